This is an optimization exercise on Yosys and OpenROAD, whose aim is small area, a short achievable clock period and few clock cycles per item, not a production implementation. RTL that was checked went through simulation tests only; none was proved equivalent to the original. Order is by start time. A run may have started before the one above it ended, and the first run may already hold edits. Some runs may be left out. An edit can pass the tests and still lose a function that they never use. Function not checked in runs 2, 8, 14 and 27: the RTL went through the layout flow alone. Power and IR drop assume default switching activity.

$ cat config.mk
export PLATFORM = sky130hd
export DESIGN_NAME = keccak
export DESIGN_NICKNAME = keccak
export VERILOG_FILES = /design/flow/design.v
export SDC_FILE = /design/flow/constraint.sdc
export NUM_CORES = 8
export LEC_CHECK = 0
export CAP_MARGIN = 50
export CORE_MARGIN = 2
export CORE_UTILIZATION = 30
export PLACE_DENSITY = 0.4
export SLEW_MARGIN = 50
$ cat constraint.sdc
create_clock -name core_clock -period 10.0 [get_ports {clk}]
set_input_delay 2.0000 -clock core_clock [delete_from_list [all_inputs] [get_ports {clk}]]
set_output_delay 2.0000 -clock core_clock [all_outputs]
set_load 0.01 [all_outputs]
$ cat design.v
module padder1 (in, byte_num, out);
  input      [63:0]  in;
  input      [2:0]   byte_num;
  output reg [63:0]  out;
  always @ (*)
    case (byte_num)
      0: out =             64'h0600000000000000;
      1: out = {in[63:56], 56'h06000000000000};
      2: out = {in[63:48], 48'h060000000000};
      3: out = {in[63:40], 40'h0600000000};
      4: out = {in[63:32], 32'h06000000};
      5: out = {in[63:24], 24'h060000};
      6: out = {in[63:16], 16'h0600};
      7: out = {in[63:8],   8'h06};
    endcase
endmodule
module padder #(
  parameter r       = 576,   
  parameter c       = 1024,  
  parameter d       = 512,   
  parameter BUF_SZ  = 9      
) (clk, reset, in, in_ready, is_last, byte_num, buffer_full, out, out_ready, f_ack);
    input                         clk, reset;
    input      [63:0]             in;
    input                         in_ready, is_last;
    input      [2:0]              byte_num;
    output                        buffer_full;  
    output reg [r-1:0]            out;          
    output                        out_ready;    
    input                         f_ack;        
    reg                           state;       
    reg                           done;         
    reg        [BUF_SZ-1:0]       i;            
    wire       [63:0]             v0;           
    reg        [63:0]             v1;           
    wire                          accept,       
                                  update;
    assign buffer_full = i[BUF_SZ-1];
    assign out_ready = buffer_full;
    assign accept = (~ state) & in_ready & (~ buffer_full);  
    assign update = (accept | (state & (~ buffer_full))) & (~ done);  
    always @ (posedge clk)
      if (reset)
        out <= 0;
      else if (update)
        out <= {out[0 +: (r - 64)], v1};
    always @ (posedge clk)
      if (reset)
        i <= 0;
      else if (f_ack | update)
        i <= {i[BUF_SZ-2:0], 1'b1} & {BUF_SZ{~ f_ack}};
    always @ (posedge clk)
      if (reset)
        state <= 0;
      else if (is_last)
        state <= 1;
    always @ (posedge clk)
      if (reset)
        done <= 0;
      else if (state & out_ready)
        done <= 1;
    padder1 p0 (in, byte_num, v0);
    always @ (*)
      begin
        if (state)
          begin
            v1 = 0;
            v1[7] = v1[7] | i[BUF_SZ-2];  
          end
        else if (is_last == 0)
          v1 = in;
        else
          begin
            v1 = v0;
            v1[7] = v1[7] | i[BUF_SZ-2];
          end
      end
endmodule
module rconst2in1(i, rc1, rc2);
    input  [11:0] i;
    output [63:0] rc1, rc2;
    reg    [63:0] rc1, rc2;
    always @ (i)
      begin
        rc1 = 0;
        rc1[0] = i[0] | i[2] | i[3] | i[5] | i[6] | i[7] | i[10] | i[11];
        rc1[1] = i[1] | i[2] | i[4] | i[6] | i[8] | i[9];
        rc1[3] = i[1] | i[2] | i[4] | i[5] | i[6] | i[7] | i[9];
        rc1[7] = i[1] | i[2] | i[3] | i[4] | i[6] | i[7] | i[10];
        rc1[15] = i[1] | i[2] | i[3] | i[5] | i[6] | i[7] | i[8] | i[9] | i[10];
        rc1[31] = i[3] | i[5] | i[6] | i[10] | i[11];
        rc1[63] = i[1] | i[3] | i[7] | i[8] | i[10];
      end
    always @ (i)
      begin
        rc2 = 0;
        rc2[0] = i[2] | i[3] | i[6] | i[7];
        rc2[1] = i[0] | i[5] | i[6] | i[7] | i[9];
        rc2[3] = i[3] | i[4] | i[5] | i[6] | i[9] | i[11];
        rc2[7] = i[0] | i[4] | i[6] | i[8] | i[10];
        rc2[15] = i[0] | i[1] | i[3] | i[7] | i[10] | i[11];
        rc2[31] = i[1] | i[2] | i[5] | i[9] | i[11];
        rc2[63] = i[1] | i[3] | i[6] | i[7] | i[8] | i[9] | i[10] | i[11];
      end
endmodule
module round2in1(in, round_const_1, round_const_2, out);
    input  [1599:0] in;
    input  [63:0]   round_const_1, round_const_2;
    output [1599:0] out;
    wire   [63:0]   a[4:0][4:0];
    wire   [63:0]   b[4:0];
    wire   [63:0]   c[4:0][4:0], d[4:0][4:0], e[4:0][4:0], f[4:0][4:0], g[4:0][4:0];
    wire   [63:0]   bb[4:0];
    wire   [63:0]   cc[4:0][4:0], dd[4:0][4:0], ee[4:0][4:0], ff[4:0][4:0], gg[4:0][4:0];
    genvar x, y;
    generate
      for(y=0; y<5; y=y+1)
        begin : L0
          for(x=0; x<5; x=x+1)
            begin : L1
              assign a[x][y] = in[1599 - 64*(5*y+x) : 1599 - 64*(5*y+x) - 63];
            end
        end
    endgenerate
    generate
      for(x=0; x<5; x=x+1)
        begin : L2
          assign b[x] = a[x][0] ^ a[x][1] ^ a[x][2] ^ a[x][3] ^ a[x][4];
        end
    endgenerate
    generate
      for(y=0; y<5; y=y+1)
        begin : L3
          for(x=0; x<5; x=x+1)
            begin : L4
              assign c[x][y] = a[x][y] ^ b[(x == 0 ? 4 : x - 1)] ^ {b[(x == 4 ? 0 : x + 1)][62:0], b[(x == 4 ? 0 : x + 1)][63]};
            end
        end
    endgenerate
    assign d[0][0] = c[0][0];
    assign d[1][0] = {c[1][0][62:0], c[1][0][63]};
    assign d[2][0] = {c[2][0][63-62:0], c[2][0][63:63-62+1]};
    assign d[3][0] = {c[3][0][63-28:0], c[3][0][63:63-28+1]};
    assign d[4][0] = {c[4][0][63-27:0], c[4][0][63:63-27+1]};
    assign d[0][1] = {c[0][1][63-36:0], c[0][1][63:63-36+1]};
    assign d[1][1] = {c[1][1][63-44:0], c[1][1][63:63-44+1]};
    assign d[2][1] = {c[2][1][63-6:0], c[2][1][63:63-6+1]};
    assign d[3][1] = {c[3][1][63-55:0], c[3][1][63:63-55+1]};
    assign d[4][1] = {c[4][1][63-20:0], c[4][1][63:63-20+1]};
    assign d[0][2] = {c[0][2][63-3:0], c[0][2][63:63-3+1]};
    assign d[1][2] = {c[1][2][63-10:0], c[1][2][63:63-10+1]};
    assign d[2][2] = {c[2][2][63-43:0], c[2][2][63:63-43+1]};
    assign d[3][2] = {c[3][2][63-25:0], c[3][2][63:63-25+1]};
    assign d[4][2] = {c[4][2][63-39:0], c[4][2][63:63-39+1]};
    assign d[0][3] = {c[0][3][63-41:0], c[0][3][63:63-41+1]};
    assign d[1][3] = {c[1][3][63-45:0], c[1][3][63:63-45+1]};
    assign d[2][3] = {c[2][3][63-15:0], c[2][3][63:63-15+1]};
    assign d[3][3] = {c[3][3][63-21:0], c[3][3][63:63-21+1]};
    assign d[4][3] = {c[4][3][63-8:0], c[4][3][63:63-8+1]};
    assign d[0][4] = {c[0][4][63-18:0], c[0][4][63:63-18+1]};
    assign d[1][4] = {c[1][4][63-2:0], c[1][4][63:63-2+1]};
    assign d[2][4] = {c[2][4][63-61:0], c[2][4][63:63-61+1]};
    assign d[3][4] = {c[3][4][63-56:0], c[3][4][63:63-56+1]};
    assign d[4][4] = {c[4][4][63-14:0], c[4][4][63:63-14+1]};
    assign e[0][0] = d[0][0];
    assign e[0][2] = d[1][0];
    assign e[0][4] = d[2][0];
    assign e[0][1] = d[3][0];
    assign e[0][3] = d[4][0];
    assign e[1][3] = d[0][1];
    assign e[1][0] = d[1][1];
    assign e[1][2] = d[2][1];
    assign e[1][4] = d[3][1];
    assign e[1][1] = d[4][1];
    assign e[2][1] = d[0][2];
    assign e[2][3] = d[1][2];
    assign e[2][0] = d[2][2];
    assign e[2][2] = d[3][2];
    assign e[2][4] = d[4][2];
    assign e[3][4] = d[0][3];
    assign e[3][1] = d[1][3];
    assign e[3][3] = d[2][3];
    assign e[3][0] = d[3][3];
    assign e[3][2] = d[4][3];
    assign e[4][2] = d[0][4];
    assign e[4][4] = d[1][4];
    assign e[4][1] = d[2][4];
    assign e[4][3] = d[3][4];
    assign e[4][0] = d[4][4];
    generate
      for(y=0; y<5; y=y+1)
        begin : L5
          for(x=0; x<5; x=x+1)
            begin : L6
              assign f[x][y] = e[x][y] ^ ((~ e[(x == 4 ? 0 : x + 1)][y]) & e[(x == 3 ? 0 : x == 4 ? 1 : x + 2)][y]);
            end
        end
    endgenerate
    generate
      for(x=0; x<64; x=x+1)
        begin : L60
          if(x==0 || x==1 || x==3 || x==7 || x==15 || x==31 || x==63)
            assign g[0][0][x] = f[0][0][x] ^ round_const_1[x];
          else
            assign g[0][0][x] = f[0][0][x];
        end
    endgenerate
    generate
      for(y=0; y<5; y=y+1)
        begin : L7
          for(x=0; x<5; x=x+1)
            begin : L8
              if(x!=0 || y!=0)
                assign g[x][y] = f[x][y];
            end
        end
    endgenerate
    generate
      for(x=0; x<5; x=x+1)
        begin : L12
          assign bb[x] = g[x][0] ^ g[x][1] ^ g[x][2] ^ g[x][3] ^ g[x][4];
        end
    endgenerate
    generate
      for(y=0; y<5; y=y+1)
        begin : L13
          for(x=0; x<5; x=x+1)
            begin : L14
              assign cc[x][y] = g[x][y] ^ bb[(x == 0 ? 4 : x - 1)] ^ {bb[(x == 4 ? 0 : x + 1)][62:0], bb[(x == 4 ? 0 : x + 1)][63]};
            end
        end
    endgenerate
    assign dd[0][0] = cc[0][0];
    assign dd[1][0] = {cc[1][0][62:0], cc[1][0][63]};
    assign dd[2][0] = {cc[2][0][63-62:0], cc[2][0][63:63-62+1]};
    assign dd[3][0] = {cc[3][0][63-28:0], cc[3][0][63:63-28+1]};
    assign dd[4][0] = {cc[4][0][63-27:0], cc[4][0][63:63-27+1]};
    assign dd[0][1] = {cc[0][1][63-36:0], cc[0][1][63:63-36+1]};
    assign dd[1][1] = {cc[1][1][63-44:0], cc[1][1][63:63-44+1]};
    assign dd[2][1] = {cc[2][1][63-6:0], cc[2][1][63:63-6+1]};
    assign dd[3][1] = {cc[3][1][63-55:0], cc[3][1][63:63-55+1]};
    assign dd[4][1] = {cc[4][1][63-20:0], cc[4][1][63:63-20+1]};
    assign dd[0][2] = {cc[0][2][63-3:0], cc[0][2][63:63-3+1]};
    assign dd[1][2] = {cc[1][2][63-10:0], cc[1][2][63:63-10+1]};
    assign dd[2][2] = {cc[2][2][63-43:0], cc[2][2][63:63-43+1]};
    assign dd[3][2] = {cc[3][2][63-25:0], cc[3][2][63:63-25+1]};
    assign dd[4][2] = {cc[4][2][63-39:0], cc[4][2][63:63-39+1]};
    assign dd[0][3] = {cc[0][3][63-41:0], cc[0][3][63:63-41+1]};
    assign dd[1][3] = {cc[1][3][63-45:0], cc[1][3][63:63-45+1]};
    assign dd[2][3] = {cc[2][3][63-15:0], cc[2][3][63:63-15+1]};
    assign dd[3][3] = {cc[3][3][63-21:0], cc[3][3][63:63-21+1]};
    assign dd[4][3] = {cc[4][3][63-8:0], cc[4][3][63:63-8+1]};
    assign dd[0][4] = {cc[0][4][63-18:0], cc[0][4][63:63-18+1]};
    assign dd[1][4] = {cc[1][4][63-2:0], cc[1][4][63:63-2+1]};
    assign dd[2][4] = {cc[2][4][63-61:0], cc[2][4][63:63-61+1]};
    assign dd[3][4] = {cc[3][4][63-56:0], cc[3][4][63:63-56+1]};
    assign dd[4][4] = {cc[4][4][63-14:0], cc[4][4][63:63-14+1]};
    assign ee[0][0] = dd[0][0];
    assign ee[0][2] = dd[1][0];
    assign ee[0][4] = dd[2][0];
    assign ee[0][1] = dd[3][0];
    assign ee[0][3] = dd[4][0];
    assign ee[1][3] = dd[0][1];
    assign ee[1][0] = dd[1][1];
    assign ee[1][2] = dd[2][1];
    assign ee[1][4] = dd[3][1];
    assign ee[1][1] = dd[4][1];
    assign ee[2][1] = dd[0][2];
    assign ee[2][3] = dd[1][2];
    assign ee[2][0] = dd[2][2];
    assign ee[2][2] = dd[3][2];
    assign ee[2][4] = dd[4][2];
    assign ee[3][4] = dd[0][3];
    assign ee[3][1] = dd[1][3];
    assign ee[3][3] = dd[2][3];
    assign ee[3][0] = dd[3][3];
    assign ee[3][2] = dd[4][3];
    assign ee[4][2] = dd[0][4];
    assign ee[4][4] = dd[1][4];
    assign ee[4][1] = dd[2][4];
    assign ee[4][3] = dd[3][4];
    assign ee[4][0] = dd[4][4];
    generate
      for(y=0; y<5; y=y+1)
        begin : L15
          for(x=0; x<5; x=x+1)
            begin : L16
              assign ff[x][y] = ee[x][y] ^ ((~ ee[(x == 4 ? 0 : x + 1)][y]) & ee[(x == 3 ? 0 : x == 4 ? 1 : x + 2)][y]);
            end
        end
    endgenerate
    generate
      for(x=0; x<64; x=x+1)
        begin : L160
          if(x==0 || x==1 || x==3 || x==7 || x==15 || x==31 || x==63)
            assign gg[0][0][x] = ff[0][0][x] ^ round_const_2[x];
          else
            assign gg[0][0][x] = ff[0][0][x];
        end
    endgenerate
    generate
      for(y=0; y<5; y=y+1)
        begin : L17
          for(x=0; x<5; x=x+1)
            begin : L18
              if(x!=0 || y!=0)
                assign gg[x][y] = ff[x][y];
            end
        end
    endgenerate
    generate
      for(y=0; y<5; y=y+1)
        begin : L99
          for(x=0; x<5; x=x+1)
            begin : L100
              assign out[1599 - 64*(5*y+x) : 1599 - 64*(5*y+x) - 63] = gg[x][y];
            end
        end
    endgenerate
endmodule
module f_permutation #(
  parameter r = 576,   
  parameter c = 1024,  
  parameter d = 512    
) (clk, resetn, in, in_ready, ack, out, out_ready);
    input                     clk, resetn;
    input      [r-1:0]        in;
    input                     in_ready;
    output                    ack;
    output reg [1599:0]       out;
    output reg                out_ready;
    reg        [10:0]         i;  
    wire       [1599:0]       round_in, round_out;
    wire       [63:0]         rc1, rc2;
    wire                      update;
    wire                      accept;
    reg                       calc;  
    reg                       ready_tick;
    assign accept = in_ready & (~ calc);  
    always @ (posedge clk)
      if (resetn) i <= 0;
      else       i <= {i[9:0], accept};
    always @ (posedge clk)
      if (resetn) calc <= 0;
      else       calc <= (calc & (~ i[10])) | accept;
    assign update = calc | accept;
    assign ack = accept;
    always @ (posedge clk)
      if (resetn) begin
        out_ready <= 0;
        ready_tick <= 0;
      end else if (accept)
        out_ready <= 0;
      else if (i[10] & ~ready_tick) begin  
        out_ready <= 1;
        ready_tick <= 1;
      end else begin
        out_ready <= 0;
        ready_tick <= 0;
      end
    assign round_in = accept ? {in ^ out[1599 -: r], out[0 +: c]} : out;
    rconst2in1
      rconst_ (
        .i({i, accept}), .rc1(rc1), .rc2(rc2)
      );
    round2in1
      round_ (
        .in(round_in), 
        .round_const_1(rc1), 
        .round_const_2(rc2), 
        .out(round_out)
      );
    always @ (posedge clk)
      if (resetn)
        out <= 0;
      else if (update)
        out <= round_out;
endmodule
module keccak #(
  parameter r       = 576,   
  parameter c       = 1024,  
  parameter d       = 512    
) (clk, reset, in, in_ready, is_last, byte_num, buffer_full, out, out_ready);
  input                 clk, reset;
  input       [63:0]    in;
  input                 in_ready, is_last;
  input       [2:0]     byte_num;
  output                buffer_full;         
  output      [d-1:0]   out;
  output reg            out_ready;
  reg                   state;              
  wire        [r-1:0]   padder_out,
                        padder_out_1;        
  wire                  padder_out_ready;
  wire                  f_ack;
  wire        [1599:0]  f_out;
  wire                  f_out_ready;
  wire        [d-1:0]   out1;                
  reg         [10:0]    i;                   
  genvar w, b;
  localparam OUTPUT_W = (d == 'd256) ? 4  : 8;   
  localparam PADDER_W = (d == 'd256) ? 17 : 9;   
  assign out1 = f_out[1599 -: d];
  always @ (posedge clk)
    if (reset)
      i <= 0;
    else
      i <= {i[9:0], state & f_ack};
  always @ (posedge clk)
    if (reset)
      state <= 0;
    else if (is_last)
      state <= 1;
  generate
    for(w=0; w<OUTPUT_W; w=w+1)
      begin : L0
        for(b=0; b<8; b=b+1)
          begin : L1
            assign out[(((w)*64 + (b)*8) + 7):((w)*64 + (b)*8)] = out1[(((w)*64 + (7-b)*8) + 7):((w)*64 + (7-b)*8)];
          end
      end
  endgenerate
  generate
    for(w=0; w<PADDER_W; w=w+1)
      begin : L2
        for(b=0; b<8; b=b+1)
          begin : L3
            assign padder_out[(((w)*64 + (b)*8) + 7):((w)*64 + (b)*8)] = padder_out_1[(((w)*64 + (7-b)*8) + 7):((w)*64 + (7-b)*8)];
          end
      end
  endgenerate
  always @ (posedge clk)
    if (reset)
      out_ready <= 0;
    else if (i[10])
      out_ready <= 1;
  padder #(.r(r), .c(c), .BUF_SZ(r/64))  
    padder_ (clk, reset, in, in_ready, is_last, byte_num, buffer_full, padder_out_1, padder_out_ready, f_ack);
  f_permutation #(.r(r), .c(c))
    f_permutation_ (clk, reset, padder_out, padder_out_ready, f_ack, f_out, f_out_ready);
endmodule
$ cat run.sh
#!/bin/bash
# synth_recipe.tcl (not shown) runs the flow's synth.tcl, then flattens the netlist and writes it again
# the make line also repeats each setting of config.mk as NAME=value (left out here)
make -C /OpenROAD-flow-scripts/flow DESIGN_CONFIG=/design/flow/config.mk WORK_HOME=/design/flow/orfs CLKGATE_MAP_FILE= SYNTH_SCRIPT=/design/flow/synth_recipe.tcl finish
==> results of run 1 <==
==> per-layer routing <==
layer,part of all wire,wire (um),GRT usage,vias up
met1,0.32,851000,0.615,120000
li1,-,-,-,78200
met2,0.36,952000,0.795,26300
met5,0.0061,16000,0.164,-
met3,0.17,458000,0.473,8194
met4,0.14,370000,0.664,190
==> sequential cells by signal, summed over array words and instances, names as in the netlist <==
register / flops
out_ready: 1
padder_.out: 576
padder_.i: 9
f_permutation_.i: 11
f_permutation_.calc: 1
padder_.done: 1
padder_.state: 1
i: 11
f_permutation_.out: 1600
==> cells by family (layout without fill, tap and decap cells) <==
| kind of cell | count (synthesis) | after routing |
|---|---|---|
| AOI/OAI and AO/OA | 2414 | 2414 |
| muxes | 9 | 9 |
| other | 0 | 608 |
| xor gates and xnor gates | 9775 | 9775 |
| DFF | 2211 | 2211 |
| buffers and inverters | 1589 | 2750 |
| and+or+nand+nor | 6922 | 6922 |
==> layout make-up <==
cell class                 count  area [um^2]
clock buffer                 444         9160
tap                        10600        13300
antenna                      608         1520
inverter                      22         90.1
fill                       79500       515000
timing repair buffer        2151        20000
sequential                  2211        44300
clock inverter               133         1970
multi-input combinational  19100       197000
==> worst paths after layout <==
path           startpoint                      end  slack, ns
max          padder_.i[8]  f_permutation_.out[608]       1.76
min                  i[3]                     i[4]       0.44
max reg2reg  padder_.i[8]  f_permutation_.out[608]       1.76
min reg2reg          i[3]                     i[4]       0.44
==> power breakdown <==
group | leakage (nW) | switching [W] | internal [W]
sequential | 17.8 | 0.0000707 | 0.00884
clock | 5.41 | 0.00591 | 0.00730
combinational | 107 | 0.00691 | 0.00225
==> worst max-delay path: stages, from the launching register on <==
cell and delay [ns]:
dfxtp_4 0.61, nand2b_4 0.54, buf_12 0.39, buf_16 0.24
nor2_1 0.33, xnor3_4 0.73, xnor3_2 0.79, nor2b_1 0.30
xnor2_1 0.42, xor2_1 0.25, xor3_1 0.69, xnor3_2 0.70
nor2_1 0.41, xor2_2 0.64, buf_4 0.33, a211oi_1 0.10
==> stage by stage <==
stage	cell area [um^2]	setup TNS, ns
2_1_floorplan	241000	0
3_3_place_gp	266000	-19.77
3_5_place_dp	274000	0
4_1_cts	285000	0
5_1_grt	287000	0
6_report	288000	0
==> Yosys cell counts, drive strengths merged, types with 19 or more instances <==
| cell type | number |
|---|---|
| nand3 | 151 |
| a211o | 19 |
| a22oi | 37 |
| a311oi | 56 |
| nor2 | 1781 |
| xor2 | 2111 |
| xnor3 | 3430 |
| nor2b | 522 |
| nand3b | 157 |
| nand2b | 451 |
| nand4 | 36 |
| xor3 | 516 |
| clkbuf | 652 |
| inv | 21 |
| nor3b | 21 |
| dfxtp | 2211 |
| a21oi | 613 |
| nand2 | 3549 |
| or3 | 85 |
| o211ai | 22 |
| xnor2 | 3718 |
| a211oi | 368 |
| nor3 | 65 |
| o21ai | 1162 |
| buf | 915 |
| nor4 | 22 |
| a31oi | 53 |
==> impl_metrics.toml, run 1 <==
[place]
gp_congestion = 1.28
dp.cells = 34100
dp_hpwl_um = 2330000
io_buffers = 584
place_ws_ns = 2.33

[layout]
nNetsFinal = 23900
fin_util = 0.359
instances_no_fill = 35300
mostFrequentLayoutCells = "nand2_1, xnor2_1, xnor3_1, dfxtp_1, xor2_1"
synthToLayoutAreaGrowth_pct = 19.1
drive_above_1_share = 0.186
layout_commonest_cell = "nand2_1"

[die]
start_util = 0.301
io_pins = 585
coreArea_um2 = 802000
dieArea_um2 = 812000
rows = 329
die_w_um = 901
fp.dieH_um = 901

[sta]
hold_viol = 0
fin_crit_ns = 8.24
setup_viol_count_final = 0
setup_ws_ns = 1.76
period_share = 0.824
tightest_slew_ns = 1.13
clock_skew_ns = 0.109
drv_slew = 0
rsz0062_at_grt = "false"
slew_headroom = 0.249
max_freq_ghz = 0.121
fin_hold_ws_ns = 0.441

[job]
maxCapViolations = 0

[clocking]
cts_resized = 0
cts_tree = "yes"
clk_pin_slew_ns = 0.06
postCtsSetupRepairBufs = 0
cts_htree_levels = 5
root_buffer = "clkbuf_16"
cts_hold_buf = 0
cts.sinks = 2211
clock_path_buffers = 4
worstSkewPairLatency_ns = 1.25
cts_made_buffers = 322

[logic_synthesis]
syn_area_um2 = 241000
muxShareOfSynthArea = 0.000373
synth_edf_count = 0
synth_xor_area_frac = 0.597
synth_fa_ha_area_frac = 0
seq_area_frac_synth = 0.183
yosysWarnings = 6
synthSimpleGateAreaFrac = 0.125
yosys.area.top_type = "xnor3_1"
synth_top_area_frac = 0.319
ys.flop_type = "dfxtp_1"
async_flop_share = 0
synth_cells = 22900
synth.ff_latch_count = 2211
synth.area.top_cells = "xnor3_1, dfxtp_1, xnor2_1"
ys_types = 77
syn_area_per_cell_um2 = 10.5
synth_top_family_by_area = "XOR/XNOR gates"
synth-compound-area-share = 0.0573

[pwr]
power.leakage_nw = 130
p_per_area_nw_per_um2 = 109
total_power_w = 0.0313
ir_drop_mv = 0.152

[routing]
drtIter0Drc = 47200
viasPerCell = 6.61
finalWirelength_um = 2650000
vias = 233000
antenna_left = 0
drtPass1Iterations = 10
drcViolationCount = 0
wl_per_cell_um = 75.0

[setup_path]
path_class = "register to register"
cp.arrival_ns = 9.23
crit_required_ns = 10.99
r2r_cells = 15
end_kind = "register"
critPathMaxFanout = 48
critPathLaunchType = "register"

[status]
status = "no timing/DRC/antenna violations"

[global_route]
grt_pass1_vias = 191000
grt.overflow.total = 0
grt_pass1_wl_um = 3090000
grt_max_degree = 115
antenna_found_initial = 407
grt.total_usage = 0.629

[hold_path]
holdPathStages = 1
hold_class = "register to register"
Testbench counts, summed over its fixed seeds: cycles 3,036, bytes 9,368.
==> inputs of run 2 (changes only) <==
==> design.v (replaced) <==
module keccak (clk, reset, in, in_ready, is_last, byte_num, buffer_full, out, out_ready);
  input              clk, reset;
  input      [63:0]  in;
  input              in_ready, is_last;
  input      [2:0]   byte_num;
  output reg         buffer_full;
  output     [511:0] out;
  output reg         out_ready;
  reg  [63:0] st [0:24];       
  reg  [3:0]  cnt;             
  reg  [4:0]  rnd;             
  reg         perm;            
  reg         last;            
  wire        take = in_ready & ~buffer_full;
  wire [63:0] w_sw;
  reg  [63:0] w_pad;
  genvar gi;
  generate
    for (gi = 0; gi < 8; gi = gi + 1) begin : SW
      assign w_sw[8*gi +: 8] = in[63-8*gi -: 8];
    end
  endgenerate
  integer k;
  always @(*) begin
    for (k = 0; k < 8; k = k + 1)
      if (~is_last || k < byte_num)
        w_pad[8*k +: 8] = w_sw[8*k +: 8];
      else if (k == byte_num)
        w_pad[8*k +: 8] = 8'h06;
      else
        w_pad[8*k +: 8] = 8'h00;
  end
  function integer rotc(input integer i);
    case (i)
       0: rotc =  0;  1: rotc =  1;  2: rotc = 62;  3: rotc = 28;  4: rotc = 27;
       5: rotc = 36;  6: rotc = 44;  7: rotc =  6;  8: rotc = 55;  9: rotc = 20;
      10: rotc =  3; 11: rotc = 10; 12: rotc = 43; 13: rotc = 25; 14: rotc = 39;
      15: rotc = 41; 16: rotc = 45; 17: rotc = 15; 18: rotc = 21; 19: rotc =  8;
      20: rotc = 18; 21: rotc =  2; 22: rotc = 61; 23: rotc = 56; default: rotc = 14;
    endcase
  endfunction
  wire [63:0] c [0:4];
  wire [63:0] d [0:4];
  wire [63:0] th [0:24];
  wire [63:0] b [0:24];
  wire [63:0] ro [0:24];
  reg  [63:0] rc;
  genvar x, y;
  generate
    for (x = 0; x < 5; x = x + 1) begin : TC
      assign c[x] = st[x] ^ st[x+5] ^ st[x+10] ^ st[x+15] ^ st[x+20];
    end
    for (x = 0; x < 5; x = x + 1) begin : TD
      assign d[x] = c[(x+4)%5] ^ {c[(x+1)%5][62:0], c[(x+1)%5][63]};
    end
    for (y = 0; y < 5; y = y + 1) begin : RY
      for (x = 0; x < 5; x = x + 1) begin : RX
        assign th[x+5*y] = st[x+5*y] ^ d[x];
        if (rotc(x+5*y) == 0) begin : R0
          assign b[y+5*((2*x+3*y)%5)] = th[x+5*y];
        end else begin : RN
          assign b[y+5*((2*x+3*y)%5)] =
            {th[x+5*y][63-rotc(x+5*y):0], th[x+5*y][63:64-rotc(x+5*y)]};
        end
      end
    end
    for (y = 0; y < 5; y = y + 1) begin : CY
      for (x = 0; x < 5; x = x + 1) begin : CX
        if (x == 0 && y == 0) begin : I0
          assign ro[0] = b[0] ^ (~b[1] & b[2]) ^ rc;
        end else begin : IN
          assign ro[x+5*y] = b[x+5*y] ^ (~b[(x+1)%5+5*y] & b[(x+2)%5+5*y]);
        end
      end
    end
  endgenerate
  always @(*) begin
    rc = 64'd0;
    case (rnd)
       0: rc = 64'h0000000000000001;  1: rc = 64'h0000000000008082;
       2: rc = 64'h800000000000808A;  3: rc = 64'h8000000080008000;
       4: rc = 64'h000000000000808B;  5: rc = 64'h0000000080000001;
       6: rc = 64'h8000000080008081;  7: rc = 64'h8000000000008009;
       8: rc = 64'h000000000000008A;  9: rc = 64'h0000000000000088;
      10: rc = 64'h0000000080008009; 11: rc = 64'h000000008000000A;
      12: rc = 64'h000000008000808B; 13: rc = 64'h800000000000008B;
      14: rc = 64'h8000000000008089; 15: rc = 64'h8000000000008003;
      16: rc = 64'h8000000000008002; 17: rc = 64'h8000000000000080;
      18: rc = 64'h000000000000800A; 19: rc = 64'h800000008000000A;
      20: rc = 64'h8000000080008081; 21: rc = 64'h8000000000008080;
      22: rc = 64'h0000000080000001; 23: rc = 64'h8000000080008008;
      default: rc = 64'd0;
    endcase
  end
  generate
    for (gi = 0; gi < 25; gi = gi + 1) begin : ST
      always @(posedge clk)
        if (reset)
          st[gi] <= 64'd0;
        else if (perm)
          st[gi] <= ro[gi];
        else if (gi < 9) begin
          if (take && cnt == gi)
            st[gi] <= st[gi] ^ w_pad ^ ((gi == 8 && is_last) ? 64'h8000000000000000 : 64'd0);
          else if (gi == 8 && take && is_last)
            st[gi] <= st[gi] ^ 64'h8000000000000000;
        end
    end
  endgenerate
  always @(posedge clk)
    if (reset) begin
      cnt <= 0;
      rnd <= 0;
      perm <= 0;
      last <= 0;
      buffer_full <= 0;
      out_ready <= 0;
    end else if (perm) begin
      rnd <= rnd + 1'b1;
      if (rnd == 5'd23) begin
        rnd <= 0;
        perm <= 0;
        if (last)
          out_ready <= 1;
        else
          buffer_full <= 0;
      end
    end else if (take) begin
      if (is_last || cnt == 4'd8) begin
        cnt <= 0;
        perm <= 1;
        buffer_full <= 1;
        last <= is_last;
      end else
        cnt <= cnt + 1'b1;
    end
  generate
    for (gi = 0; gi < 64; gi = gi + 1) begin : OUT
      assign out[511-8*gi -: 8] = st[gi/8][8*(gi%8) +: 8];
    end
  endgenerate
endmodule
==> impl_metrics.toml, run 2 <==
[sta]
setup_viol_count_final = 0
drv_slew = 0
rsz0062_at_grt = "false"
slew_headroom = 0.378
period_share = 0.466
clock_skew_ns = 0.0657
tightest_slew_ns = 0.934
fin_crit_ns = 4.66
max_freq_ghz = 0.215
tns_ns = 0
hold_viol = 0

[layout]
layout_commonest_cell = "xnor2_1"
largest_reg_flops = 1600
nFillCells = 45500
fin_util = 0.356
regMostFlops = "st"
mostFrequentLayoutCells = "xnor2_1, dfxtp_1, nor2_1, xnor3_1, a211oi_1"
nNetsFinal = 13400
synthToLayoutAreaGrowth_pct = 18.4
drive_above_1_share = 0.132

[routing]
wl_per_cell_um = 55.6
finalWirelength_um = 1100000
drtIter0Drc = 20000
vias = 119000
antenna_left = 0
drtPass1Iterations = 7
viasPerCell = 5.99
drcViolationCount = 0

[clocking]
cts_resized = 0
clk_pin_slew_ns = 0.06
root_buffer = "clkbuf_16"
clock_path_buffers = 4
cts_made_buffers = 233
postCtsSetupRepairBufs = 0
cts.sinks = 1620
cts_htree_levels = 4
worstSkewPairLatency_ns = 1.04
cts_tree = "yes"
cts_hold_buf = 0

[global_route]
grt.overflow.total = 0
antenna_found_initial = 192
grt_pass1_vias = 103000
grt_pass1_wl_um = 1330000
grt_max_degree = 136
grt.total_usage = 0.459

[die]
fp.dieH_um = 683
die_w_um = 683
start_util = 0.301
coreArea_um2 = 459000
rows = 249
io_pins = 585
dieArea_um2 = 466000

[logic_synthesis]
yosysMostFrequentCell = "xnor2_1"
synth_top_area_frac = 0.270
synth.area.top_cells = "xnor3_1, dfxtp_1, xnor2_1"
yosys.area.top_type = "xnor3_1"
seq_area_frac_synth = 0.235
ys_types = 69
synth_edf_count = 0
synth.ff_latch_count = 1620
yosysWarnings = 2
synth_commonest_cells = "xnor2_1, xnor3_1, dfxtp_1, nor2_1, a211oi_1"
synth_cells = 12800
ys.flop_type = "dfxtp_1"
async_flop_share = 0
syn_area_per_cell_um2 = 10.8
syn_area_um2 = 138000

[setup_path]
crit_required_ns = 8.00
rr_startpoint = "perm"
cp.arrival_ns = 2.66
end_kind = "output pin"
slowest_delay_ns = 0.90
r2r_cells = 8
critPathMaxFanout = 4
critPathBufInv = 1
cp_cell_sequence = "clkdlybuf4s50_1"
regToRegSetupSlack_ns = 5.91
path_class = "register to output pin"
r2r-end = "st[11][39]"
crit_slowest_cell = "dfxtp_1"
cpLargestDelayFamily = "flip-flops"
critPathLaunchType = "register"

[place]
dp_hpwl_um = 926000
gp_congestion = 1.11
io_buffers = 584

[status]
status = "no timing/DRC/antenna violations"

[hold_path]
whs_endpoint = "out_ready"
hp-start = "out_ready"
holdPathStages = 2
hold_class = "register to register"

[job]
maxCapViolations = 0
## run 2: final cells by class
class | instances | area, um^2 | share of cell area
antenna | 147 | 368 | 0.00225
clock buffer | 357 | 7050 | 0.0431
clock inverter | 76 | 785 | 0.00480
inverter | 11 | 41.3 | 0.000253
multi-input combinational | 10400 | 105000 | 0.640
sequential | 1620 | 32400 | 0.198
tap | 6149 | 7690 | 0.0470
timing repair buffer | 1033 | 10400 | 0.0636
## run 2: cell families (layout without fill, tap and decap cells)
kind of cell / Yosys count / after routing / synth area share
compound gates: 3054 / 3054 / 0.137
flops: 1620 / 1620 / 0.235
xor+xnor: 4287 / 4287 / 0.500
buf+inv: 738 / 1477 / 0.0202
fa+ha+maj: 12 / 12 / 0.00109
mux: 12 / 12 / 0.000924
other cells: 0 / 147 / 0
simple gates: 3069 / 3069 / 0.105
## run 2: worst max-delay path by stage
| stage | start | cells past startpoint | endpoint |
|---|---|---|---|
| 3_5_place_dp | in_ready | 10 | st[2][53] |
| 5_1_grt | st[6][34] | 1 | out[90] |
| 6_report | st[6][34] | 1 | out[90] |
| 3_3_place_gp | is_last | 7 | st[5][18] |
| 2_1_floorplan | byte_num[1] | 8 | st[8][2] |
| 4_1_cts | st[5][32] | 1 | out[152] |
## run 2: per-layer routing
metal | global-route usage | vias to the layer above | share of wire
met3 | 0.180 | 1889 | 0.13
met2 | 0.618 | 9211 | 0.39
met1 | 0.562 | 61200 | 0.38
met4 | 0.405 | 66 | 0.11
li1 | - | 46300 | -
met5 | 0.00876 | - | 0.0016
## run 2: through the flow
| step | std cells | hold WS [ns] | area (um^2) | worst slack (ns) |
|---|---|---|---|---|
| after floorplan | 12800 | 0.461 | 138000 | 6.05 |
| after global placement | 19200 | 0.494 | 152000 | 3.89 |
| after detailed placement | 19200 | 0.496 | 155000 | 4.64 |
| after CTS | 19700 | 0.508 | 163000 | 5.44 |
| after global routing | 19700 | 0.524 | 163000 | 5.45 |
| final | 19800 | 0.497 | 164000 | 5.34 |
## run 2: worst min-delay path: stages (launching register included)
cell and delay [ns]:
dfxtp_1 0.34, a31oi_1 0.05, nor2_1 0.07
Power of run 2 is left out: the tool's default activity adds up to more than one toggle a clock period on the data nets, which glitch-free logic cannot reach.
==> inputs of run 3 (changes only) <==
--- a/design.v
+++ b/design.v
@@ -1,3 +1,25 @@
+module kc_andn (b, c, y);
+  input  [63:0] b, c;
+  output [63:0] y;
+  assign y = ~b & c;
+endmodule
+module kc_and (s, w, y);
+  input         s;
+  input  [63:0] w;
+  output [63:0] y;
+  assign y = {64{s}} & w;
+endmodule
+module kc_xor (a, b, y);
+  input  [63:0] a, b;
+  output [63:0] y;
+  assign y = a ^ b;
+endmodule
+module kc_upd (perm, keep, r, q, d);
+  input         perm, keep;
+  input  [63:0] r, q;
+  output [63:0] d;
+  assign d = ({64{perm}} & r) | ({64{keep}} & q);
+endmodule
 module keccak (clk, reset, in, in_ready, is_last, byte_num, buffer_full, out, out_ready);
   input              clk, reset;
   input      [63:0]  in;
@@ -7,11 +29,48 @@
   output     [511:0] out;
   output reg         out_ready;
   reg  [63:0] st [0:24];       
-  reg  [3:0]  cnt;             
+  reg  [8:0]  ptr;             
   reg  [4:0]  rnd;             
   reg         perm;            
   reg         last;            
-  wire        take = in_ready & ~buffer_full;
+  reg  [24:0] perm_l;          
+  reg  [24:0] keep_l;          
+  wire end_blk = in_ready & (is_last | ptr[8]) & ~buffer_full;
+  wire end_prm = perm & (rnd == 5'd23);
+  wire perm_nx = ~reset & (perm ? ~end_prm : end_blk);
+  always @(posedge clk) begin
+    perm_l <= {25{perm_nx}};
+    keep_l <= {25{~reset & ~perm_nx}};
+  end
+  always @(posedge clk)
+    if (reset) begin
+      ptr <= 9'd1;
+      rnd <= 0;
+      perm <= 0;
+      last <= 0;
+      buffer_full <= 0;
+      out_ready <= 0;
+    end else begin
+      perm <= perm_nx;
+      if (perm) begin
+        rnd <= end_prm ? 5'd0 : rnd + 1'b1;
+        if (end_prm) begin
+          if (last)
+            out_ready <= 1;
+          else begin
+            buffer_full <= 0;
+            ptr <= 9'd1;
+          end
+        end
+      end else if (in_ready & ~buffer_full) begin
+        if (is_last | ptr[8]) begin
+          ptr <= 0;
+          buffer_full <= 1;
+          last <= is_last;
+        end else
+          ptr <= {ptr[7:0], 1'b0};
+      end
+    end
   wire [63:0] w_sw;
   reg  [63:0] w_pad;
   genvar gi;
@@ -30,6 +89,8 @@
       else
         w_pad[8*k +: 8] = 8'h00;
   end
+  wire [63:0] w8 = ({64{ptr[8]}} & w_pad) ^ {is_last, 63'd0};
+  wire [8:0]  sel = {in_ready & (ptr[8] | (is_last & ~buffer_full)), ptr[7:0] & {8{in_ready}}};
   function integer rotc(input integer i);
     case (i)
        0: rotc =  0;  1: rotc =  1;  2: rotc = 62;  3: rotc = 28;  4: rotc = 27;
@@ -43,19 +104,25 @@
   wire [63:0] d [0:4];
   wire [63:0] th [0:24];
   wire [63:0] b [0:24];
+  wire [63:0] ch [0:24];
   wire [63:0] ro [0:24];
+  wire [63:0] nx [0:24];
   reg  [63:0] rc;
   genvar x, y;
   generate
     for (x = 0; x < 5; x = x + 1) begin : TC
-      assign c[x] = st[x] ^ st[x+5] ^ st[x+10] ^ st[x+15] ^ st[x+20];
+      wire [63:0] p01, p23, p234;
+      kc_xor x01 (st[x], st[x+5], p01);
+      kc_xor x23 (st[x+10], st[x+15], p23);
+      kc_xor x234 (p23, st[x+20], p234);
+      kc_xor xc (p01, p234, c[x]);
     end
     for (x = 0; x < 5; x = x + 1) begin : TD
-      assign d[x] = c[(x+4)%5] ^ {c[(x+1)%5][62:0], c[(x+1)%5][63]};
+      kc_xor dx (c[(x+4)%5], {c[(x+1)%5][62:0], c[(x+1)%5][63]}, d[x]);
     end
     for (y = 0; y < 5; y = y + 1) begin : RY
       for (x = 0; x < 5; x = x + 1) begin : RX
-        assign th[x+5*y] = st[x+5*y] ^ d[x];
+        kc_xor tx (st[x+5*y], d[x], th[x+5*y]);
         if (rotc(x+5*y) == 0) begin : R0
           assign b[y+5*((2*x+3*y)%5)] = th[x+5*y];
         end else begin : RN
@@ -66,16 +133,18 @@
     end
     for (y = 0; y < 5; y = y + 1) begin : CY
       for (x = 0; x < 5; x = x + 1) begin : CX
+        wire [63:0] an;
+        kc_andn ax (b[(x+1)%5+5*y], b[(x+2)%5+5*y], an);
+        kc_xor cx (b[x+5*y], an, ch[x+5*y]);
         if (x == 0 && y == 0) begin : I0
-          assign ro[0] = b[0] ^ (~b[1] & b[2]) ^ rc;
+          assign ro[0] = ch[0] ^ rc;
         end else begin : IN
-          assign ro[x+5*y] = b[x+5*y] ^ (~b[(x+1)%5+5*y] & b[(x+2)%5+5*y]);
+          assign ro[x+5*y] = ch[x+5*y];
         end
       end
     end
   endgenerate
   always @(*) begin
-    rc = 64'd0;
     case (rnd)
        0: rc = 64'h0000000000000001;  1: rc = 64'h0000000000008082;
        2: rc = 64'h800000000000808A;  3: rc = 64'h8000000080008000;
@@ -94,46 +163,18 @@
   end
   generate
     for (gi = 0; gi < 25; gi = gi + 1) begin : ST
+      if (gi < 9) begin : RT
+        wire [63:0] h, m;
+        kc_upd u (perm_l[gi], keep_l[gi], ro[gi], st[gi], h);
+        kc_and a (sel[gi], gi == 8 ? w8 : w_pad, m);
+        kc_xor xi (h, m, nx[gi]);
+      end else begin : CP
+        kc_upd u (perm_l[gi], keep_l[gi], ro[gi], st[gi], nx[gi]);
+      end
       always @(posedge clk)
-        if (reset)
-          st[gi] <= 64'd0;
-        else if (perm)
-          st[gi] <= ro[gi];
-        else if (gi < 9) begin
-          if (take && cnt == gi)
-            st[gi] <= st[gi] ^ w_pad ^ ((gi == 8 && is_last) ? 64'h8000000000000000 : 64'd0);
-          else if (gi == 8 && take && is_last)
-            st[gi] <= st[gi] ^ 64'h8000000000000000;
-        end
+        st[gi] <= nx[gi];
     end
   endgenerate
-  always @(posedge clk)
-    if (reset) begin
-      cnt <= 0;
-      rnd <= 0;
-      perm <= 0;
-      last <= 0;
-      buffer_full <= 0;
-      out_ready <= 0;
-    end else if (perm) begin
-      rnd <= rnd + 1'b1;
-      if (rnd == 5'd23) begin
-        rnd <= 0;
-        perm <= 0;
-        if (last)
-          out_ready <= 1;
-        else
-          buffer_full <= 0;
-      end
-    end else if (take) begin
-      if (is_last || cnt == 4'd8) begin
-        cnt <= 0;
-        perm <= 1;
-        buffer_full <= 1;
-        last <= is_last;
-      end else
-        cnt <= cnt + 1'b1;
-    end
   generate
     for (gi = 0; gi < 64; gi = gi + 1) begin : OUT
       assign out[511-8*gi -: 8] = st[gi/8][8*(gi%8) +: 8];
--- a/config.mk
+++ b/config.mk
@@ -10,3 +10,4 @@
 export CORE_UTILIZATION = 30
 export PLACE_DENSITY = 0.4
 export SLEW_MARGIN = 50
+export SYNTH_HIERARCHICAL = 1
==> impl_metrics.toml, run 3 <==
[status]
status = "no timing/DRC/antenna violations"

[setup_path]
crit_required_ns = 8.00
critPathMaxFanout = 4
path_class = "register to output pin"
critPathBufInv = 1
crit_slowest_cell = "dfxtp_1"
cpLargestDelayFamily = "flip-flops"
cp_cell_sequence = "clkdlybuf4s50_1"
cp.arrival_ns = 2.48
end_kind = "output pin"
slowest_delay_ns = 0.77
critPathLaunchType = "register"

[layout]
instances_no_fill = 18600
layout_commonest_cell = "xor2_1"
mostFrequentLayoutCells = "xor2_1, dfxtp_1, a22o_1, nor2b_4, xor2_2"
regMostFlops = "st"
largest_reg_flops = 1600
fin_util = 0.400
multi_input_area_um2 = 105000
nFillCells = 40300
synthToLayoutAreaGrowth_pct = 32.8
nNetsFinal = 12900
regArea_um2 = 32600
drive_above_1_share = 0.372

[logic_synthesis]
synth_top_family_by_area = "XOR/XNOR gates"
synth.ff_latch_count = 1627
yosysMostFrequentCell = "xor2_1"
synth_fa_ha_area_frac = 0.000792
synth_top_area_frac = 0.373
async_flop_share = 0
synth-compound-area-share = 0.114
muxShareOfSynthArea = 0.000495
synth_xor_area_frac = 0.373
syn_area_per_cell_um2 = 11.0
synth_edf_count = 0
ys.flop_type = "dfxtp_1"
yosys.area.top_type = "xor2_1"
synth_commonest_cells = "xor2_1, dfxtp_1, a22o_1, nor2b_4, and2_2"
yosysWarnings = 9
synthSimpleGateAreaFrac = 0.218
syn_area_um2 = 126000
synth_cells = 11500
synth.area.top_cells = "xor2_1, dfxtp_1, nor2b_4"
ys_types = 62
seq_area_frac_synth = 0.258

[global_route]
grt_max_degree = 119
antenna_found_initial = 64
grt_pass1_vias = 95600
grt.total_usage = 0.450
grt.overflow.total = 0
grt_pass1_wl_um = 1200000

[place]
place_ws_ns = 5.04
io_buffers = 584
gp_congestion = 1.10
dp_hpwl_um = 861000
dp.cells = 18100

[clocking]
cts.sinks = 1627
cts_tree = "yes"
clk_pin_slew_ns = 0.06
cts_htree_levels = 4
worstSkewPairLatency_ns = 1.03
postCtsSetupRepairBufs = 0
clock_path_buffers = 4
root_buffer = "clkbuf_16"
cts_hold_buf = 0
cts_resized = 0
cts_made_buffers = 230

[die]
fp.dieH_um = 653
rows = 238
coreArea_um2 = 420000
die_w_um = 653
dieArea_um2 = 426000
start_util = 0.301
io_pins = 585

[hold_path]
hold_class = "register to register"

[routing]
antenna_left = 0
drcViolationCount = 0
finalWirelength_um = 987000
drtIter0Drc = 12100
viasPerCell = 5.34
wl_per_cell_um = 53.2
vias = 99100
drtPass1Iterations = 5

[sta]
hold_viol = 0
drv_slew = 0
clock_skew_ns = 0.0609
fin_crit_ns = 4.48
period_share = 0.448
tightest_slew_ns = 0.895
max_freq_ghz = 0.223
rsz0062_at_grt = "false"
tns_ns = 0
slew_headroom = 0.403
setup_viol_count_final = 0
setup_ws_ns = 5.52

[job]
maxCapViolations = 0
[run 3: cell types whose count changed in the layout (fill, tap and decap cells not counted), sizes merged, moves of 443 or more]
cell and change:
xor2 +5027, xnor2 -2010, xnor3 -1663, a22o +1603, nor2 -1449, nor2b +1375, a211oi -1132, a21oi -898
nand2b -839, and2 +614, buf +483, o21ai -461, a31oi -443
[run 3: worst paths after layout]
path	depth (start not counted)	to	slack (ns)	from
min	2	ptr[7]	0.47	ptr[7]
min reg2reg	2	ptr[7]	0.47	ptr[7]
max reg2reg	12	st[0][7]	5.80	st[12][26]
max	1	out[271]	5.52	st[3][55]
[run 3: modules after synthesis, one instance, submodules excluded]
module   cells  copies in the design  cell area [um^2]
kc_and      70                     9               510
kc_andn     64                    25               881
kc_upd      78                    25               718
kc_xor      64                    84               561
keccak    1966                     1             34700
[run 3: logic make-up (layout without fill, tap and decap cells)]
family          after synthesis  in the layout
compound gates             1660           1660
xor+xnor                   5386           5386
fa+ha+maj                     8              8
buf+inv                     442           1942
flops                      1627           1627
mux                           4              4
other cells                   0             19
simple gates               2395           2395
[run 3: final cells by class]
class	count	area share
Sequential cell	1627	0.194
Antenna cell	19	0.000283
Timing Repair Buffer	1515	0.0912
Multi-Input combinational cell	9453	0.626
Clock buffer	355	0.0416
Inverter	10	0.000239
Tap cell	5520	0.0412
Clock inverter	62	0.00483
[run 3: routing by layer]
layer	share of wire	global-route usage	vias up
met5	0.000034	0	-
met4	0.093	0.337	6
met2	0.42	0.661	5099
met1	0.39	0.547	53000
met3	0.098	0.147	1434
li1	-	-	39600
[run 3: metrics by stage]
step           cell area, um^2  hold slack (ns)
2_1_floorplan           126000            0.441
4_1_cts                 167000            0.466
3_3_place_gp            148000            0.462
6_report                168000            0.469
5_1_grt                 168000            0.520
3_5_place_dp            159000            0.460
Testbench counts for the RTL of run 3, summed over its fixed seeds: cycles 5,495, bytes 9,368.
Power of run 3 is left out for the same reason.
==> inputs of run 4 (changes only) <==
==> config.mk (replaced) <==
export PLATFORM = sky130hd
export DESIGN_NAME = keccak
export DESIGN_NICKNAME = keccak
export VERILOG_FILES = /design/flow/design.v
export SDC_FILE = /design/flow/constraint.sdc
export NUM_CORES = 8
export LEC_CHECK = 0
export CAP_MARGIN = 20
export CORE_MARGIN = 2
export CORE_UTILIZATION = 55
export PLACE_DENSITY = 0.65
export SLEW_MARGIN = 20
export SYNTH_HIERARCHICAL = 1
==> impl_metrics.toml, run 4 <==
[logic_synthesis]
synth_xor_area_frac = 0.373
syn_area_um2 = 126000
synth.area.top_cells = "xor2_1, dfxtp_1, nor2b_4"
synth-compound-area-share = 0.114
synth.ff_latch_count = 1627
synth_edf_count = 0
ys.flop_type = "dfxtp_1"
synth_fa_ha_area_frac = 0.000792
yosysWarnings = 9
yosys.area.top_type = "xor2_1"
synth_top_family_by_area = "XOR/XNOR gates"
synth_commonest_cells = "xor2_1, dfxtp_1, a22o_1, nor2b_4, and2_2"
muxShareOfSynthArea = 0.000495
yosysMostFrequentCell = "xor2_1"
syn_area_per_cell_um2 = 11.0
seq_area_frac_synth = 0.258
synthSimpleGateAreaFrac = 0.218
async_flop_share = 0
ys_types = 62
synth_top_area_frac = 0.373
synth_cells = 11500

[routing]
wl_per_cell_um = 49.3
antenna_left = 0
drcViolationCount = 0
drtPass1Iterations = 10
viasPerCell = 6.68
drtIter0Drc = 18500
finalWirelength_um = 767000
vias = 104000

[clocking]
cts_made_buffers = 194
cts_resized = 0
cts.sinks = 1627
root_buffer = "clkbuf_16"
clock_path_buffers = 3
clk_pin_slew_ns = 0.06
cts_tree = "yes"
worstSkewPairLatency_ns = 0.92
cts_hold_buf = 0
cts_htree_levels = 4
postCtsSetupRepairBufs = 0

[setup_path]
cp.arrival_ns = 5.56
critPathLaunchType = "register"
regToRegSetupSlack_ns = 5.24
path_class = "register to register"
critPathBufInv = 0
critPathMaxFanout = 5
end_kind = "register"
crit_required_ns = 10.80
cp_cell_sequence = "xor2_1 -> xor2_1 -> xor2_1 -> xor2_1 -> xor2_1 -> nor2b_4 -> xor2_1 -> a22o_1"
path_common_cell = "xor2_1"
cpLargestDelayFamily = "XOR/XNOR gates"
slowest_delay_ns = 1.15
crit_slowest_cell = "xor2_1"

[global_route]
antenna_found_initial = 39
grt_pass1_wl_um = 971000
grt.overflow.total = 0
grt_max_degree = 203
grt_pass1_vias = 95000
grt.total_usage = 0.630

[layout]
mostFrequentLayoutCells = "xor2_1, dfxtp_1, a22o_1, nor2b_4, and2_2"
drive_above_1_share = 0.284
layout_commonest_cell = "xor2_1"
largest_reg_flops = 1600
synthToLayoutAreaGrowth_pct = 16.4
regMostFlops = "st"
nNetsFinal = 12400

[die]
die_w_um = 483
coreArea_um2 = 228000
fp.dieH_um = 483
rows = 175
io_pins = 585
start_util = 0.554
dieArea_um2 = 234000

[sta]
period_share = 0.476
slew_headroom = -0.00589
max_freq_ghz = 0.210
rsz0062_at_grt = "false"
drv_slew = 4
hold_viol = 0
tns_ns = 0
fin_crit_ns = 4.76
setup_viol_count_final = 0
clock_skew_ns = 0.0419
tightest_slew_ns = 1.51

[place]
dp_hpwl_um = 638000
gp_congestion = 1.33
io_buffers = 584

[hold_path]
hold_class = "register to register"

[job]
maxCapViolations = 3

[status]
status = "complete, but fails checks"
violations = "max-capacitance violations, max-slew violations"
-- run 4: final cells by class --
type	instances	area, um^2
Multi-Input combinational cell	9453	94000
Fill cell	18200	80800
Sequential cell	1627	32600
Timing Repair Buffer	1080	9790
Clock buffer	287	5860
Tap cell	3009	3760
Clock inverter	77	1020
Inverter	10	40.0
Antenna cell	10	25.0
-- run 4: stage by stage --
stage / util / instance area, um^2 / setup slack (ns) / std cells / hold WS [ns]
after detailed placement: 0.612 / 139000 / 4.86 / 15200 / 0.479
final: 0.645 / 147000 / 5.24 / 15600 / 0.489
after floorplan: - / 126000 / 6.29 / 11500 / 0.441
after CTS: 0.642 / 146000 / 5.71 / 15500 / 0.489
after global placement: 0.609 / 139000 / 4.86 / 15200 / 0.469
after global routing: 0.645 / 147000 / 5.53 / 15500 / 0.520
-- run 4: logic make-up (layout without fill, tap and decap cells) --
logic type	Yosys count	after routing
buf+inv	442	1454
simple gates	2395	2395
fa+ha+maj	8	8
other cells	0	10
flops	1627	1627
mux	4	4
compound gates	1660	1660
xor+xnor	5386	5386
-- run 4: final timing paths --
check              from    endpoint  depth (start not counted)
max reg2reg  st[16][45]  st[16][60]                          8
max          st[16][45]  st[16][60]                          8
min reg2reg      ptr[5]      ptr[6]                          2
min              ptr[5]      ptr[6]                          2
-- run 4: worst min-delay path: stages (launching register included) --
cell and delay (ns):
dfxtp_1 0.32, nand3_1 0.07, a21oi_1 0.06
-- run 4: per-layer routing --
layer	wire length [um]	GRT usage	part of all wire	up-vias
li1	-	-	-	39200
met1	245000	0.648	0.32	52100
met2	277000	0.810	0.36	9430
met3	135000	0.420	0.18	3162
met4	104000	0.648	0.14	60
met5	5150	0.145	0.0067	-
-- run 4: per-module statistics from Yosys (local to each module, per instance) --
module	area (um^2)	cells	flops+latches	copies in the design
kc_and	510	70	0	9
kc_andn	881	64	0	25
kc_upd	718	78	0	25
kc_xor	561	64	0	84
keccak	34700	1966	1627	1
Power of run 4 is left out for the same reason.
==> inputs of run 5 (changes only) <==
--- a/design.v
+++ b/design.v
@@ -35,12 +35,14 @@
   reg         last;            
   reg  [24:0] perm_l;          
   reg  [24:0] keep_l;          
+  reg         rst_r;           
   wire end_blk = in_ready & (is_last | ptr[8]) & ~buffer_full;
   wire end_prm = perm & (rnd == 5'd23);
   wire perm_nx = ~reset & (perm ? ~end_prm : end_blk);
   always @(posedge clk) begin
     perm_l <= {25{perm_nx}};
-    keep_l <= {25{~reset & ~perm_nx}};
+    keep_l <= {{16{~reset & ~perm_nx}}, ~perm_nx, {7{~reset & ~perm_nx}}, ~perm_nx};
+    rst_r <= reset;
   end
   always @(posedge clk)
     if (reset) begin
@@ -135,12 +137,14 @@
       for (x = 0; x < 5; x = x + 1) begin : CX
         wire [63:0] an;
         kc_andn ax (b[(x+1)%5+5*y], b[(x+2)%5+5*y], an);
-        kc_xor cx (b[x+5*y], an, ch[x+5*y]);
         if (x == 0 && y == 0) begin : I0
-          assign ro[0] = ch[0] ^ rc;
+          wire [63:0] bi;
+          kc_xor ix (b[0], rc, bi);     
+          kc_xor cx (bi, an, ch[0]);
         end else begin : IN
-          assign ro[x+5*y] = ch[x+5*y];
+          kc_xor cx (b[x+5*y], an, ch[x+5*y]);
         end
+        assign ro[x+5*y] = ch[x+5*y];
       end
     end
   endgenerate
@@ -163,11 +167,17 @@
   end
   generate
     for (gi = 0; gi < 25; gi = gi + 1) begin : ST
-      if (gi < 9) begin : RT
-        wire [63:0] h, m;
-        kc_upd u (perm_l[gi], keep_l[gi], ro[gi], st[gi], h);
+      if (gi == 0 || gi == 8) begin : R0
+        wire [63:0] qm, m, xw;
+        kc_and a0 (~rst_r, st[gi], qm);
         kc_and a (sel[gi], gi == 8 ? w8 : w_pad, m);
-        kc_xor xi (h, m, nx[gi]);
+        kc_xor xi (qm, m, xw);
+        kc_upd u (perm_l[gi], keep_l[gi], ro[gi], xw, nx[gi]);
+      end else if (gi < 9) begin : RT
+        wire [63:0] m, xw;
+        kc_and a (sel[gi], gi == 8 ? w8 : w_pad, m);
+        kc_xor xi (st[gi], m, xw);
+        kc_upd u (perm_l[gi], keep_l[gi], ro[gi], xw, nx[gi]);
       end else begin : CP
         kc_upd u (perm_l[gi], keep_l[gi], ro[gi], st[gi], nx[gi]);
       end
==> flow/run.sh (new file) <==
#!/bin/bash
# Own layout flow: the standard flow (standard.sh) with these changes:
#  1. after the standard synthesis, every combinational cell is set to its
#     smallest drive strength (downsize.tcl); the repair steps size up what
#     timing, slew and capacitance need;
#  2. the repair steps aim at a setup slack margin (SETUP_MARGIN below);
#  3. the port buffers are plain buffers (buf_2) instead of delay cells.
# Each tool's output goes to a log file of its own in this folder.
set -euo pipefail
HERE=$(pwd)
SETUP_MARGIN=${SETUP_MARGIN:-6.3}
PORT_BUF=${PORT_BUF:-sky130_fd_sc_hd__buf_2}
R=$HERE/orfs/results/$FLOW_PLATFORM/keccak/base

bash standard.sh synth > log_1_synth.txt 2>&1

ODB_IN=$R/1_synth.odb ODB_OUT=$R/1_synth.odb \
  openroad -no_init -exit flow/downsize.tcl > log_1b_downsize.txt 2>&1

bash standard.sh SETUP_SLACK_MARGIN=$SETUP_MARGIN \
  "BUFFER_PORTS_ARGS=-buffer_cell $PORT_BUF" finish > log_2_layout.txt 2>&1
==> flow/downsize.tcl (new file) <==
# Set every combinational cell of the synthesized netlist to the smallest
# drive strength of its function; the later repair steps size up what the
# timing and slew limits need. Registers, ties and taps are left alone.
read_db $::env(ODB_IN)
set db [ord::get_db]
set block [ord::get_db_block]
set dont_use [list]
if {[info exists ::env(DONT_USE_CELLS)]} { set dont_use $::env(DONT_USE_CELLS) }
set n 0
set saved 0.0
foreach inst [$block getInsts] {
  set m [$inst getMaster]
  set name [$m getName]
  if {![regexp {^(sky130_fd_sc_hd__)([a-z0-9]+)_([0-9]+)$} $name -> pfx base sz]} { continue }
  if {[regexp {^(df|edf|sdf|sedf|dl|conb|tap|decap|fill|diode|clk)} $base]} { continue }
  foreach s {0 1 2} {
    if {$s >= $sz} { break }
    set cand "${pfx}${base}_${s}"
    if {[lsearch -exact $dont_use $cand] >= 0} { continue }
    set cm [$db findMaster $cand]
    if {$cm == "NULL" || $cm == ""} { continue }
    set saved [expr {$saved + ([$m getWidth] - [$cm getWidth]) * [$m getHeight] / 1e6}]
    $inst swapMaster $cm
    incr n
    break
  }
}
puts "downsize: swapped $n instances, area saved [format %.1f $saved] um^2"
write_db $::env(ODB_OUT)
==> standard.sh (new file) <==
#!/bin/bash
# synth_recipe.tcl (not shown) runs the flow's synth.tcl, then flattens the netlist and writes it again
# the make line also repeats each setting of config.mk as NAME=value (left out here)
make -C /OpenROAD-flow-scripts/flow DESIGN_CONFIG=/design/flow/config.mk WORK_HOME=/design/flow/orfs CLKGATE_MAP_FILE= SYNTH_SCRIPT=/design/flow/synth_recipe.tcl "${@:-finish}"
==> config.mk (replaced) <==
export PLATFORM = sky130hd
export DESIGN_NAME = keccak
export DESIGN_NICKNAME = keccak
export VERILOG_FILES = /design/flow/design.v
export SDC_FILE = /design/flow/constraint.sdc
export NUM_CORES = 8
export LEC_CHECK = 0
export CAP_MARGIN = 35
export CORE_MARGIN = 2
export CORE_UTILIZATION = 40
export PLACE_DENSITY = 0.55
export SLEW_MARGIN = 35
export SYNTH_HIERARCHICAL = 1
removed: run.sh
==> impl_metrics.toml, run 5 <==
[clocking]
root_buffer = "clkbuf_16"
worstSkewPairLatency_ns = 0.96
cts.sinks = 1629
cts_htree_levels = 4
cts_hold_buf = 0
cts_made_buffers = 207
clock_path_buffers = 4
cts_tree = "yes"
clk_pin_slew_ns = 0.06

[routing]
dr_wl_met2_um = 314000
wl_per_cell_um = 50.5
dr.max_layer_used = "met5"
drtPass1Iterations = 8
drcViolationCount = 0
antenna_left = 0
viasPerCell = 6.37
met3_length_um = 140000
vias = 107000
drtIter0Drc = 17600
finalWirelength_um = 846000
wl_met1_um = 279000

[sta]
max_freq_ghz = 0.249
setup_viol_count_final = 0
period_share = 0.401
drv_slew = 0
fin_crit_ns = 4.01
hold_viol = 0
tightest_slew_ns = 1.22
clock_skew_ns = 0.0414
slew_headroom = 0.189
tns_ns = 0
rsz0062_at_grt = "true"

[setup_path]
critPathMaxFanout = 5
critPathLaunchType = "register"
cp.arrival_ns = 4.90
crit_required_ns = 10.89
path_class = "register to register"
end_kind = "register"

[die]
io_pins = 585
start_util = 0.402
die_w_um = 534
rows = 194
fp.dieH_um = 534
dieArea_um2 = 285000
coreArea_um2 = 279000

[global_route]
grt.total_usage = 0.570
grt_max_degree = 187
grt_pass1_vias = 96700
grt.overflow.total = 0
grt_pass1_wl_um = 1050000
antenna_found_initial = 148

[layout]
drive_above_1_share = 0.198
nNetsFinal = 12800
synthToLayoutAreaGrowth_pct = 25.2
largest_reg_flops = 1600
mostFrequentLayoutCells = "xor2_1, nor2b_1, a22o_1, dfxtp_1, and2_0"
finalInstanceArea_um2 = 141000
layout_commonest_cell = "xor2_1"
nFillCells = 25400
regMostFlops = "st"

[place]
dp_hpwl_um = 705000
gp_congestion = 1.25
postPlaceCellArea_um2 = 130000
io_buffers = 584

[logic_synthesis]
syn_area_per_cell_um2 = 9.58
syn_area_um2 = 112000
synth_cells = 11700
yosysWarnings = 9

[job]
maxCapViolations = 0

[hold_path]
hold_class = "register to register"

[status]
status = "no timing/DRC/antenna violations"
==> run 5: path summary, 6_finish.rpt <==
check / start / endpoint / slack, ns / cells after the start
worst max-delay path: st[13][47] / st[11][55] / 5.99 / 8
worst min register to register: ptr[3] / ptr[3] / 0.48 / 2
worst min-delay path: ptr[3] / ptr[3] / 0.48 / 2
worst max register to register: st[13][47] / st[11][55] / 5.99 / 8
==> run 5: repair_timing <==
action                                  CTS  global route
gates resized for setup                 289           101
hold endpoints to repair                  0             0
endpoints found under the setup margin  371           246
setup buffers                             6            11
pin swaps                                 3            16
==> run 5: per-layer routing <==
layer	track usage	vias to the layer above
met1	0.604	53600
met5	0.0273	-
li1	-	40000
met2	0.745	10000
met4	0.587	60
met3	0.348	2998
==> run 5: cell type report <==
cell class                      instances  area (um^2)  area share
Multi-Input combinational cell       9695        88000       0.626
Sequential cell                      1629        32900       0.234
Timing Repair Buffer                 1132         7600      0.0541
Clock buffer                          326         6340      0.0451
Tap cell                             3724         4660      0.0332
Clock inverter                         51          577     0.00410
Antenna cell                          181          453     0.00322
Inverter                               12         47.5    0.000338
==> run 5: worst max-delay path: stages, from the launching register on <==
cell and delay (ns):
dfxtp_1 0.46, xor2_1 0.30, xor2_1 0.43, xor2_1 0.37, xor2_2 0.54, xor2_1 0.83, nor2b_1 0.28, xor2_1 0.49
a22o_1 0.23
==> run 5: through the flow <==
stage	utilization	std cells	hold slack [ns]	setup WS [ns]
after floorplan	-	11800	0.441	6.32
after global placement	0.449	16200	0.450	4.80
after detailed placement	0.467	16200	0.470	4.90
after CTS	0.495	16600	0.477	6.16
after global routing	0.502	16600	0.503	6.18
final	0.503	16800	0.484	5.99
Testbench counts for the RTL of run 5, summed over its fixed seeds: cycles 5,495, bytes 9,368.
Power of run 5 is left out for the same reason.
==> inputs of run 6 (changes only) <==
--- a/design.v
+++ b/design.v
@@ -138,8 +138,7 @@
         wire [63:0] an;
         kc_andn ax (b[(x+1)%5+5*y], b[(x+2)%5+5*y], an);
         if (x == 0 && y == 0) begin : I0
-          wire [63:0] bi;
-          kc_xor ix (b[0], rc, bi);     
+          wire [63:0] bi = b[0] ^ rc;   
           kc_xor cx (bi, an, ch[0]);
         end else begin : IN
           kc_xor cx (b[x+5*y], an, ch[x+5*y]);
--- a/config.mk
+++ b/config.mk
@@ -8,6 +8,8 @@
 export CAP_MARGIN = 35
 export CORE_MARGIN = 2
 export CORE_UTILIZATION = 40
+export CTS_CLUSTER_DIAMETER = 100
+export CTS_CLUSTER_SIZE = 20
 export PLACE_DENSITY = 0.55
 export SLEW_MARGIN = 35
 export SYNTH_HIERARCHICAL = 1
==> impl_metrics.toml, run 6 <==
[logic_synthesis]
yosysWarnings = 9
synth_cells = 11700
syn_area_per_cell_um2 = 9.58
syn_area_um2 = 112000

[layout]
mostFrequentLayoutCells = "xor2_1, nor2b_1, a22o_1, dfxtp_1, and2_0"
layout_commonest_cell = "xor2_1"
nNetsFinal = 12500
drive_above_1_share = 0.175
nFillCells = 26100
synthToLayoutAreaGrowth_pct = 21.1
regMostFlops = "st"
multi_input_area_um2 = 86800
regArea_um2 = 32700
largest_reg_flops = 1600

[setup_path]
critPathMaxFanout = 4
critPathLaunchType = "register"
crit_required_ns = 10.82
path_class = "register to register"
cp.arrival_ns = 4.83
end_kind = "register"

[clocking]
worstSkewPairLatency_ns = 0.88
root_buffer = "clkbuf_16"
cts_htree_levels = 3
cts_tree = "yes"
cts.sinks = 1629
clk_pin_slew_ns = 0.10
cts_made_buffers = 111
clock_path_buffers = 3

[global_route]
grt_max_degree = 202
grt_pass1_wl_um = 1010000
antenna_found_initial = 133
grt_pass1_vias = 93000
grt.total_usage = 0.549
grt.overflow.total = 0

[routing]
viasPerCell = 6.32
finalWirelength_um = 812000
wl_per_cell_um = 49.6
drtPass1Iterations = 8
drtIter0Drc = 16500
wl_met1_um = 275000
dr.max_layer_used = "met5"
dr_wl_met2_um = 301000
antenna_left = 0
vias = 103000
met3_length_um = 131000
drcViolationCount = 0

[die]
dieArea_um2 = 284000
coreArea_um2 = 279000
io_pins = 585
die_w_um = 533
rows = 194
start_util = 0.401
fp.dieH_um = 533

[sta]
tightest_slew_ns = 1.18
period_share = 0.402
drv_slew = 0
max_freq_ghz = 0.249
tns_ns = 0
setup_viol_count_final = 0
slew_headroom = 0.212
rsz0062_at_grt = "true"
fin_crit_ns = 4.02
hold_viol = 0
clock_skew_ns = 0.0587

[job]
maxCapViolations = 0

[place]
dp_hpwl_um = 681000
gp_congestion = 1.31
io_buffers = 584

[hold_path]
hold_class = "register to register"

[status]
status = "no timing/DRC/antenna violations"
==> run 6: what timing repair did <==
item                                    4_1_cts  5_1_grt
buffers inserted                              0        2
pin swaps                                     0       11
hold buffers                                  0        0
resized for setup                           139       94
endpoints found under the setup margin      335      247
==> run 6: final cells by class <==
type | count | share of cell area
Multi-Input combinational cell | 9581 | 0.641
Sequential cell | 1629 | 0.242
Timing Repair Buffer | 1084 | 0.0520
Tap cell | 3724 | 0.0344
Clock buffer | 129 | 0.0222
Clock inverter | 63 | 0.00492
Antenna cell | 152 | 0.00281
Inverter | 12 | 0.000370
==> run 6: final timing paths <==
kind	from	end	slack, ns	cells after the start
max	st[16][54]	st[15][27]	5.98	9
min	ptr[7]	ptr[8]	0.48	2
max reg2reg	st[16][54]	st[15][27]	5.98	9
min reg2reg	ptr[7]	ptr[8]	0.48	2
==> run 6: worst max-delay path, stage by stage (launching register included) <==
cell and delay [ns]:
dfxtp_1 0.40, xor2_1 0.48, xor2_1 0.30, xor2_2 0.45, xor2_2 0.47, buf_4 0.28
xor2_4 0.61, nor2b_1 0.13, xor2_1 0.57, a22o_1 0.23
==> run 6: metrics by stage <==
| step | std cells | instance area, um^2 | utilization | worst slack (ns) | hold WS, ns |
|---|---|---|---|---|---|
| 3_3_place_gp | 16000 | 124000 | 0.445 | 4.84 | 0.448 |
| 5_1_grt | 16200 | 135000 | 0.484 | 6.13 | 0.499 |
| 6_report | 16400 | 135000 | 0.486 | 5.98 | 0.478 |
| 3_5_place_dp | 16000 | 129000 | 0.463 | 4.87 | 0.470 |
| 2_1_floorplan | 11700 | 112000 | - | 6.32 | 0.441 |
| 4_1_cts | 16200 | 133000 | 0.478 | 6.20 | 0.482 |
==> run 6: metal layers <==
layer / global-route usage / up-vias
li1: - / 39300
met5: 0.0504 / -
met1: 0.597 / 52500
met2: 0.712 / 9141
met3: 0.326 / 2446
met4: 0.548 / 54
Testbench counts for the RTL of run 6, summed over its fixed seeds: cycles 5,495, bytes 9,368.
Power of run 6 is left out for the same reason.
==> inputs of run 7 (changes only) <==
--- a/config.mk
+++ b/config.mk
@@ -7,9 +7,10 @@
 export LEC_CHECK = 0
 export CAP_MARGIN = 35
 export CORE_MARGIN = 2
-export CORE_UTILIZATION = 40
+export CORE_UTILIZATION = 35
 export CTS_CLUSTER_DIAMETER = 100
 export CTS_CLUSTER_SIZE = 20
-export PLACE_DENSITY = 0.55
+export GPL_ROUTABILITY_DRIVEN = 0
+export PLACE_DENSITY = 0.5
 export SLEW_MARGIN = 35
 export SYNTH_HIERARCHICAL = 1
==> impl_metrics.toml, run 7 <==
[die]
die_w_um = 569
io_pins = 585
start_util = 0.352
dieArea_um2 = 324000
fp.dieH_um = 569
rows = 207
coreArea_um2 = 318000

[place]
io_buffers = 584
dp_hpwl_um = 645000
place_ws_ns = 5.19
dp.cells = 16500
postPlaceCellArea_um2 = 128000

[global_route]
grt_max_degree = 192
antenna_found_initial = 111
grt.total_usage = 0.460
grt_pass1_vias = 90400
grt_pass1_wl_um = 966000
grt.overflow.total = 0

[clocking]
worstSkewPairLatency_ns = 1.01
root_buffer = "clkbuf_16"
clk_pin_slew_ns = 0.09
cts_htree_levels = 3
cts.sinks = 1629
cts_tree = "yes"
cts_made_buffers = 114
clock_path_buffers = 4

[logic_synthesis]
synth_cells = 11700
syn_area_um2 = 112000
yosysWarnings = 9
syn_area_per_cell_um2 = 9.58

[layout]
largest_reg_flops = 1600
nFillCells = 31000
mostFrequentLayoutCells = "xor2_1, nor2b_1, a22o_1, dfxtp_1, and2_0"
nNetsFinal = 12500
layout_commonest_cell = "xor2_1"
drive_above_1_share = 0.181
synthToLayoutAreaGrowth_pct = 20.5
instances_no_fill = 16800
regMostFlops = "st"
finalInstanceArea_um2 = 135000

[routing]
wl_per_cell_um = 46.3
vias = 100000
drcViolationCount = 0
finalWirelength_um = 776000
viasPerCell = 5.97
drtPass1Iterations = 8
drtIter0Drc = 15800
antenna_left = 0

[setup_path]
crit_required_ns = 10.90
path_common_cell = "xor2_1"
slowest_delay_ns = 0.86
crit_slowest_cell = "xor2_1"
cp.arrival_ns = 4.89
end_kind = "register"
path_class = "register to register"
cp_cell_sequence = "xor2_1 -> xor2_1 -> xor2_1 -> xor2_1 -> buf_4 -> xor2_1 -> nor2b_1 -> xor2_1 -> a22o_1"
critPathMaxFanout = 5
critPathLaunchType = "register"

[sta]
clock_skew_ns = 0.0839
setup_viol_count_final = 0
setup_ws_ns = 6.00
fin_crit_ns = 4.00
tns_ns = 0
max_freq_ghz = 0.250
slew_headroom = 0.154
drv_slew = 0
hold_viol = 0
rsz0062_at_grt = "true"
tightest_slew_ns = 1.27
period_share = 0.400

[job]
maxCapViolations = 0

[status]
status = "no timing/DRC/antenna violations"

[hold_path]
hold_class = "register to register"
-- run 7: path summary, 6_finish.rpt --
kind / slack, ns / endpoint / depth (start not counted) / startpoint
setup / recovery: 6.00 / st[10][3] / 9 / st[12][42]
hold / removal: 0.48 / ptr[7] / 2 / ptr[7]
hold reg to reg: 0.48 / ptr[7] / 2 / ptr[7]
setup reg to reg: 6.00 / st[10][3] / 9 / st[12][42]
-- run 7: worst max-delay path: cells and delay by family (launching register included) --
family          cells  cell delay [ns]
flops               1             0.42
xor+xnor            6             2.77
simple gates        1             0.25
compound gates      1             0.18
buf+inv             1             0.25
-- run 7: per-layer routing --
| metal | up-vias | track usage | part of all wire |
|---|---|---|---|
| li1 | 39400 | - | - |
| met1 | 50800 | 0.496 | 0.34 |
| met2 | 7590 | 0.608 | 0.37 |
| met3 | 2240 | 0.274 | 0.16 |
| met4 | 60 | 0.447 | 0.12 |
| met5 | - | 0.0251 | 0.0023 |
-- run 7: what timing repair did --
action / CTS / global route
hold buffers: 0 / 0
resized for setup: 296 / 80
gates cloned: 0 / 2
setup buffers: 1 / 2
pin swaps: 1 / 4
endpoints found under the setup margin: 340 / 148
-- run 7: cell type report --
type / count / area [um^2] / share of cell area
repair buffers: 1092 / 7170 / 0.0532
multi-input cells: 9583 / 85100 / 0.632
well taps: 4180 / 5230 / 0.0388
diodes: 95 / 238 / 0.00177
clock inverters: 62 / 863 / 0.00641
inverters: 12 / 50.0 / 0.000372
flip-flops and latches: 1629 / 33000 / 0.245
clock buffers: 130 / 2960 / 0.0220
-- run 7: per-stage QoR --
stage | hold WS [ns] | utilization
finish | 0.477 | 0.424
global route | 0.495 | 0.423
CTS | 0.478 | 0.418
detailed placement | 0.458 | 0.404
global placement | 0.459 | 0.391
floorplan | 0.441 | -
Power of run 7 is left out for the same reason.
==> inputs of run 8 (changes only) <==
--- a/design.v
+++ b/design.v
@@ -2,6 +2,12 @@
   input  [63:0] b, c;
   output [63:0] y;
   assign y = ~b & c;
+endmodule
+module kc_andn3 (pn, b, c, y);
+  input         pn;
+  input  [63:0] b, c;
+  output [63:0] y;
+  assign y = ~{64{pn}} & ~b & c;
 endmodule
 module kc_and (s, w, y);
   input         s;
@@ -34,6 +40,7 @@
   reg         perm;            
   reg         last;            
   reg  [24:0] perm_l;          
+  reg  [24:0] perm_n_l;        
   reg  [24:0] keep_l;          
   reg         rst_r;           
   wire end_blk = in_ready & (is_last | ptr[8]) & ~buffer_full;
@@ -41,6 +48,7 @@
   wire perm_nx = ~reset & (perm ? ~end_prm : end_blk);
   always @(posedge clk) begin
     perm_l <= {25{perm_nx}};
+    perm_n_l <= {25{~perm_nx}};
     keep_l <= {{16{~reset & ~perm_nx}}, ~perm_nx, {7{~reset & ~perm_nx}}, ~perm_nx};
     rst_r <= reset;
   end
@@ -74,25 +82,33 @@
       end
     end
   wire [63:0] w_sw;
-  reg  [63:0] w_pad;
   genvar gi;
   generate
     for (gi = 0; gi < 8; gi = gi + 1) begin : SW
       assign w_sw[8*gi +: 8] = in[63-8*gi -: 8];
     end
   endgenerate
+  reg  [7:0]  keep, pad;
   integer k;
-  always @(*) begin
-    for (k = 0; k < 8; k = k + 1)
-      if (~is_last || k < byte_num)
-        w_pad[8*k +: 8] = w_sw[8*k +: 8];
-      else if (k == byte_num)
-        w_pad[8*k +: 8] = 8'h06;
-      else
-        w_pad[8*k +: 8] = 8'h00;
-  end
-  wire [63:0] w8 = ({64{ptr[8]}} & w_pad) ^ {is_last, 63'd0};
-  wire [8:0]  sel = {in_ready & (ptr[8] | (is_last & ~buffer_full)), ptr[7:0] & {8{in_ready}}};
+  always @(*)
+    for (k = 0; k < 8; k = k + 1) begin
+      keep[k] = ~is_last | (k < byte_num);
+      pad[k]  = is_last & (k == byte_num);
+    end
+  wire [8:0]  sel = {9{in_ready & ~buffer_full}} & ptr;
+  wire        pad80 = in_ready & ~buffer_full & is_last;
+  wire [63:0] m [0:8];
+  generate
+    for (gi = 0; gi < 9; gi = gi + 1) begin : MW
+      wire [7:0] en = keep & {8{sel[gi]}};
+      wire [7:0] pd = pad & {8{sel[gi]}};
+      genvar gk;
+      for (gk = 0; gk < 8; gk = gk + 1) begin : MB
+        assign m[gi][8*gk +: 8] = (w_sw[8*gk +: 8] & {8{en[gk]}}) | {5'd0, pd[gk], pd[gk], 1'b0}
+                                  | ((gi == 8 && gk == 7) ? {pad80, 7'd0} : 8'd0);
+      end
+    end
+  endgenerate
   function integer rotc(input integer i);
     case (i)
        0: rotc =  0;  1: rotc =  1;  2: rotc = 62;  3: rotc = 28;  4: rotc = 27;
@@ -106,8 +122,9 @@
   wire [63:0] d [0:4];
   wire [63:0] th [0:24];
   wire [63:0] b [0:24];
-  wire [63:0] ch [0:24];
-  wire [63:0] ro [0:24];
+  wire [63:0] b0 [0:24];
+  wire [63:0] an [0:24];
+  wire [63:0] hd [0:24];
   wire [63:0] nx [0:24];
   reg  [63:0] rc;
   genvar x, y;
@@ -135,15 +152,12 @@
     end
     for (y = 0; y < 5; y = y + 1) begin : CY
       for (x = 0; x < 5; x = x + 1) begin : CX
-        wire [63:0] an;
-        kc_andn ax (b[(x+1)%5+5*y], b[(x+2)%5+5*y], an);
+        kc_andn3 ax (perm_n_l[x+5*y], b[(x+1)%5+5*y], b[(x+2)%5+5*y], an[x+5*y]);
         if (x == 0 && y == 0) begin : I0
-          wire [63:0] bi = b[0] ^ rc;   
-          kc_xor cx (bi, an, ch[0]);
+          assign b0[0] = b[0] ^ rc;
         end else begin : IN
-          kc_xor cx (b[x+5*y], an, ch[x+5*y]);
+          assign b0[x+5*y] = b[x+5*y];
         end
-        assign ro[x+5*y] = ch[x+5*y];
       end
     end
   endgenerate
@@ -167,19 +181,18 @@
   generate
     for (gi = 0; gi < 25; gi = gi + 1) begin : ST
       if (gi == 0 || gi == 8) begin : R0
-        wire [63:0] qm, m, xw;
+        wire [63:0] qm, xw;
         kc_and a0 (~rst_r, st[gi], qm);
-        kc_and a (sel[gi], gi == 8 ? w8 : w_pad, m);
-        kc_xor xi (qm, m, xw);
-        kc_upd u (perm_l[gi], keep_l[gi], ro[gi], xw, nx[gi]);
+        kc_xor xi (qm, m[gi], xw);
+        kc_upd u (perm_l[gi], keep_l[gi], b0[gi], xw, hd[gi]);
       end else if (gi < 9) begin : RT
-        wire [63:0] m, xw;
-        kc_and a (sel[gi], gi == 8 ? w8 : w_pad, m);
-        kc_xor xi (st[gi], m, xw);
-        kc_upd u (perm_l[gi], keep_l[gi], ro[gi], xw, nx[gi]);
+        wire [63:0] xw;
+        kc_xor xi (st[gi], m[gi], xw);
+        kc_upd u (perm_l[gi], keep_l[gi], b0[gi], xw, hd[gi]);
       end else begin : CP
-        kc_upd u (perm_l[gi], keep_l[gi], ro[gi], st[gi], nx[gi]);
-      end
+        kc_upd u (perm_l[gi], keep_l[gi], b0[gi], st[gi], hd[gi]);
+      end
+      kc_xor xn (hd[gi], an[gi], nx[gi]);
       always @(posedge clk)
         st[gi] <= nx[gi];
     end
==> impl_metrics.toml, run 8 <==
[logic_synthesis]
syn_area_per_cell_um2 = 9.64
synth_cells = 11800
syn_area_um2 = 113000
yosysWarnings = 9

[setup_path]
path_common_cell = "xor2_1"
rr_startpoint = "st[11][2]"
path_class = "register to register"
worstSetupStartpoint = "st[11][2]"
cp_cell_sequence = "xor2_1 -> xor2_1 -> xor2_2 -> xor2_2 -> xor2_1 -> nor3b_1 -> xor2_1"
critPathMaxFanout = 5
crit_required_ns = 10.87
slowest_delay_ns = 0.84
end_kind = "register"
cp.arrival_ns = 4.91
crit_slowest_cell = "xor2_1"
critPathLaunchType = "register"

[clocking]
root_buffer = "clkbuf_16"
cts_made_buffers = 113
cts_tree = "yes"
clk_pin_slew_ns = 0.10
cts.sinks = 1629
clock_path_buffers = 4
cts_htree_levels = 3
worstSkewPairLatency_ns = 0.96

[hold_path]
hp-start = "ptr[4]"
hold_class = "register to register"

[layout]
nFillCells = 31500
drive_above_1_share = 0.188
largest_reg_flops = 1600
regArea_um2 = 33100
layout_commonest_cell = "xor2_1"
regMostFlops = "st"
fin_util = 0.423
finalInstanceArea_um2 = 136000
synthToLayoutAreaGrowth_pct = 20.2
mostFrequentLayoutCells = "xor2_1, a22o_1, nor3b_1, dfxtp_1, buf_2"
multi_input_area_um2 = 86000
nNetsFinal = 12400

[sta]
tns_ns = 0
clock_skew_ns = 0.0653
max_freq_ghz = 0.247
hold_viol = 0
period_share = 0.404
setup_ws_ns = 5.96
fin_crit_ns = 4.04
drv_slew = 0
rsz0062_at_grt = "true"
slew_headroom = 0.103
tightest_slew_ns = 1.35
setup_viol_count_final = 0

[routing]
vias = 109000
drtPass1Iterations = 9
viasPerCell = 6.46
finalWirelength_um = 815000
drcViolationCount = 0
drtIter0Drc = 19800
antenna_left = 0
wl_per_cell_um = 48.1

[place]
io_buffers = 584
dp_hpwl_um = 667000
place_ws_ns = 4.76
postPlaceCellArea_um2 = 129000

[global_route]
grt.total_usage = 0.474
globalRouteMet3Util = 0.301
antenna_found_initial = 160
met2_usage = 0.594
grt.overflow.total = 0
grt_pass1_vias = 95800
busiest_layer = "met2"
grt_max_degree = 209
met1_usage = 0.520
grt_pass1_wl_um = 1020000

[die]
rows = 208
die_w_um = 573
fp.dieH_um = 573
coreArea_um2 = 322000
start_util = 0.352
io_pins = 585
dieArea_um2 = 328000

[job]
maxCapViolations = 0

[status]
status = "no timing/DRC/antenna violations"
## run 8: routing by layer
metal,share of wire,up-vias
met3,0.17,2795
met5,0.0036,-
met4,0.13,58
li1,-,41000
met1,0.34,55200
met2,0.36,10500
## run 8: layout make-up
class                      count  area share
inverter                      10    0.000404
clock buffer                 132      0.0223
sequential                  1629       0.243
multi-input combinational   9518       0.632
timing repair buffer        1070      0.0535
antenna                      221     0.00406
clock inverter                56     0.00502
tap                         4305      0.0396
## run 8: worst max-delay path: cells and delay by family (launching register included)
kind	cells	cell delay [ns]
xor gates and xnor gates	6	2.98
DFF	1	0.61
and+or+nand+nor	1	0.35
## run 8: final timing paths
path,endpoint,depth (start not counted),slack [ns]
worst min register to register,ptr[4],2,0.51
worst max register to register,st[7][63],7,5.96
worst max-delay path,st[7][63],7,5.96
worst min-delay path,ptr[4],2,0.51
## run 8: repair_timing
item	CTS	global route
buffers inserted	9	4
hold buffers	0	0
gates cloned	2	0
endpoints found under the hold margin	0	0
endpoints found under the setup margin	664	232
resized for setup	422	56
pin swaps	5	2
## run 8: metrics by stage
stage          cells  hold WS, ns
3_3_place_gp   16500        0.473
3_5_place_dp   16500        0.478
4_1_cts        16700        0.500
5_1_grt        16700        0.511
6_report       16900        0.508
2_1_floorplan  11800        0.445
Power of run 8 is left out for the same reason.
==> inputs of run 9 (changes only) <==
==> design.v: back to that of run 6 <==
--- a/config.mk
+++ b/config.mk
@@ -5,12 +5,12 @@
 export SDC_FILE = /design/flow/constraint.sdc
 export NUM_CORES = 8
 export LEC_CHECK = 0
-export CAP_MARGIN = 35
+export CAP_MARGIN = 45
 export CORE_MARGIN = 2
 export CORE_UTILIZATION = 35
 export CTS_CLUSTER_DIAMETER = 100
 export CTS_CLUSTER_SIZE = 20
 export GPL_ROUTABILITY_DRIVEN = 0
 export PLACE_DENSITY = 0.5
-export SLEW_MARGIN = 35
+export SLEW_MARGIN = 45
 export SYNTH_HIERARCHICAL = 1
==> impl_metrics.toml, run 9 <==
[status]
status = "no timing/DRC/antenna violations"

[clocking]
cts_tree = "yes"
clock_path_buffers = 4
cts_made_buffers = 112
clk_pin_slew_ns = 0.11
cts_htree_levels = 3
cts.sinks = 1629
worstSkewPairLatency_ns = 1.00
root_buffer = "clkbuf_16"

[layout]
nNetsFinal = 12500
synthToLayoutAreaGrowth_pct = 22.5
fin_util = 0.431
mostFrequentLayoutCells = "xor2_1, nor2b_1, a22o_1, dfxtp_1, and2_0"
regMostFlops = "st"
drive_above_1_share = 0.192
layout_commonest_cell = "xor2_1"
largest_reg_flops = 1600

[global_route]
globalRouteMet3Util = 0.286
grt_max_degree = 153
grt_pass1_vias = 91100
antenna_found_initial = 118
met2_usage = 0.605
met1_usage = 0.485
busiest_layer = "met2"
grt.total_usage = 0.460
grt.overflow.total = 0
grt_pass1_wl_um = 966000

[die]
coreArea_um2 = 318000
dieArea_um2 = 324000
die_w_um = 569
io_pins = 585
rows = 207
start_util = 0.352
fp.dieH_um = 569

[sta]
slew_headroom = 0.299
tns_ns = 0
setup_viol_count_final = 0
tightest_slew_ns = 1.05
fin_crit_ns = 3.95
max_freq_ghz = 0.253
rsz0062_at_grt = "true"
clock_skew_ns = 0.0899
fin_hold_ws_ns = 0.479
hold_viol = 0
drv_slew = 0
setup_ws_ns = 6.05
period_share = 0.395

[routing]
vias = 99700
drtIter0Drc = 14900
wl_per_cell_um = 46.0
viasPerCell = 5.93
drtPass1Iterations = 6
drcViolationCount = 0
finalWirelength_um = 772000
antenna_left = 0

[setup_path]
crit_required_ns = 10.89
cp.arrival_ns = 4.84
critPathMaxFanout = 5
path_class = "register to register"
end_kind = "register"
critPathLaunchType = "register"

[logic_synthesis]
syn_area_per_cell_um2 = 9.58
synth_cells = 11700
yosysWarnings = 9
syn_area_um2 = 112000

[place]
place_ws_ns = 5.32
dp_hpwl_um = 648000
io_buffers = 584

[job]
maxCapViolations = 0

[hold_path]
hold_class = "register to register"
run 9: routing by layer:
metal,up-vias,share of wire,wire length (um)
met4,66,0.12,96100
li1,39300,-,-
met1,50500,0.34,259000
met3,2244,0.16,126000
met2,7524,0.37,289000
met5,-,0.0027,2050
run 9: what timing repair did:
action,in CTS,in global routing
pin swaps,1,3
buffers inserted,0,2
resized for setup,306,14
hold buffers,0,0
setup endpoints to repair,296,29
cloned,0,0
run 9: stage by stage:
stage,cells,cell area (um^2)
2_1_floorplan,11700,112000
3_3_place_gp,16500,124000
3_5_place_dp,16500,132000
4_1_cts,16700,136000
5_1_grt,16700,137000
6_report,16800,137000
run 9: cell type report:
class	count	area, um^2
multi-input combinational	9581	87100
clock inverter	57	667
antenna	110	275
sequential	1629	33000
tap	4180	5230
clock buffer	133	3020
inverter	12	50.0
timing repair buffer	1105	7510
fill	30700	181000
run 9: worst max-delay path, stage by stage, from the launching register on:
cell and delay, ns:
dfxtp_1 0.45, xor2_1 0.22, xor2_1 0.63, xor2_1 0.45, xor2_2 0.65, xor2_2 0.59, nor2b_1 0.25, xor2_1 0.36
a22o_1 0.20
run 9: path summary, 6_finish.rpt:
path                                  from          to  slack (ns)  cells past startpoint
worst max-delay path            st[13][42]  st[16][58]        6.05                      8
worst min-delay path                ptr[6]      ptr[6]        0.48                      2
worst max register to register  st[13][42]  st[16][58]        6.05                      8
worst min register to register      ptr[6]      ptr[6]        0.48                      2
Testbench counts for the RTL of run 9, summed over its fixed seeds: cycles 5,495, bytes 9,368.
Power of run 9 is left out for the same reason.
==> inputs of run 10 (changes only) <==
==> flow/run.sh (replaced) <==
#!/bin/bash
# Own layout flow: the standard flow (standard.sh) with these changes:
#  1. after the standard synthesis, every combinational cell is set to its
#     smallest drive strength (downsize.tcl); the repair steps size up what
#     timing, slew and capacitance need;
#  2. the repair steps aim at a setup slack margin (SETUP_MARGIN below);
#  3. the port buffers are plain buffers (buf_2) instead of delay cells;
#  4. global routing favours timing-critical nets (-critical_nets_percentage)
#     and is resistance aware.
# Each tool's output goes to a log file of its own in this folder.
set -euo pipefail
HERE=$(pwd)
SETUP_MARGIN=${SETUP_MARGIN:-6.3}
PORT_BUF=${PORT_BUF:-sky130_fd_sc_hd__buf_2}
GRT_ARGS=${GRT_ARGS:--congestion_iterations 30 -congestion_report_iter_step 5 -verbose -critical_nets_percentage 30}
RES_AWARE=${RES_AWARE:-1}
R=$HERE/orfs/results/$FLOW_PLATFORM/keccak/base

bash standard.sh synth > log_1_synth.txt 2>&1

ODB_IN=$R/1_synth.odb ODB_OUT=$R/1_synth.odb \
  openroad -no_init -exit flow/downsize.tcl > log_1b_downsize.txt 2>&1

bash standard.sh SETUP_SLACK_MARGIN=$SETUP_MARGIN \
  "BUFFER_PORTS_ARGS=-buffer_cell $PORT_BUF" \
  "GLOBAL_ROUTE_ARGS=$GRT_ARGS" ENABLE_RESISTANCE_AWARE=$RES_AWARE \
  finish > log_2_layout.txt 2>&1
--- a/config.mk
+++ b/config.mk
@@ -5,12 +5,12 @@
 export SDC_FILE = /design/flow/constraint.sdc
 export NUM_CORES = 8
 export LEC_CHECK = 0
-export CAP_MARGIN = 45
+export CAP_MARGIN = 35
 export CORE_MARGIN = 2
 export CORE_UTILIZATION = 35
 export CTS_CLUSTER_DIAMETER = 100
 export CTS_CLUSTER_SIZE = 20
 export GPL_ROUTABILITY_DRIVEN = 0
 export PLACE_DENSITY = 0.5
-export SLEW_MARGIN = 45
+export SLEW_MARGIN = 35
 export SYNTH_HIERARCHICAL = 1
==> impl_metrics.toml, run 10 <==
[status]
status = "no timing/DRC/antenna violations"

[setup_path]
r2r-end = "st[19][53]"
crit_path_end = "st[19][53]"
r2r_cells = 8
crit_slowest_cell = "xor2_2"
cp.arrival_ns = 4.86
rr_startpoint = "st[13][26]"
worstSetupStartpoint = "st[13][26]"
end_kind = "register"
critPathMaxFanout = 5
path_class = "register to register"
path_common_cell = "xor2_1"
cp_cell_sequence = "xor2_1 -> xor2_1 -> xor2_1 -> xor2_2 -> xor2_2 -> nor2b_1 -> xor2_1 -> a22o_1"
regToRegSetupSlack_ns = 5.99
slowest_delay_ns = 0.74
crit_required_ns = 10.85
critPathLaunchType = "register"

[place]
dp.cells = 16500
io_buffers = 584
dp_hpwl_um = 645000

[routing]
finalWirelength_um = 776000
wl_per_cell_um = 46.2
vias = 100000
drtIter0Drc = 15800
drcViolationCount = 0
antenna_left = 0
viasPerCell = 5.96
drtPass1Iterations = 7

[sta]
fin_crit_ns = 4.01
hold_viol = 0
setup_viol_count_final = 0
tightest_slew_ns = 1.21
max_freq_ghz = 0.250
clock_skew_ns = 0.0844
drv_slew = 0
slew_headroom = 0.191
period_share = 0.401
tns_ns = 0
rsz0062_at_grt = "true"

[clocking]
root_buffer = "clkbuf_16"
clock_path_buffers = 4
cts_htree_levels = 3
worstSkewPairLatency_ns = 1.00
clk_pin_slew_ns = 0.10
cts_made_buffers = 114
cts_tree = "yes"
cts.sinks = 1629

[layout]
nNetsFinal = 12500
layout_commonest_cell = "xor2_1"
regMostFlops = "st"
largest_reg_flops = 1600
drive_above_1_share = 0.182
mostFrequentLayoutCells = "xor2_1, nor2b_1, a22o_1, dfxtp_1, and2_0"
instances_no_fill = 16800
synthToLayoutAreaGrowth_pct = 20.6

[die]
rows = 207
dieArea_um2 = 324000
io_pins = 585
coreArea_um2 = 318000
start_util = 0.352
die_w_um = 569
fp.dieH_um = 569

[global_route]
grt_pass1_vias = 90400
grt.total_usage = 0.460
grt_max_degree = 192
grt_pass1_wl_um = 965000
antenna_found_initial = 114
grt.overflow.total = 0

[hold_path]
hold_class = "register to register"

[logic_synthesis]
syn_area_per_cell_um2 = 9.58
yosysWarnings = 9
syn_area_um2 = 112000
synth_cells = 11700

[job]
maxCapViolations = 0
[run 10: worst min path at each step]
stage               startpoint  depth (start not counted)        end  slack [ns]
finish                  ptr[7]                          2     ptr[7]        0.48
global route            ptr[7]                          2     ptr[7]        0.50
CTS                     ptr[6]                          2     ptr[6]        0.48
detailed placement   out_ready                          2  out_ready        0.46
global placement        ptr[7]                          2     ptr[7]        0.46
floorplan               ptr[1]                          2     ptr[1]        0.44
[run 10: area by class of cell]
type                            instances  area, um^2
Inverter                               12        50.0
Fill cell                           31000      183000
Timing Repair Buffer                 1097        7220
Tap cell                             4180        5230
Clock inverter                         62         863
Clock buffer                          130        2960
Antenna cell                          110         275
Sequential cell                      1629       33000
Multi-Input combinational cell       9583       85200
[run 10: timing repair]
| item | CTS | global route |
|---|---|---|
| pin swaps | 1 | 5 |
| hold buffers | 0 | 0 |
| gates resized for setup | 296 | 81 |
| setup buffers | 1 | 6 |
| gates cloned | 0 | 2 |
| endpoints found under the setup margin | 340 | 146 |
[run 10: metrics by stage]
step / hold WS (ns) / cell area, um^2 / utilization / worst slack, ns
after floorplan: 0.441 / 112000 / - / 6.32
after global placement: 0.459 / 124000 / 0.391 / 5.25
after detailed placement: 0.458 / 128000 / 0.404 / 5.19
after CTS: 0.478 / 133000 / 0.418 / 6.21
after global routing: 0.495 / 135000 / 0.423 / 6.19
final: 0.477 / 135000 / 0.424 / 5.99
[run 10: worst max-delay path, delay by kind of cell (launching register included)]
family	cells	cell delay (ns)
xor gates and xnor gates	6	2.92
AOI/OAI and AO/OA	1	0.30
DFF	1	0.45
and+or+nand+nor	1	0.20
[run 10: per-layer routing]
metal | part of all wire | global-route usage
met3 | 0.16 | 0.270
met4 | 0.12 | 0.445
met2 | 0.37 | 0.609
met1 | 0.34 | 0.497
met5 | 0.0020 | 0.0251
Power of run 10 is left out for the same reason.
==> inputs of run 11 (changes only) <==
==> flow/run.sh (replaced) <==
#!/bin/bash
# Own layout flow: the standard flow (standard.sh) with these changes:
#  1. after the standard synthesis, every combinational cell is set to its
#     smallest drive strength (downsize.tcl); the repair steps size up what
#     timing, slew and capacitance need;
#  2. the repair steps aim at a setup slack margin (SETUP_MARGIN below);
#  3. the port buffers are plain buffers (buf_2) instead of delay cells.
# Each tool's output goes to a log file of its own in this folder.
set -euo pipefail
HERE=$(pwd)
SETUP_MARGIN=${SETUP_MARGIN:-6.3}
PORT_BUF=${PORT_BUF:-sky130_fd_sc_hd__buf_1}
R=$HERE/orfs/results/$FLOW_PLATFORM/keccak/base

bash standard.sh synth > log_1_synth.txt 2>&1

ODB_IN=$R/1_synth.odb ODB_OUT=$R/1_synth.odb \
  openroad -no_init -exit flow/downsize.tcl > log_1b_downsize.txt 2>&1

bash standard.sh SETUP_SLACK_MARGIN=$SETUP_MARGIN \
  "BUFFER_PORTS_ARGS=-buffer_cell $PORT_BUF" finish > log_2_layout.txt 2>&1
==> impl_metrics.toml, run 11 <==
[status]
status = "no timing/DRC/antenna violations"

[setup_path]
r2r-end = "st[10][19]"
cpLargestDelayFamily = "XOR/XNOR gates"
critPathBufInv = 0
critPathMaxFanout = 5
slowest_delay_ns = 0.86
rr_startpoint = "st[19][57]"
worstSetupStartpoint = "st[19][57]"
path_class = "register to register"
path_common_cell = "xor2_1"
crit_required_ns = 10.91
regToRegSetupSlack_ns = 6.03
crit_path_end = "st[10][19]"
path_depth = 8
cp_cell_sequence = "xor2_1 -> xor2_1 -> xor2_1 -> xor2_1 -> xor2_1 -> nor2b_1 -> xor2_1 -> a22o_1"
critPathLaunchType = "register"
end_kind = "register"
cp.arrival_ns = 4.88
crit_slowest_cell = "xor2_1"
r2r_cells = 8

[clocking]
root_buffer = "clkbuf_16"
clock_path_buffers = 4
cts_htree_levels = 3
cts_tree = "yes"
worstSkewPairLatency_ns = 0.98
cts.sinks = 1629
cts_made_buffers = 112
postCtsSetupRepairBufs = 0
clk_pin_slew_ns = 0.10

[hold_path]
hold_class = "register to register"
holdPathStages = 2

[routing]
drcViolationCount = 0
antenna_left = 0
wl_per_cell_um = 45.9
vias = 100000
drtPass1Iterations = 8
finalWirelength_um = 770000
drtIter0Drc = 16000
viasPerCell = 5.96

[sta]
tightest_slew_ns = 1.26
period_share = 0.397
setup_viol_count_final = 0
rsz0062_at_grt = "true"
hold_viol = 0
fin_crit_ns = 3.97
tns_ns = 0
clock_skew_ns = 0.0530
max_freq_ghz = 0.252
drv_slew = 0
fin_hold_ws_ns = 0.481
slew_headroom = 0.159

[global_route]
grt_max_degree = 178
grt.total_usage = 0.456
grt_pass1_wl_um = 962000
grt.overflow.total = 0
grt_pass1_vias = 90600
antenna_found_initial = 127

[logic_synthesis]
syn_area_per_cell_um2 = 9.58
yosysWarnings = 9
synth_cells = 11700
syn_area_um2 = 112000

[layout]
drive_above_1_share = 0.134
nFillCells = 31100
regArea_um2 = 33000
multi_input_area_um2 = 84800
mostFrequentLayoutCells = "xor2_1, nor2b_1, a22o_1, dfxtp_1, and2_0"
layout_commonest_cell = "xor2_1"
nNetsFinal = 12500
regMostFlops = "st"
largest_reg_flops = 1600
synthToLayoutAreaGrowth_pct = 19.6

[place]
dp_hpwl_um = 644000
io_buffers = 584

[die]
dieArea_um2 = 324000
rows = 207
coreArea_um2 = 318000
start_util = 0.352
die_w_um = 569
io_pins = 585
fp.dieH_um = 569

[job]
maxCapViolations = 0
## run 11: worst min path at each step
stage	from	endpoint	slack [ns]
3_3_place_gp	ptr[7]	ptr[7]	0.46
3_5_place_dp	out_ready	out_ready	0.46
4_1_cts	ptr[5]	ptr[5]	0.48
2_1_floorplan	ptr[1]	ptr[1]	0.44
5_1_grt	ptr[1]	ptr[1]	0.50
6_report	ptr[6]	ptr[6]	0.48
## run 11: final cells by class
cell class | instances | share of cell area
Multi-Input combinational cell | 9581 | 0.634
Inverter | 12 | 0.000375
Clock inverter | 57 | 0.00654
Clock buffer | 126 | 0.0221
Tap cell | 4180 | 0.0391
Antenna cell | 83 | 0.00155
Sequential cell | 1629 | 0.247
Timing Repair Buffer | 1107 | 0.0491
## run 11: repair_timing
item | in CTS | in global routing
endpoints found under the setup margin | 439 | 128
hold buffers | 0 | 0
gates resized for setup | 326 | 37
## run 11: metrics by stage
step                      worst slack (ns)  utilization  instance area [um^2]  cells
after global placement                4.56        0.389                124000  16500
after global routing                  6.27        0.420                133000  16700
after floorplan                       6.32            -                112000  11700
after detailed placement              4.77        0.402                128000  16500
final                                 6.03        0.420                134000  16800
after CTS                             6.26        0.416                132000  16700
## run 11: routing by layer
layer	up-vias	track usage	share of wire
met3	2219	0.266	0.16
met5	-	0.00416	0.00062
met4	46	0.472	0.13
li1	39400	-	-
met2	7770	0.599	0.37
met1	50600	0.490	0.34
## run 11: worst min-delay path, delay by kind of cell, from the launching register on
kind               cells  cell delay (ns)
AOI/OAI and AO/OA      1             0.05
DFF                    1             0.34
and+or+nand+nor        1             0.06
Power of run 11 is left out for the same reason.
==> inputs of run 12 (changes only) <==
--- a/flow/run.sh
+++ b/flow/run.sh
@@ -8,8 +8,8 @@
 # Each tool's output goes to a log file of its own in this folder.
 set -euo pipefail
 HERE=$(pwd)
-SETUP_MARGIN=${SETUP_MARGIN:-6.3}
-PORT_BUF=${PORT_BUF:-sky130_fd_sc_hd__buf_1}
+SETUP_MARGIN=${SETUP_MARGIN:-6.45}
+PORT_BUF=${PORT_BUF:-sky130_fd_sc_hd__buf_2}
 R=$HERE/orfs/results/$FLOW_PLATFORM/keccak/base
 
 bash standard.sh synth > log_1_synth.txt 2>&1
==> impl_metrics.toml, run 12 <==
[layout]
regMostFlops = "st"
nNetsFinal = 12700
multi_input_area_um2 = 86700
nFillCells = 30600
layout_commonest_cell = "xor2_1"
drive_above_1_share = 0.222
largest_reg_flops = 1600
mostFrequentLayoutCells = "xor2_1, nor2b_1, a22o_1, dfxtp_1, and2_0"
regArea_um2 = 34200
synthToLayoutAreaGrowth_pct = 24.7

[global_route]
grt.overflow.total = 0
grt_pass1_vias = 90800
grt_pass1_wl_um = 979000
grt.total_usage = 0.467
antenna_found_initial = 106
grt_max_degree = 194

[routing]
finalWirelength_um = 786000
antenna_left = 0
viasPerCell = 5.95
drtIter0Drc = 15800
wl_per_cell_um = 46.2
vias = 101000
drcViolationCount = 0
drtPass1Iterations = 8

[sta]
tightest_slew_ns = 1.22
clock_skew_ns = 0.0481
tns_ns = 0
period_share = 0.388
setup_ws_ns = 6.12
max_freq_ghz = 0.257
rsz0062_at_grt = "true"
fin_crit_ns = 3.88
setup_viol_count_final = 0
drv_slew = 0
hold_viol = 0
slew_headroom = 0.184

[logic_synthesis]
syn_area_um2 = 112000
syn_area_per_cell_um2 = 9.58
synth_cells = 11700
yosysWarnings = 9

[setup_path]
critPathMaxFanout = 5
cp.arrival_ns = 4.73
crit_required_ns = 10.85
end_kind = "register"
path_class = "register to register"
critPathLaunchType = "register"

[die]
dieArea_um2 = 324000
rows = 207
coreArea_um2 = 318000
fp.dieH_um = 569
start_util = 0.352
io_pins = 585
die_w_um = 569

[clocking]
cts_made_buffers = 113
worstSkewPairLatency_ns = 0.98
cts_htree_levels = 3
cts_hold_buf = 0
cts.sinks = 1629
clock_path_buffers = 4
clk_pin_slew_ns = 0.10
root_buffer = "clkbuf_16"
cts_tree = "yes"

[place]
io_buffers = 584
place_ws_ns = 5.38
dp_hpwl_um = 647000

[hold_path]
hold_class = "register to register"

[status]
status = "no timing/DRC/antenna violations"

[job]
maxCapViolations = 0
-- run 12: repair_timing --
item | in CTS | in global routing
pin swaps | 3 | 13
cloned | 4 | 1
buffers inserted | 167 | 89
endpoints found under the setup margin | 832 | 499
hold endpoints to repair | 0 | 0
gates resized for setup | 991 | 222
-- run 12: layout make-up --
cell class,instances,area share
timing repair buffer,1325,0.0669
multi-input combinational,9586,0.622
inverter,12,0.000359
sequential,1629,0.245
tap,4180,0.0375
clock buffer,129,0.0214
clock inverter,59,0.00449
antenna,121,0.00217
-- run 12: final timing paths --
path | slack [ns] | depth (start not counted) | to | start
worst min-delay path | 0.49 | 2 | ptr[6] | ptr[6]
worst max-delay path | 6.12 | 8 | st[10][40] | st[18][33]
worst min register to register | 0.49 | 2 | ptr[6] | ptr[6]
worst max register to register | 6.12 | 8 | st[10][40] | st[18][33]
-- run 12: worst max-delay path: stages, from the launching register on --
cell	delay [ns]
dfxtp_1	0.42
xor2_1	0.29
xor2_1	0.28
xor2_1	0.69
xor2_2	0.65
xor2_1	0.78
nor2b_1	0.14
xor2_1	0.23
a22o_1	0.27
-- run 12: routing by layer --
metal / vias to the layer above / GRT usage / part of all wire / wire, um
li1: 39900 / - / - / -
met1: 51600 / 0.518 / 0.34 / 271000
met2: 7823 / 0.595 / 0.36 / 286000
met3: 1956 / 0.282 / 0.17 / 131000
met4: 42 / 0.455 / 0.12 / 96700
met5: - / 0.0211 / 0.0029 / 2280
-- run 12: stage by stage --
step	instances	cell area, um^2	util	hold WS, ns
after global routing	16900	139000	0.438	0.517
after floorplan	11700	112000	-	0.441
after CTS	16800	136000	0.428	0.487
after global placement	16500	124000	0.391	0.458
final	17000	139000	0.439	0.493
after detailed placement	16500	129000	0.404	0.461
Power of run 12 is left out for the same reason.
==> inputs of run 13 (changes only) <==
--- a/flow/run.sh
+++ b/flow/run.sh
@@ -4,12 +4,13 @@
 #     smallest drive strength (downsize.tcl); the repair steps size up what
 #     timing, slew and capacitance need;
 #  2. the repair steps aim at a setup slack margin (SETUP_MARGIN below);
-#  3. the port buffers are plain buffers (buf_2) instead of delay cells.
+#  3. the port buffers are plain buffers (buf_1) instead of delay cells;
+#     the repair steps size up the ones timing needs.
 # Each tool's output goes to a log file of its own in this folder.
 set -euo pipefail
 HERE=$(pwd)
-SETUP_MARGIN=${SETUP_MARGIN:-6.45}
-PORT_BUF=${PORT_BUF:-sky130_fd_sc_hd__buf_2}
+SETUP_MARGIN=${SETUP_MARGIN:-6.3}
+PORT_BUF=${PORT_BUF:-sky130_fd_sc_hd__buf_1}
 R=$HERE/orfs/results/$FLOW_PLATFORM/keccak/base
 
 bash standard.sh synth > log_1_synth.txt 2>&1
==> impl_metrics.toml, run 13 <==
[setup_path]
cp.arrival_ns = 4.88
r2r_cells = 8
path_class = "register to register"
end_kind = "register"
slowest_delay_ns = 0.86
crit_slowest_cell = "xor2_1"
cp_cell_sequence = "xor2_1 -> xor2_1 -> xor2_1 -> xor2_1 -> xor2_1 -> nor2b_1 -> xor2_1 -> a22o_1"
crit_required_ns = 10.91
critPathMaxFanout = 5
path_common_cell = "xor2_1"
critPathLaunchType = "register"

[routing]
drtPass1Iterations = 8
finalWirelength_um = 770000
wl_per_cell_um = 45.9
vias = 100000
viasPerCell = 5.96
drcViolationCount = 0
drtIter0Drc = 16000
antenna_left = 0

[clocking]
clock_path_buffers = 4
postCtsSetupRepairBufs = 0
cts_htree_levels = 3
cts.sinks = 1629
cts_tree = "yes"
worstSkewPairLatency_ns = 0.98
clk_pin_slew_ns = 0.10
root_buffer = "clkbuf_16"
cts_hold_buf = 0
cts_made_buffers = 112

[sta]
clock_skew_ns = 0.0530
tightest_slew_ns = 1.26
hold_viol = 0
drv_slew = 0
fin_crit_ns = 3.97
slew_headroom = 0.159
setup_viol_count_final = 0
max_freq_ghz = 0.252
period_share = 0.397
rsz0062_at_grt = "true"
tns_ns = 0

[die]
rows = 207
coreArea_um2 = 318000
io_pins = 585
start_util = 0.352
fp.dieH_um = 569
die_w_um = 569
dieArea_um2 = 324000

[global_route]
grt_pass1_wl_um = 962000
grt_max_degree = 178
grt.total_usage = 0.456
globalRouteMet3Util = 0.266
busiest_layer = "met2"
met2_usage = 0.599
grt.overflow.total = 0
met1_usage = 0.490
antenna_found_initial = 127
grt_pass1_vias = 90600

[job]
maxCapViolations = 0

[layout]
regMostFlops = "st"
layout_commonest_cell = "xor2_1"
largest_reg_flops = 1600
regArea_um2 = 33000
synthToLayoutAreaGrowth_pct = 19.6
instances_no_fill = 16800
nFillCells = 31100
drive_above_1_share = 0.134
mostFrequentLayoutCells = "xor2_1, nor2b_1, a22o_1, dfxtp_1, and2_0"
nNetsFinal = 12500
multi_input_area_um2 = 84800

[logic_synthesis]
yosysWarnings = 9
syn_area_per_cell_um2 = 9.58
syn_area_um2 = 112000
synth_cells = 11700

[hold_path]
hold_class = "register to register"
holdPathStages = 2

[status]
status = "no timing/DRC/antenna violations"

[place]
dp.cells = 16500
io_buffers = 584
dp_hpwl_um = 644000
## run 13: worst max-delay path: cells and delay by family, from the launching register on
family	cells	cell delay (ns)
flops	1	0.45
xor+xnor	6	3.02
compound gates	1	0.18
simple gates	1	0.25
## run 13: path summary, 6_finish.rpt
check / startpoint / to / slack [ns]
min: ptr[6] / ptr[6] / 0.48
min reg2reg: ptr[6] / ptr[6] / 0.48
max reg2reg: st[19][57] / st[10][19] / 6.03
max: st[19][57] / st[10][19] / 6.03
## run 13: per-stage QoR
step / utilization / cell area (um^2) / setup slack (ns) / hold WS (ns)
floorplan: - / 112000 / 6.32 / 0.441
global placement: 0.389 / 124000 / 4.56 / 0.455
detailed placement: 0.402 / 128000 / 4.77 / 0.461
CTS: 0.416 / 132000 / 6.26 / 0.479
global route: 0.420 / 133000 / 6.27 / 0.500
finish: 0.420 / 134000 / 6.03 / 0.481
## run 13: timing repair
item	in CTS	in global routing
gates resized for setup	326	37
setup endpoints to repair	439	128
pin swaps	0	0
hold endpoints to repair	0	0
## run 13: area by class of cell
type	instances	share of cell area
sequential	1629	0.247
tap	4180	0.0391
antenna	83	0.00155
inverter	12	0.000375
clock buffer	126	0.0221
multi-input combinational	9581	0.634
clock inverter	57	0.00654
timing repair buffer	1107	0.0491
## run 13: metal layers
| layer | vias to the layer above | wire length [um] |
|---|---|---|
| li1 | 39400 | - |
| met1 | 50600 | 260000 |
| met2 | 7770 | 287000 |
| met3 | 2219 | 124000 |
| met4 | 46 | 98600 |
| met5 | - | 478 |
Power of run 13 is left out for the same reason.
==> inputs of run 14 (changes only) <==
--- a/design.v
+++ b/design.v
@@ -74,25 +74,33 @@
       end
     end
   wire [63:0] w_sw;
-  reg  [63:0] w_pad;
   genvar gi;
   generate
     for (gi = 0; gi < 8; gi = gi + 1) begin : SW
       assign w_sw[8*gi +: 8] = in[63-8*gi -: 8];
     end
   endgenerate
+  reg  [7:0]  keep, pad;
   integer k;
-  always @(*) begin
-    for (k = 0; k < 8; k = k + 1)
-      if (~is_last || k < byte_num)
-        w_pad[8*k +: 8] = w_sw[8*k +: 8];
-      else if (k == byte_num)
-        w_pad[8*k +: 8] = 8'h06;
-      else
-        w_pad[8*k +: 8] = 8'h00;
-  end
-  wire [63:0] w8 = ({64{ptr[8]}} & w_pad) ^ {is_last, 63'd0};
-  wire [8:0]  sel = {in_ready & (ptr[8] | (is_last & ~buffer_full)), ptr[7:0] & {8{in_ready}}};
+  always @(*)
+    for (k = 0; k < 8; k = k + 1) begin
+      keep[k] = ~is_last | (k < byte_num);
+      pad[k]  = is_last & (k == byte_num);
+    end
+  wire [8:0]  sel = {9{in_ready & ~buffer_full}} & ptr;
+  wire        pad80 = in_ready & ~buffer_full & is_last;
+  wire [63:0] m [0:8];
+  generate
+    for (gi = 0; gi < 9; gi = gi + 1) begin : MW
+      wire [7:0] en = keep & {8{sel[gi]}};
+      wire [7:0] pd = pad & {8{sel[gi]}};
+      genvar gk;
+      for (gk = 0; gk < 8; gk = gk + 1) begin : MB
+        assign m[gi][8*gk +: 8] = (w_sw[8*gk +: 8] & {8{en[gk]}}) | {5'd0, pd[gk], pd[gk], 1'b0}
+                                  | ((gi == 8 && gk == 7) ? {pad80, 7'd0} : 8'd0);
+      end
+    end
+  endgenerate
   function integer rotc(input integer i);
     case (i)
        0: rotc =  0;  1: rotc =  1;  2: rotc = 62;  3: rotc = 28;  4: rotc = 27;
@@ -104,6 +112,7 @@
   endfunction
   wire [63:0] c [0:4];
   wire [63:0] d [0:4];
+  wire [63:0] d2 [0:4];        
   wire [63:0] th [0:24];
   wire [63:0] b [0:24];
   wire [63:0] ch [0:24];
@@ -121,10 +130,11 @@
     end
     for (x = 0; x < 5; x = x + 1) begin : TD
       kc_xor dx (c[(x+4)%5], {c[(x+1)%5][62:0], c[(x+1)%5][63]}, d[x]);
+      kc_xor dx2 (c[(x+4)%5], {c[(x+1)%5][62:0], c[(x+1)%5][63]}, d2[x]);
     end
     for (y = 0; y < 5; y = y + 1) begin : RY
       for (x = 0; x < 5; x = x + 1) begin : RX
-        kc_xor tx (st[x+5*y], d[x], th[x+5*y]);
+        kc_xor tx (st[x+5*y], y < 3 ? d[x] : d2[x], th[x+5*y]);
         if (rotc(x+5*y) == 0) begin : R0
           assign b[y+5*((2*x+3*y)%5)] = th[x+5*y];
         end else begin : RN
@@ -167,15 +177,13 @@
   generate
     for (gi = 0; gi < 25; gi = gi + 1) begin : ST
       if (gi == 0 || gi == 8) begin : R0
-        wire [63:0] qm, m, xw;
+        wire [63:0] qm, xw;
         kc_and a0 (~rst_r, st[gi], qm);
-        kc_and a (sel[gi], gi == 8 ? w8 : w_pad, m);
-        kc_xor xi (qm, m, xw);
+        kc_xor xi (qm, m[gi], xw);
         kc_upd u (perm_l[gi], keep_l[gi], ro[gi], xw, nx[gi]);
       end else if (gi < 9) begin : RT
-        wire [63:0] m, xw;
-        kc_and a (sel[gi], gi == 8 ? w8 : w_pad, m);
-        kc_xor xi (st[gi], m, xw);
+        wire [63:0] xw;
+        kc_xor xi (st[gi], m[gi], xw);
         kc_upd u (perm_l[gi], keep_l[gi], ro[gi], xw, nx[gi]);
       end else begin : CP
         kc_upd u (perm_l[gi], keep_l[gi], ro[gi], st[gi], nx[gi]);
==> impl_metrics.toml, run 14 <==
[layout]
drive_above_1_share = 0.126
nFillCells = 32000
synthToLayoutAreaGrowth_pct = 18.5
layout_commonest_cell = "xor2_1"
mostFrequentLayoutCells = "xor2_1, nor2b_1, a22o_1, dfxtp_1, buf_1"
nNetsFinal = 12700
regMostFlops = "st"
largest_reg_flops = 1600

[setup_path]
rr_startpoint = "st[13][53]"
critPathLaunchType = "register"
r2r-end = "st[18][16]"
crit_slowest_cell = "xor2_1"
slowest_delay_ns = 0.92
cpLargestDelayFamily = "XOR/XNOR gates"
r2r_cells = 8
regToRegSetupSlack_ns = 5.88
cp_cell_sequence = "xor2_1 -> xor2_1 -> xor2_2 -> xor2_2 -> xor2_1 -> nor2b_1 -> xor2_1 -> a22o_1"
critPathBufInv = 0
path_class = "register to register"
cp.arrival_ns = 4.96
crit_required_ns = 10.84
end_kind = "register"
critPathMaxFanout = 4
path_common_cell = "xor2_1"

[routing]
antenna_left = 0
viasPerCell = 6.02
vias = 103000
finalWirelength_um = 800000
wl_per_cell_um = 46.7
drcViolationCount = 0
drtPass1Iterations = 6
drtIter0Drc = 16500

[sta]
max_freq_ghz = 0.243
fin_crit_ns = 4.12
slew_headroom = 0.115
hold_viol = 0
setup_viol_count_final = 0
tightest_slew_ns = 1.32
period_share = 0.412
clock_skew_ns = 0.0701
rsz0062_at_grt = "true"
tns_ns = 0
drv_slew = 0

[hold_path]
hold_class = "register to register"
holdPathStages = 2
whs_endpoint = "ptr[7]"
hp-start = "ptr[7]"

[clocking]
cts_hold_buf = 0
worstSkewPairLatency_ns = 0.98
cts_htree_levels = 3
cts_made_buffers = 114
cts_tree = "yes"
clk_pin_slew_ns = 0.09
root_buffer = "clkbuf_16"
clock_path_buffers = 4
cts.sinks = 1629

[logic_synthesis]
yosysWarnings = 9
synth_cells = 11900
syn_area_um2 = 113000
syn_area_per_cell_um2 = 9.53

[die]
dieArea_um2 = 329000
start_util = 0.351
die_w_um = 573
io_pins = 585
coreArea_um2 = 323000
fp.dieH_um = 573
rows = 209

[global_route]
grt_pass1_wl_um = 998000
grt.total_usage = 0.466
grt.overflow.total = 0
grt_pass1_vias = 92200
grt_max_degree = 181
antenna_found_initial = 100

[status]
status = "no timing/DRC/antenna violations"

[job]
maxCapViolations = 0

[place]
io_buffers = 584
dp_hpwl_um = 664000
run 14: changes by cell type in the layout (fill, tap and decap cells not counted), moves of 31 or more:
| cell | before | now |
|---|---|---|
| and2_0 | 762 | 453 |
| nor2_1 | 25 | 201 |
| xor2_4 | 210 | 168 |
| nor3_1 | 3 | 46 |
| buf_4 | 484 | 341 |
| xor2_2 | 455 | 424 |
| xor2_1 | 4719 | 5113 |
| dfxtp_1 | 1356 | 1322 |
run 14: how the worst max path moves through the flow:
stage                          start    endpoint  depth (start not counted)
after floorplan                reset       rc[7]                          9
after global placement       is_last    st[4][8]                          7
after detailed placement     is_last   st[0][40]                         10
after CTS                    is_last   st[1][55]                         10
after global routing      st[13][53]  st[18][16]                          8
final                     st[13][53]  st[18][16]                          8
run 14: layout make-up:
cell class,count,area (um^2),share of cell area
multi-input cells,9837,85900,0.639
flip-flops and latches,1629,33100,0.246
repair buffers,996,5920,0.0441
well taps,4325,5410,0.0403
clock buffers,134,3040,0.0226
clock inverters,66,703,0.00523
diodes,109,273,0.00203
inverters,10,55.1,0.000410
run 14: metal layers:
layer | vias up | track usage | part of all wire
li1 | 40100 | - | -
met1 | 52100 | 0.516 | 0.34
met2 | 8419 | 0.591 | 0.36
met3 | 2286 | 0.263 | 0.16
met4 | 30 | 0.501 | 0.14
met5 | - | 0.0125 | 0.00064
run 14: worst reg2reg max path: cells and delay by family (launching register included):
family / cells / cell delay (ns)
AO/OA/AOI/OAI: 1 / 0.28
XOR/XNOR: 6 / 2.63
flip-flops: 1 / 0.82
AND/OR/NAND/NOR: 1 / 0.29
run 14: metrics by stage:
step | instances | util | instance area, um^2 | hold WS, ns | setup slack, ns
5_1_grt | 17000 | 0.415 | 134000 | 0.526 | 6.24
4_1_cts | 17000 | 0.411 | 133000 | 0.500 | 6.10
3_5_place_dp | 16800 | 0.397 | 128000 | 0.486 | 4.58
3_3_place_gp | 16800 | 0.385 | 124000 | 0.469 | 3.94
6_report | 17100 | 0.416 | 134000 | 0.505 | 5.88
2_1_floorplan | 11900 | - | 113000 | 0.445 | 6.23
run 14: repair_timing:
action | CTS | global route
setup buffers | 4 | 3
pin swaps | 2 | 7
resized for setup | 438 | 102
setup endpoints to repair | 831 | 344
cloned | 1 | 0
Power of run 14 is left out for the same reason.
==> inputs of run 15 (changes only) <==
==> design.v: back to that of run 6 <==
--- a/flow/run.sh
+++ b/flow/run.sh
@@ -19,4 +19,5 @@
   openroad -no_init -exit flow/downsize.tcl > log_1b_downsize.txt 2>&1
 
 bash standard.sh SETUP_SLACK_MARGIN=$SETUP_MARGIN \
-  "BUFFER_PORTS_ARGS=-buffer_cell $PORT_BUF" finish > log_2_layout.txt 2>&1
+  "BUFFER_PORTS_ARGS=-buffer_cell $PORT_BUF" \
+  "GLOBAL_PLACEMENT_ARGS=-timing_driven_net_weight_max 5 -timing_driven_nets_percentage 30" finish > log_2_layout.txt 2>&1
==> impl_metrics.toml, run 15 <==
[layout]
nFillCells = 31100
largest_reg_flops = 1600
regMostFlops = "st"
mostFrequentLayoutCells = "xor2_1, nor2b_1, a22o_1, dfxtp_1, and2_0"
synthToLayoutAreaGrowth_pct = 18.9
finalInstanceArea_um2 = 133000
drive_above_1_share = 0.132
nNetsFinal = 12500
instances_no_fill = 16800
fin_util = 0.418
layout_commonest_cell = "xor2_1"

[routing]
vias = 101000
finalWirelength_um = 789000
wl_per_cell_um = 46.9
drcViolationCount = 0
drtPass1Iterations = 7
viasPerCell = 6.01
drtIter0Drc = 16200
antenna_left = 0

[global_route]
grt_pass1_vias = 90900
grt.overflow.total = 0
globalRouteMet3Util = 0.272
met2_usage = 0.615
antenna_found_initial = 134
grt_pass1_wl_um = 980000
busiest_layer = "met2"
met1_usage = 0.510
grt.total_usage = 0.468
grt_max_degree = 197

[sta]
max_freq_ghz = 0.240
hold_viol = 0
slew_headroom = 0.169
clock_skew_ns = 0.0752
rsz0062_at_grt = "true"
period_share = 0.416
tns_ns = 0
setup_viol_count_final = 0
fin_crit_ns = 4.16
drv_slew = 0
tightest_slew_ns = 1.24

[setup_path]
end_kind = "register"
cpLargestDelayFamily = "XOR/XNOR gates"
critPathMaxFanout = 5
path_class = "register to register"
cp_cell_sequence = "xor2_1 -> xor2_1 -> xor2_1 -> xor2_1 -> xor2_2 -> nor2b_1 -> xor2_1 -> a22o_1"
crit_required_ns = 10.92
critPathBufInv = 0
crit_slowest_cell = "xor2_1"
slowest_delay_ns = 0.84
critPathLaunchType = "register"
cp.arrival_ns = 5.08
path_common_cell = "xor2_1"

[die]
die_w_um = 569
dieArea_um2 = 324000
io_pins = 585
rows = 207
start_util = 0.352
coreArea_um2 = 318000
fp.dieH_um = 569

[hold_path]
hold_class = "register to register"

[place]
dp_hpwl_um = 648000
postPlaceCellArea_um2 = 127000
io_buffers = 584
dp.cells = 16500

[clocking]
clk_pin_slew_ns = 0.10
clock_path_buffers = 4
cts_tree = "yes"
cts_made_buffers = 108
cts_hold_buf = 0
root_buffer = "clkbuf_16"
cts.sinks = 1629
worstSkewPairLatency_ns = 0.98
cts_htree_levels = 3

[status]
status = "no timing/DRC/antenna violations"

[logic_synthesis]
synth_cells = 11700
syn_area_um2 = 112000
syn_area_per_cell_um2 = 9.58
yosysWarnings = 9

[job]
maxCapViolations = 0
[run 15: path summary, 6_finish.rpt]
check	endpoint	slack, ns	startpoint	depth (start not counted)
hold reg to reg	ptr[3]	0.52	ptr[3]	2
setup reg to reg	st[10][55]	5.84	st[13][48]	8
setup / recovery	st[10][55]	5.84	st[13][48]	8
hold / removal	ptr[3]	0.52	ptr[3]	2
[run 15: repair_timing]
item | CTS | global route
buffers inserted | 1 | 9
pin swaps | 4 | 6
endpoints found under the setup margin | 545 | 147
gates resized for setup | 328 | 36
cloned | 4 | 3
[run 15: layout make-up]
class | count | area, um^2 | area share
Antenna cell | 115 | 288 | 0.00216
Clock inverter | 42 | 418 | 0.00314
Inverter | 12 | 50.0 | 0.000377
Multi-Input combinational cell | 9588 | 84400 | 0.635
Tap cell | 4180 | 5230 | 0.0393
Timing Repair Buffer | 1123 | 6710 | 0.0505
Sequential cell | 1629 | 33000 | 0.248
Clock buffer | 130 | 2870 | 0.0216
[run 15: worst min-delay path, delay by kind of cell, from the launching register on]
family	cells	cell delay (ns)
and+or+nand+nor	1	0.07
AOI/OAI and AO/OA	1	0.05
DFF	1	0.36
[run 15: layer usage]
metal,part of all wire,vias up
met5,0.0023,-
met4,0.12,44
met3,0.16,2239
met2,0.37,8095
met1,0.34,51200
li1,-,39500
[run 15: per-stage QoR]
| stage | worst slack, ns | hold slack [ns] |
|---|---|---|
| after floorplan | 6.32 | 0.441 |
| after global placement | 5.08 | 0.471 |
| after detailed placement | 5.07 | 0.475 |
| after CTS | 6.20 | 0.503 |
| after global routing | 6.18 | 0.549 |
| final | 5.84 | 0.515 |
Testbench counts for the RTL of run 15, summed over its fixed seeds: cycles 5,495, bytes 9,368.
Power of run 15 is left out for the same reason.
==> inputs of run 16 (changes only) <==
--- a/flow/run.sh
+++ b/flow/run.sh
@@ -20,4 +20,4 @@
 
 bash standard.sh SETUP_SLACK_MARGIN=$SETUP_MARGIN \
   "BUFFER_PORTS_ARGS=-buffer_cell $PORT_BUF" \
-  "GLOBAL_PLACEMENT_ARGS=-timing_driven_net_weight_max 5 -timing_driven_nets_percentage 30" finish > log_2_layout.txt 2>&1
+  "GLOBAL_PLACEMENT_ARGS=-timing_driven_net_weight_max 3 -timing_driven_nets_percentage 50 -timing_driven_net_reweight_overflow {79 64 49 29 21 15}" finish > log_2_layout.txt 2>&1
==> impl_metrics.toml, run 16 <==
[global_route]
antenna_found_initial = 129
grt_max_degree = 198
grt.total_usage = 0.453
grt_pass1_vias = 89900
grt_pass1_wl_um = 953000
grt.overflow.total = 0

[sta]
drv_slew = 0
period_share = 0.391
slew_headroom = 0.185
setup_viol_count_final = 0
rsz0062_at_grt = "true"
clock_skew_ns = 0.0612
tns_ns = 0
max_freq_ghz = 0.255
tightest_slew_ns = 1.22
hold_viol = 0
fin_crit_ns = 3.91

[die]
fp.dieH_um = 569
io_pins = 585
dieArea_um2 = 324000
coreArea_um2 = 318000
start_util = 0.352
rows = 207
die_w_um = 569

[clocking]
cts_hold_buf = 0
cts_tree = "yes"
cts_made_buffers = 111
root_buffer = "clkbuf_16"
clock_path_buffers = 4
cts.sinks = 1629
cts_htree_levels = 3
worstSkewPairLatency_ns = 0.97
clk_pin_slew_ns = 0.09

[routing]
antenna_left = 0
vias = 99800
wl_per_cell_um = 45.2
drcViolationCount = 0
finalWirelength_um = 765000
drtPass1Iterations = 8
drtIter0Drc = 15800
viasPerCell = 5.90

[layout]
nNetsFinal = 12600
layout_commonest_cell = "xor2_1"
largest_reg_flops = 1600
mostFrequentLayoutCells = "xor2_1, nor2b_1, a22o_1, dfxtp_1, and2_0"
synthToLayoutAreaGrowth_pct = 17.3
drive_above_1_share = 0.123
instances_no_fill = 16900
regMostFlops = "st"

[place]
dp_hpwl_um = 643000
io_buffers = 584
dp.cells = 16600

[logic_synthesis]
syn_area_um2 = 112000
syn_area_per_cell_um2 = 9.58
synth_cells = 11700
yosysWarnings = 9

[setup_path]
critPathLaunchType = "register"
critPathMaxFanout = 5
end_kind = "register"
crit_required_ns = 10.83
path_class = "register to register"
cp.arrival_ns = 4.75

[job]
maxCapViolations = 0

[hold_path]
hold_class = "register to register"

[status]
status = "no timing/DRC/antenna violations"
[run 16: layout make-up]
class	count	area, um^2
Clock buffer	124	2910
Antenna cell	98	245
Timing Repair Buffer	1230	7390
Tap cell	4180	5230
Multi-Input combinational cell	9581	81800
Clock inverter	57	608
Inverter	12	47.5
Sequential cell	1629	32900
Fill cell	31300	187000
[run 16: routing by layer]
layer	vias up	GRT usage	routed length (um)
met4	40	0.455	94600
met3	1951	0.253	120000
li1	39800	-	-
met1	50400	0.494	262000
met5	-	0.0192	1150
met2	7542	0.598	287000
[run 16: repair_timing]
item	in CTS	in global routing
setup buffers	0	1
endpoints found under the setup margin	357	122
hold endpoints to repair	0	0
gates resized for setup	297	18
[run 16: worst paths after layout]
path,endpoint,cells after the start,startpoint,slack (ns)
hold / removal,ptr[4],2,ptr[4],0.48
hold reg to reg,ptr[4],2,ptr[4],0.48
setup reg to reg,st[22][14],8,st[16][36],6.09
setup / recovery,st[22][14],8,st[16][36],6.09
[run 16: worst max-delay path: stages (launching register included)]
cell,delay (ns)
dfxtp_1,0.44
xor2_1,0.49
xor2_1,0.23
xor2_1,0.43
xor2_2,0.64
xor2_2,0.91
nor2b_1,0.14
xor2_1,0.23
a22o_1,0.29
[run 16: stage by stage]
step            util  cell area (um^2)  worst slack [ns]  hold WS, ns
6_report       0.413            131000              6.09        0.478
5_1_grt        0.412            131000              6.28        0.501
4_1_cts        0.410            130000              6.16        0.480
3_5_place_dp   0.397            126000              5.15        0.468
3_3_place_gp   0.389            123000              5.11        0.461
2_1_floorplan      -            112000              6.32        0.441
Power of run 16 is left out for the same reason.
==> inputs of run 17 (changes only) <==
--- a/flow/run.sh
+++ b/flow/run.sh
@@ -20,4 +20,4 @@
 
 bash standard.sh SETUP_SLACK_MARGIN=$SETUP_MARGIN \
   "BUFFER_PORTS_ARGS=-buffer_cell $PORT_BUF" \
-  "GLOBAL_PLACEMENT_ARGS=-timing_driven_net_weight_max 3 -timing_driven_nets_percentage 50 -timing_driven_net_reweight_overflow {79 64 49 29 21 15}" finish > log_2_layout.txt 2>&1
+  "GLOBAL_PLACEMENT_ARGS=-timing_driven_net_weight_max 2.5 -timing_driven_nets_percentage 70 -timing_driven_net_reweight_overflow {79 64 49 29 21 15}" finish > log_2_layout.txt 2>&1
==> impl_metrics.toml, run 17 <==
[status]
status = "no timing/DRC/antenna violations"

[setup_path]
critPathLaunchType = "register"
cp_cell_sequence = "xor2_1 -> xor2_1 -> xor2_1 -> xor2_1 -> xor2_1 -> a22o_1"
cp.arrival_ns = 4.79
critPathBufInv = 0
end_kind = "register"
slowest_delay_ns = 0.75
path_class = "register to register"
cpLargestDelayFamily = "XOR/XNOR gates"
crit_required_ns = 10.88
crit_slowest_cell = "xor2_1"
critPathMaxFanout = 5
path_common_cell = "xor2_1"

[routing]
drtIter0Drc = 15000
vias = 98800
finalWirelength_um = 761000
drtPass1Iterations = 6
wl_per_cell_um = 44.9
viasPerCell = 5.84
antenna_left = 0
drcViolationCount = 0

[sta]
fin_crit_ns = 3.91
slew_headroom = 0.188
drv_slew = 0
tns_ns = 0
fin_hold_ws_ns = 0.488
tightest_slew_ns = 1.22
clock_skew_ns = 0.0574
setup_ws_ns = 6.09
period_share = 0.391
hold_viol = 0
rsz0062_at_grt = "false"
setup_viol_count_final = 0
max_freq_ghz = 0.256

[layout]
instances_no_fill = 16900
regMostFlops = "st"
nFillCells = 31400
mostFrequentLayoutCells = "xor2_1, nor2b_1, a22o_1, dfxtp_1, and2_0"
nNetsFinal = 12700
layout_commonest_cell = "xor2_1"
synthToLayoutAreaGrowth_pct = 17.4
multi_input_area_um2 = 81500
largest_reg_flops = 1600
regArea_um2 = 32900
drive_above_1_share = 0.122

[global_route]
grt_max_degree = 184
antenna_found_initial = 114
grt.total_usage = 0.452
grt_pass1_vias = 90100
grt.overflow.total = 0
grt_pass1_wl_um = 953000

[die]
fp.dieH_um = 569
die_w_um = 569
io_pins = 585
dieArea_um2 = 324000
start_util = 0.352
rows = 207
coreArea_um2 = 318000

[place]
dp.cells = 16600
io_buffers = 584
place_ws_ns = 5.20
dp_hpwl_um = 641000

[logic_synthesis]
synth_cells = 11700
syn_area_um2 = 112000
syn_area_per_cell_um2 = 9.58
yosysWarnings = 9

[clocking]
root_buffer = "clkbuf_16"
cts_htree_levels = 3
worstSkewPairLatency_ns = 0.94
cts_made_buffers = 113
clock_path_buffers = 4
clk_pin_slew_ns = 0.10
cts.sinks = 1629
cts_tree = "yes"

[hold_path]
hold_class = "register to register"

[job]
maxCapViolations = 0
-- run 17: worst reg2reg max path: stages, from the launching register on --
cell and delay, ns:
dfxtp_1 0.42, xor2_1 0.71, xor2_1 0.41, xor2_1 0.69, xor2_1 0.75, xor2_1 0.63
a22o_1 0.24
-- run 17: cell type report --
type,count,area share
tap,4180,0.0399
clock buffer,131,0.0232
timing repair buffer,1234,0.0566
inverter,12,0.000362
multi-input combinational,9581,0.621
sequential,1629,0.251
clock inverter,62,0.00614
antenna,98,0.00187
-- run 17: per-stage QoR --
stage / util / area (um^2)
after floorplan: - / 112000
after global placement: 0.389 / 124000
after detailed placement: 0.397 / 126000
after CTS: 0.410 / 130000
after global routing: 0.412 / 131000
final: 0.413 / 131000
-- run 17: what timing repair did --
action	4_1_cts	5_1_grt
pin swaps	0	0
resized for setup	289	16
endpoints found under the setup margin	276	32
buffers inserted	0	0
hold buffers	0	0
-- run 17: worst paths after layout --
path,start,to,slack (ns),cells after the start
max,st[5][22],st[15][50],6.09,6
min,ptr[2],ptr[2],0.49,2
max reg2reg,st[5][22],st[15][50],6.09,6
min reg2reg,ptr[2],ptr[2],0.49,2
-- run 17: routing by layer --
metal,share of wire,global-route usage
met5,0.00077,0.00922
met4,0.12,0.455
met3,0.15,0.255
met2,0.37,0.595
met1,0.35,0.492
Power of run 17 is left out for the same reason.
==> inputs of run 18 (changes only) <==
--- a/flow/run.sh
+++ b/flow/run.sh
@@ -20,4 +20,4 @@
 
 bash standard.sh SETUP_SLACK_MARGIN=$SETUP_MARGIN \
   "BUFFER_PORTS_ARGS=-buffer_cell $PORT_BUF" \
-  "GLOBAL_PLACEMENT_ARGS=-timing_driven_net_weight_max 2.5 -timing_driven_nets_percentage 70 -timing_driven_net_reweight_overflow {79 64 49 29 21 15}" finish > log_2_layout.txt 2>&1
+  "GLOBAL_PLACEMENT_ARGS=-timing_driven_net_weight_max 3 -timing_driven_nets_percentage 50" finish > log_2_layout.txt 2>&1
==> impl_metrics.toml, run 18 <==
[routing]
vias = 99200
antenna_left = 0
drcViolationCount = 0
drtPass1Iterations = 7
viasPerCell = 5.91
finalWirelength_um = 771000
wl_per_cell_um = 45.9
drtIter0Drc = 14800

[die]
die_w_um = 569
rows = 207
io_pins = 585
dieArea_um2 = 324000
start_util = 0.352
fp.dieH_um = 569
coreArea_um2 = 318000

[setup_path]
crit_required_ns = 10.85
critPathMaxFanout = 5
slowest_delay_ns = 0.91
critPathBufInv = 0
path_common_cell = "xor2_1"
cp_cell_sequence = "xor2_1 -> xor2_1 -> xor2_1 -> xor2_1 -> xor2_1 -> xor2_1 -> a22o_1"
crit_slowest_cell = "xor2_1"
cpLargestDelayFamily = "XOR/XNOR gates"
r2r-end = "st[15][45]"
rr_startpoint = "st[10][17]"
end_kind = "register"
cp.arrival_ns = 4.84
r2r_cells = 7
path_class = "register to register"
regToRegSetupSlack_ns = 6.01
critPathLaunchType = "register"

[global_route]
antenna_found_initial = 109
grt_max_degree = 193
grt.overflow.total = 0
grt_pass1_vias = 90100
grt.total_usage = 0.458
grt_pass1_wl_um = 960000

[sta]
tns_ns = 0
tightest_slew_ns = 1.28
hold_viol = 0
slew_headroom = 0.142
drv_slew = 0
clock_skew_ns = 0.0733
period_share = 0.399
setup_viol_count_final = 0
fin_hold_ws_ns = 0.493
max_freq_ghz = 0.251
fin_crit_ns = 3.99
rsz0062_at_grt = "true"

[clocking]
clock_path_buffers = 4
root_buffer = "clkbuf_16"
cts.sinks = 1629
cts_tree = "yes"
clk_pin_slew_ns = 0.10
cts_made_buffers = 109
cts_htree_levels = 3
worstSkewPairLatency_ns = 0.96

[hold_path]
holdPathStages = 2
hp-start = "ptr[5]"
hold_class = "register to register"
whs_endpoint = "ptr[5]"

[status]
status = "no timing/DRC/antenna violations"

[place]
dp_hpwl_um = 643000
io_buffers = 584

[layout]
drive_above_1_share = 0.130
synthToLayoutAreaGrowth_pct = 18.9
regMostFlops = "st"
nNetsFinal = 12500
largest_reg_flops = 1600
mostFrequentLayoutCells = "xor2_1, nor2b_1, a22o_1, dfxtp_1, and2_0"
fin_util = 0.418
layout_commonest_cell = "xor2_1"

[logic_synthesis]
synth_cells = 11700
yosysWarnings = 9
syn_area_um2 = 112000
syn_area_per_cell_um2 = 9.58

[job]
maxCapViolations = 0
==> run 18: cell count changes in the layout (fill, tap and decap cells not counted), sizes merged <==
cell,change
buf,-131
bufinv,-4
clkbuf,-9
clkinv,-9
clkinvlp,-1
diode,+9
==> run 18: metrics by stage <==
| stage | instances | area, um^2 | setup slack (ns) |
|---|---|---|---|
| detailed placement | 16500 | 128000 | 4.99 |
| global placement | 16500 | 123000 | 5.00 |
| global route | 16700 | 133000 | 6.25 |
| finish | 16800 | 133000 | 6.01 |
| floorplan | 11700 | 112000 | 6.32 |
| CTS | 16700 | 131000 | 6.30 |
==> run 18: area by class of cell <==
type                       count  area, um^2
fill                       31200      185000
multi-input combinational   9581       84400
sequential                  1629       32900
timing repair buffer        1103        6580
tap                         4180        5230
clock buffer                 122        2860
clock inverter                48         594
antenna                      107         268
inverter                      12        50.0
==> run 18: worst min-delay path, delay by kind of cell (launching register included) <==
| kind | cells | cell delay (ns) |
|---|---|---|
| flip-flops | 1 | 0.33 |
| AND/OR/NAND/NOR | 1 | 0.06 |
| AO/OA/AOI/OAI | 1 | 0.06 |
==> run 18: worst max-delay path by stage <==
| stage | startpoint | endpoint | slack (ns) | depth (start not counted) |
|---|---|---|---|---|
| 4_1_cts | st[5][43] | out[147] | 6.30 | 1 |
| 5_1_grt | st[12][42] | st[11][3] | 6.25 | 8 |
| 3_5_place_dp | is_last | st[8][36] | 4.99 | 9 |
| 3_3_place_gp | is_last | st[8][39] | 5.00 | 9 |
| 2_1_floorplan | byte_num[1] | st[5][0] | 6.32 | 8 |
| 6_report | st[10][17] | st[15][45] | 6.01 | 7 |
==> run 18: per-layer routing <==
metal  track usage  wire, um
met1         0.486    260000
met2         0.602    286000
met3         0.273    123000
met4         0.467     99900
met5        0.0289      1350
==> run 18: what timing repair did <==
item                                    in CTS  in global routing
gates cloned                                 0                  0
endpoints found under the setup margin     330                 67
resized for setup                          293                 36
setup buffers                                0                  0
pin swaps                                    0                  3
hold buffers                                 0                  0
Power of run 18 is left out for the same reason.
==> inputs of run 19 (changes only) <==
--- a/flow/run.sh
+++ b/flow/run.sh
@@ -5,7 +5,9 @@
 #     timing, slew and capacitance need;
 #  2. the repair steps aim at a setup slack margin (SETUP_MARGIN below);
 #  3. the port buffers are plain buffers (buf_1) instead of delay cells;
-#     the repair steps size up the ones timing needs.
+#     the repair steps size up the ones timing needs;
+#  4. timing-driven global placement weights more nets (half of them, up to
+#     3x) and re-weights them more often (at more overflow levels).
 # Each tool's output goes to a log file of its own in this folder.
 set -euo pipefail
 HERE=$(pwd)
@@ -20,4 +22,4 @@
 
 bash standard.sh SETUP_SLACK_MARGIN=$SETUP_MARGIN \
   "BUFFER_PORTS_ARGS=-buffer_cell $PORT_BUF" \
-  "GLOBAL_PLACEMENT_ARGS=-timing_driven_net_weight_max 3 -timing_driven_nets_percentage 50" finish > log_2_layout.txt 2>&1
+  "GLOBAL_PLACEMENT_ARGS=-timing_driven_net_weight_max 3 -timing_driven_nets_percentage 50 -timing_driven_net_reweight_overflow {79 64 49 29 21 15}" finish > log_2_layout.txt 2>&1
==> impl_metrics.toml, run 19 <==
[global_route]
antenna_found_initial = 129
grt_pass1_vias = 89900
grt_max_degree = 198
grt_pass1_wl_um = 953000
grt.overflow.total = 0
grt.total_usage = 0.453

[sta]
clock_skew_ns = 0.0612
tightest_slew_ns = 1.22
rsz0062_at_grt = "true"
period_share = 0.391
slew_headroom = 0.185
tns_ns = 0
drv_slew = 0
fin_crit_ns = 3.91
hold_viol = 0
max_freq_ghz = 0.255
setup_viol_count_final = 0

[setup_path]
cp.arrival_ns = 4.75
crit_required_ns = 10.83
critPathBufInv = 0
critPathMaxFanout = 5
crit_slowest_cell = "xor2_2"
end_kind = "register"
cp_cell_sequence = "xor2_1 -> xor2_1 -> xor2_1 -> xor2_2 -> xor2_2 -> nor2b_1 -> xor2_1 -> a22o_1"
slowest_delay_ns = 0.91
cpLargestDelayFamily = "XOR/XNOR gates"
regToRegSetupSlack_ns = 6.09
path_common_cell = "xor2_1"
path_class = "register to register"
rr_startpoint = "st[16][36]"
r2r-end = "st[22][14]"
critPathLaunchType = "register"
worstSetupStartpoint = "st[16][36]"
r2r_cells = 8

[die]
dieArea_um2 = 324000
start_util = 0.352
rows = 207
io_pins = 585
coreArea_um2 = 318000
fp.dieH_um = 569
die_w_um = 569

[clocking]
cts_made_buffers = 111
worstSkewPairLatency_ns = 0.97
cts_htree_levels = 3
clock_path_buffers = 4
root_buffer = "clkbuf_16"
clk_pin_slew_ns = 0.09
cts_tree = "yes"
cts.sinks = 1629

[hold_path]
whs_endpoint = "ptr[4]"
hp-start = "ptr[4]"
holdPathStages = 2
hold_class = "register to register"

[routing]
drtPass1Iterations = 8
viasPerCell = 5.90
finalWirelength_um = 765000
drtIter0Drc = 15800
vias = 99800
drcViolationCount = 0
antenna_left = 0
wl_per_cell_um = 45.2

[logic_synthesis]
syn_area_per_cell_um2 = 9.58
syn_area_um2 = 112000
synth_cells = 11700
yosysWarnings = 9

[job]
maxCapViolations = 0

[status]
status = "no timing/DRC/antenna violations"

[place]
dp_hpwl_um = 643000
dp.cells = 16600
io_buffers = 584

[layout]
layout_commonest_cell = "xor2_1"
mostFrequentLayoutCells = "xor2_1, nor2b_1, a22o_1, dfxtp_1, and2_0"
instances_no_fill = 16900
drive_above_1_share = 0.123
regMostFlops = "st"
synthToLayoutAreaGrowth_pct = 17.3
nNetsFinal = 12600
largest_reg_flops = 1600
## run 19: layout make-up
type	count	area, um^2
fill	31300	187000
multi-input combinational	9581	81800
sequential	1629	32900
timing repair buffer	1230	7390
tap	4180	5230
clock buffer	124	2910
clock inverter	57	608
antenna	98	245
inverter	12	47.5
## run 19: what timing repair did
item / 4_1_cts / 5_1_grt
buffers inserted: 0 / 1
gates resized for setup: 297 / 18
setup endpoints to repair: 357 / 122
hold buffers: 0 / 0
pin swaps: 0 / 0
## run 19: how the worst max path moves through the flow
stage                            end  slack (ns)  cells after the start
after floorplan             st[5][0]        6.32                      8
after global placement      st[8][9]        5.11                     11
after detailed placement    st[8][9]        5.15                     11
after CTS                   out[314]        6.16                      1
after global routing        st[8][1]        6.28                      9
final                     st[22][14]        6.09                      8
## run 19: metal layers
layer | vias up | part of all wire | GRT usage
li1 | 39800 | - | -
met2 | 7542 | 0.37 | 0.598
met5 | - | 0.0015 | 0.0192
met4 | 40 | 0.12 | 0.455
met3 | 1951 | 0.16 | 0.253
met1 | 50400 | 0.34 | 0.494
## run 19: worst register-to-register path: stages, from the launching register on
cell     delay, ns
dfxtp_1       0.44
xor2_1        0.49
xor2_1        0.23
xor2_1        0.43
xor2_2        0.64
xor2_2        0.91
nor2b_1       0.15
xor2_1        0.23
a22o_1        0.29
## run 19: stage by stage
step	utilization	hold slack [ns]	worst slack, ns	instance area [um^2]
global placement	0.389	0.461	5.11	123000
floorplan	-	0.441	6.32	112000
detailed placement	0.397	0.468	5.15	126000
global route	0.412	0.501	6.28	131000
CTS	0.410	0.480	6.16	130000
finish	0.413	0.478	6.09	131000
Power of run 19 is left out for the same reason.
==> inputs of run 20 (changes only) <==
--- a/flow/run.sh
+++ b/flow/run.sh
@@ -22,4 +22,4 @@
 
 bash standard.sh SETUP_SLACK_MARGIN=$SETUP_MARGIN \
   "BUFFER_PORTS_ARGS=-buffer_cell $PORT_BUF" \
-  "GLOBAL_PLACEMENT_ARGS=-timing_driven_net_weight_max 3 -timing_driven_nets_percentage 50 -timing_driven_net_reweight_overflow {79 64 49 29 21 15}" finish > log_2_layout.txt 2>&1
+  "GLOBAL_PLACEMENT_ARGS=-timing_driven_net_weight_max 3 -timing_driven_nets_percentage 50 -timing_driven_net_reweight_overflow {79 70 64 56 49 40 29 21 15 10}" finish > log_2_layout.txt 2>&1
==> impl_metrics.toml, run 20 <==
[layout]
fin_util = 0.408
drive_above_1_share = 0.118
multi_input_area_um2 = 79500
regArea_um2 = 33000
layout_commonest_cell = "xor2_1"
regMostFlops = "st"
mostFrequentLayoutCells = "xor2_1, nor2b_1, a22o_1, dfxtp_1, and2_0"
nNetsFinal = 12800
synthToLayoutAreaGrowth_pct = 16.1
largest_reg_flops = 1600
nFillCells = 31600

[global_route]
grt.total_usage = 0.454
grt_pass1_vias = 90400
grt.overflow.total = 0
antenna_found_initial = 129
globalRouteMet3Util = 0.254
grt_pass1_wl_um = 957000
met2_usage = 0.598
grt_max_degree = 178
busiest_layer = "met2"
met1_usage = 0.498

[sta]
period_share = 0.392
fin_hold_ws_ns = 0.494
max_freq_ghz = 0.255
fin_crit_ns = 3.92
clock_skew_ns = 0.0635
tns_ns = 0
slew_headroom = 0.154
setup_viol_count_final = 0
drv_slew = 0
hold_viol = 0
setup_ws_ns = 6.08
tightest_slew_ns = 1.27
rsz0062_at_grt = "true"

[setup_path]
critPathLaunchType = "register"
path_common_cell = "xor2_1"
r2r_cells = 7
crit_required_ns = 10.86
cp_cell_sequence = "xor2_1 -> xor2_1 -> xor2_1 -> xor2_1 -> xor2_1 -> xor2_1 -> a22o_1"
crit_slowest_cell = "xor2_1"
path_class = "register to register"
end_kind = "register"
cp.arrival_ns = 4.78
slowest_delay_ns = 0.96
critPathMaxFanout = 5

[clocking]
clk_pin_slew_ns = 0.10
cts_made_buffers = 111
clock_path_buffers = 4
cts_htree_levels = 3
root_buffer = "clkbuf_16"
cts_tree = "yes"
cts.sinks = 1629
worstSkewPairLatency_ns = 0.99

[logic_synthesis]
syn_area_per_cell_um2 = 9.58
synth_cells = 11700
yosysWarnings = 9
syn_area_um2 = 112000

[place]
dp_hpwl_um = 642000
place_ws_ns = 5.10
io_buffers = 584

[die]
dieArea_um2 = 324000
io_pins = 585
rows = 207
fp.dieH_um = 569
die_w_um = 569
coreArea_um2 = 318000
start_util = 0.352

[routing]
drtIter0Drc = 15500
finalWirelength_um = 766000
viasPerCell = 5.88
antenna_left = 0
drcViolationCount = 0
drtPass1Iterations = 6
wl_per_cell_um = 45.0
vias = 100000

[hold_path]
hold_class = "register to register"
holdPathStages = 2

[job]
maxCapViolations = 0

[status]
status = "no timing/DRC/antenna violations"
==> run 20: path summary, 6_finish.rpt <==
path	start	endpoint	slack [ns]
setup / recovery	st[13][18]	st[15][45]	6.08
hold / removal	ptr[3]	ptr[3]	0.49
setup reg to reg	st[13][18]	st[15][45]	6.08
hold reg to reg	ptr[3]	ptr[3]	0.49
==> run 20: final cells by class <==
class,instances,area share
sequential,1629,0.254
clock inverter,52,0.00426
multi-input combinational,9581,0.613
inverter,12,0.000366
timing repair buffer,1336,0.0631
tap,4180,0.0403
clock buffer,132,0.0230
antenna,109,0.00210
==> run 20: worst max-delay path, delay by kind of cell (launching register included) <==
family	cells	cell delay [ns]
compound gates	1	0.33
xor+xnor	6	3.04
flops	1	0.41
==> run 20: timing repair <==
action                                  in CTS  in global routing
endpoints found under the setup margin     261                 97
buffers inserted                             0                  2
hold buffers                                 0                  0
resized for setup                          242                 93
==> run 20: per-layer routing <==
layer  wire length [um]  vias up
met4              95600       40
met1             266000    50400
met3             118000     2076
li1                   -    40200
met2             285000     7466
met5                662        -
==> run 20: metrics by stage <==
stage	instances	instance area [um^2]
finish	17000	130000
global route	16900	130000
CTS	16900	129000
detailed placement	16700	125000
global placement	16700	123000
floorplan	11700	112000
Power of run 20 is left out for the same reason.
==> inputs of run 21 (changes only) <==
--- a/flow/run.sh
+++ b/flow/run.sh
@@ -22,4 +22,4 @@
 
 bash standard.sh SETUP_SLACK_MARGIN=$SETUP_MARGIN \
   "BUFFER_PORTS_ARGS=-buffer_cell $PORT_BUF" \
-  "GLOBAL_PLACEMENT_ARGS=-timing_driven_net_weight_max 3 -timing_driven_nets_percentage 50 -timing_driven_net_reweight_overflow {79 70 64 56 49 40 29 21 15 10}" finish > log_2_layout.txt 2>&1
+  "GLOBAL_PLACEMENT_ARGS=-timing_driven_net_weight_max 3 -timing_driven_nets_percentage 70 -timing_driven_net_reweight_overflow {79 70 64 56 49 40 29 21 15 10}" finish > log_2_layout.txt 2>&1
==> impl_metrics.toml, run 21 <==
[layout]
layout_commonest_cell = "xor2_1"
drive_above_1_share = 0.119
finalInstanceArea_um2 = 130000
fin_util = 0.408
largest_reg_flops = 1600
synthToLayoutAreaGrowth_pct = 16.1
mostFrequentLayoutCells = "xor2_1, nor2b_1, a22o_1, dfxtp_1, and2_0"
nNetsFinal = 12700
regMostFlops = "st"

[setup_path]
path_class = "register to register"
critPathMaxFanout = 5
cp_cell_sequence = "xor2_1 -> xor2_1 -> xor2_1 -> xor2_1 -> nor2b_1 -> xor2_1 -> a22o_1"
cp.arrival_ns = 4.68
rr_startpoint = "st[5][51]"
critPathLaunchType = "register"
worstSetupStartpoint = "st[5][51]"
crit_required_ns = 10.83
path_common_cell = "xor2_1"
end_kind = "register"
crit_slowest_cell = "xor2_1"
slowest_delay_ns = 0.96

[sta]
setup_viol_count_final = 0
fin_hold_ws_ns = 0.462
clock_skew_ns = 0.0856
rsz0062_at_grt = "true"
max_freq_ghz = 0.260
drv_slew = 0
slew_headroom = 0.213
tightest_slew_ns = 1.18
tns_ns = 0
hold_viol = 0
period_share = 0.385
fin_crit_ns = 3.85

[place]
dp_hpwl_um = 645000
io_buffers = 584
postPlaceCellArea_um2 = 125000

[global_route]
grt.total_usage = 0.455
grt_pass1_vias = 90600
grt_pass1_wl_um = 958000
grt.overflow.total = 0
grt_max_degree = 187
met2_usage = 0.606
antenna_found_initial = 138
met1_usage = 0.497
busiest_layer = "met2"
globalRouteMet3Util = 0.255

[die]
coreArea_um2 = 318000
dieArea_um2 = 324000
fp.dieH_um = 569
start_util = 0.352
rows = 207
die_w_um = 569
io_pins = 585

[clocking]
cts.sinks = 1629
root_buffer = "clkbuf_16"
cts_hold_buf = 0
cts_made_buffers = 114
cts_resized = 338
clk_pin_slew_ns = 0.10
cts_tree = "yes"
postCtsSetupRepairBufs = 0
cts_htree_levels = 3
clock_path_buffers = 4
worstSkewPairLatency_ns = 0.98

[hold_path]
hp-start = "ptr[7]"
hold_class = "register to register"

[logic_synthesis]
syn_area_um2 = 112000
syn_area_per_cell_um2 = 9.58
synth_cells = 11700
yosysWarnings = 9

[routing]
drtIter0Drc = 15400
vias = 99900
antenna_left = 0
drcViolationCount = 0
viasPerCell = 5.88
finalWirelength_um = 768000
drtPass1Iterations = 8
wl_per_cell_um = 45.1

[status]
status = "no timing/DRC/antenna violations"

[job]
maxCapViolations = 0
## run 21: through the flow
stage | worst slack [ns] | instances
floorplan | 6.32 | 11700
global placement | 4.98 | 16700
detailed placement | 4.95 | 16700
CTS | 6.30 | 16900
global route | 6.26 | 16900
finish | 6.15 | 17000
## run 21: cell type report
type,instances,area [um^2]
Timing Repair Buffer,1307,7990
Sequential cell,1629,32900
Fill cell,31500,188000
Inverter,12,47.5
Clock buffer,128,3000
Multi-Input combinational cell,9581,79500
Antenna cell,103,258
Tap cell,4180,5230
Clock inverter,61,769
## run 21: worst max-delay path: cells and delay by family (launching register included)
| kind | cells | cell delay (ns) |
|---|---|---|
| AND/OR/NAND/NOR | 1 | 0.14 |
| AO/OA/AOI/OAI | 1 | 0.26 |
| XOR/XNOR | 5 | 2.84 |
| flip-flops | 1 | 0.43 |
## run 21: layer usage
metal  vias up  part of all wire
met2      7353              0.38
li1      40100                 -
met3      1961              0.15
met4        52              0.12
met1     50400              0.35
met5         -            0.0027
## run 21: path summary, 6_finish.rpt
kind	depth (start not counted)	to	slack, ns
min reg2reg	2	ptr[8]	0.46
max	7	st[16][61]	6.15
min	2	ptr[8]	0.46
max reg2reg	7	st[16][61]	6.15
Power of run 21 is left out for the same reason.
==> inputs of run 22 (changes only) <==
--- a/flow/run.sh
+++ b/flow/run.sh
@@ -6,7 +6,7 @@
 #  2. the repair steps aim at a setup slack margin (SETUP_MARGIN below);
 #  3. the port buffers are plain buffers (buf_1) instead of delay cells;
 #     the repair steps size up the ones timing needs;
-#  4. timing-driven global placement weights more nets (half of them, up to
+#  4. timing-driven global placement weights more nets (70% of them, up to
 #     3x) and re-weights them more often (at more overflow levels).
 # Each tool's output goes to a log file of its own in this folder.
 set -euo pipefail
==> impl_metrics.toml, run 22 <==
[sta]
period_share = 0.385
rsz0062_at_grt = "true"
drv_slew = 0
tightest_slew_ns = 1.18
max_freq_ghz = 0.260
tns_ns = 0
setup_viol_count_final = 0
slew_headroom = 0.213
fin_crit_ns = 3.85
hold_viol = 0
clock_skew_ns = 0.0856

[routing]
antenna_left = 0
wl_per_cell_um = 45.1
viasPerCell = 5.88
drcViolationCount = 0
drtIter0Drc = 15400
finalWirelength_um = 768000
vias = 99900
drtPass1Iterations = 8

[logic_synthesis]
syn_area_per_cell_um2 = 9.58
syn_area_um2 = 112000
yosysWarnings = 9
synth_cells = 11700

[clocking]
clk_pin_slew_ns = 0.10
cts_tree = "yes"
cts_htree_levels = 3
root_buffer = "clkbuf_16"
cts_resized = 338
cts_hold_buf = 0
cts.sinks = 1629
clock_path_buffers = 4
postCtsSetupRepairBufs = 0
cts_made_buffers = 114
worstSkewPairLatency_ns = 0.98

[place]
dp_hpwl_um = 645000
io_buffers = 584

[setup_path]
cp.arrival_ns = 4.68
path_class = "register to register"
critPathLaunchType = "register"
crit_required_ns = 10.83
crit_slowest_cell = "xor2_1"
end_kind = "register"
slowest_delay_ns = 0.96
cp_cell_sequence = "xor2_1 -> xor2_1 -> xor2_1 -> xor2_1 -> nor2b_1 -> xor2_1 -> a22o_1"
critPathMaxFanout = 5
path_common_cell = "xor2_1"

[die]
coreArea_um2 = 318000
rows = 207
die_w_um = 569
start_util = 0.352
io_pins = 585
dieArea_um2 = 324000
fp.dieH_um = 569

[job]
maxCapViolations = 0

[status]
status = "no timing/DRC/antenna violations"

[global_route]
grt.total_usage = 0.455
grt_pass1_vias = 90600
grt_pass1_wl_um = 958000
grt_max_degree = 187
antenna_found_initial = 138
grt.overflow.total = 0

[layout]
layout_commonest_cell = "xor2_1"
nFillCells = 31500
nNetsFinal = 12700
mostFrequentLayoutCells = "xor2_1, nor2b_1, a22o_1, dfxtp_1, and2_0"
multi_input_area_um2 = 79500
regArea_um2 = 32900
largest_reg_flops = 1600
synthToLayoutAreaGrowth_pct = 16.1
drive_above_1_share = 0.119
regMostFlops = "st"

[hold_path]
hold_class = "register to register"
run 22: worst max-delay path, delay by kind of cell (launching register included):
| kind | cells | cell delay [ns] |
|---|---|---|
| compound gates | 1 | 0.26 |
| flops | 1 | 0.43 |
| xor+xnor | 5 | 2.84 |
| simple gates | 1 | 0.14 |
run 22: metal layers:
metal / wire length [um] / global-route usage / vias to the layer above
met5: 2100 / 0.0204 / -
met4: 93000 / 0.444 / 52
met3: 118000 / 0.255 / 1961
met2: 289000 / 0.606 / 7353
met1: 265000 / 0.497 / 50400
li1: - / - / 40100
run 22: final cells by class:
type	count	area share
Multi-Input combinational cell	9581	0.613
Tap cell	4180	0.0403
Clock inverter	61	0.00593
Antenna cell	103	0.00199
Clock buffer	128	0.0231
Sequential cell	1629	0.254
Inverter	12	0.000366
Timing Repair Buffer	1307	0.0616
run 22: final timing paths:
check / from / endpoint / slack, ns / cells past startpoint
worst min register to register: ptr[7] / ptr[8] / 0.46 / 2
worst min-delay path: ptr[7] / ptr[8] / 0.46 / 2
worst max register to register: st[5][51] / st[16][61] / 6.15 / 7
worst max-delay path: st[5][51] / st[16][61] / 6.15 / 7
run 22: through the flow:
step / util / instance area [um^2] / hold slack (ns) / instances / worst slack [ns]
2_1_floorplan: - / 112000 / 0.441 / 11700 / 6.32
3_3_place_gp: 0.388 / 123000 / 0.454 / 16700 / 4.98
3_5_place_dp: 0.393 / 125000 / 0.456 / 16700 / 4.95
4_1_cts: 0.406 / 129000 / 0.469 / 16900 / 6.30
5_1_grt: 0.408 / 130000 / 0.515 / 16900 / 6.26
6_report: 0.408 / 130000 / 0.462 / 17000 / 6.15
Power of run 22 is left out for the same reason.
==> inputs of run 23 (changes only) <==
--- a/flow/run.sh
+++ b/flow/run.sh
@@ -22,4 +22,4 @@
 
 bash standard.sh SETUP_SLACK_MARGIN=$SETUP_MARGIN \
   "BUFFER_PORTS_ARGS=-buffer_cell $PORT_BUF" \
-  "GLOBAL_PLACEMENT_ARGS=-timing_driven_net_weight_max 3 -timing_driven_nets_percentage 70 -timing_driven_net_reweight_overflow {79 70 64 56 49 40 29 21 15 10}" finish > log_2_layout.txt 2>&1
+  "GLOBAL_PLACEMENT_ARGS=-timing_driven_net_weight_max 3 -timing_driven_nets_percentage 90 -timing_driven_net_reweight_overflow {79 70 64 56 49 40 29 21 15 10}" finish > log_2_layout.txt 2>&1
==> impl_metrics.toml, run 23 <==
[sta]
tns_ns = 0
rsz0062_at_grt = "true"
max_freq_ghz = 0.257
hold_viol = 0
period_share = 0.389
setup_ws_ns = 6.11
tightest_slew_ns = 1.33
clock_skew_ns = 0.0634
drv_slew = 0
fin_crit_ns = 3.89
fin_hold_ws_ns = 0.493
slew_headroom = 0.110
setup_viol_count_final = 0

[setup_path]
cp.arrival_ns = 4.69
path_class = "register to register"
end_kind = "register"
critPathMaxFanout = 5
regToRegSetupSlack_ns = 6.11
crit_required_ns = 10.81
critPathLaunchType = "register"

[routing]
drcViolationCount = 0
drtIter0Drc = 16200
drtPass1Iterations = 8
viasPerCell = 5.90
wl_per_cell_um = 45.3
antenna_left = 0
finalWirelength_um = 770000
vias = 100000

[global_route]
grt.total_usage = 0.457
grt_pass1_wl_um = 962000
grt_max_degree = 191
antenna_found_initial = 138
grt_pass1_vias = 90600
grt.overflow.total = 0

[clocking]
cts.sinks = 1629
cts_made_buffers = 113
worstSkewPairLatency_ns = 0.96
cts_tree = "yes"
root_buffer = "clkbuf_16"
cts_hold_buf = 0
clk_pin_slew_ns = 0.10
cts_htree_levels = 3
clock_path_buffers = 4

[die]
fp.dieH_um = 569
io_pins = 585
start_util = 0.352
coreArea_um2 = 318000
rows = 207
dieArea_um2 = 324000
die_w_um = 569

[layout]
regArea_um2 = 32900
layout_commonest_cell = "xor2_1"
regMostFlops = "st"
multi_input_area_um2 = 79700
nNetsFinal = 12700
mostFrequentLayoutCells = "xor2_1, nor2b_1, a22o_1, dfxtp_1, and2_0"
synthToLayoutAreaGrowth_pct = 16.2
largest_reg_flops = 1600
nFillCells = 31600
drive_above_1_share = 0.120

[logic_synthesis]
syn_area_um2 = 112000
yosysWarnings = 9
syn_area_per_cell_um2 = 9.58
synth_cells = 11700

[status]
status = "no timing/DRC/antenna violations"

[place]
place_ws_ns = 5.09
io_buffers = 584
dp_hpwl_um = 645000

[hold_path]
hold_class = "register to register"

[job]
maxCapViolations = 0
## run 23: final timing paths
check / start / depth (start not counted) / end
worst max register to register: st[5][54] / 7 / st[2][5]
worst min register to register: ptr[3] / 2 / ptr[3]
worst min-delay path: ptr[3] / 2 / ptr[3]
worst max-delay path: st[5][54] / 7 / st[2][5]
## run 23: per-stage QoR
| step | util | instances | cell area (um^2) |
|---|---|---|---|
| 3_3_place_gp | 0.388 | 16700 | 123000 |
| 4_1_cts | 0.406 | 16900 | 129000 |
| 6_report | 0.409 | 17000 | 130000 |
| 5_1_grt | 0.408 | 16900 | 130000 |
| 3_5_place_dp | 0.393 | 16700 | 125000 |
| 2_1_floorplan | - | 11700 | 112000 |
## run 23: critical path: stages, from the launching register on
cell and delay (ns):
dfxtp_1 0.44, xor2_1 0.76, xor2_1 0.35, xor2_1 0.77, xor2_1 0.81, nor2b_1 0.25
xor2_1 0.09, a22o_1 0.25
## run 23: final cells by class
class / instances / share of cell area
clock inverters: 57 / 0.00489
diodes: 102 / 0.00197
repair buffers: 1312 / 0.0622
multi-input cells: 9581 / 0.614
inverters: 12 / 0.000366
flip-flops and latches: 1629 / 0.254
well taps: 4180 / 0.0403
clock buffers: 131 / 0.0232
## run 23: timing repair
action                                  in CTS  in global routing
buffers inserted                             0                  2
gates resized for setup                    302                 52
endpoints found under the setup margin     272                 94
## run 23: per-layer routing
layer	global-route usage	vias to the layer above	part of all wire	wire (um)
li1	-	40100	-	-
met1	0.500	50600	0.34	264000
met2	0.605	7565	0.37	288000
met3	0.256	2061	0.16	122000
met4	0.446	64	0.12	95100
met5	0.0251	-	0.0022	1720
Power of run 23 is left out for the same reason.
==> inputs of run 24 (changes only) <==
--- a/flow/run.sh
+++ b/flow/run.sh
@@ -22,4 +22,4 @@
 
 bash standard.sh SETUP_SLACK_MARGIN=$SETUP_MARGIN \
   "BUFFER_PORTS_ARGS=-buffer_cell $PORT_BUF" \
-  "GLOBAL_PLACEMENT_ARGS=-timing_driven_net_weight_max 3 -timing_driven_nets_percentage 90 -timing_driven_net_reweight_overflow {79 70 64 56 49 40 29 21 15 10}" finish > log_2_layout.txt 2>&1
+  "GLOBAL_PLACEMENT_ARGS=-timing_driven_net_weight_max 5 -timing_driven_nets_percentage 70 -timing_driven_net_reweight_overflow {79 70 64 56 49 40 29 21 15 10}" finish > log_2_layout.txt 2>&1
==> impl_metrics.toml, run 24 <==
[clocking]
clock_path_buffers = 4
cts_htree_levels = 3
cts_made_buffers = 114
cts.sinks = 1629
root_buffer = "clkbuf_16"
cts_hold_buf = 0
cts_tree = "yes"
worstSkewPairLatency_ns = 1.00
clk_pin_slew_ns = 0.10

[setup_path]
r2r-end = "st[2][62]"
critPathMaxFanout = 5
critPathLaunchType = "register"
path_class = "register to register"
r2r_cells = 8
cp.arrival_ns = 4.76
rr_startpoint = "st[13][48]"
regToRegSetupSlack_ns = 6.11
crit_required_ns = 10.86
end_kind = "register"

[die]
coreArea_um2 = 318000
rows = 207
fp.dieH_um = 569
dieArea_um2 = 324000
io_pins = 585
start_util = 0.352
die_w_um = 569

[global_route]
grt_pass1_wl_um = 972000
grt_pass1_vias = 92000
grt.overflow.total = 0
grt.total_usage = 0.461
antenna_found_initial = 131
grt_max_degree = 192

[sta]
max_freq_ghz = 0.257
drv_slew = 0
slew_headroom = 0.149
fin_crit_ns = 3.89
rsz0062_at_grt = "true"
clock_skew_ns = 0.0660
setup_viol_count_final = 0
hold_viol = 0
fin_hold_ws_ns = 0.503
tightest_slew_ns = 1.27
period_share = 0.389
tns_ns = 0

[layout]
synthToLayoutAreaGrowth_pct = 16.4
nFillCells = 31500
multi_input_area_um2 = 79800
regArea_um2 = 33000
regMostFlops = "st"
drive_above_1_share = 0.122
finalInstanceArea_um2 = 130000
mostFrequentLayoutCells = "xor2_1, nor2b_1, a22o_1, dfxtp_1, and2_0"
largest_reg_flops = 1600
nNetsFinal = 12700
layout_commonest_cell = "xor2_1"

[hold_path]
hold_class = "register to register"
hp-start = "out_ready"
holdPathStages = 2
whs_endpoint = "out_ready"

[job]
maxCapViolations = 0

[routing]
drtPass1Iterations = 8
viasPerCell = 5.95
drcViolationCount = 0
finalWirelength_um = 778000
drtIter0Drc = 15400
wl_per_cell_um = 45.7
antenna_left = 0
vias = 101000

[place]
io_buffers = 584
dp_hpwl_um = 654000
postPlaceCellArea_um2 = 125000

[logic_synthesis]
syn_area_per_cell_um2 = 9.58
syn_area_um2 = 112000
synth_cells = 11700
yosysWarnings = 9

[status]
status = "no timing/DRC/antenna violations"
run 24: metal layers:
metal,global-route usage,up-vias,part of all wire
li1,-,40100,-
met1,0.493,50800,0.34
met2,0.609,7972,0.37
met3,0.265,2302,0.16
met4,0.473,32,0.13
met5,0.0190,-,0.0016
run 24: cell type report:
class	instances	area share
diodes	116	0.00223
inverters	12	0.000366
multi-input cells	9581	0.614
clock buffers	130	0.0233
well taps	4180	0.0402
flip-flops and latches	1629	0.253
repair buffers	1297	0.0612
clock inverters	59	0.00563
run 24: metrics by stage:
stage           util  cells  setup slack, ns
6_report       0.409  17000             6.11
5_1_grt        0.408  16900             6.26
4_1_cts        0.407  16900             6.10
3_5_place_dp   0.393  16700             5.12
3_3_place_gp   0.388  16700             5.11
2_1_floorplan      -  11700             6.32
run 24: worst max-delay path by stage:
stage,startpoint,to,slack (ns),depth (start not counted)
finish,st[13][48],st[2][62],6.11,8
global route,st[3][2],out[314],6.26,1
floorplan,byte_num[1],st[5][0],6.32,8
CTS,st[3][2],out[314],6.10,1
global placement,is_last,st[8][9],5.11,9
detailed placement,is_last,st[8][9],5.12,9
run 24: worst max-delay path: stages (launching register included):
cell     delay (ns)
dfxtp_1        0.41
xor2_1         0.51
xor2_1         0.23
xor2_1         0.40
xor2_2         0.88
xor2_1         0.78
nor2b_1        0.24
xor2_1         0.08
a22o_1         0.21
run 24: repair_timing:
action	4_1_cts	5_1_grt
setup buffers	1	0
setup endpoints to repair	314	43
resized for setup	370	18
pin swaps	0	0
Power of run 24 is left out for the same reason.
==> inputs of run 25 (changes only) <==
--- a/flow/run.sh
+++ b/flow/run.sh
@@ -11,7 +11,7 @@
 # Each tool's output goes to a log file of its own in this folder.
 set -euo pipefail
 HERE=$(pwd)
-SETUP_MARGIN=${SETUP_MARGIN:-6.3}
+SETUP_MARGIN=${SETUP_MARGIN:-6.45}
 PORT_BUF=${PORT_BUF:-sky130_fd_sc_hd__buf_1}
 R=$HERE/orfs/results/$FLOW_PLATFORM/keccak/base
 
@@ -22,4 +22,4 @@
 
 bash standard.sh SETUP_SLACK_MARGIN=$SETUP_MARGIN \
   "BUFFER_PORTS_ARGS=-buffer_cell $PORT_BUF" \
-  "GLOBAL_PLACEMENT_ARGS=-timing_driven_net_weight_max 5 -timing_driven_nets_percentage 70 -timing_driven_net_reweight_overflow {79 70 64 56 49 40 29 21 15 10}" finish > log_2_layout.txt 2>&1
+  "GLOBAL_PLACEMENT_ARGS=-timing_driven_net_weight_max 3 -timing_driven_nets_percentage 70 -timing_driven_net_reweight_overflow {79 70 64 56 49 40 29 21 15 10}" finish > log_2_layout.txt 2>&1
==> impl_metrics.toml, run 25 <==
[job]
maxCapViolations = 0

[layout]
drive_above_1_share = 0.173
nNetsFinal = 12800
synthToLayoutAreaGrowth_pct = 19.0
multi_input_area_um2 = 80000
regMostFlops = "st"
nFillCells = 31400
largest_reg_flops = 1600
regArea_um2 = 34100
mostFrequentLayoutCells = "xor2_1, nor2b_1, a22o_1, dfxtp_1, buf_4"
finalInstanceArea_um2 = 133000
layout_commonest_cell = "xor2_1"

[place]
place_ws_ns = 5.02
postPlaceCellArea_um2 = 125000
io_buffers = 584
dp_hpwl_um = 645000

[clocking]
cts_htree_levels = 3
cts.sinks = 1629
clock_path_buffers = 4
cts_tree = "yes"
worstSkewPairLatency_ns = 1.00
root_buffer = "clkbuf_16"
cts_made_buffers = 112
clk_pin_slew_ns = 0.09

[global_route]
grt_pass1_vias = 90400
grt_max_degree = 199
grt.overflow.total = 0
antenna_found_initial = 97
grt.total_usage = 0.461
grt_pass1_wl_um = 969000

[logic_synthesis]
syn_area_um2 = 112000
syn_area_per_cell_um2 = 9.58
synth_cells = 11700
yosysWarnings = 9

[die]
start_util = 0.352
dieArea_um2 = 324000
coreArea_um2 = 318000
rows = 207
die_w_um = 569
io_pins = 585
fp.dieH_um = 569

[routing]
finalWirelength_um = 776000
vias = 100000
drcViolationCount = 0
viasPerCell = 5.88
drtPass1Iterations = 9
drtIter0Drc = 15700
wl_per_cell_um = 45.4
antenna_left = 0

[status]
status = "no timing/DRC/antenna violations"

[sta]
period_share = 0.387
drv_slew = 0
max_freq_ghz = 0.258
tightest_slew_ns = 1.27
setup_ws_ns = 6.13
fin_hold_ws_ns = 0.506
fin_crit_ns = 3.87
slew_headroom = 0.150
hold_viol = 0
clock_skew_ns = 0.0827
tns_ns = 0
setup_viol_count_final = 0
rsz0062_at_grt = "true"

[setup_path]
critPathMaxFanout = 5
crit_required_ns = 10.87
critPathLaunchType = "register"
cp.arrival_ns = 4.74
path_class = "register to register"
end_kind = "register"

[hold_path]
hold_class = "register to register"
## run 25: worst max-delay path, stage by stage (launching register included)
cell,delay (ns)
dfxtp_2,0.39
xor2_1,0.63
xor2_1,0.35
xor2_1,0.85
xor2_1,0.92
nor2b_1,0.15
xor2_1,0.21
a22o_1,0.26
## run 25: through the flow
| step | util | std cells |
|---|---|---|
| 2_1_floorplan | - | 11700 |
| 3_3_place_gp | 0.388 | 16700 |
| 3_5_place_dp | 0.393 | 16700 |
| 4_1_cts | 0.415 | 17000 |
| 5_1_grt | 0.418 | 17000 |
| 6_report | 0.418 | 17100 |
## run 25: what timing repair did
item / 4_1_cts / 5_1_grt
buffers inserted: 104 / 20
hold buffers: 0 / 0
hold endpoints to repair: 0 / 0
setup endpoints to repair: 837 / 193
resized for setup: 1317 / 103
## run 25: worst paths after layout
path	startpoint	endpoint	slack, ns	cells after the start
max	st[0][40]	st[19][4]	6.13	7
min	out_ready	out_ready	0.51	2
max reg2reg	st[0][40]	st[19][4]	6.13	7
min reg2reg	out_ready	out_ready	0.51	2
## run 25: area by class of cell
class | count | share of cell area
multi-input combinational | 9581 | 0.602
sequential | 1629 | 0.256
timing repair buffer | 1404 | 0.0721
tap | 4180 | 0.0393
clock buffer | 130 | 0.0224
clock inverter | 60 | 0.00589
antenna | 95 | 0.00179
inverter | 12 | 0.000358
## run 25: metal layers
metal,up-vias,share of wire,GRT usage
li1,40300,-,-
met1,50700,0.34,0.507
met2,7610,0.36,0.590
met3,1829,0.17,0.272
met4,28,0.13,0.470
met5,-,0.00059,0.00610
Power of run 25 is left out for the same reason.
==> inputs of run 26 (changes only) <==
--- a/flow/run.sh
+++ b/flow/run.sh
@@ -11,7 +11,7 @@
 # Each tool's output goes to a log file of its own in this folder.
 set -euo pipefail
 HERE=$(pwd)
-SETUP_MARGIN=${SETUP_MARGIN:-6.45}
+SETUP_MARGIN=${SETUP_MARGIN:-6.15}
 PORT_BUF=${PORT_BUF:-sky130_fd_sc_hd__buf_1}
 R=$HERE/orfs/results/$FLOW_PLATFORM/keccak/base
 
==> impl_metrics.toml, run 26 <==
[sta]
period_share = 0.398
tns_ns = 0
clock_skew_ns = 0.0502
hold_viol = 0
drv_slew = 0
slew_headroom = 0.156
max_freq_ghz = 0.251
fin_crit_ns = 3.98
rsz0062_at_grt = "true"
setup_viol_count_final = 0
tightest_slew_ns = 1.26

[clocking]
cts.sinks = 1629
cts_hold_buf = 0
worstSkewPairLatency_ns = 1.03
cts_htree_levels = 3
root_buffer = "clkbuf_16"
clock_path_buffers = 4
cts_tree = "yes"
clk_pin_slew_ns = 0.10
cts_made_buffers = 115

[global_route]
grt.overflow.total = 0
antenna_found_initial = 113
grt_pass1_vias = 90100
grt_max_degree = 186
grt_pass1_wl_um = 958000
grt.total_usage = 0.456

[layout]
regMostFlops = "st"
drive_above_1_share = 0.0983
instances_no_fill = 17000
fin_util = 0.408
finalInstanceArea_um2 = 130000
nFillCells = 31700
layout_commonest_cell = "xor2_1"
synthToLayoutAreaGrowth_pct = 15.9
nNetsFinal = 12700
mostFrequentLayoutCells = "xor2_1, nor2b_1, a22o_1, dfxtp_1, and2_0"
largest_reg_flops = 1600

[place]
postPlaceCellArea_um2 = 125000
io_buffers = 584
dp_hpwl_um = 645000
dp.cells = 16700

[routing]
vias = 99600
finalWirelength_um = 769000
drtPass1Iterations = 8
wl_per_cell_um = 45.3
drtIter0Drc = 16500
viasPerCell = 5.87
drcViolationCount = 0
antenna_left = 0

[die]
io_pins = 585
fp.dieH_um = 569
die_w_um = 569
dieArea_um2 = 324000
rows = 207
start_util = 0.352
coreArea_um2 = 318000

[setup_path]
critPathBufInv = 0
path_class = "register to register"
worstSetupStartpoint = "st[13][26]"
crit_slowest_cell = "xor2_2"
cpLargestDelayFamily = "XOR/XNOR gates"
critPathMaxFanout = 5
end_kind = "register"
slowest_delay_ns = 0.76
rr_startpoint = "st[13][26]"
regToRegSetupSlack_ns = 6.02
cp_cell_sequence = "xor2_1 -> xor2_1 -> xor2_1 -> xor2_2 -> xor2_1 -> nor2b_1 -> xor2_1 -> a22o_1"
critPathLaunchType = "register"
crit_required_ns = 10.89
cp.arrival_ns = 4.87
r2r-end = "st[19][53]"
path_common_cell = "xor2_1"
r2r_cells = 8

[hold_path]
holdPathStages = 2
whs_endpoint = "ptr[4]"
hold_class = "register to register"
hp-start = "ptr[4]"

[job]
maxCapViolations = 0

[logic_synthesis]
yosysWarnings = 9
syn_area_per_cell_um2 = 9.58
syn_area_um2 = 112000
synth_cells = 11700

[status]
status = "no timing/DRC/antenna violations"
run 26: worst max path at each step:
stage	end	slack [ns]	cells after the start
floorplan	rc[1]	6.23	8
global placement	st[8][2]	5.15	9
detailed placement	st[8][9]	5.23	10
CTS	out[442]	6.11	1
global route	out[370]	6.13	1
finish	st[19][53]	6.02	8
run 26: layout make-up:
| class | instances | area (um^2) | area share |
|---|---|---|---|
| well taps | 4180 | 5230 | 0.0404 |
| flip-flops and latches | 1629 | 32700 | 0.252 |
| repair buffers | 1304 | 7950 | 0.0614 |
| clock buffers | 131 | 3040 | 0.0235 |
| multi-input cells | 9581 | 79700 | 0.615 |
| inverters | 12 | 47.5 | 0.000367 |
| clock inverters | 65 | 701 | 0.00541 |
| diodes | 68 | 170 | 0.00131 |
run 26: metrics by stage:
stage	hold slack, ns	worst slack, ns
3_3_place_gp	0.463	5.15
4_1_cts	0.487	6.11
3_5_place_dp	0.472	5.23
5_1_grt	0.522	6.13
2_1_floorplan	0.441	6.23
6_report	0.489	6.02
run 26: timing repair:
action / CTS / global route
resized for setup: 31 / 23
setup buffers: 0 / 0
setup endpoints to repair: 31 / 41
run 26: worst register-to-register path: stages (launching register included):
cell and delay (ns):
dfxtp_1 0.41, xor2_1 0.18, xor2_1 0.55, xor2_1 0.44, xor2_2 0.76, xor2_1 0.74, nor2b_1 0.26, xor2_1 0.24
a22o_1 0.26
run 26: metal layers:
layer	global-route usage	vias to the layer above	wire (um)
met2	0.597	7492	284000
met3	0.270	1974	127000
met1	0.494	50000	262000
li1	-	40100	-
met5	0.00654	-	778
met4	0.453	52	95400
Power of run 26 is left out for the same reason.
==> inputs of run 27 (changes only) <==
==> design.v: back to that of run 8 <==
--- a/flow/run.sh
+++ b/flow/run.sh
@@ -11,7 +11,7 @@
 # Each tool's output goes to a log file of its own in this folder.
 set -euo pipefail
 HERE=$(pwd)
-SETUP_MARGIN=${SETUP_MARGIN:-6.15}
+SETUP_MARGIN=${SETUP_MARGIN:-6.3}
 PORT_BUF=${PORT_BUF:-sky130_fd_sc_hd__buf_1}
 R=$HERE/orfs/results/$FLOW_PLATFORM/keccak/base
 
==> impl_metrics.toml, run 27 <==
[status]
status = "no timing/DRC/antenna violations"

[sta]
period_share = 0.405
setup_viol_count_final = 0
tightest_slew_ns = 1.31
drv_slew = 0
clock_skew_ns = 0.0861
tns_ns = 0
slew_headroom = 0.122
max_freq_ghz = 0.247
hold_viol = 0
rsz0062_at_grt = "true"
fin_hold_ws_ns = 0.502
fin_crit_ns = 4.05

[setup_path]
r2r_cells = 7
r2r-end = "st[18][59]"
critPathLaunchType = "register"
rr_startpoint = "st[0][31]"
cp.arrival_ns = 4.97
critPathMaxFanout = 4
crit_required_ns = 10.93
regToRegSetupSlack_ns = 5.95
path_class = "register to register"
end_kind = "register"

[job]
maxCapViolations = 0

[hold_path]
holdPathStages = 2
whs_endpoint = "ptr[4]"
hold_class = "register to register"
hp-start = "ptr[4]"

[global_route]
antenna_found_initial = 141
grt_pass1_vias = 96600
grt.total_usage = 0.468
grt_pass1_wl_um = 1020000
grt_max_degree = 205
grt.overflow.total = 0

[routing]
antenna_left = 0
wl_per_cell_um = 47.3
finalWirelength_um = 806000
drtPass1Iterations = 7
viasPerCell = 6.34
drtIter0Drc = 18600
vias = 108000
drcViolationCount = 0

[die]
coreArea_um2 = 322000
start_util = 0.352
fp.dieH_um = 573
dieArea_um2 = 328000
die_w_um = 573
rows = 208
io_pins = 585

[layout]
mostFrequentLayoutCells = "xor2_1, a22o_1, nor3b_1, dfxtp_1, buf_4"
drive_above_1_share = 0.136
nFillCells = 32000
regMostFlops = "st"
synthToLayoutAreaGrowth_pct = 16.9
largest_reg_flops = 1600
nNetsFinal = 12600
layout_commonest_cell = "xor2_1"

[clocking]
cts_made_buffers = 113
cts_htree_levels = 3
cts_hold_buf = 0
worstSkewPairLatency_ns = 0.99
root_buffer = "clkbuf_16"
cts_tree = "yes"
cts.sinks = 1629
clk_pin_slew_ns = 0.10
clock_path_buffers = 4

[logic_synthesis]
synth_cells = 11800
yosysWarnings = 9
syn_area_per_cell_um2 = 9.64
syn_area_um2 = 113000

[place]
dp_hpwl_um = 663000
io_buffers = 584
[run 27: changes by cell type in the layout (fill, tap and decap cells not counted), sizes merged, moves of 5 or more]
cell,before,now
diode,68,182
nor3,3,62
clkbuf,136,151
nor2,26,225
nor2b,1614,6
clkinv,27,17
and3,44,55
buf,1299,1192
nor3b,5,1601
clkinvlp,11,6
and2,776,453
[run 27: worst max-delay path, cell delays in order, from the launching register on]
cell	delay (ns)
dfxtp_1	0.49
xor2_1	0.91
xor2_1	0.54
xor2_1	0.28
buf_4	0.28
xor2_1	0.96
nor3b_1	0.35
xor2_1	0.19
[run 27: worst max-delay path by stage]
stage | startpoint | endpoint | slack [ns]
after floorplan | byte_num[2] | st[5][25] | 6.18
after global placement | in_ready | st[0][20] | 3.77
after detailed placement | in_ready | st[0][39] | 4.42
after CTS | st[2][61] | out[325] | 6.30
after global routing | in_ready | st[6][23] | 6.26
final | st[0][31] | st[18][59] | 5.95
[run 27: cell type report]
cell class              instances  area [um^2]  area share
clock inverters                57          744     0.00562
multi-input cells            9516        82000       0.619
clock buffers                 134         3040      0.0229
repair buffers               1209         7760      0.0586
inverters                      10         52.6    0.000397
well taps                    4305         5390      0.0407
flip-flops and latches       1629        33000       0.249
diodes                        182          455     0.00344
[run 27: metal layers]
| metal | track usage | wire length [um] |
|---|---|---|
| met1 | 0.501 | 271000 |
| met2 | 0.594 | 291000 |
| met3 | 0.309 | 142000 |
| met4 | 0.465 | 100000 |
| met5 | 0.0528 | 1610 |
[run 27: repair_timing]
item | 4_1_cts | 5_1_grt
buffers inserted | 6 | 3
resized for setup | 509 | 54
pin swaps | 2 | 0
endpoints found under the setup margin | 702 | 156
[run 27: stage by stage]
| step | setup WS [ns] | cell area, um^2 | instances | util |
|---|---|---|---|---|
| 3_3_place_gp | 3.77 | 124000 | 16600 | 0.385 |
| 5_1_grt | 6.26 | 132000 | 16900 | 0.411 |
| 4_1_cts | 6.30 | 131000 | 16800 | 0.407 |
| 6_report | 5.95 | 132000 | 17000 | 0.412 |
| 2_1_floorplan | 6.18 | 113000 | 11800 | - |
| 3_5_place_dp | 4.42 | 126000 | 16600 | 0.393 |
Power of run 27 is left out for the same reason.
==> inputs of run 28 (changes only) <==
==> design.v: back to that of run 6 <==
--- a/config.mk
+++ b/config.mk
@@ -7,10 +7,10 @@
 export LEC_CHECK = 0
 export CAP_MARGIN = 35
 export CORE_MARGIN = 2
-export CORE_UTILIZATION = 35
+export CORE_UTILIZATION = 45
 export CTS_CLUSTER_DIAMETER = 100
 export CTS_CLUSTER_SIZE = 20
 export GPL_ROUTABILITY_DRIVEN = 0
-export PLACE_DENSITY = 0.5
+export PLACE_DENSITY = 0.6
 export SLEW_MARGIN = 35
 export SYNTH_HIERARCHICAL = 1
==> impl_metrics.toml, run 28 <==
[status]
status = "no timing/DRC/antenna violations"

[setup_path]
crit_slowest_cell = "xor2_1"
critPathLaunchType = "register"
regToRegSetupSlack_ns = 6.07
end_kind = "register"
cp_cell_sequence = "xor2_1 -> xor2_1 -> xor2_1 -> xor2_2 -> xor2_1 -> nor2b_1 -> xor2_1 -> a22o_1"
r2r-end = "st[5][46]"
crit_required_ns = 10.72
cpLargestDelayFamily = "XOR/XNOR gates"
cp.arrival_ns = 4.65
critPathMaxFanout = 5
rr_startpoint = "st[13][26]"
critPathBufInv = 0
path_common_cell = "xor2_1"
r2r_cells = 8
path_class = "register to register"
slowest_delay_ns = 0.95

[layout]
mostFrequentLayoutCells = "xor2_1, nor2b_1, a22o_1, dfxtp_1, and2_0"
largest_reg_flops = 1600
layout_commonest_cell = "xor2_1"
nFillCells = 23000
regMostFlops = "st"
finalInstanceArea_um2 = 127000
nNetsFinal = 12600
multi_input_area_um2 = 79800
synthToLayoutAreaGrowth_pct = 13.8
regArea_um2 = 32700
drive_above_1_share = 0.0888

[global_route]
grt_max_degree = 204
grt.total_usage = 0.544
grt_pass1_vias = 90300
grt_pass1_wl_um = 902000
antenna_found_initial = 94
grt.overflow.total = 0

[sta]
tightest_slew_ns = 1.29
rsz0062_at_grt = "true"
slew_headroom = 0.137
fin_hold_ws_ns = 0.476
hold_viol = 0
tns_ns = 0
drv_slew = 0
clock_skew_ns = 0.0809
fin_crit_ns = 3.93
period_share = 0.393
max_freq_ghz = 0.254
setup_viol_count_final = 0

[clocking]
cts.sinks = 1629
clk_pin_slew_ns = 0.10
clock_path_buffers = 3
cts_hold_buf = 0
cts_made_buffers = 100
postCtsSetupRepairBufs = 0
cts_tree = "yes"
root_buffer = "clkbuf_16"
cts_htree_levels = 3
worstSkewPairLatency_ns = 0.90

[hold_path]
whs_endpoint = "ptr[6]"
hold_class = "register to register"
holdPathStages = 2
hp-start = "ptr[6]"

[routing]
antenna_left = 0
vias = 103000
finalWirelength_um = 715000
wl_per_cell_um = 44.8
drtPass1Iterations = 9
drtIter0Drc = 18600
drcViolationCount = 0
viasPerCell = 6.42

[die]
coreArea_um2 = 246000
fp.dieH_um = 502
die_w_um = 502
dieArea_um2 = 252000
io_pins = 585
rows = 182
start_util = 0.454

[place]
postPlaceCellArea_um2 = 123000
dp_hpwl_um = 588000
io_buffers = 584

[job]
maxCapViolations = 0

[logic_synthesis]
yosysWarnings = 9
synth_cells = 11700
syn_area_um2 = 112000
syn_area_per_cell_um2 = 9.58
[run 28: cell count changes in the layout (fill, tap and decap cells not counted), moves of 109 or more]
cell and delta:
and2_0 +309, buf_1 +150, buf_2 -109, dfxtp_1 +259, dfxtp_2 -242, nor2_1 -172, nor2b_1 +1608, nor3b_1 -1594
[run 28: worst max path at each step]
stage	cells after the start	start	to	slack [ns]
4_1_cts	1	st[3][2]	out[314]	6.19
3_5_place_dp	9	byte_num[1]	st[8][1]	5.21
2_1_floorplan	8	byte_num[1]	st[5][0]	6.32
3_3_place_gp	6	in_ready	st[2][41]	5.13
5_1_grt	6	in_ready	st[7][58]	6.23
6_report	8	st[13][26]	st[5][46]	6.07
[run 28: layer usage]
layer / vias to the layer above / GRT usage / part of all wire
met5: - / 0.0533 / 0.0037
met4: 50 / 0.558 / 0.14
met3: 2825 / 0.391 / 0.19
met2: 9194 / 0.685 / 0.35
met1: 50800 / 0.558 / 0.32
li1: 39800 / - / -
[run 28: layout make-up]
cell class	count	area share
multi-input cells	9581	0.627
flip-flops and latches	1629	0.257
repair buffers	1207	0.0573
well taps	3312	0.0326
clock buffers	115	0.0209
clock inverters	33	0.00300
diodes	92	0.00181
inverters	12	0.000374
[run 28: stage by stage]
step                utilization  instances  setup slack, ns
detailed placement        0.500      15700             5.21
finish                    0.516      16000             6.07
CTS                       0.513      15900             6.19
floorplan                     -      11700             6.32
global placement          0.492      15700             5.13
global route              0.515      15900             6.23
[run 28: what timing repair did]
item                                    CTS  global route
endpoints found under the setup margin   75           119
cloned                                    0             0
resized for setup                        30            20
[run 28: worst reg2reg max path, cell delays in order (launching register included)]
cell and delay, ns:
dfxtp_1 0.41, xor2_1 0.18, xor2_1 0.48, xor2_1 0.36
xor2_2 0.78, xor2_1 0.97, nor2b_1 0.14, xor2_1 0.21
a22o_1 0.24
Testbench counts for the RTL of run 28, summed over its fixed seeds: cycles 5,495, bytes 9,368.
Power of run 28 is left out for the same reason.
==> inputs of run 29 (changes only) <==
--- a/config.mk
+++ b/config.mk
@@ -7,10 +7,10 @@
 export LEC_CHECK = 0
 export CAP_MARGIN = 35
 export CORE_MARGIN = 2
-export CORE_UTILIZATION = 45
+export CORE_UTILIZATION = 30
 export CTS_CLUSTER_DIAMETER = 100
 export CTS_CLUSTER_SIZE = 20
 export GPL_ROUTABILITY_DRIVEN = 0
-export PLACE_DENSITY = 0.6
+export PLACE_DENSITY = 0.45
 export SLEW_MARGIN = 35
 export SYNTH_HIERARCHICAL = 1
==> impl_metrics.toml, run 29 <==
[clocking]
clock_path_buffers = 4
root_buffer = "clkbuf_16"
clk_pin_slew_ns = 0.10
cts.sinks = 1629
cts_tree = "yes"
cts_htree_levels = 3
cts_hold_buf = 0
cts_made_buffers = 116
worstSkewPairLatency_ns = 0.98

[sta]
max_freq_ghz = 0.255
fin_crit_ns = 3.92
tns_ns = 0
slew_headroom = 0.198
hold_viol = 0
drv_slew = 0
tightest_slew_ns = 1.20
setup_ws_ns = 6.08
period_share = 0.392
clock_skew_ns = 0.0792
fin_hold_ws_ns = 0.479
rsz0062_at_grt = "true"
setup_viol_count_final = 0

[die]
coreArea_um2 = 372000
io_pins = 585
die_w_um = 614
start_util = 0.301
fp.dieH_um = 614
rows = 224
dieArea_um2 = 377000

[hold_path]
holdPathStages = 2
hold_class = "register to register"

[logic_synthesis]
syn_area_per_cell_um2 = 9.58
synth_cells = 11700
syn_area_um2 = 112000
yosysWarnings = 9

[setup_path]
crit_required_ns = 10.84
path_depth = 8
critPathBufInv = 0
slowest_delay_ns = 0.88
critPathMaxFanout = 5
cp.arrival_ns = 4.76
cpLargestDelayFamily = "XOR/XNOR gates"
r2r_cells = 8
cp_cell_sequence = "xor2_1 -> xor2_1 -> xor2_1 -> xor2_2 -> xor2_2 -> nor2b_1 -> xor2_1 -> a22o_1"
end_kind = "register"
crit_slowest_cell = "xor2_2"
path_common_cell = "xor2_1"
path_class = "register to register"
critPathLaunchType = "register"

[global_route]
grt_pass1_wl_um = 990000
grt_pass1_vias = 90600
antenna_found_initial = 153
grt.total_usage = 0.404
grt_max_degree = 182
grt.overflow.total = 0

[place]
postPlaceCellArea_um2 = 126000
place_ws_ns = 5.18
io_buffers = 584
dp_hpwl_um = 680000

[layout]
mostFrequentLayoutCells = "xor2_1, nor2b_1, a22o_1, dfxtp_1, and2_0"
regMostFlops = "st"
layout_commonest_cell = "xor2_1"
nNetsFinal = 12800
drive_above_1_share = 0.133
synthToLayoutAreaGrowth_pct = 17.9
largest_reg_flops = 1600
finalInstanceArea_um2 = 132000

[routing]
antenna_left = 0
drcViolationCount = 0
vias = 99300
viasPerCell = 5.56
finalWirelength_um = 798000
wl_per_cell_um = 44.7
drtPass1Iterations = 6
drtIter0Drc = 14100

[status]
status = "no timing/DRC/antenna violations"

[job]
maxCapViolations = 0
## run 29: worst paths after layout
check | startpoint | slack, ns | to
hold reg to reg | ptr[7] | 0.48 | ptr[7]
hold / removal | ptr[7] | 0.48 | ptr[7]
setup / recovery | st[19][47] | 6.08 | st[9][12]
setup reg to reg | st[19][47] | 6.08 | st[9][12]
## run 29: worst register-to-register path, delay by kind of cell, from the launching register on
family          cells  cell delay [ns]
flops               1             0.40
simple gates        1             0.14
compound gates      1             0.25
xor+xnor            6             2.99
## run 29: what timing repair did
action	4_1_cts	5_1_grt
endpoints found under the setup margin	427	47
pin swaps	0	0
buffers inserted	1	0
gates resized for setup	499	11
## run 29: per-stage QoR
step,util,instances
after floorplan,-,11700
after global placement,0.336,17500
after detailed placement,0.340,17500
after CTS,0.353,17700
after global routing,0.354,17800
final,0.355,17800
## run 29: cell type report
class / instances / area, um^2
clock buffer: 138 / 3160
multi-input combinational: 9581 / 79600
tap: 4972 / 6220
antenna: 97 / 243
timing repair buffer: 1357 / 8560
clock inverter: 63 / 833
inverter: 12 / 47.5
fill: 38300 / 240000
sequential: 1629 / 33000
## run 29: routing by layer
| layer | global-route usage | share of wire |
|---|---|---|
| met5 | 0.00303 | 0.0013 |
| met4 | 0.377 | 0.12 |
| met3 | 0.202 | 0.14 |
| met2 | 0.556 | 0.39 |
| met1 | 0.449 | 0.36 |
Power of run 29 is left out for the same reason.

static timing again, ports no longer ideal:
The flow's constraints put no driver on any port. The routed layouts listed below were extracted and timed again, unchanged, in two steps.
Step 1, drivers: a clkbuf_16 drives clk and a buf_2 each remaining input, both assumed.
Step 2 adds t to the input delays and takes it off the output delays; t is the mean of the earliest and latest rising clock arrival at the registers after step 1. Input paths then give back, and output paths get back, about the clock's delay inside the block.
Three values: ideal, step 1, step 2; two values: the first two.
run	t, ns	setup WS [ns]	worst setup path at the end	worst register clock-pin slew, ns
run 1	1.361	1.759 / 1.759 / 1.759	register to register	0.09 / 0.09
run 2	1.139	5.344 / 5.214 / 4.470	input to register	0.07 / 0.07
run 3	1.122	5.523 / 5.402 / 4.901	input to register	0.07 / 0.07
run 4	1.011	5.237 / 5.237 / 4.693	input to register	0.07 / 0.07
run 5	1.063	5.991 / 5.991 / 5.123	input to register	0.07 / 0.07
run 6	0.970	5.982 / 5.982 / 5.245	input to register	0.11 / 0.11
run 7	1.081	6.005 / 6.005 / 5.187	input to register	0.10 / 0.10
run 8	1.054	5.957 / 5.957 / 5.245	input to register	0.10 / 0.10
run 9	1.065	6.048 / 6.048 / 5.174	input to register	0.11 / 0.11
run 10	1.075	5.994 / 5.994 / 5.107	input to register	0.10 / 0.10
run 11	1.052	6.031 / 6.031 / 5.230	input to register	0.10 / 0.10
run 12	1.070	6.116 / 6.116 / 5.357	input to register	0.10 / 0.10
run 13	1.052	6.031 / 6.031 / 5.230	input to register	0.10 / 0.10
run 14	1.062	5.877 / 5.877 / 5.277	input to register	0.11 / 0.11
run 15	1.045	5.839 / 5.839 / 5.247	input to register	0.11 / 0.11
run 16	1.041	6.085 / 6.085 / 5.278	input to register	0.10 / 0.10
run 17	1.020	6.089 / 6.089 / 5.364	input to register	0.10 / 0.10
run 18	1.043	6.008 / 6.008 / 5.269	input to register	0.11 / 0.11
run 19	1.041	6.085 / 6.085 / 5.278	input to register	0.10 / 0.10
run 20	1.081	6.082 / 6.082 / 5.313	input to register	0.10 / 0.10
run 21	1.064	6.153 / 6.153 / 5.312	input to register	0.11 / 0.11
run 22	1.064	6.153 / 6.153 / 5.312	input to register	0.11 / 0.11
run 23	1.047	6.113 / 6.113 / 5.411	input to register	0.10 / 0.10
run 24	1.062	6.107 / 6.107 / 5.252	input to register	0.10 / 0.10
run 25	1.077	6.128 / 6.128 / 5.436	input to register	0.10 / 0.10
run 26	1.103	6.021 / 5.939 / 5.030	input to register	0.10 / 0.10
run 27	1.075	5.953 / 5.953 / 5.226	input to register	0.11 / 0.11
run 28	0.976	6.070 / 6.070 / 5.293	input to register	0.11 / 0.11
run 29	1.062	6.084 / 6.084 / 5.302	input to register	0.11 / 0.11
The setup slack of run 26, which loses most, moves by -0.082 ns with the drivers and by -0.991 ns with both steps.
